This is an optimization exercise on Yosys and OpenROAD, whose aim is a short achievable clock period and few clock cycles, not a production implementation.
RTL that was checked went through simulation tests only; none was proved equivalent to the original.
The runs stand in the order in which they began. Some may have run side by side, so a run need not build on the results above it, and the first need not be the original design.
Some runs may be left out. An edit can pass the tests and still lose a function that they never use.
The RTL of run 1 was laid out without a check of its function.
No activity file was given, so power comes from the tool's default toggle rates.

$ cat run.sh
#!/bin/bash
# synth_recipe.tcl (not shown) runs the flow's synth.tcl, then flattens the netlist and writes it again
# the make line also repeats each setting of config.mk as NAME=value (left out here)
make -C /OpenROAD-flow-scripts/flow DESIGN_CONFIG=/design/flow/config.mk WORK_HOME=/design/flow/orfs CLKGATE_MAP_FILE= SYNTH_SCRIPT=/design/flow/synth_recipe.tcl finish
$ cat constraint.sdc
create_clock -name core_clock -period 10.0 [get_ports {clk}]
set_input_delay 2.0000 -clock core_clock [delete_from_list [all_inputs] [get_ports {clk}]]
set_output_delay 2.0000 -clock core_clock [all_outputs]
set_load 0.01 [all_outputs]
$ cat design.v
typedef logic [31:0] rv32i_word;
typedef logic [4:0] rv32i_reg;
typedef logic [3:0] rv32i_mem_wmask;
typedef enum bit [6:0] {
    op_lui   = 7'b0110111,  
    op_auipc = 7'b0010111,  
    op_jal   = 7'b1101111,  
    op_jalr  = 7'b1100111,  
    op_br    = 7'b1100011,  
    op_load  = 7'b0000011,  
    op_store = 7'b0100011,  
    op_imm   = 7'b0010011,  
    op_reg   = 7'b0110011,  
    op_csr   = 7'b1110011   
} rv32i_opcode;
typedef enum bit [2:0] {
    beq  = 3'b000,
    bne  = 3'b001,
    blt  = 3'b100,
    bge  = 3'b101,
    bltu = 3'b110,
    bgeu = 3'b111
} branch_funct3_t;
typedef enum bit [2:0] {
    lb  = 3'b000,
    lh  = 3'b001,
    lw  = 3'b010,
    lbu = 3'b100,
    lhu = 3'b101
} load_funct3_t;
typedef enum bit [2:0] {
    sb = 3'b000,
    sh = 3'b001,
    sw = 3'b010
} store_funct3_t;
typedef enum bit [2:0] {
    add  = 3'b000,  
    sll  = 3'b001,
    slt  = 3'b010,
    sltu = 3'b011,
    axor = 3'b100,
    sr   = 3'b101,  
    aor  = 3'b110,
    aand = 3'b111
} arith_funct3_t;
typedef enum bit [2:0] {
    alu_add = 3'b000,
    alu_sll = 3'b001,
    alu_sra = 3'b010,
    alu_sub = 3'b011,
    alu_xor = 3'b100,
    alu_srl = 3'b101,
    alu_or  = 3'b110,
    alu_and = 3'b111
} alu_ops;
 typedef struct packed {
    logic [6:0] opcode;
    logic [2:0] aluop;
    logic [1:0] pcmux_sel;
    logic cmpmux_sel;
    logic alumux1_sel;
    logic [2:0] alumux2_sel;
    logic [3:0] regfilemux_sel;
    logic [2:0] cmpop;
    logic mem_read;
    logic mem_write;
    logic regfile_load;
    logic mem_resp;
    logic [3:0] mem_byte_enable;
 } rv32i_control_word;
   typedef struct packed {
    logic commit;
	 rv32i_word inst; 
    logic trap; 
	 rv32i_reg rs1_addr; 
	 rv32i_reg rs2_addr; 
	 rv32i_word rs1_rdata; 
	 rv32i_word rs2_rdata; 
    logic load_regfile; 
    rv32i_reg rd_addr; 
    rv32i_word rd_wdata; 
    rv32i_word pc_rdata; 
    rv32i_word pc_wdata; 
    rv32i_word mem_addr; 
    rv32i_mem_wmask mem_rmask; 
    rv32i_mem_wmask mem_wmask; 
    rv32i_word mem_rdata;
    rv32i_word mem_wdata; 
    logic [15:0] errorcode; 
} RVFIMonPacket;
package pcmux;
typedef enum bit [1:0] {
    pc_plus4  = 2'b00
    ,alu_out  = 2'b01
    ,alu_mod2 = 2'b10
} pcmux_sel_t;
endpackage
package marmux;
typedef enum bit {
    pc_out = 1'b0
    ,alu_out = 1'b1
} marmux_sel_t;
endpackage
package cmpmux;
typedef enum bit {
    rs2_out = 1'b0
    ,i_imm = 1'b1
} cmpmux_sel_t;
endpackage
package alumux;
typedef enum bit {
    rs1_out = 1'b0
    ,pc_out = 1'b1
} alumux1_sel_t;
typedef enum bit [2:0] {
    i_imm    = 3'b000
    ,u_imm   = 3'b001
    ,b_imm   = 3'b010
    ,s_imm   = 3'b011
    ,j_imm   = 3'b100
    ,rs2_out = 3'b101
} alumux2_sel_t;
endpackage
package regfilemux;
typedef enum bit [3:0] {
    alu_out   = 4'b0000
    ,br_en    = 4'b0001
    ,u_imm    = 4'b0010
    ,lw       = 4'b0011
    ,pc_plus4 = 4'b0100
    ,lb        = 4'b0101
    ,lbu       = 4'b0110   
    ,lh        = 4'b0111
    ,lhu       = 4'b1000   
} regfilemux_sel_t;
endpackage
module cpu(
    input clk,
    input rst,
    input logic [31:0] inst_rdata,
    input logic [31:0] data_rdata,
    input logic inst_resp,
    input logic data_resp,
    input logic icache_hit,
    input logic dcache_hit,
    output logic inst_read,
    output logic [31:0] inst_addr,
    output logic data_read,
    output logic data_write,
    output logic [3:0] data_mbe,
    output logic [31:0] data_addr,
    output logic [31:0] data_wdata
);
    logic [31:0] pc;
    logic        ifid_v;
    logic [31:0] ifid_ins, ifid_pc;
    logic        idex_we, idex_ld, idex_st, idex_br, idex_jalr, idex_pred;
    logic [4:0]  idex_rd;
    logic [2:0]  idex_f3;
    logic [31:0] idex_a, idex_b, idex_sd, idex_pre, idex_alt;
    logic        idex_fa_m, idex_fa_w, idex_fb_m, idex_fb_w, idex_fs_m, idex_fs_w;
    logic        idex_sub, idex_sra;
    logic        idex_r_sum, idex_r_sll, idex_r_slt, idex_r_sltu, idex_r_xor,
                 idex_r_sr, idex_r_or, idex_r_and, idex_r_pre;
    logic        exmem_we, exmem_ld, exmem_st;
    logic [4:0]  exmem_rd;
    logic [2:0]  exmem_f3;
    logic [31:0] exmem_res, exmem_wdata;
    logic [3:0]  exmem_mbe;
    logic        memwb_we;
    logic [4:0]  memwb_rd;
    logic [31:0] memwb_val;
    logic [31:0] rf [1:31];
    assign data_read  = exmem_ld;
    assign data_write = exmem_st;
    assign data_addr  = {exmem_res[31:2], 2'b00};
    assign data_mbe   = exmem_mbe;
    assign data_wdata = exmem_wdata;
    logic stall;
    assign stall = (exmem_ld | exmem_st) & ~data_resp;
    logic [31:0] ld_sh, ld_val, mem_val;
    always_comb begin
        ld_sh = data_rdata >> {exmem_res[1:0], 3'b000};
        case (exmem_f3)
            3'b000:  ld_val = {{24{ld_sh[7]}}, ld_sh[7:0]};
            3'b001:  ld_val = {{16{ld_sh[15]}}, ld_sh[15:0]};
            3'b100:  ld_val = {24'b0, ld_sh[7:0]};
            3'b101:  ld_val = {16'b0, ld_sh[15:0]};
            default: ld_val = ld_sh;
        endcase
        mem_val = exmem_ld ? ld_val : exmem_res;
    end
    logic [31:0] ex_a, ex_b, ex_sd, ex_sum, ex_sll, ex_sr, ex_res, ex_target;
    logic ex_eq, ex_lt, ex_ltu, ex_taken, ex_redirect;
    logic [31:0] ex_wdata;
    logic [3:0]  ex_mbe;
    always_comb begin
        ex_a  = ({32{idex_fa_m}} & exmem_res) | ({32{idex_fa_w}} & memwb_val)
              | ({32{~idex_fa_m & ~idex_fa_w}} & idex_a);
        ex_b  = ({32{idex_fb_m}} & exmem_res) | ({32{idex_fb_w}} & memwb_val)
              | ({32{~idex_fb_m & ~idex_fb_w}} & idex_b);
        ex_sd = ({32{idex_fs_m}} & exmem_res) | ({32{idex_fs_w}} & memwb_val)
              | ({32{~idex_fs_m & ~idex_fs_w}} & idex_sd);
        ex_sum = ex_a + (ex_b ^ {32{idex_sub}}) + {31'b0, idex_sub};
        ex_eq  = (ex_a == ex_b);
        ex_ltu = (ex_a < ex_b);
        ex_lt  = ($signed(ex_a) < $signed(ex_b));
        ex_sll = ex_a << ex_b[4:0];
        ex_sr  = 32'($signed({idex_sra & ex_a[31], ex_a}) >>> ex_b[4:0]);
        ex_res = ({32{idex_r_sum}}  & ex_sum)
               | ({32{idex_r_sll}}  & ex_sll)
               | ({32{idex_r_slt}}  & {31'b0, ex_lt})
               | ({32{idex_r_sltu}} & {31'b0, ex_ltu})
               | ({32{idex_r_xor}}  & (ex_a ^ ex_b))
               | ({32{idex_r_sr}}   & ex_sr)
               | ({32{idex_r_or}}   & (ex_a | ex_b))
               | ({32{idex_r_and}}  & (ex_a & ex_b))
               | ({32{idex_r_pre}}  & idex_pre);
        case (idex_f3)
            3'b000:  ex_taken = ex_eq;
            3'b001:  ex_taken = ~ex_eq;
            3'b100:  ex_taken = ex_lt;
            3'b101:  ex_taken = ~ex_lt;
            3'b110:  ex_taken = ex_ltu;
            default: ex_taken = ~ex_ltu;
        endcase
        ex_redirect = idex_jalr | (idex_br & (ex_taken ^ idex_pred));
        ex_target   = idex_jalr ? {ex_sum[31:1], 1'b0} : idex_alt;
        ex_wdata = ex_sd << {ex_sum[1:0], 3'b000};
        case (idex_f3[1:0])
            2'b00:   ex_mbe = 4'b0001 << ex_sum[1:0];
            2'b01:   ex_mbe = 4'b0011 << ex_sum[1:0];
            default: ex_mbe = 4'b1111;
        endcase
    end
    logic [6:0]  op;
    logic [2:0]  f3;
    logic [4:0]  rs1, rs2, rd;
    logic is_lui, is_auipc, is_jal, is_jalr, is_br, is_ld, is_st, is_opi, is_op;
    logic use1, use2, id_we, use_imm, pred;
    logic [31:0] imm_i, imm_s, imm_b, imm_u, imm_j, imm, timm, id_tgt, id_pc4;
    logic [31:0] rv1, rv2;
    logic lu_stall, id_redirect;
    always_comb begin
        op  = ifid_ins[6:0];
        f3  = ifid_ins[14:12];
        rs1 = ifid_ins[19:15];
        rs2 = ifid_ins[24:20];
        rd  = ifid_ins[11:7];
        is_lui   = op == 7'b0110111;
        is_auipc = op == 7'b0010111;
        is_jal   = op == 7'b1101111;
        is_jalr  = op == 7'b1100111;
        is_br    = op == 7'b1100011;
        is_ld    = op == 7'b0000011;
        is_st    = op == 7'b0100011;
        is_opi   = op == 7'b0010011;
        is_op    = op == 7'b0110011;
        use1 = is_jalr | is_br | is_ld | is_st | is_opi | is_op;
        use2 = is_br | is_st | is_op;
        id_we = (rd != 5'd0) & (is_lui | is_auipc | is_jal | is_jalr | is_ld | is_opi | is_op);
        use_imm = is_jalr | is_ld | is_st | is_opi;
        imm_i = {{21{ifid_ins[31]}}, ifid_ins[30:20]};
        imm_s = {{21{ifid_ins[31]}}, ifid_ins[30:25], ifid_ins[11:7]};
        imm_b = {{20{ifid_ins[31]}}, ifid_ins[7], ifid_ins[30:25], ifid_ins[11:8], 1'b0};
        imm_u = {ifid_ins[31:12], 12'h000};
        imm_j = {{12{ifid_ins[31]}}, ifid_ins[19:12], ifid_ins[20], ifid_ins[30:21], 1'b0};
        imm   = is_st ? imm_s : imm_i;
        timm  = is_jal ? imm_j : (is_br ? imm_b : imm_u);
        id_tgt = ifid_pc + timm;
        id_pc4 = ifid_pc + 32'd4;
        pred   = is_jal | (is_br & ifid_ins[31]);
        rv1 = (rs1 == 5'd0) ? 32'd0 : (memwb_we && memwb_rd == rs1) ? memwb_val : rf[rs1];
        rv2 = (rs2 == 5'd0) ? 32'd0 : (memwb_we && memwb_rd == rs2) ? memwb_val : rf[rs2];
        lu_stall = ifid_v & idex_ld & ((use1 & rs1 == idex_rd) | (use2 & rs2 == idex_rd));
        id_redirect = ifid_v & pred & ~lu_stall;
    end
    assign inst_read = 1'b1;
    assign inst_addr = pc;
    always_ff @(posedge clk) begin
        if (rst) begin
            pc <= 32'h60;
            ifid_v <= 1'b0;
        end else if (!stall) begin
            if (ex_redirect) begin
                pc <= ex_target;
                ifid_v <= 1'b0;
            end else if (!lu_stall) begin
                ifid_v   <= inst_resp & ~id_redirect;
                ifid_ins <= inst_rdata;
                ifid_pc  <= pc;
                if (id_redirect)   pc <= id_tgt;
                else if (inst_resp) pc <= pc + 32'd4;
            end
        end
    end
    logic id_go;
    assign id_go = ifid_v & ~lu_stall & ~ex_redirect;
    always_ff @(posedge clk) begin
        if (rst) begin
            idex_we <= 1'b0; idex_ld <= 1'b0; idex_st <= 1'b0;
            idex_br <= 1'b0; idex_jalr <= 1'b0;
        end else if (!stall) begin
            idex_we   <= id_go & id_we;
            idex_ld   <= id_go & is_ld;
            idex_st   <= id_go & is_st;
            idex_br   <= id_go & is_br;
            idex_jalr <= id_go & is_jalr;
        end
    end
    always_ff @(posedge clk) begin
        if (!stall) begin
            idex_pred <= pred;
            idex_rd   <= rd;
            idex_f3   <= f3;
            idex_a    <= rv1;
            idex_b    <= use_imm ? imm : rv2;
            idex_sd   <= rv2;
            idex_pre  <= (is_jal | is_jalr) ? id_pc4 : (is_lui ? imm_u : id_tgt);
            idex_alt  <= pred ? id_pc4 : id_tgt;
            idex_fa_m <= use1 & idex_we & (idex_rd == rs1);
            idex_fa_w <= use1 & exmem_we & (exmem_rd == rs1) & ~(idex_we & (idex_rd == rs1));
            idex_fb_m <= ~use_imm & use2 & idex_we & (idex_rd == rs2);
            idex_fb_w <= ~use_imm & use2 & exmem_we & (exmem_rd == rs2) & ~(idex_we & (idex_rd == rs2));
            idex_fs_m <= use2 & idex_we & (idex_rd == rs2);
            idex_fs_w <= use2 & exmem_we & (exmem_rd == rs2) & ~(idex_we & (idex_rd == rs2));
            idex_sub  <= is_br | ((is_op | is_opi) & (f3 == 3'b010 | f3 == 3'b011))
                       | (is_op & f3 == 3'b000 & ifid_ins[30]);
            idex_sra  <= ifid_ins[30];
            idex_r_sum  <= ((is_op | is_opi) & f3 == 3'b000) | is_ld | is_st;
            idex_r_sll  <= (is_op | is_opi) & f3 == 3'b001;
            idex_r_slt  <= (is_op | is_opi) & f3 == 3'b010;
            idex_r_sltu <= (is_op | is_opi) & f3 == 3'b011;
            idex_r_xor  <= (is_op | is_opi) & f3 == 3'b100;
            idex_r_sr   <= (is_op | is_opi) & f3 == 3'b101;
            idex_r_or   <= (is_op | is_opi) & f3 == 3'b110;
            idex_r_and  <= (is_op | is_opi) & f3 == 3'b111;
            idex_r_pre  <= is_lui | is_auipc | is_jal | is_jalr;
        end
    end
    always_ff @(posedge clk) begin
        if (rst) begin
            exmem_we <= 1'b0; exmem_ld <= 1'b0; exmem_st <= 1'b0;
            memwb_we <= 1'b0;
        end else if (!stall) begin
            exmem_we <= idex_we;
            exmem_ld <= idex_ld;
            exmem_st <= idex_st;
            memwb_we <= exmem_we;
        end
    end
    always_ff @(posedge clk) begin
        if (!stall) begin
            exmem_rd    <= idex_rd;
            exmem_f3    <= idex_f3;
            exmem_res   <= ex_res;
            exmem_wdata <= ex_wdata;
            exmem_mbe   <= ex_mbe;
            memwb_rd    <= exmem_rd;
            memwb_val   <= mem_val;
        end
    end
    always_ff @(posedge clk) begin
        if (memwb_we) rf[memwb_rd] <= memwb_val;
    end
endmodule
$ cat config.mk
export PLATFORM = sky130hd
export DESIGN_NAME = cpu
export DESIGN_NICKNAME = cpu
export VERILOG_FILES = /design/flow/design.v
export SDC_FILE = /design/flow/constraint.sdc
export NUM_CORES = 4
export LEC_CHECK = 0
export ABC_CLOCK_PERIOD_IN_PS = 4000
export CAP_MARGIN = 20
export CORE_MARGIN = 2
export CORE_UTILIZATION = 40
export SETUP_SLACK_MARGIN = 5
export SLEW_MARGIN = 20
==> results of run 1 <==
==> critical path: stages (launching register included) <==
cell and delay, ps:
edfxtp_1 940, buf_4 520, nor3b_2 190, nor2_1 260, fa_2 280, a21o_1 120
a21oi_1 80, nand2b_1 250, a2111o_1 520, nand2_1 150, a21o_1 120, a21oi_1 70
xnor2_1 900, nand2_1 180, o2111ai_1 220
==> flip-flops by register name (all words and copies together), names as in the netlist, 3 cells and up, named ones only <==
signal	cells
memwb_rd	5
exmem_rd	5
rf	992
idex_rd	5
idex_alt	32
idex_pre	32
exmem_wdata	32
ifid_ins	32
pc	32
ifid_pc	32
memwb_val	32
idex_sd	32
idex_a	32
exmem_mbe	4
idex_b	32
idex_f3	3
exmem_res	32
exmem_f3	3
==> synth_stat cells, types with 31 or more instances <==
| library cell | number |
|---|---|
| nor2b_1 | 49 |
| a221oi_1 | 47 |
| dfxtp_1 | 47 |
| nand3_1 | 65 |
| o21ai_0 | 234 |
| a21o_1 | 94 |
| nor3_1 | 75 |
| xnor2_1 | 108 |
| a22oi_1 | 36 |
| a21oi_1 | 412 |
| buf_4 | 33 |
| edfxtp_1 | 1355 |
| xor2_1 | 69 |
| buf_1 | 82 |
| inv_1 | 110 |
| mux2i_1 | 252 |
| a211oi_1 | 89 |
| o211ai_1 | 72 |
| ha_1 | 159 |
| a22o_1 | 95 |
| nor2_1 | 402 |
| nand2_1 | 322 |
| clkbuf_1 | 298 |
| mux2_2 | 63 |
| mux4_2 | 493 |
| o221ai_1 | 31 |
==> cells by family after synthesis <==
logic type	Yosys count	share of synthesized area, %
flops	1402	55.18
simple gates	1080	6.470
buf+inv	554	2.960
compound gates	1329	11.63
xor+xnor	177	2.055
mux	808	19.00
other cells	2	0.009955
fa+ha+maj	161	2.690
==> path summary, 6_finish.rpt <==
check | cells past startpoint | start | to | slack [ps]
min reg2reg | 0 | pc[1]$_SDFFE_PP0P_ | ifid_pc[1]$_DFFE_PN_ | 480
max reg2reg | 14 | idex_sub$_DFFE_PN_ | exmem_res[16]$_DFFE_PN_ | 4940
max | 14 | idex_sub$_DFFE_PN_ | exmem_res[16]$_DFFE_PN_ | 4940
min | 0 | pc[1]$_SDFFE_PP0P_ | ifid_pc[1]$_DFFE_PN_ | 480
==> report_power, final <==
group / total, mW / internal [mW] / switching (mW) / leakage (nW)
sequential: 6.89 / 6.69 / 0.205 / 13.5
clock: 5.55 / 3.15 / 2.40 / 2.34
combinational: 3.32 / 1.21 / 2.11 / 13.9
total: 15.8 / 11.1 / 4.71 / 29.8
==> stage by stage <==
| step | worst slack, ps | instances | utilization, % | hold slack, ps | total power [mW] |
|---|---|---|---|---|---|
| after floorplan | 3815 | 5514 | - | 424.4 | 8.827 |
| after global placement | 3525 | 7886 | 42.72 | 465.9 | 10.17 |
| after detailed placement | 3460 | 7889 | 42.74 | 458.2 | 10.16 |
| after CTS | 5007 | 8200 | 45.76 | 476.4 | 15.73 |
| after global routing | 4942 | 8231 | 46.00 | 489.4 | 16.23 |
| final | 4936 | 8232 | 46.00 | 482.8 | 15.76 |
==> timing repair <==
item                                    CTS  global route
gates resized for setup                  91            33
setup buffers                            39            28
gates cloned                              2             2
endpoints found under the setup margin  148           127
pin swaps                                 7             7
==> layout make-up <==
| cell class | instances | share of cell area (%) |
|---|---|---|
| Sequential cell | 1402 | 48.26 |
| Multi-Input combinational cell | 3559 | 37.67 |
| Clock buffer | 202 | 4.794 |
| Timing Repair Buffer | 388 | 4.348 |
| Tap cell | 2495 | 3.617 |
| Clock inverter | 68 | 0.7800 |
| Inverter | 117 | 0.5277 |
| Antenna cell | 1 | 0.002900 |
==> metal layers <==
layer  vias to the layer above  global-route usage [%]  wire length, µm
li1                      22101                       -                -
met1                     27006                   37.35           107100
met2                      3026                   43.68           125800
met3                       578                   5.892            26300
met4                        10                   13.95            15350
met5                         -                       0               69
==> flow_metrics.py, run 1 <==
metrics = {
    "route": {
        "drt_iter0_drc": 6920,
        "drc": 0,
        "drtAntennaViolNets": 0,
        "finalWirelength_um": 274600,
        "wire_per_inst_um": 33.36,
        "num_vias": 52721,
        "vias_per_cell": 6.404,
        "firstDrtPassIters": 6,
    },
    "layout": {
        "syn_to_final_growth_pct": 14.40,
        "layout_common_cells": "1,355 x edfxtp_1, 493 x mux4_2, 373 x a21oi_1, 364 x nor2_1, 320 x nand2_1",
        "register_area_um2": 41650,
        "layout_commonest_cell": "edfxtp_1",
        "nFillCells": 16430,
        "multi_input_area_um2": 32510,
        "layout.nets": 5853,
        "stdcell_area_um2": 86300,
        "drive_gt1_share_pct": 20.12,
    },
    "clocking": {
        "cts_root_buffer": "clkbuf_16",
        "tritoncts": "built",
        "cts_hold_buf": 0,
        "cts_inserted_buffers": 154,
        "clockBufferDepth": 3,
        "clk_pin_slew_ps": 70,
        "clkLatencyLatePin_ps": 830,
        "cts_sinks": 1402,
        "htree_levels": 4,
    },
    "floorplan": {
        "io_pins": 173,
        "start_util_pct": 40.21,
        "die_y_um": 438.3,
        "fp.dieArea_um2": 192100,
        "design.core.area_um2": 187600,
        "fp.dieW_um": 438.3,
        "rows": 159,
    },
    "synthesis": {
        "synth_area_leaders": "edfxtp_1 54%, mux4_2 15%, mux2i_1 3.3%",
        "yosysTopAreaCell": "edfxtp_1",
        "synth_top_area_share_pct": 53.93,
        "synth_area_per_cell_um2": 13.68,
        "synthArstFlopShare_pct": 0,
        "synth_ff_type": "edfxtp_1",
        "ys_seq_area_share_pct": 55.18,
        "synth_seq_cells": 1402,
        "synth_area_um2": 75440,
        "syn_inst": 5513,
        "yosysUniqueCellTypes": 83,
        "yosysWarningCount": 1,
        "synth_edf_count": 1355,
    },
    "global_routing": {
        "grt_max_degree": 163,
        "overflow": 0,
        "grt_usage_pct": 28.07,
        "grt_pass1_vias": 50879,
        "antenna_found_initial": 8,
        "grt_pass1_wl_um": 383900,
    },
    "sta": {
        "rsz0062_at_grt": "yes",
        "setup_viol": 0,
        "min_period_ps": 5064,
        "worst_pin_slew_ps": 1160,
        "slew_viol_final": 0,
        "relSlewSlack_pct": 22.13,
        "clock-skew-final_ps": 38.96,
        "min_period_over_period_pct": 50.64,
        "fin_setup_tns_ps": 0,
        "hold_violations": 0,
        "fmax_ghz": 0.1975,
    },
    "critical_path": {
        "worstPathArrival_ps": 5640,
        "worstSetupEndpointType": "register",
        "critPathRequiredTime_ps": 10580,
        "worstPathMaxFanout": 20,
        "crit_type": "register to register",
        "start_kind": "register",
    },
    "power_and_ir_drop": {
        "peakVddDrop_uv": 188.9,
        "leakage_nw": 29.81,
        "power.density_nw_per_um2": 182.6,
    },
    "place": {
        "place_area_um2": 80190,
        "gp_congestion": 1.017,
        "hpwlAfterDp_um": 178900,
        "io_buffers": 167,
    },
    "job": {
        "max-cap-violations": 0,
    },
    "status": {
        "outcome": "finished clean",
    },
    "hold_path": {
        "hold_path_class": "register to register",
    },
}
==> inputs of run 2 (changes only) <==
--- a/design.v
+++ b/design.v
@@ -154,5 +154,6 @@
     logic [31:0] pc;
-    logic        ifid_v;
+    logic        ifid_v, ifid_btb;
+    logic [31:2] ifid_npc;
     logic [31:0] ifid_ins, ifid_pc;
-    logic        idex_we, idex_ld, idex_st, idex_br, idex_jalr, idex_pred;
+    logic        idex_we, idex_ld, idex_st, idex_br, idex_jalr, idex_pred, idex_bad;
     logic [4:0]  idex_rd;
@@ -160,3 +161,4 @@
     logic [31:0] idex_a, idex_b, idex_sd, idex_pre, idex_alt;
-    logic        idex_fa_m, idex_fa_w, idex_fb_m, idex_fb_w, idex_fs_m, idex_fs_w;
+    logic [31:2] idex_pc;
+    logic        idex_fa_m, idex_fb_m, idex_fs_m;
     logic        idex_sub, idex_sra;
@@ -173,13 +175,49 @@
     logic [31:0] rf [1:31];
-    assign data_read  = exmem_ld;
-    assign data_write = exmem_st;
-    assign data_addr  = {exmem_res[31:2], 2'b00};
-    assign data_mbe   = exmem_mbe;
-    assign data_wdata = exmem_wdata;
+    logic        wb_v, lb_v, lr_v, mb_v, lb_take, dep_ex, dep_id;
+    logic [31:0] wb_addr, wb_data, lr_val;
+    logic [3:0]  wb_mbe;
+    logic [4:0]  lb_rd, lr_rd;
+    logic [2:0]  lb_f3;
+    logic        dbusy, d_fetch, d_pre;
+    assign mb_v       = wb_v | lb_v;
+    assign dbusy      = exmem_ld | exmem_st | mb_v;
+    assign data_read  = lb_v | (~wb_v & ((exmem_ld | exmem_st) ? exmem_ld : (d_fetch | d_pre)));
+    assign data_write = wb_v | (~lb_v & exmem_st);
+    assign data_addr  = mb_v ? {wb_addr[31:2], 2'b00} : (exmem_ld | exmem_st) ? {exmem_res[31:2], 2'b00}
+                      : d_fetch ? {pc[31:2], 2'b00} : {pf_line, 5'b0};
+    assign data_mbe   = wb_v ? wb_mbe : exmem_mbe;
+    assign data_wdata = wb_v ? wb_data : exmem_wdata;
+    assign dep_ex  = idex_we & (idex_rd == exmem_rd);
+    assign lb_take = exmem_ld & exmem_we & ~mb_v & ~data_resp & ~dep_ex & ~dep_id;
     logic stall;
-    assign stall = (exmem_ld | exmem_st) & ~data_resp;
+    assign stall = lb_v ? (exmem_ld | exmem_st)
+                 : wb_v ? (exmem_ld | (exmem_st & ~data_resp))
+                 : (exmem_ld & ~data_resp & ~lb_take);
+    always_ff @(posedge clk) begin
+        if (rst) begin
+            wb_v <= 1'b0;
+            lb_v <= 1'b0;
+            lr_v <= 1'b0;
+        end else begin
+            if (!lb_v && (wb_v ? data_resp : 1'b1)) wb_v <= exmem_st & (wb_v | ~data_resp);
+            if (lb_v) lb_v <= ~data_resp;
+            else      lb_v <= lb_take;
+            lr_v <= lb_v & data_resp;
+        end
+    end
+    always_ff @(posedge clk) begin
+        if (!mb_v || (wb_v && data_resp)) begin
+            wb_addr <= exmem_res;
+            wb_data <= exmem_wdata;
+            wb_mbe  <= exmem_mbe;
+            lb_rd   <= exmem_rd;
+            lb_f3   <= exmem_f3;
+        end
+        lr_rd  <= lb_rd;
+        lr_val <= ld_val;
+    end
     logic [31:0] ld_sh, ld_val, mem_val;
     always_comb begin
-        ld_sh = data_rdata >> {exmem_res[1:0], 3'b000};
-        case (exmem_f3)
+        ld_sh = data_rdata >> {(lb_v ? wb_addr[1:0] : exmem_res[1:0]), 3'b000};
+        case (lb_v ? lb_f3 : exmem_f3)
             3'b000:  ld_val = {{24{ld_sh[7]}}, ld_sh[7:0]};
@@ -197,8 +235,5 @@
     always_comb begin
-        ex_a  = ({32{idex_fa_m}} & exmem_res) | ({32{idex_fa_w}} & memwb_val)
-              | ({32{~idex_fa_m & ~idex_fa_w}} & idex_a);
-        ex_b  = ({32{idex_fb_m}} & exmem_res) | ({32{idex_fb_w}} & memwb_val)
-              | ({32{~idex_fb_m & ~idex_fb_w}} & idex_b);
-        ex_sd = ({32{idex_fs_m}} & exmem_res) | ({32{idex_fs_w}} & memwb_val)
-              | ({32{~idex_fs_m & ~idex_fs_w}} & idex_sd);
+        ex_a  = idex_fa_m ? exmem_res : idex_a;
+        ex_b  = idex_fb_m ? exmem_res : idex_b;
+        ex_sd = idex_fs_m ? exmem_res : idex_sd;
         ex_sum = ex_a + (ex_b ^ {32{idex_sub}}) + {31'b0, idex_sub};
@@ -226,4 +261,4 @@
         endcase
-        ex_redirect = idex_jalr | (idex_br & (ex_taken ^ idex_pred));
-        ex_target   = idex_jalr ? {ex_sum[31:1], 1'b0} : idex_alt;
+        ex_redirect = idex_jalr | idex_bad | (idex_br & (ex_taken ^ idex_pred));
+        ex_target   = idex_jalr ? {ex_sum[31:1], 1'b0} : idex_bad ? {idex_pc, 2'b00} : idex_alt;
         ex_wdata = ex_sd << {ex_sum[1:0], 3'b000};
@@ -239,3 +274,3 @@
     logic is_lui, is_auipc, is_jal, is_jalr, is_br, is_ld, is_st, is_opi, is_op;
-    logic use1, use2, id_we, use_imm, pred;
+    logic use1, use2, id_we, use_imm, pred, spred, btb_ok, id_bad;
     logic [31:0] imm_i, imm_s, imm_b, imm_u, imm_j, imm, timm, id_tgt, id_pc4;
@@ -243,2 +278,3 @@
     logic lu_stall, id_redirect;
+    logic [31:0] id_npc;
     always_comb begin
@@ -271,10 +307,148 @@
         id_pc4 = ifid_pc + 32'd4;
-        pred   = is_jal | (is_br & ifid_ins[31]);
-        rv1 = (rs1 == 5'd0) ? 32'd0 : (memwb_we && memwb_rd == rs1) ? memwb_val : rf[rs1];
-        rv2 = (rs2 == 5'd0) ? 32'd0 : (memwb_we && memwb_rd == rs2) ? memwb_val : rf[rs2];
-        lu_stall = ifid_v & idex_ld & ((use1 & rs1 == idex_rd) | (use2 & rs2 == idex_rd));
-        id_redirect = ifid_v & pred & ~lu_stall;
+        spred  = is_jal | (is_br & ifid_ins[31]);
+        btb_ok = ifid_btb & (is_br | is_jal);
+        id_bad = btb_ok & (ifid_npc != id_tgt[31:2]);
+        pred   = btb_ok | spred;
+        rv1 = (rs1 == 5'd0) ? 32'd0 : (exmem_we && exmem_rd == rs1) ? mem_val
+            : (memwb_we && memwb_rd == rs1) ? memwb_val : rf[rs1];
+        rv2 = (rs2 == 5'd0) ? 32'd0 : (exmem_we && exmem_rd == rs2) ? mem_val
+            : (memwb_we && memwb_rd == rs2) ? memwb_val : rf[rs2];
+        lu_stall = ifid_v & ((idex_ld & ((use1 & rs1 == idex_rd) | (use2 & rs2 == idex_rd)))
+                 | (lb_v & ((use1 & rs1 == lb_rd) | (use2 & rs2 == lb_rd) | (id_we & rd == lb_rd)))
+                 | (lr_v & ((use1 & rs1 == lr_rd) | (use2 & rs2 == lr_rd) | (id_we & rd == lr_rd))));
+        dep_id = ifid_v & exmem_we & ((use1 & rs1 == exmem_rd) | (use2 & rs2 == exmem_rd) | (id_we & rd == exmem_rd));
+        id_redirect = ifid_v & ~lu_stall & (ifid_btb ? ~btb_ok : spred);
+        id_npc = pred ? id_tgt : id_pc4;
+    end
+    logic        hold, iv, dv, dsrc, ipm, dpre, pfv, fresp;
+    logic        hit_i, hit_d, nhit_i, nhit_d, k_i, k_d, n_i, n_d;
+    logic        c_unk, c_seq, f_i, f_d, hold_n, pfv_n, nrdy_n, prot_n;
+    logic [26:0] iline, dline, pf_line, p1, p2;
+    logic        crossed;
+    logic [2:0]  scnt;
+    logic [31:0] fdata;
+    logic [2:0]  r0, r1, r2, r3;
+    always_ff @(posedge clk) begin
+        if (rst) begin
+            r0 <= 3'd0;
+            r1 <= 3'd0;
+            r2 <= 3'd0;
+            r3 <= 3'd0;
+        end else if (dbusy & data_resp) begin
+            r0 <= data_addr[7:5];
+            r1 <= r0;
+            r2 <= r1;
+            r3 <= r2;
+        end
+    end
+    assign pf_line = crossed ? p2 : p1;
+    logic [2:0] x1, x2;
+    logic prot1, prot2;
+    assign x1 = pc[7:5] + 3'd1;
+    assign x2 = pc[7:5] + 3'd2;
+    assign prot1 = (x1 == r0) | (x1 == r1) | (x1 == r2) | (x1 == r3);
+    assign prot2 = (x2 == r0) | (x2 == r1) | (x2 == r2) | (x2 == r3);
+    assign d_fetch = dsrc;
+    assign d_pre   = dpre;
+    always_comb begin
+        hit_i  = iv & (iline == pc[31:5]);
+        hit_d  = dv & (dline == pc[31:5]);
+        nhit_i = iv & (iline == pf_line);
+        nhit_d = dv & (dline == pf_line);
+        fresp  = dsrc ? (~dbusy & data_resp) : (~ipm & inst_resp);
+        fdata  = dsrc ? data_rdata : inst_rdata;
+        k_i = hit_i | (~ipm & inst_resp);
+        k_d = (hit_d | (dsrc & ~dbusy & data_resp)) & ~(dsrc & ~dbusy & ~data_resp);
+        n_i = pfv & (nhit_i | (ipm & inst_resp));
+        n_d = pfv & (nhit_d | (dpre & ~dbusy & data_resp));
+        c_unk = ~stall & (ex_redirect | (~lu_stall & (id_redirect | (fresp & btb_hit))));
+        c_seq = ~stall & ~ex_redirect & ~lu_stall & ~id_redirect & fresp & ~btb_hit
+              & (pc[4:2] == 3'b111);
+        f_i = c_unk ? 1'b0 : c_seq ? n_i : k_i;
+        f_d = c_unk ? 1'b0 : c_seq ? n_d : k_d;
+        pfv_n  = ~c_unk;
+        nrdy_n = ~c_seq & (n_i | n_d);
+        prot_n = c_seq ? prot2 : prot1;
+        hold_n = stall & (scnt < 3'd7);
     end
     assign inst_read = 1'b1;
-    assign inst_addr = pc;
+    assign inst_addr = ipm ? {pf_line, 5'b0} : pc;
+    always_ff @(posedge clk) begin
+        p1 <= pc[31:5] + 27'd1;
+        p2 <= pc[31:5] + 27'd2;
+        crossed <= ~rst & c_seq;
+        if (rst) begin
+            iv   <= 1'b0;
+            dv   <= 1'b0;
+            hold <= 1'b0;
+            scnt <= 3'd0;
+            dsrc <= 1'b0;
+            ipm  <= 1'b0;
+            dpre <= 1'b0;
+            pfv  <= 1'b0;
+        end else begin
+            hold <= hold_n;
+            scnt <= stall ? scnt + 3'd1 : 3'd0;
+            dsrc <= ~hold_n & ~f_i & f_d;
+            ipm  <= pfv_n & ~nrdy_n & ((f_d & ~f_i & ~hold_n) | (hold_n & (f_i | f_d)));
+            dpre <= ~(~hold_n & ~f_i & f_d) & pfv_n & ~nrdy_n & ~prot_n;
+            pfv  <= pfv_n;
+            if (inst_resp) begin
+                iv    <= 1'b1;
+                iline <= inst_addr[31:5];
+            end
+            if (~dbusy & data_read & data_resp) begin
+                dv    <= 1'b1;
+                dline <= data_addr[31:5];
+            end else if (dsrc & ~dbusy & ~data_resp) begin
+                dv    <= 1'b0;
+            end
+        end
+    end
+    localparam NB = 8;
+    logic [NB-1:0] bt_v, bt_hit;
+    logic [31:2]   bt_pc [NB];
+    logic [31:2]   bt_tg [NB];
+    logic [2:0]    bt_ptr;
+    logic          u_ins, u_del;
+    logic [31:2]   u_pc, u_tg;
+    logic          btb_hit;
+    logic [31:2]   btb_tgt;
+    always_comb begin
+        btb_tgt = '0;
+        for (int k = 0; k < NB; k++) begin
+            bt_hit[k] = bt_v[k] & (bt_pc[k] == pc[31:2]);
+            btb_tgt = btb_tgt | ({30{bt_hit[k]}} & bt_tg[k]);
+        end
+        btb_hit = |bt_hit;
+    end
+    always_ff @(posedge clk) begin
+        if (rst) begin
+            bt_v   <= '0;
+            bt_ptr <= '0;
+            u_ins  <= 1'b0;
+            u_del  <= 1'b0;
+        end else begin
+            if (u_ins) begin
+                bt_v[bt_ptr]  <= 1'b1;
+                bt_pc[bt_ptr] <= u_pc;
+                bt_tg[bt_ptr] <= u_tg;
+                bt_ptr        <= bt_ptr + 3'd1;
+            end
+            if (u_del)
+                for (int k = 0; k < NB; k++)
+                    if (bt_pc[k] == u_pc) bt_v[k] <= 1'b0;
+            if (idex_br | idex_bad) begin
+                u_pc <= idex_pc;
+                u_tg <= idex_alt[31:2];
+                u_ins <= ~stall & idex_br & ~idex_bad & ~idex_pred & ex_taken;
+                u_del <= ~stall & (idex_bad | (idex_br & idex_pred & ~ex_taken));
+            end else begin
+                u_pc <= ifid_pc[31:2];
+                u_tg <= id_tgt[31:2];
+                u_ins <= ~stall & ~ex_redirect & id_redirect & spred & ~ifid_btb;
+                u_del <= 1'b0;
+            end
+        end
+    end
     always_ff @(posedge clk) begin
@@ -288,7 +462,9 @@
             end else if (!lu_stall) begin
-                ifid_v   <= inst_resp & ~id_redirect;
-                ifid_ins <= inst_rdata;
+                ifid_v   <= fresp & ~id_redirect;
+                ifid_btb <= btb_hit;
+                ifid_npc <= btb_tgt;
+                ifid_ins <= fdata;
                 ifid_pc  <= pc;
-                if (id_redirect)   pc <= id_tgt;
-                else if (inst_resp) pc <= pc + 32'd4;
+                if (id_redirect)   pc <= id_npc;
+                else if (fresp) pc <= btb_hit ? {btb_tgt, 2'b00} : pc + 32'd4;
             end
@@ -301,3 +477,3 @@
             idex_we <= 1'b0; idex_ld <= 1'b0; idex_st <= 1'b0;
-            idex_br <= 1'b0; idex_jalr <= 1'b0;
+            idex_br <= 1'b0; idex_jalr <= 1'b0; idex_bad <= 1'b0;
         end else if (!stall) begin
@@ -308,2 +484,3 @@
             idex_jalr <= id_go & is_jalr;
+            idex_bad  <= id_go & id_bad;
         end
@@ -313,2 +490,3 @@
             idex_pred <= pred;
+            idex_pc   <= ifid_pc[31:2];
             idex_rd   <= rd;
@@ -321,7 +499,4 @@
             idex_fa_m <= use1 & idex_we & (idex_rd == rs1);
-            idex_fa_w <= use1 & exmem_we & (exmem_rd == rs1) & ~(idex_we & (idex_rd == rs1));
             idex_fb_m <= ~use_imm & use2 & idex_we & (idex_rd == rs2);
-            idex_fb_w <= ~use_imm & use2 & exmem_we & (exmem_rd == rs2) & ~(idex_we & (idex_rd == rs2));
             idex_fs_m <= use2 & idex_we & (idex_rd == rs2);
-            idex_fs_w <= use2 & exmem_we & (exmem_rd == rs2) & ~(idex_we & (idex_rd == rs2));
             idex_sub  <= is_br | ((is_op | is_opi) & (f3 == 3'b010 | f3 == 3'b011))
@@ -348,3 +523,3 @@
             exmem_st <= idex_st;
-            memwb_we <= exmem_we;
+            memwb_we <= exmem_we & ~lb_take;
         end
@@ -364,2 +539,3 @@
         if (memwb_we) rf[memwb_rd] <= memwb_val;
+        if (lr_v) rf[lr_rd] <= lr_val;
     end
==> run 2 against run 1 <==
Net effect: utilization increased by 0.11 points; count of clock-buffer cells in the layout increased by 143; die area increased by 68%; clock skew increased by 36 ps; clock power increased by 84%; global-route usage increased by 2.3 points; worst hold slack got worse by 34 ps; flip-flop and latch count increased by 863; first-iteration DRC count increased by 89%; power increased by 70%; combinational power increased by 56%; non-clock buffer count increased by 196; largest power group unchanged.
==> flow_metrics.py, run 2 <==
metrics = {
    "power_and_ir_drop": {
        "peakVddDrop_uv": 125.4,
        "leakage_nw": 51.64,
        "power.density_nw_per_um2": 183.9,
    },
    "layout": {
        "multi_input_area_um2": 58910,
        "largestRegisters": "rf (992), bt_pc (240), bt_tg (240)",
        "layout.nets": 9891,
        "top_register": "rf",
        "layout_commonest_cell": "edfxtp_1",
        "layout_common_cells": "2,083 x edfxtp_1, 1,084 x mux2_2, 597 x mux4_2, 591 x nand2_1, 564 x xnor2_1",
        "stdcell_area_um2": 145500,
        "syn_to_final_growth_pct": 14.52,
        "register_area_um2": 66260,
        "nFillCells": 27966,
        "largest_reg_flops": 992,
        "drive_gt1_share_pct": 28.50,
    },
    "hold_path": {
        "hold_path_class": "register to register",
        "whs_path_depth": 0,
        "hold_start": "exmem_wdata[3]$_SDFFCE_PN0N_",
        "min_to": "wb_data[3]$_DFFE_PP_",
    },
    "critical_path": {
        "reg2reg_from": "ifid_ins[3]$_DFFE_PP_",
        "cp_common_cell": "buf_4",
        "critPathRequiredTime_ps": 10460,
        "crit_type": "primary input to register",
        "crit_path_top_delay_cell": "buf_16",
        "ff2ff_setup_slack_ps": 5030,
        "r2r_end": "idex_bad$_SDFFE_PP0N_",
        "worstSetupEndpointType": "register",
        "worstPathMaxFanout": 176,
        "path_buf_inv": 5,
        "slowest_delay_ps": 540,
        "cp_top_family": "buffers and inverters",
        "path_cells": "clkdlybuf4s50_1 > buf_4 > nor3_1 > nand3_1 > a31o_2 > a221o_1 > buf_4 > inv_12 > buf_16",
        "rr_worst_depth": 18,
        "worstPathArrival_ps": 5430,
        "start_kind": "primary input",
    },
    "route": {
        "vias_per_cell": 6.460,
        "drtAntennaViolNets": 0,
        "wire_per_inst_um": 36.11,
        "num_vias": 90705,
        "drt_iter0_drc": 13053,
        "firstDrtPassIters": 8,
        "drc": 0,
        "finalWirelength_um": 507000,
    },
    "floorplan": {
        "fp.dieArea_um2": 322100,
        "io_pins": 173,
        "die_y_um": 567.5,
        "rows": 206,
        "fp.dieW_um": 567.5,
        "start_util_pct": 40.26,
        "design.core.area_um2": 315500,
    },
    "clocking": {
        "clkLatencyLatePin_ps": 910,
        "clk_pin_slew_ps": 60,
        "cts_inserted_buffers": 267,
        "clockBufferDepth": 4,
        "cts_root_buffer": "clkbuf_16",
        "cts_sinks": 2265,
        "tritoncts": "built",
        "htree_levels": 5,
        "cts_hold_buf": 0,
    },
    "job": {
        "max-cap-violations": 0,
    },
    "synthesis": {
        "synth_area_per_cell_um2": 13.11,
        "synth_area_um2": 127000,
        "synth_ff_type": "edfxtp_1",
        "synthMuxAreaShare_pct": 22.75,
        "synth_edf_count": 2083,
        "ys_seq_area_share_pct": 52.11,
        "synth_area_leaders": "edfxtp_1 49%, mux4_2 11%, mux2_2 9.6%",
        "synth_common_cells": "2,083 x edfxtp_1, 1,084 x mux2_2, 655 x clkbuf_1",
        "yosysUniqueCellTypes": 98,
        "synth_top_area_share_pct": 49.24,
        "synth_top_family_by_area": "multiplexers",
        "synth_most_common_cell": "edfxtp_1",
        "synth-simple-area-share_pct": 6.698,
        "yosysWarningCount": 1,
        "syn_inst": 9688,
        "synth_seq_cells": 2265,
        "synth-xor-area-share_pct": 6.318,
        "synth_compound_area_share_pct": 7.317,
        "synthArstFlopShare_pct": 0,
        "yosysTopAreaCell": "edfxtp_1",
        "synth_fa_ha_area_share_pct": 1.667,
    },
    "place": {
        "place_area_um2": 133600,
        "io_buffers": 167,
        "hpwlAfterDp_um": 315300,
        "gp_congestion": 0.9878,
    },
    "global_routing": {
        "antenna_found_initial": 33,
        "overflow": 0,
        "grt_usage_pct": 30.37,
        "grt_pass1_vias": 87336,
        "grt_max_degree": 177,
        "grt_pass1_wl_um": 692000,
    },
    "sta": {
        "fin_setup_tns_ps": 0,
        "fmax_ghz": 0.2011,
        "setup_viol": 0,
        "min_period_over_period_pct": 49.73,
        "min_period_ps": 4973,
        "hold_violations": 0,
        "slew_viol_final": 0,
        "rsz0062_at_grt": "yes",
        "worst_pin_slew_ps": 1203,
        "clock-skew-final_ps": 74.47,
        "relSlewSlack_pct": 17.53,
    },
    "status": {
        "outcome": "finished clean",
    },
}
-- run 2: cell types whose count changed in the layout (fill, tap and decap cells not counted), sizes merged, moves of 85 or more --
cell,previous run,this run
mux2,63,1093
edfxtp,1355,2083
xnor2,108,578
nand2,324,610
xor2,69,333
buf,219,409
nor2,402,584
clkbuf,203,351
dfxtp,47,182
nand4,11,145
mux4,493,597
a21oi,412,506
a22o,95,10
-- run 2: worst max path at each step --
stage	start	to	slack (ps)	cells past startpoint
6_report	data_resp	idex_a[6]$_SDFFCE_PN0N_	5030	9
5_1_grt	ifid_ins[6]$_DFFE_PP_	idex_bad$_SDFFE_PP0N_	4900	19
4_1_cts	crossed$_DFF_P_	data_addr[18]	4850	9
3_5_place_dp	idex_fb_m$_DFFE_PN_	ifid_pc[26]$_DFFE_PP_	2660	15
3_3_place_gp	idex_fb_m$_DFFE_PN_	ifid_pc[26]$_DFFE_PP_	2710	15
2_1_floorplan	rst	bt_pc[5][0]$_DFFE_PP_	4290	5
-- run 2: layout make-up --
class	count	share of cell area (%)
flip-flops and latches	2265	45.55
multi-input cells	6401	40.50
clock buffers	345	5.030
repair buffers	584	3.843
well taps	4160	3.578
clock inverters	133	1.117
inverters	134	0.3552
diodes	18	0.03096
-- run 2: repair_timing --
action | in CTS | in global routing
endpoints found under the setup margin | 247 | 220
gates cloned | 9 | 6
pin swaps | 23 | 16
buffers inserted | 66 | 34
gates resized for setup | 241 | 97
-- run 2: per-layer routing --
layer  wire length (µm)  part of all wire (%)  vias to the layer above  GRT usage (%)
met5                 42                0.0083                        -              0
met4              34790                   6.9                        6          17.34
met3              57360                    11                     1365          7.138
met2             223800                    44                     6031          46.06
met1             191000                    38                    46246          39.88
li1                   -                     -                    37057              -
-- run 2: power breakdown --
part / total [mW] / internal (mW) / leakage (nW) / switching [mW]
Clock: 10.2 / 6.02 / 4.35 / 4.14
Sequential: 11.4 / 10.8 / 21.5 / 0.590
Combinational: 5.19 / 1.92 / 25.8 / 3.27
-- run 2: cells by family after synthesis --
family	after synthesis
xor+xnor	913
fa+ha+maj	168
other cells	2
flops	2265
mux	2003
buf+inv	1026
compound gates	1459
simple gates	1852
-- run 2: per-stage QoR --
| step | util (%) | total power, mW | hold WS, ps | cells | worst slack, ps |
|---|---|---|---|---|---|
| finish | 46.11 | 26.76 | 449.0 | 14040 | 5027 |
| CTS | 45.74 | 26.61 | 436.3 | 13967 | 4850 |
| floorplan | - | 14.11 | 363.9 | 9689 | 4295 |
| global route | 46.10 | 27.38 | 440.0 | 14026 | 4895 |
| global placement | 42.31 | 16.34 | 432.3 | 13409 | 2710 |
| detailed placement | 42.34 | 16.37 | 430.9 | 13414 | 2661 |
Testbench counts for the RTL of run 2, summed over its fixed seeds: cycles 110,867.
==> inputs of run 3 (changes only) <==
==> flow/run.sh (new file) <==
#!/bin/bash
set -euo pipefail
bash standard.sh SETUP_SLACK_MARGIN=7 finish > standard.log 2>&1
==> standard.sh (new file) <==
#!/bin/bash
# synth_recipe.tcl (not shown) runs the flow's synth.tcl, then flattens the netlist and writes it again
# the make line also repeats each setting of config.mk as NAME=value (left out here)
make -C /OpenROAD-flow-scripts/flow DESIGN_CONFIG=/design/flow/config.mk WORK_HOME=/design/flow/orfs CLKGATE_MAP_FILE= SYNTH_SCRIPT=/design/flow/synth_recipe.tcl "${@:-finish}"
--- a/config.mk
+++ b/config.mk
@@ -11,3 +11,2 @@
 export CORE_UTILIZATION = 40
-export SETUP_SLACK_MARGIN = 5
 export SLEW_MARGIN = 20
removed: run.sh
==> run 3 against run 2 <==
Net effect: non-clock buffer count increased by 908; clock skew rose by 10 ps; synthesized area is the same; count of clock-buffer cells in the layout did not move; flip-flop and latch count unchanged; global-route usage rose by 2.9 points; synthesized cell count did not move; via count rose by 9.0%; utilization increased by 6.2 points; clock power shrank 4%; cell area grew 14%; sequential share of layout area down 5.4 points; largest power group unchanged; highest routed layer unchanged.
==> flow_metrics.py, run 3 <==
metrics = {
    "hold_path": {
        "hold_path_class": "register to register",
        "whs_path_depth": 0,
        "min_to": "wb_data[17]$_DFFE_PP_",
        "hold_start": "exmem_wdata[17]$_DFFE_PN_",
    },
    "layout": {
        "top_register": "rf",
        "layout_commonest_cell": "edfxtp_1",
        "layout_common_cells": "2,083 x edfxtp_1, 1,043 x mux2_2, 631 x buf_4, 597 x mux4_2, 559 x nand2_1",
        "nFillCells": 25649,
        "syn_to_final_growth_pct": 29.99,
        "largestRegisters": "rf (992), bt_pc (240), bt_tg (240)",
        "layout.nets": 10826,
        "drive_gt1_share_pct": 43.09,
        "largest_reg_flops": 992,
        "stdcell_area_um2": 165100,
    },
    "clocking": {
        "cts_sinks": 2265,
        "cts_root_buffer": "clkbuf_16",
        "clkLatencyLatePin_ps": 940,
        "cts_inserted_buffers": 265,
        "tritoncts": "built",
        "clockBufferDepth": 4,
        "htree_levels": 5,
        "clk_pin_slew_ps": 60,
    },
    "route": {
        "drt_iter0_drc": 15639,
        "wl_met2_um": 240500,
        "drtAntennaViolNets": 0,
        "wire_per_inst_um": 37.42,
        "firstDrtPassIters": 9,
        "top_layer": "met5",
        "wl_met1_um": 200900,
        "drc": 0,
        "met3_length_um": 71850,
        "num_vias": 98900,
        "vias_per_cell": 6.599,
        "finalWirelength_um": 560900,
    },
    "sta": {
        "hold_violations": 0,
        "fmax_ghz": 0.2059,
        "rsz0062_at_grt": "yes",
        "clock-skew-final_ps": 84.97,
        "setup_viol": 0,
        "slew_viol_final": 0,
        "worst_hold_slack_ps": 452.8,
        "min_period_over_period_pct": 48.56,
        "worst_pin_slew_ps": 1169,
        "fin_setup_tns_ps": 0,
        "min_period_ps": 4856,
        "relSlewSlack_pct": 22.06,
    },
    "synthesis": {
        "synth_area_per_cell_um2": 13.11,
        "ys_seq_area_share_pct": 52.11,
        "synthArstFlopShare_pct": 0,
        "synth_seq_cells": 2265,
        "syn_inst": 9688,
        "yosysTopAreaCell": "edfxtp_1",
        "synth_most_common_cell": "edfxtp_1",
        "synth_edf_count": 2083,
        "yosysUniqueCellTypes": 98,
        "synth_common_cells": "2,083 x edfxtp_1, 1,084 x mux2_2, 655 x clkbuf_1",
        "synth_area_um2": 127000,
        "synth_ff_type": "edfxtp_1",
        "synth_area_leaders": "edfxtp_1 49%, mux4_2 11%, mux2_2 9.6%",
        "synth_top_area_share_pct": 49.24,
        "yosysWarningCount": 1,
    },
    "floorplan": {
        "rows": 206,
        "design.core.area_um2": 315500,
        "fp.dieW_um": 567.5,
        "die_y_um": 567.5,
        "io_pins": 173,
        "fp.dieArea_um2": 322100,
        "start_util_pct": 40.26,
    },
    "global_routing": {
        "grt_max_degree": 89,
        "grt_usage_pct": 33.27,
        "overflow": 0,
        "grt_pass1_wl_um": 754400,
        "antenna_found_initial": 33,
        "grt_pass1_vias": 94201,
    },
    "critical_path": {
        "ff2ff_setup_slack_ps": 5140,
        "worstSetupEndpointType": "register",
        "start_kind": "register",
        "critPathRequiredTime_ps": 10820,
        "reg2reg_from": "idex_fb_m$_DFFE_PN_",
        "crit_type": "register to register",
        "worstPathMaxFanout": 8,
        "rr_worst_depth": 20,
        "worstPathArrival_ps": 5670,
    },
    "place": {
        "hpwlAfterDp_um": 313700,
        "io_buffers": 167,
        "place_area_um2": 133800,
        "gp_congestion": 0.9800,
    },
    "power_and_ir_drop": {
        "power.density_nw_per_um2": 172.0,
        "leakage_nw": 59.85,
        "peakVddDrop_uv": 162.1,
    },
    "job": {
        "max-cap-violations": 0,
    },
    "status": {
        "outcome": "finished clean",
    },
}
[run 3: worst max path at each step]
stage                     cells after the start           startpoint               endpoint  slack, ps
after floorplan                               4                  rst  bt_pc[0][0]$_DFFE_PP_       5530
after global placement                       16  idex_fb_m$_DFFE_PN_               register       2920
after detailed placement                     16  idex_fb_m$_DFFE_PN_               register       2830
after CTS                                    19  idex_fb_m$_DFFE_PN_               register       5250
after global routing                         21  idex_fb_m$_DFFE_PN_               register       5110
final                                        20  idex_fb_m$_DFFE_PN_               register       5140
[run 3: logic make-up after synthesis]
family	share of synthesized area, %
AND/OR/NAND/NOR	6.698
XOR/XNOR	6.318
multiplexers	22.75
AO/OA/AOI/OAI	7.317
other	0.005912
buffers and inverters	3.137
flip-flops	52.11
adder cells (fa/ha/maj)	1.667
[run 3: timing repair]
item | 4_1_cts | 5_1_grt
gates cloned | 150 | 20
resized for setup | 2252 | 683
hold buffers | 0 | 0
setup endpoints to repair | 1982 | 1116
setup buffers | 632 | 253
pin swaps | 268 | 321
[run 3: routing by layer]
metal  GRT usage, %  vias to the layer above
met5        0.07437                        -
met4          22.55                       16
met3          9.107                     1983
met2          49.17                     7808
met1          42.59                    50014
li1               -                    39079
[run 3: final cells by class]
cell class                 instances  area [µm²]  share of cell area (%)
sequential                      2265       66300                   40.15
multi-input combinational       6419       65620                   39.74
timing repair buffer            1492       18580                   11.25
clock buffer                     345        7222                   4.374
tap                             4160        5205                   3.152
clock inverter                   135        1350                  0.8176
inverter                         134       540.5                  0.3274
timing repair inverter            11       232.7                  0.1409
antenna                           27       67.56                 0.04092
[run 3: worst max-delay path, cell delays in order (launching register included)]
cell and delay, ps:
edfxtp_1 430, buf_6 140, buf_12 180, mux2i_4 300, ha_4 240, or4_4 540
nand2b_4 230, a211oi_4 350, o41ai_4 130, buf_4 180, buf_4 150, and4_1 240
o21ai_2 170, o41a_4 200, and3_4 210, nand2_4 70, nor3_4 140, buf_12 200
buf_12 140, buf_16 150, mux2_4 310
[run 3: per-stage QoR]
step	util (%)	std cells	setup slack [ps]	total power, mW
after floorplan	-	9689	5531	14.15
after global placement	42.39	13405	2924	16.34
after detailed placement	42.42	13409	2833	16.36
after CTS	50.46	14671	5251	27.55
after global routing	52.32	14969	5109	28.96
final	52.34	14988	5144	28.39
[run 3: power breakdown]
part	total, mW	internal (mW)	switching [mW]	leakage [nW]
clock network	9.84	5.65	4.19	4.15
logic	7.15	3.10	4.05	34.2
registers	11.4	10.8	0.577	21.6
total	28.4	19.6	8.81	59.9
==> inputs of run 4 (changes only) <==
--- a/design.v
+++ b/design.v
@@ -155,5 +155,5 @@
     logic        ifid_v, ifid_btb;
-    logic [31:2] ifid_npc;
     logic [31:0] ifid_ins, ifid_pc;
-    logic        idex_we, idex_ld, idex_st, idex_br, idex_jalr, idex_pred, idex_bad;
+    logic        idex_we, idex_ld, idex_st, idex_br, idex_jalr, idex_pred;
+    logic        idex_m_eq, idex_m_ne, idex_m_lt, idex_m_ge, idex_m_ltu, idex_m_geu, idex_fca, idex_fcb;
     logic [4:0]  idex_rd;
@@ -183,8 +183,37 @@
     assign dbusy      = exmem_ld | exmem_st | mb_v;
-    assign data_read  = lb_v | (~wb_v & ((exmem_ld | exmem_st) ? exmem_ld : (d_fetch | d_pre)));
+    logic wb_v_n, lb_v_n, exld_n, exst_n, dsrc_n, ipm_n, dpre_n, crossed_n;
+    logic sa_wb, sa_ex, sa_pc, sa_p1, sa_p2, si_pc, si_p1, si_p2, rd_q, sw_wb, sw_ex;
+    always_comb begin
+        wb_v_n = wb_v;
+        if (!lb_v && (wb_v ? data_resp : 1'b1)) wb_v_n = exmem_st & (wb_v | ~data_resp);
+        lb_v_n = lb_v ? ~data_resp : lb_take;
+        exld_n = stall ? exmem_ld : idex_ld;
+        exst_n = stall ? exmem_st : idex_st;
+        if (rst) begin
+            wb_v_n = 1'b0;
+            lb_v_n = 1'b0;
+            exld_n = 1'b0;
+            exst_n = 1'b0;
+        end
+    end
+    always_ff @(posedge clk) begin
+        sa_wb <= wb_v_n | lb_v_n;
+        sa_ex <= ~(wb_v_n | lb_v_n) & (exld_n | exst_n);
+        sa_pc <= ~(wb_v_n | lb_v_n) & ~(exld_n | exst_n) & dsrc_n;
+        sa_p1 <= ~(wb_v_n | lb_v_n) & ~(exld_n | exst_n) & ~dsrc_n & ~crossed_n;
+        sa_p2 <= ~(wb_v_n | lb_v_n) & ~(exld_n | exst_n) & ~dsrc_n & crossed_n;
+        si_pc <= ~ipm_n;
+        si_p1 <= ipm_n & ~crossed_n;
+        si_p2 <= ipm_n & crossed_n;
+        sw_wb <= wb_v_n;
+        sw_ex <= ~wb_v_n;
+        rd_q  <= lb_v_n | (~wb_v_n & ((exld_n | exst_n) ? exld_n : (dsrc_n | dpre_n)));
+    end
+    assign data_read  = rd_q;
     assign data_write = wb_v | (~lb_v & exmem_st);
-    assign data_addr  = mb_v ? {wb_addr[31:2], 2'b00} : (exmem_ld | exmem_st) ? {exmem_res[31:2], 2'b00}
-                      : d_fetch ? {pc[31:2], 2'b00} : {pf_line, 5'b0};
-    assign data_mbe   = wb_v ? wb_mbe : exmem_mbe;
-    assign data_wdata = wb_v ? wb_data : exmem_wdata;
+    assign data_addr  = ({32{sa_wb}} & {wb_addr[31:2], 2'b00}) | ({32{sa_ex}} & {exmem_res[31:2], 2'b00})
+                      | ({32{sa_pc}} & {pc[31:2], 2'b00}) | ({32{sa_p1}} & {p1, 5'b0})
+                      | ({32{sa_p2}} & {p2, 5'b0});
+    assign data_mbe   = ({4{sw_wb}} & wb_mbe) | ({4{sw_ex}} & exmem_mbe);
+    assign data_wdata = ({32{sw_wb}} & wb_data) | ({32{sw_ex}} & exmem_wdata);
     assign dep_ex  = idex_we & (idex_rd == exmem_rd);
@@ -232,2 +261,4 @@
     logic ex_eq, ex_lt, ex_ltu, ex_taken, ex_redirect;
+    logic [31:0] c_a, c_b;
+    logic c_eq, c_lt, c_ltu;
     logic [31:0] ex_wdata;
@@ -253,12 +284,20 @@
                | ({32{idex_r_pre}}  & idex_pre);
+        c_a   = idex_fca ? exmem_res : idex_a;
+        c_b   = idex_fcb ? exmem_res : idex_b;
+        c_eq  = (c_a == c_b);
+        c_ltu = (c_a < c_b);
+        c_lt  = ($signed(c_a) < $signed(c_b));
         case (idex_f3)
-            3'b000:  ex_taken = ex_eq;
-            3'b001:  ex_taken = ~ex_eq;
-            3'b100:  ex_taken = ex_lt;
-            3'b101:  ex_taken = ~ex_lt;
-            3'b110:  ex_taken = ex_ltu;
-            default: ex_taken = ~ex_ltu;
+            3'b000:  ex_taken = c_eq;
+            3'b001:  ex_taken = ~c_eq;
+            3'b100:  ex_taken = c_lt;
+            3'b101:  ex_taken = ~c_lt;
+            3'b110:  ex_taken = c_ltu;
+            default: ex_taken = ~c_ltu;
         endcase
-        ex_redirect = idex_jalr | idex_bad | (idex_br & (ex_taken ^ idex_pred));
-        ex_target   = idex_jalr ? {ex_sum[31:1], 1'b0} : idex_bad ? {idex_pc, 2'b00} : idex_alt;
+        ex_redirect = idex_jalr
+                    | (c_eq & idex_m_eq) | (~c_eq & idex_m_ne)
+                    | (c_lt & idex_m_lt) | (~c_lt & idex_m_ge)
+                    | (c_ltu & idex_m_ltu) | (~c_ltu & idex_m_geu);
+        ex_target   = idex_jalr ? {ex_sum[31:1], 1'b0} : idex_alt;
         ex_wdata = ex_sd << {ex_sum[1:0], 3'b000};
@@ -274,3 +313,3 @@
     logic is_lui, is_auipc, is_jal, is_jalr, is_br, is_ld, is_st, is_opi, is_op;
-    logic use1, use2, id_we, use_imm, pred, spred, btb_ok, id_bad;
+    logic use1, use2, id_we, use_imm, pred, spred, btb_ok;
     logic [31:0] imm_i, imm_s, imm_b, imm_u, imm_j, imm, timm, id_tgt, id_pc4;
@@ -309,3 +348,2 @@
         btb_ok = ifid_btb & (is_br | is_jal);
-        id_bad = btb_ok & (ifid_npc != id_tgt[31:2]);
         pred   = btb_ok | spred;
@@ -372,5 +410,9 @@
         hold_n = stall & (scnt < 3'd7);
+        dsrc_n = ~rst & ~hold_n & ~f_i & f_d;
+        ipm_n  = ~rst & pfv_n & ~nrdy_n & ((f_d & ~f_i & ~hold_n) | (hold_n & (f_i | f_d)));
+        dpre_n = ~rst & ~(~hold_n & ~f_i & f_d) & pfv_n & ~nrdy_n & ~prot_n;
+        crossed_n = ~rst & c_seq;
     end
     assign inst_read = 1'b1;
-    assign inst_addr = ipm ? {pf_line, 5'b0} : pc;
+    assign inst_addr = ({32{si_pc}} & pc) | ({32{si_p1}} & {p1, 5'b0}) | ({32{si_p2}} & {p2, 5'b0});
     always_ff @(posedge clk) begin
@@ -378,3 +420,3 @@
         p2 <= pc[31:5] + 27'd2;
-        crossed <= ~rst & c_seq;
+        crossed <= crossed_n;
         if (rst) begin
@@ -391,5 +433,5 @@
             scnt <= stall ? scnt + 3'd1 : 3'd0;
-            dsrc <= ~hold_n & ~f_i & f_d;
-            ipm  <= pfv_n & ~nrdy_n & ((f_d & ~f_i & ~hold_n) | (hold_n & (f_i | f_d)));
-            dpre <= ~(~hold_n & ~f_i & f_d) & pfv_n & ~nrdy_n & ~prot_n;
+            dsrc <= dsrc_n;
+            ipm  <= ipm_n;
+            dpre <= dpre_n;
             pfv  <= pfv_n;
@@ -431,2 +473,5 @@
         end else begin
+            if (data_write && data_resp)
+                for (int k = 0; k < NB; k++)
+                    if (bt_pc[k] == data_addr[31:2]) bt_v[k] <= 1'b0;
             if (u_ins) begin
@@ -440,7 +485,7 @@
                     if (bt_pc[k] == u_pc) bt_v[k] <= 1'b0;
-            if (idex_br | idex_bad) begin
+            if (idex_br) begin
                 u_pc <= idex_pc;
                 u_tg <= idex_alt[31:2];
-                u_ins <= ~stall & idex_br & ~idex_bad & ~idex_pred & ex_taken;
-                u_del <= ~stall & (idex_bad | (idex_br & idex_pred & ~ex_taken));
+                u_ins <= ~stall & ~idex_pred & ex_taken;
+                u_del <= ~stall & idex_pred & ~ex_taken;
             end else begin
@@ -463,6 +508,2 @@
                 ifid_v   <= fresp & ~id_redirect;
-                ifid_btb <= btb_hit;
-                ifid_npc <= btb_tgt;
-                ifid_ins <= fdata;
-                ifid_pc  <= pc;
                 if (id_redirect)   pc <= id_npc;
@@ -472,2 +513,9 @@
     end
+    always_ff @(posedge clk) begin
+        if (!stall && !lu_stall) begin
+            ifid_btb <= btb_hit;
+            ifid_ins <= fdata;
+            ifid_pc  <= pc;
+        end
+    end
     logic id_go;
@@ -477,3 +525,5 @@
             idex_we <= 1'b0; idex_ld <= 1'b0; idex_st <= 1'b0;
-            idex_br <= 1'b0; idex_jalr <= 1'b0; idex_bad <= 1'b0;
+            idex_br <= 1'b0; idex_jalr <= 1'b0;
+            idex_m_eq <= 1'b0; idex_m_ne <= 1'b0; idex_m_lt <= 1'b0;
+            idex_m_ge <= 1'b0; idex_m_ltu <= 1'b0; idex_m_geu <= 1'b0;
         end else if (!stall) begin
@@ -484,3 +534,8 @@
             idex_jalr <= id_go & is_jalr;
-            idex_bad  <= id_go & id_bad;
+            idex_m_eq  <= id_go & is_br & ((f3 == 3'b000 & ~pred) | (f3 == 3'b001 & pred));
+            idex_m_ne  <= id_go & is_br & ((f3 == 3'b001 & ~pred) | (f3 == 3'b000 & pred));
+            idex_m_lt  <= id_go & is_br & ((f3 == 3'b100 & ~pred) | (f3 == 3'b101 & pred));
+            idex_m_ge  <= id_go & is_br & ((f3 == 3'b101 & ~pred) | (f3 == 3'b100 & pred));
+            idex_m_ltu <= id_go & is_br & ((f3 == 3'b110 & ~pred) | (f3 == 3'b111 & pred));
+            idex_m_geu <= id_go & is_br & ((f3 == 3'b111 & ~pred) | (f3 == 3'b110 & pred));
         end
@@ -499,2 +554,4 @@
             idex_fa_m <= use1 & idex_we & (idex_rd == rs1);
+            idex_fca  <= is_br & idex_we & (idex_rd == rs1);
+            idex_fcb  <= is_br & idex_we & (idex_rd == rs2);
             idex_fb_m <= ~use_imm & use2 & idex_we & (idex_rd == rs2);
==> run 4 against run 3 <==
Net effect: non-clock buffer count is 60 higher; die area is 2.5% higher; via count is 3.3% higher; first-iteration DRC count is 5.7% higher; global-route usage is 1.2 points higher; utilization is 0.66 points lower; wire length is 5.6% higher; synthesized area is 2.5% higher; largest cell class is now multi-input combinational cells.
==> flow_metrics.py, run 4 <==
metrics = {
    "status": {
        "outcome": "finished clean",
    },
    "layout": {
        "largest_reg_flops": 992,
        "largestRegisters": "rf (992), bt_pc (240), bt_tg (240)",
        "layout_common_cells": "2,055 x edfxtp_1, 1,096 x mux2_2, 704 x xnor2_1, 660 x buf_4, 598 x mux4_2",
        "top_register": "rf",
        "layout_commonest_cell": "edfxtp_1",
        "syn_to_final_growth_pct": 28.62,
        "layout.nets": 11151,
        "drive_gt1_share_pct": 41.92,
        "fin_cells": 15420,
    },
    "critical_path": {
        "critPathRequiredTime_ps": 8000,
        "worstPathMaxFanout": 5,
        "worstPathArrival_ps": 2480,
        "start_kind": "register",
        "rr_worst_depth": 29,
        "path_buf_inv": 5,
        "worstSetupEndpointType": "output port",
        "r2r_end": "iline[14]$_DFFE_PP_",
        "slowest_delay_ps": 460,
        "crit_path_top_delay_cell": "a222oi_1",
        "cp_common_cell": "buf_6",
        "crit_start": "si_pc$_DFF_P_",
        "reg2reg_from": "si_pc$_DFF_P_",
        "crit_type": "register to output port",
        "ff2ff_setup_slack_ps": 5570,
        "cp_top_family": "buffers and inverters",
        "path_cells": "buf_12 > buf_6 > buf_6 > a222oi_1 > inv_1 > buf_6",
    },
    "clocking": {
        "cts_sinks": 2252,
        "cts_hold_buf": 0,
        "tritoncts": "built",
        "cts_root_buffer": "clkbuf_16",
        "clk_pin_slew_ps": 60,
        "htree_levels": 5,
        "clkLatencyLatePin_ps": 990,
        "cts_inserted_buffers": 265,
        "clockBufferDepth": 4,
    },
    "synthesis": {
        "yosysUniqueCellTypes": 95,
        "synth_seq_cells": 2252,
        "syn_inst": 9936,
        "synth_area_per_cell_um2": 13.10,
        "synth_common_cells": "2,055 x edfxtp_1, 1,157 x mux2_2, 743 x xnor2_1",
        "synth_area_leaders": "edfxtp_1 47%, mux4_2 10%, mux2_2 10%",
        "synthArstFlopShare_pct": 0,
        "synth_top_area_share_pct": 47.40,
        "synth_edf_count": 2055,
        "yosysTopAreaCell": "edfxtp_1",
        "synth_most_common_cell": "edfxtp_1",
        "synth_area_um2": 130200,
        "ys_seq_area_share_pct": 50.43,
        "yosysWarningCount": 1,
        "synth_ff_type": "edfxtp_1",
    },
    "hold_path": {
        "hold_start": "exmem_wdata[17]$_DFFE_PN_",
        "min_to": "wb_data[17]$_DFFE_PP_",
        "whs_path_depth": 0,
        "hold_path_class": "register to register",
    },
    "sta": {
        "min_period_over_period_pct": 44.79,
        "fmax_ghz": 0.2233,
        "fin_setup_tns_ps": 0,
        "slew_viol_final": 0,
        "setup_viol": 0,
        "worst_pin_slew_ps": 1260,
        "min_period_ps": 4479,
        "rsz0062_at_grt": "yes",
        "relSlewSlack_pct": 16.00,
        "clock-skew-final_ps": 100.4,
        "hold_violations": 0,
    },
    "power_and_ir_drop": {
        "power.density_nw_per_um2": 155.4,
        "leakage_nw": 60.99,
        "power_mw": 26.01,
        "peakVddDrop_uv": 147.4,
    },
    "place": {
        "gp_congestion": 1.008,
        "dp_cells": 13829,
        "hpwlAfterDp_um": 332300,
        "io_buffers": 167,
    },
    "route": {
        "drt_iter0_drc": 16527,
        "finalWirelength_um": 592200,
        "wire_per_inst_um": 38.41,
        "drtAntennaViolNets": 0,
        "num_vias": 102129,
        "firstDrtPassIters": 10,
        "drc": 0,
        "vias_per_cell": 6.623,
    },
    "global_routing": {
        "grt_max_degree": 70,
        "overflow": 0,
        "grt_pass1_vias": 97268,
        "antenna_found_initial": 42,
        "grt_pass1_wl_um": 794800,
        "grt_usage_pct": 34.44,
    },
    "floorplan": {
        "die_y_um": 574.5,
        "start_util_pct": 40.18,
        "design.core.area_um2": 324000,
        "io_pins": 173,
        "rows": 209,
        "fp.dieW_um": 574.5,
        "fp.dieArea_um2": 330000,
    },
    "job": {
        "max-cap-violations": 0,
    },
}
run 4: worst register-to-register path: cells and delay by family, from the launching register on:
kind / cells / cell delay (ps)
buffers and inverters: 28 / 3410
AO/OA/AOI/OAI: 1 / 440
flip-flops: 1 / 370
run 4: what timing repair did:
action                                  in CTS  in global routing
resized for setup                         1996                590
gates cloned                               125                 15
endpoints found under the setup margin    1656               1331
pin swaps                                  329                313
hold endpoints to repair                     0                  0
setup buffers                              741                211
run 4: final cells by class:
cell class / instances / area, µm²
Antenna cell: 15 / 37.54
Clock buffer: 357 / 7383
Clock inverter: 109 / 1047
Fill cell: 26574 / 156600
Inverter: 168 / 715.7
Multi-Input combinational cell: 6631 / 68050
Sequential cell: 2252 / 65800
Tap cell: 4325 / 5411
Timing Repair Buffer: 1552 / 18800
Timing Repair inverter: 11 / 187.7
run 4: cells by family (layout without fill, tap and decap cells):
kind of cell	count (synthesis)	count (layout)	synth area share [%]
other cells	2	18	0.005769
fa+ha+maj	200	200	1.934
simple gates	1748	1753	6.336
buf+inv	1064	2197	3.135
compound gates	1439	1443	7.511
mux	2122	2123	23.18
flops	2252	2252	50.43
xor+xnor	1109	1109	7.461
run 4: how the worst max path moves through the flow:
stage                     slack (ps)  depth (start not counted)               endpoint
after CTS                       5610                          5           data_addr[6]
after floorplan                 5210                          4  bt_pc[0][0]$_DFFE_PP_
after global placement          4140                         10           rd_q$_DFF_P_
final                           5520                          6          inst_addr[13]
after detailed placement        4130                         17    pc[26]$_SDFFE_PP0P_
after global routing            5430                         29    iline[14]$_DFFE_PP_
run 4: report_power, final:
| group | switching, mW | internal, mW |
|---|---|---|
| combinational | 2.96 | 2.21 |
| sequential | 0.469 | 10.6 |
| clock | 4.16 | 5.60 |
run 4: per-stage QoR:
step	setup slack (ps)	hold WS (ps)	utilization [%]	area, µm²
floorplan	5206	394.1	-	132500
global placement	4138	436.8	42.63	138100
detailed placement	4133	438.9	42.63	138100
CTS	5611	454.1	50.20	162700
global route	5430	467.2	51.67	167400
finish	5521	453.3	51.68	167400
run 4: metal layers:
layer	GRT usage, %	share of wire, %	up-vias
met2	50.66	43	7867
met1	42.95	35	51678
met4	25.49	9.3	42
met5	0	0.044	-
li1	-	-	40353
met3	10.27	13	2189
Testbench counts for the RTL of run 4, summed over its fixed seeds: cycles 110,867.
==> inputs of run 5 (changes only) <==
--- a/design.v
+++ b/design.v
@@ -183,4 +183,4 @@
     assign dbusy      = exmem_ld | exmem_st | mb_v;
-    logic wb_v_n, lb_v_n, exld_n, exst_n, dsrc_n, ipm_n, dpre_n, crossed_n;
-    logic sa_wb, sa_ex, sa_pc, sa_p1, sa_p2, si_pc, si_p1, si_p2, rd_q, sw_wb, sw_ex;
+    logic wb_v_n, lb_v_n, exld_n, exst_n, dsrc_n, ipm_n, dpre_n;
+    logic sa_wb, sa_ex, sa_pc, sa_pf, si_pc, si_pf, rd_q, sw_wb, sw_ex;
     always_comb begin
@@ -202,7 +202,5 @@
         sa_pc <= ~(wb_v_n | lb_v_n) & ~(exld_n | exst_n) & dsrc_n;
-        sa_p1 <= ~(wb_v_n | lb_v_n) & ~(exld_n | exst_n) & ~dsrc_n & ~crossed_n;
-        sa_p2 <= ~(wb_v_n | lb_v_n) & ~(exld_n | exst_n) & ~dsrc_n & crossed_n;
+        sa_pf <= ~(wb_v_n | lb_v_n) & ~(exld_n | exst_n) & ~dsrc_n;
         si_pc <= ~ipm_n;
-        si_p1 <= ipm_n & ~crossed_n;
-        si_p2 <= ipm_n & crossed_n;
+        si_pf <= ipm_n;
         sw_wb <= wb_v_n;
@@ -214,4 +212,3 @@
     assign data_addr  = ({32{sa_wb}} & {wb_addr[31:2], 2'b00}) | ({32{sa_ex}} & {exmem_res[31:2], 2'b00})
-                      | ({32{sa_pc}} & {pc[31:2], 2'b00}) | ({32{sa_p1}} & {p1, 5'b0})
-                      | ({32{sa_p2}} & {p2, 5'b0});
+                      | ({32{sa_pc}} & {pc[31:2], 2'b00}) | ({32{sa_pf}} & {pf_line, 5'b0});
     assign data_mbe   = ({4{sw_wb}} & wb_mbe) | ({4{sw_ex}} & exmem_mbe);
@@ -314,3 +311,3 @@
     logic use1, use2, id_we, use_imm, pred, spred, btb_ok;
-    logic [31:0] imm_i, imm_s, imm_b, imm_u, imm_j, imm, timm, id_tgt, id_pc4;
+    logic [31:0] imm_i, imm_s, imm_b, imm_u, imm_j, imm, id_pc4, tgt_j, tgt_b, tgt_u;
     logic [31:0] rv1, rv2;
@@ -343,4 +340,5 @@
         imm   = is_st ? imm_s : imm_i;
-        timm  = is_jal ? imm_j : (is_br ? imm_b : imm_u);
-        id_tgt = ifid_pc + timm;
+        tgt_j  = ifid_pc + imm_j;
+        tgt_b  = ifid_pc + imm_b;
+        tgt_u  = ifid_pc + imm_u;
         id_pc4 = ifid_pc + 32'd4;
@@ -358,3 +356,3 @@
         id_redirect = ifid_v & ~lu_stall & (ifid_btb ? ~btb_ok : spred);
-        id_npc = pred ? id_tgt : id_pc4;
+        id_npc = ~pred ? id_pc4 : is_jal ? tgt_j : tgt_b;
     end
@@ -363,4 +361,4 @@
     logic        c_unk, c_seq, f_i, f_d, hold_n, pfv_n, nrdy_n, prot_n;
-    logic [26:0] iline, dline, pf_line, p1, p2;
-    logic        crossed;
+    logic [26:0] iline, dline, pf_line;
+    logic        c_seq0;
     logic [2:0]  scnt;
@@ -368,2 +366,4 @@
     logic [2:0]  r0, r1, r2, r3;
+    logic        dwait;
+    always_ff @(posedge clk) dwait <= ~rst & (mb_v | exmem_ld | exmem_st) & ~data_resp;
     always_ff @(posedge clk) begin
@@ -374,3 +374,3 @@
             r3 <= 3'd0;
-        end else if (dbusy & data_resp) begin
+        end else if (dbusy & data_resp & ~dwait) begin
             r0 <= data_addr[7:5];
@@ -381,3 +381,2 @@
     end
-    assign pf_line = crossed ? p2 : p1;
     logic [2:0] x1, x2;
@@ -413,10 +412,8 @@
         dpre_n = ~rst & ~(~hold_n & ~f_i & f_d) & pfv_n & ~nrdy_n & ~prot_n;
-        crossed_n = ~rst & c_seq;
+        c_seq0 = ~stall & ~lu_stall & ~id_redirect & fresp & ~btb_hit & (pc[4:2] == 3'b111);
     end
     assign inst_read = 1'b1;
-    assign inst_addr = ({32{si_pc}} & pc) | ({32{si_p1}} & {p1, 5'b0}) | ({32{si_p2}} & {p2, 5'b0});
+    assign inst_addr = ({32{si_pc}} & pc) | ({32{si_pf}} & {pf_line, 5'b0});
     always_ff @(posedge clk) begin
-        p1 <= pc[31:5] + 27'd1;
-        p2 <= pc[31:5] + 27'd2;
-        crossed <= crossed_n;
+        pf_line <= c_seq0 ? pc[31:5] + 27'd2 : pc[31:5] + 27'd1;
         if (rst) begin
@@ -439,3 +436,3 @@
                 iv    <= 1'b1;
-                iline <= inst_addr[31:5];
+                iline <= ipm ? pf_line : pc[31:5];
             end
@@ -492,3 +489,3 @@
                 u_pc <= ifid_pc[31:2];
-                u_tg <= id_tgt[31:2];
+                u_tg <= is_jal ? tgt_j[31:2] : tgt_b[31:2];
                 u_ins <= ~stall & ~ex_redirect & id_redirect & spred & ~ifid_btb;
@@ -551,4 +548,4 @@
             idex_sd   <= rv2;
-            idex_pre  <= (is_jal | is_jalr) ? id_pc4 : (is_lui ? imm_u : id_tgt);
-            idex_alt  <= pred ? id_pc4 : id_tgt;
+            idex_pre  <= (is_jal | is_jalr) ? id_pc4 : (is_lui ? imm_u : tgt_u);
+            idex_alt  <= pred ? id_pc4 : tgt_b;
             idex_fa_m <= use1 & idex_we & (idex_rd == rs1);
--- a/config.mk
+++ b/config.mk
@@ -10,3 +10,3 @@
 export CORE_MARGIN = 2
-export CORE_UTILIZATION = 40
+export CORE_UTILIZATION = 55
 export SLEW_MARGIN = 20
==> run 5 against run 4 <==
Net effect: still clean; cell area rose by 0.87%; maximum frequency down 7.3%; wire length grew 3.4%; global-route usage is 14 points higher; die area fell by 27%; utilization grew 20 points; via count increased by 4.2%; non-clock buffer count is 148 higher; final cell count fell by 5.5%; count of clock-buffer cells in the layout down 59; first-iteration DRC count up 13%.
==> flow_metrics.py, run 5 <==
metrics = {
    "status": {
        "outcome": "finished clean",
    },
    "layout": {
        "nFillCells": 15790,
        "syn_to_final_growth_pct": 29.34,
        "layout_commonest_cell": "edfxtp_1",
        "largestRegisters": "rf (992), bt_pc (240), bt_tg (240)",
        "final_util_pct": 71.67,
        "layout_common_cells": "2,055 x edfxtp_1, 1,134 x mux2_2, 762 x xnor2_1, 760 x buf_4, 597 x mux4_2",
        "layout.nets": 11492,
        "largest_reg_flops": 992,
        "top_register": "rf",
        "drive_gt1_share_pct": 43.65,
        "fin_cells": 14565,
    },
    "critical_path": {
        "cp_common_cell": "buf_12",
        "crit_type": "register to register",
        "worstPathArrival_ps": 5660,
        "r2r_end": "pc[31]$_SDFFE_PP0P_",
        "start_kind": "register",
        "critPathRequiredTime_ps": 10830,
        "reg2reg_from": "idex_fb_m$_DFFE_PN_",
        "crit_path_top_delay_cell": "xor2_4",
        "path_cells": "buf_6 > buf_12 > buf_12 > buf_4 > buf_12 > mux2i_4 > xnor2_1 > ha_2 > a21oi_1 > nand2_1 > or3_4 > nor3_4 > nor4b_4 > buf_6 > buf_4 > buf_8 > a311oi_4 > xor2_4 > nand2_2 > a311oi_2",
        "ff2ff_setup_slack_ps": 5170,
        "worstSetupEndpointType": "register",
        "rr_worst_depth": 20,
        "worstPathMaxFanout": 8,
        "slowest_delay_ps": 430,
    },
    "place": {
        "dp_cells": 12905,
        "gp_congestion": 1.021,
        "hpwlAfterDp_um": 337000,
        "io_buffers": 167,
    },
    "clocking": {
        "clockBufferDepth": 3,
        "clk_pin_slew_ps": 60,
        "cts_sinks": 2223,
        "htree_levels": 4,
        "clkLatencyLatePin_ps": 960,
        "cts_inserted_buffers": 238,
        "tritoncts": "built",
        "cts_root_buffer": "clkbuf_16",
    },
    "synthesis": {
        "synth_common_cells": "2,055 x edfxtp_1, 1,198 x mux2_2, 805 x xnor2_1",
        "synth-simple-area-share_pct": 6.785,
        "syn_inst": 10145,
        "synth_compound_area_share_pct": 7.585,
        "synth_edf_count": 2055,
        "synth_fa_ha_area_share_pct": 2.198,
        "synth_top_area_share_pct": 47.26,
        "yosysUniqueCellTypes": 89,
        "synth_area_per_cell_um2": 12.87,
        "yosysWarningCount": 1,
        "synth_area_um2": 130600,
        "ys_seq_area_share_pct": 49.83,
        "synth_seq_cells": 2223,
        "synth-xor-area-share_pct": 7.566,
        "yosysTopAreaCell": "edfxtp_1",
        "synth_ff_type": "edfxtp_1",
        "synth_most_common_cell": "edfxtp_1",
        "synth_area_leaders": "edfxtp_1 47%, mux2_2 10%, mux4_2 10%",
        "synthArstFlopShare_pct": 0,
        "synth_top_family_by_area": "multiplexers",
        "synthMuxAreaShare_pct": 22.98,
    },
    "global_routing": {
        "use_met1_pct": 59.01,
        "grt_pass1_vias": 99659,
        "grt_pass1_wl_um": 810000,
        "grt_max_degree": 77,
        "gr-max-usage-layer": "met2",
        "grtUsageMet3_pct": 15.81,
        "grt_usage_pct": 48.47,
        "overflow": 0,
        "met2_usage_pct": 70.13,
        "antenna_found_initial": 43,
    },
    "sta": {
        "rsz0062_at_grt": "yes",
        "min_period_over_period_pct": 48.33,
        "setup_viol": 0,
        "min_period_ps": 4833,
        "clock-skew-final_ps": 117.3,
        "slew_viol_final": 0,
        "hold_violations": 0,
        "fmax_ghz": 0.2069,
        "relSlewSlack_pct": 13.35,
        "worst_pin_slew_ps": 1300,
        "fin_setup_tns_ps": 0,
    },
    "floorplan": {
        "fp.dieArea_um2": 241300,
        "design.core.area_um2": 235600,
        "die_y_um": 491.3,
        "io_pins": 173,
        "rows": 178,
        "fp.dieW_um": 491.3,
        "start_util_pct": 55.42,
    },
    "hold_path": {
        "hold_path_class": "register to register",
        "hold_start": "exmem_wdata[19]$_DFFE_PN_",
        "min_to": "wb_data[19]$_DFFE_PP_",
        "whs_path_depth": 0,
    },
    "route": {
        "wire_per_inst_um": 42.04,
        "drc": 0,
        "vias_per_cell": 7.304,
        "drt_iter0_drc": 18593,
        "drtAntennaViolNets": 0,
        "firstDrtPassIters": 9,
        "finalWirelength_um": 612300,
        "num_vias": 106380,
    },
    "power_and_ir_drop": {
        "leakage_nw": 61.83,
        "power.density_nw_per_um2": 190.7,
        "peakVddDrop_uv": 245.8,
    },
    "job": {
        "max-cap-violations": 0,
    },
}
## run 5: cell count changes after synthesis, sizes merged, moves of 43 or more
| cell | previous run | this run |
|---|---|---|
| clkbuf | 664 | 709 |
| xor2 | 366 | 323 |
| nand2 | 661 | 618 |
| xnor2 | 743 | 805 |
| a22o | 50 | 99 |
| nor2 | 386 | 536 |
| a21oi | 400 | 450 |
| a222oi | 89 | 3 |
| mux2i | 367 | 306 |
| o21ai | 234 | 316 |
| a22oi | 93 | 151 |
## run 5: how the worst max path moves through the flow
stage          cells past startpoint                    end                   start  slack [ps]
6_report                          20    pc[31]$_SDFFE_PP0P_     idex_fb_m$_DFFE_PN_        5170
5_1_grt                           20    pc[30]$_SDFFE_PP0P_     idex_fb_m$_DFFE_PN_        5160
4_1_cts                            5           data_addr[3]  exmem_res[3]$_DFFE_PN_        5550
3_5_place_dp                      11          sa_pf$_DFF_P_               data_resp        3240
3_3_place_gp                      11          sa_pf$_DFF_P_               data_resp        3280
2_1_floorplan                      3  bt_pc[0][0]$_DFFE_PP_                     rst        5380
## run 5: what timing repair did
action                      CTS  global route
cloned                      112            45
pin swaps                   387           377
setup buffers               722           307
setup endpoints to repair  2236          1436
gates resized for setup    2425           695
hold buffers                  0             0
## run 5: routing by layer
| layer | up-vias | wire, µm |
|---|---|---|
| met3 | 2981 | 87330 |
| met5 | - | 369 |
| met1 | 52842 | 199200 |
| li1 | 41078 | - |
| met4 | 46 | 67300 |
| met2 | 9433 | 258100 |
## run 5: cell families (layout without fill, tap and decap cells)
logic type               count (synthesis)  after routing
multiplexers                          2101           2102
buffers and inverters                 1049           2299
XOR/XNOR                              1128           1128
flip-flops                            2223           2223
AO/OA/AOI/OAI                         1523           1524
adder cells (fa/ha/maj)                227            227
AND/OR/NAND/NOR                       1892           1895
other                                    2             17
## run 5: critical path: cells and delay by family (launching register included)
kind | cells | cell delay, ps
multiplexers | 1 | 340
adder cells (fa/ha/maj) | 1 | 340
flip-flops | 1 | 380
buffers and inverters | 8 | 1140
AO/OA/AOI/OAI | 3 | 850
AND/OR/NAND/NOR | 5 | 1020
XOR/XNOR | 2 | 620
## run 5: stage by stage
stage               total power, mW  hold slack (ps)  instance area, µm²  worst slack (ps)
floorplan                     15.75            402.9              131100              5384
global placement              18.93            435.8              136500              3284
detailed placement            18.99            441.1              136600              3235
CTS                           30.69            427.0              162000              5547
global route                  32.62            437.0              168900              5163
finish                        32.21            426.1              168900              5167
## run 5: area by class of cell
type                            instances  area (µm²)  share of cell area (%)
Inverter                              146       656.9                  0.3889
Tap cell                             3150        3941                   2.334
Sequential cell                      2223       65230                   38.62
Multi-Input combinational cell       6879       69840                   41.35
Timing Repair Buffer                 1700       20880                   12.36
Timing Repair inverter                  7       110.1                 0.06520
Clock buffer                          298        6301                   3.731
Antenna cell                           14       35.03                 0.02074
Clock inverter                        148        1898                   1.124
## run 5: report_power, final
part,total [mW],switching [mW],internal [mW]
logic,10.8,6.30,4.52
clock network,9.47,4.09,5.38
registers,11.9,0.883,11.0
Testbench counts for the RTL of run 5, summed over its fixed seeds: cycles 110,665.
==> inputs of run 6 (changes only) <==
--- a/design.v
+++ b/design.v
@@ -175,3 +175,3 @@
     logic [31:0] rf [1:31];
-    logic        wb_v, lb_v, lr_v, mb_v, lb_take, dep_ex, dep_id;
+    logic        wb_v, lb_v, lr_v, mb_v, lb_take, dep_ex, dep_id, byp, byp_n, bq, bq_n, exop_n;
     logic [31:0] wb_addr, wb_data, lr_val;
@@ -183,2 +183,3 @@
     assign dbusy      = exmem_ld | exmem_st | mb_v;
+    assign bq         = mb_v & ~byp;
     logic wb_v_n, lb_v_n, exld_n, exst_n, dsrc_n, ipm_n, dpre_n;
@@ -187,6 +188,8 @@
         wb_v_n = wb_v;
-        if (!lb_v && (wb_v ? data_resp : 1'b1)) wb_v_n = exmem_st & (wb_v | ~data_resp);
-        lb_v_n = lb_v ? ~data_resp : lb_take;
+        if (!lb_v && !byp && (wb_v ? data_resp : 1'b1)) wb_v_n = exmem_st & (wb_v | ~data_resp);
+        lb_v_n = lb_v ? (byp | ~data_resp) : lb_take;
         exld_n = stall ? exmem_ld : idex_ld;
         exst_n = stall ? exmem_st : idex_st;
+        byp_n  = stall & (byp | (mb_v & ~data_resp & (exmem_res[31:2] != wb_addr[31:2])
+                                 & (exmem_ld | (exmem_st & lb_v))));
         if (rst) begin
@@ -196,17 +199,21 @@
             exst_n = 1'b0;
+            byp_n  = 1'b0;
         end
+        bq_n   = (wb_v_n | lb_v_n) & ~byp_n;
+        exop_n = exld_n | exst_n;
     end
     always_ff @(posedge clk) begin
-        sa_wb <= wb_v_n | lb_v_n;
-        sa_ex <= ~(wb_v_n | lb_v_n) & (exld_n | exst_n);
-        sa_pc <= ~(wb_v_n | lb_v_n) & ~(exld_n | exst_n) & dsrc_n;
-        sa_pf <= ~(wb_v_n | lb_v_n) & ~(exld_n | exst_n) & ~dsrc_n;
+        byp   <= byp_n;
+        sa_wb <= bq_n;
+        sa_ex <= ~bq_n & exop_n;
+        sa_pc <= ~bq_n & ~exop_n & dsrc_n;
+        sa_pf <= ~bq_n & ~exop_n & ~dsrc_n;
         si_pc <= ~ipm_n;
         si_pf <= ipm_n;
-        sw_wb <= wb_v_n;
-        sw_ex <= ~wb_v_n;
-        rd_q  <= lb_v_n | (~wb_v_n & ((exld_n | exst_n) ? exld_n : (dsrc_n | dpre_n)));
+        sw_wb <= wb_v_n & ~byp_n;
+        sw_ex <= ~(wb_v_n & ~byp_n);
+        rd_q  <= bq_n ? lb_v_n : exop_n ? exld_n : (dsrc_n | dpre_n);
     end
     assign data_read  = rd_q;
-    assign data_write = wb_v | (~lb_v & exmem_st);
+    assign data_write = (wb_v & ~byp) | (exmem_st & (~mb_v | byp));
     assign data_addr  = ({32{sa_wb}} & {wb_addr[31:2], 2'b00}) | ({32{sa_ex}} & {exmem_res[31:2], 2'b00})
@@ -218,3 +225,4 @@
     logic stall;
-    assign stall = lb_v ? (exmem_ld | exmem_st)
+    assign stall = byp ? ~data_resp
+                 : lb_v ? (exmem_ld | exmem_st)
                  : wb_v ? (exmem_ld | (exmem_st & ~data_resp))
@@ -227,6 +235,5 @@
         end else begin
-            if (!lb_v && (wb_v ? data_resp : 1'b1)) wb_v <= exmem_st & (wb_v | ~data_resp);
-            if (lb_v) lb_v <= ~data_resp;
-            else      lb_v <= lb_take;
-            lr_v <= lb_v & data_resp;
+            wb_v <= wb_v_n;
+            lb_v <= lb_v_n;
+            lr_v <= lb_v & ~byp & data_resp;
         end
@@ -234,3 +241,3 @@
     always_ff @(posedge clk) begin
-        if (!mb_v || (wb_v && data_resp)) begin
+        if (!mb_v || (wb_v && !byp && data_resp)) begin
             wb_addr <= exmem_res;
@@ -246,4 +253,4 @@
     always_comb begin
-        ld_sh = data_rdata >> {(lb_v ? wb_addr[1:0] : exmem_res[1:0]), 3'b000};
-        case (lb_v ? lb_f3 : exmem_f3)
+        ld_sh = data_rdata >> {(bq ? wb_addr[1:0] : exmem_res[1:0]), 3'b000};
+        case (bq ? lb_f3 : exmem_f3)
             3'b000:  ld_val = {{24{ld_sh[7]}}, ld_sh[7:0]};
@@ -500,5 +507,8 @@
         end else if (!stall) begin
-            if (ex_redirect) begin
+            if (ex_redirect && !keep) begin
                 pc <= ex_target;
                 ifid_v <= 1'b0;
+            end else if (ex_redirect) begin
+                ifid_v <= fresp;
+                if (fresp) pc <= btb_hit ? {btb_tgt, 2'b00} : pc + 32'd4;
             end else if (!lu_stall) begin
@@ -517,2 +527,4 @@
     end
+    logic keep;
+    assign keep = idex_br & ~lu_stall & (pc[31:2] == idex_alt[31:2]);
     logic id_go;
==> run 6 against run 5 <==
Net effect: utilization grew 0.13 points; sequential share of layout area shrank 0.74 points; register-to-register slack barely moved; highest routed layer unchanged; clock power is 1% lower; synthesized area up 1.5%; wire length up 3.5%; critical path type unchanged; the layout now fails its checks (capacitance limit, slew limit); final cell count up 3.7%; largest power group unchanged; flip-flop and latch count grew 2.
==> flow_metrics.py, run 6 <==
metrics = {
    "status": {
        "outcome": "failed layout checks",
        "so.violations": "capacitance limit, slew limit",
    },
    "synthesis": {
        "synth_most_common_cell": "edfxtp_1",
        "synth_common_cells": "2,055 x edfxtp_1, 1,140 x mux2_2, 837 x xnor2_1",
        "synth_area_um2": 132500,
        "synth_seq_cells": 2225,
        "synth_edf_count": 2055,
        "ys_seq_area_share_pct": 49.15,
        "synth_area_per_cell_um2": 12.62,
        "yosysWarningCount": 1,
        "synth_ff_type": "edfxtp_1",
        "syn_inst": 10497,
        "synth_top_area_share_pct": 46.58,
        "yosysUniqueCellTypes": 94,
        "synth_area_leaders": "edfxtp_1 47%, mux4_2 10%, mux2_2 9.7%",
        "yosysTopAreaCell": "edfxtp_1",
        "synthArstFlopShare_pct": 0,
    },
    "place": {
        "io_buffers": 167,
        "place_worst_setup_slack_ps": 3250,
        "hpwlAfterDp_um": 351400,
        "gp_congestion": 1.009,
    },
    "sta": {
        "fin_setup_tns_ps": 0,
        "hold_violations": 0,
        "min_period_over_period_pct": 48.27,
        "min_period_ps": 4827,
        "rsz0062_at_grt": "yes",
        "clock-skew-final_ps": 80.81,
        "worst_slack_ps": 5173,
        "setup_viol": 0,
        "slew_viol_final": 2,
        "fmax_ghz": 0.2072,
        "relSlewSlack_pct": -31.32,
        "worst_pin_slew_ps": 1957,
    },
    "layout": {
        "largestRegisters": "rf (992), bt_pc (240), bt_tg (240)",
        "syn_to_final_growth_pct": 30.12,
        "layout_commonest_cell": "edfxtp_1",
        "largest_reg_flops": 992,
        "drive_gt1_share_pct": 43.38,
        "layout_common_cells": "2,055 x edfxtp_1, 1,112 x mux2_2, 900 x buf_4, 772 x xnor2_1, 596 x mux4_2",
        "nFillCells": 16049,
        "layout.nets": 11977,
        "top_register": "rf",
    },
    "route": {
        "wire_per_inst_um": 41.99,
        "drtAntennaViolNets": 0,
        "firstDrtPassIters": 9,
        "finalWirelength_um": 634000,
        "drc": 0,
        "drt_iter0_drc": 20082,
        "vias_per_cell": 7.346,
        "num_vias": 110925,
    },
    "critical_path": {
        "worstPathMaxFanout": 8,
        "critPathRequiredTime_ps": 10800,
        "start_kind": "register",
        "worstPathArrival_ps": 5630,
        "rr_worst_depth": 20,
        "worstSetupEndpointType": "register",
        "crit_type": "register to register",
    },
    "hold_path": {
        "whs_path_depth": 0,
        "hold_path_class": "register to register",
    },
    "floorplan": {
        "start_util_pct": 55.18,
        "io_pins": 173,
        "die_y_um": 494.8,
        "design.core.area_um2": 240100,
        "rows": 180,
        "fp.dieArea_um2": 244800,
        "fp.dieW_um": 494.8,
    },
    "clocking": {
        "clk_pin_slew_ps": 60,
        "cts_sinks": 2225,
        "tritoncts": "built",
        "cts_root_buffer": "clkbuf_16",
        "htree_levels": 4,
        "clkLatencyLatePin_ps": 960,
        "clockBufferDepth": 3,
        "cts_inserted_buffers": 237,
    },
    "global_routing": {
        "antenna_found_initial": 41,
        "grt_max_degree": 67,
        "grt_pass1_wl_um": 834900,
        "grt_pass1_vias": 102792,
        "grt_usage_pct": 49.50,
        "overflow": 0,
    },
    "power_and_ir_drop": {
        "peakVddDrop_uv": 174.7,
        "leakage_nw": 63.35,
        "power_mw": 25.23,
        "power.density_nw_per_um2": 146.4,
    },
    "job": {
        "max-cap-violations": 1,
    },
}
## run 6: per-stage QoR
stage               cells  util [%]  area [µm²]  hold slack (ps)
detailed placement  13239     57.51      138100            436.9
global route        15079     71.78      172300            463.3
global placement    13237     57.49      138000            436.1
floorplan           10498         -      132800            402.9
finish              15101     71.81      172400            453.6
CTS                 14678     68.54      164600            450.8
## run 6: cells by family after synthesis
group / synth area share [%]
AO/OA/AOI/OAI: 8.024
XOR/XNOR: 7.715
adder cells (fa/ha/maj): 2.166
buffers and inverters: 3.310
flip-flops: 49.15
multiplexers: 22.34
other: 0.005669
AND/OR/NAND/NOR: 7.296
## run 6: cell type report
type                       instances  area [µm²]  area share (%)
timing repair inverter            14       325.3          0.1887
sequential                      2225       65310           37.88
inverter                         193       809.5          0.4696
tap                             3185        3985           2.312
clock buffer                     337        6608           3.833
multi-input combinational       7139       71480           41.46
antenna                           23       57.56         0.03339
clock inverter                   115        1540          0.8934
timing repair buffer            1870       22280           12.92
## run 6: path summary, 6_finish.rpt
kind / startpoint / to / slack, ps
max: idex_fca$_DFFE_PN_ / pc[27]$_SDFFE_PP0P_ / 5170
min: exmem_wdata[19]$_DFFE_PN_ / wb_data[19]$_DFFE_PP_ / 450
max reg2reg: idex_fca$_DFFE_PN_ / pc[27]$_SDFFE_PP0P_ / 5170
min reg2reg: exmem_wdata[19]$_DFFE_PN_ / wb_data[19]$_DFFE_PP_ / 450
## run 6: worst max-delay path, cell delays in order (launching register included)
cell and delay (ps):
edfxtp_1 380, buf_6 150, buf_12 150, mux2_2 360
ha_4 320, nand4_1 180, or4_4 500, buf_6 150
nor3_4 160, buf_4 130, o31ai_2 90, a32oi_2 250
a311oi_4 80, buf_4 180, buf_6 130, a31oi_4 160
buf_12 160, nand2_1 140, nor4_1 400, a31oi_2 250
a221oi_2 360
## run 6: routing by layer
layer	routed length (µm)	vias to the layer above	global-route usage (%)
met5	230	-	0
li1	-	42635	-
met3	95410	3131	16.26
met4	70500	36	41.69
met2	260500	10360	69.71
met1	207400	54763	61.66
## run 6: power breakdown
| part | switching (mW) | total (mW) | internal (mW) | leakage, nW |
|---|---|---|---|---|
| Clock | 4.11 | 9.38 | 5.28 | 3.92 |
| Combinational | 2.94 | 5.04 | 2.10 | 38.1 |
| Sequential | 0.375 | 10.8 | 10.4 | 21.4 |
| Total | 7.42 | 25.2 | 17.8 | 63.3 |
## run 6: timing repair
item,CTS,global route
gates cloned,128,24
resized for setup,2410,920
buffers inserted,859,361
hold buffers,0,0
endpoints found under the setup margin,2126,1305
pin swaps,453,452
Testbench counts for the RTL of run 6, summed over its fixed seeds: cycles 109,401.
==> inputs of run 7 (changes only) <==
--- a/design.v
+++ b/design.v
@@ -156,3 +156,3 @@
     logic [31:0] ifid_ins, ifid_pc;
-    logic        idex_we, idex_ld, idex_st, idex_br, idex_jalr, idex_pred;
+    logic        idex_we, idex_ld, idex_st, idex_br, idex_jalr, idex_pred, idex_auipc;
     logic        idex_m_eq, idex_m_ne, idex_m_lt, idex_m_ge, idex_m_ltu, idex_m_geu, idex_fca, idex_fcb;
@@ -321,3 +321,4 @@
     logic lu_stall, id_redirect;
-    logic [31:0] id_npc;
+    logic [31:0] id_npc, jr_tgt;
+    logic        jr_early;
     always_comb begin
@@ -362,4 +363,6 @@
         dep_id = ifid_v & exmem_we & ((use1 & rs1 == exmem_rd) | (use2 & rs2 == exmem_rd) | (id_we & rd == exmem_rd));
-        id_redirect = ifid_v & ~lu_stall & (ifid_btb ? ~btb_ok : spred);
-        id_npc = ~pred ? id_pc4 : is_jal ? tgt_j : tgt_b;
+        jr_early = ifid_v & is_jalr & idex_auipc & idex_we & (idex_rd == rs1);
+        jr_tgt   = idex_pre + imm_i;
+        id_redirect = ifid_v & ~lu_stall & ((ifid_btb ? ~btb_ok : spred) | jr_early);
+        id_npc = jr_early ? {jr_tgt[31:1], 1'b0} : ~pred ? id_pc4 : is_jal ? tgt_j : tgt_b;
     end
@@ -534,3 +537,3 @@
             idex_we <= 1'b0; idex_ld <= 1'b0; idex_st <= 1'b0;
-            idex_br <= 1'b0; idex_jalr <= 1'b0;
+            idex_br <= 1'b0; idex_jalr <= 1'b0; idex_auipc <= 1'b0;
             idex_m_eq <= 1'b0; idex_m_ne <= 1'b0; idex_m_lt <= 1'b0;
@@ -542,3 +545,4 @@
             idex_br   <= id_go & is_br;
-            idex_jalr <= id_go & is_jalr;
+            idex_jalr <= id_go & is_jalr & ~jr_early;
+            idex_auipc <= id_go & is_auipc;
             idex_m_eq  <= id_go & is_br & ((f3 == 3'b000 & ~pred) | (f3 == 3'b001 & pred));
--- a/config.mk
+++ b/config.mk
@@ -10,3 +10,3 @@
 export CORE_MARGIN = 2
-export CORE_UTILIZATION = 55
+export CORE_UTILIZATION = 40
 export SLEW_MARGIN = 20
==> run 7 against run 6 <==
Net effect: now clean on timing, DRC and antenna; worst hold slack got worse by 2.5 ps; combinational power up 5.4%; flip-flop and latch count up 1; count of clock-buffer cells in the layout fell by 4; sequential power about the same; first-iteration DRC count decreased by 9.7%; sequential share of layout area decreased by 0.15 points; wire length fell by 2.4%; die area up 38%; largest power group unchanged; highest routed layer unchanged.
==> flow_metrics.py, run 7 <==
metrics = {
    "clocking": {
        "clockBufferDepth": 4,
        "tritoncts": "built",
        "cts_hold_buf": 0,
        "cts_sinks": 2226,
        "htree_levels": 5,
        "cts_inserted_buffers": 266,
        "cts_root_buffer": "clkbuf_16",
        "clkLatencyLatePin_ps": 950,
        "clk_pin_slew_ps": 60,
    },
    "critical_path": {
        "path_cells": "buf_12 > mux2i_4 > buf_12 > or3_4 > nand2_4 > fa_2 > nor2b_2 > o31a_1 > o41a_1 > a41o_1 > o41a_1 > a221o_1 > a31o_2 > a21o_1 > nand2_2 > mux2i_4 > nand3_2 > a31oi_1",
        "start_kind": "register",
        "ff2ff_setup_slack_ps": 5350,
        "worstPathArrival_ps": 5490,
        "r2r_end": "pc[30]$_SDFFE_PP0P_",
        "worstPathMaxFanout": 6,
        "rr_worst_depth": 18,
        "crit_type": "register to register",
        "reg2reg_from": "idex_fb_m$_DFFE_PN_",
        "slowest_delay_ps": 470,
        "crit_path_top_delay_cell": "o41a_1",
        "worstSetupEndpointType": "register",
        "critPathRequiredTime_ps": 10840,
    },
    "sta": {
        "relSlewSlack_pct": 14.27,
        "fin_setup_tns_ps": 0,
        "worst_pin_slew_ps": 1282,
        "min_period_ps": 4652,
        "fmax_ghz": 0.2150,
        "setup_viol": 0,
        "clock-skew-final_ps": 106.7,
        "rsz0062_at_grt": "yes",
        "hold_violations": 0,
        "min_period_over_period_pct": 46.52,
        "slew_viol_final": 0,
    },
    "synthesis": {
        "ys_seq_area_share_pct": 48.72,
        "synth_area_per_cell_um2": 12.61,
        "synth_edf_count": 2055,
        "yosysWarningCount": 1,
        "syn_inst": 10601,
        "synth_ff_type": "edfxtp_1",
        "synth_common_cells": "2,055 x edfxtp_1, 1,148 x mux2_2, 866 x xnor2_1",
        "synth_area_leaders": "edfxtp_1 46%, mux4_2 10%, mux2_2 9.7%",
        "yosysUniqueCellTypes": 96,
        "synth_seq_cells": 2226,
        "synth_most_common_cell": "edfxtp_1",
        "synthArstFlopShare_pct": 0,
        "yosysTopAreaCell": "edfxtp_1",
        "synth_area_um2": 133700,
        "synth_top_area_share_pct": 46.16,
    },
    "place": {
        "hpwlAfterDp_um": 351300,
        "gp_congestion": 0.9874,
        "io_buffers": 167,
        "place_area_um2": 140600,
    },
    "floorplan": {
        "design.core.area_um2": 333200,
        "rows": 212,
        "io_pins": 173,
        "die_y_um": 582.1,
        "fp.dieW_um": 582.1,
        "fp.dieArea_um2": 338900,
        "start_util_pct": 40.13,
    },
    "route": {
        "firstDrtPassIters": 8,
        "wire_per_inst_um": 38.12,
        "drtAntennaViolNets": 0,
        "drt_iter0_drc": 18142,
        "vias_per_cell": 6.690,
        "drc": 0,
        "finalWirelength_um": 618600,
        "num_vias": 108562,
    },
    "layout": {
        "layout_commonest_cell": "edfxtp_1",
        "top_register": "rf",
        "largestRegisters": "rf (992), bt_pc (240), bt_tg (240)",
        "layout_common_cells": "2,055 x edfxtp_1, 1,125 x mux2_2, 840 x xnor2_1, 764 x buf_4, 596 x mux4_2",
        "syn_to_final_growth_pct": 29.44,
        "drive_gt1_share_pct": 41.01,
        "largest_reg_flops": 992,
        "stdcell_area_um2": 173100,
        "layout.nets": 11924,
        "final_util_pct": 51.94,
    },
    "power_and_ir_drop": {
        "power.density_nw_per_um2": 152.1,
        "leakage_nw": 63.10,
        "power_mw": 26.33,
        "peakVddDrop_uv": 113.0,
    },
    "global_routing": {
        "overflow": 0,
        "grt_usage_pct": 34.95,
        "antenna_found_initial": 44,
        "grt_max_degree": 68,
        "grt_pass1_vias": 102342,
        "grt_pass1_wl_um": 830400,
    },
    "job": {
        "max-cap-violations": 0,
    },
    "hold_path": {
        "whs_path_depth": 0,
        "hold_start": "exmem_wdata[3]$_SDFFCE_PN0N_",
        "min_to": "wb_data[3]$_DFFE_PP_",
        "hold_path_class": "register to register",
    },
    "status": {
        "outcome": "finished clean",
    },
}
run 7: worst max-delay path by stage:
stage	start	endpoint	slack, ps	cells past startpoint
after floorplan	data_resp	rd_q$_DFF_P_	1530	12
after global placement	data_resp	pf_line[14]$_DFF_P_	3830	13
after detailed placement	data_resp	pf_line[14]$_DFF_P_	3790	13
after CTS	idex_fa_m$_DFFE_PN_	pc[30]$_SDFFE_PP0P_	5270	16
after global routing	idex_fb_m$_DFFE_PN_	pc[28]$_SDFFE_PP0P_	5290	18
final	idex_fb_m$_DFFE_PN_	pc[30]$_SDFFE_PP0P_	5350	18
run 7: power breakdown:
group	internal, mW	switching, mW	leakage (nW)	total (mW)
registers	10.5	0.462	21.4	11.0
clock network	5.82	4.24	4.27	10.1
logic	2.23	3.08	37.4	5.31
total	18.5	7.78	63.1	26.3
run 7: layout make-up:
type,count,area [µm²]
Sequential cell,2226,65300
Inverter,187,753.2
Multi-Input combinational cell,7247,71480
Clock buffer,333,7208
Tap cell,4387,5489
Fill cell,27476,160100
Antenna cell,34,85.08
Timing Repair Buffer,1669,21170
Clock inverter,145,1574
run 7: through the flow:
step	cells	setup WS [ps]	hold WS, ps
after CTS	15922	5267	448.1
after global placement	14534	3833	439.0
final	16228	5348	451.1
after detailed placement	14536	3794	442.8
after floorplan	10602	1534	402.9
after global routing	16209	5288	464.2
run 7: cells by family after synthesis:
family / share of synthesized area, %
flops: 48.72
mux: 22.24
simple gates: 7.171
compound gates: 8.353
xor+xnor: 7.783
buf+inv: 3.299
fa+ha+maj: 2.433
other cells: 0.005617
run 7: critical path: cells and delay by family, from the launching register on:
family	cells	cell delay, ps
DFF	1	430
buffers and inverters	2	320
muxes	2	470
adders and majority gates	1	220
AOI/OAI and AO/OA	8	2430
and+or+nand+nor	5	700
run 7: what timing repair did:
action | in CTS | in global routing
setup buffers | 771 | 218
setup endpoints to repair | 1913 | 1400
cloned | 137 | 36
resized for setup | 2256 | 666
pin swaps | 389 | 367
run 7: metal layers:
metal	wire length (µm)	part of all wire, %	vias to the layer above	global-route usage, %
met4	56800	9.2	18	25.11
met5	109	0.018	-	0
met3	83300	13	2291	10.66
met2	262500	42	8918	51.01
li1	-	-	42772	-
met1	215900	35	54563	43.99
Testbench counts for the RTL of run 7, summed over its fixed seeds: cycles 109,070.
==> inputs of run 8 (changes only) <==
==> flow/run.sh (replaced) <==
#!/bin/bash
set -euo pipefail
bash standard.sh SETUP_SLACK_MARGIN=6 finish > standard.log 2>&1
==> run 8 against run 7 <==
Net effect: still clean on timing, DRC and antenna; wire length down 4.6%; clock power about the same; clock skew up 16 ps; final cell count down 3.7%; power down 4.0%; synthesized area unchanged; largest power group unchanged.
==> flow_metrics.py, run 8 <==
metrics = {
    "sta": {
        "slew_viol_final": 0,
        "clock-skew-final_ps": 122.7,
        "rsz0062_at_grt": "yes",
        "min_period_ps": 4578,
        "worst_slack_ps": 5422,
        "relSlewSlack_pct": 18.83,
        "min_period_over_period_pct": 45.78,
        "setup_viol": 0,
        "hold_violations": 0,
        "fin_setup_tns_ps": 0,
        "fmax_ghz": 0.2184,
        "worst_pin_slew_ps": 1218,
    },
    "layout": {
        "top_register": "rf",
        "drive_gt1_share_pct": 33.19,
        "final_util_pct": 48.08,
        "layout_common_cells": "2,055 x edfxtp_1, 1,139 x mux2_2, 851 x xnor2_1, 602 x nand2_1, 596 x mux4_2",
        "layout.nets": 11327,
        "largest_reg_flops": 992,
        "nFillCells": 29016,
        "largestRegisters": "rf (992), bt_pc (240), bt_tg (240)",
        "layout_commonest_cell": "edfxtp_1",
        "syn_to_final_growth_pct": 19.80,
    },
    "synthesis": {
        "ys_seq_area_share_pct": 48.72,
        "synth_edf_count": 2055,
        "yosysUniqueCellTypes": 96,
        "synthArstFlopShare_pct": 0,
        "yosysTopAreaCell": "edfxtp_1",
        "synth_area_per_cell_um2": 12.61,
        "synth_ff_type": "edfxtp_1",
        "yosysWarningCount": 1,
        "synth_seq_cells": 2226,
        "synth_area_leaders": "edfxtp_1 46%, mux4_2 10%, mux2_2 9.7%",
        "synth_common_cells": "2,055 x edfxtp_1, 1,148 x mux2_2, 866 x xnor2_1",
        "syn_inst": 10601,
        "synth_area_um2": 133700,
        "synth_top_area_share_pct": 46.16,
        "synth_most_common_cell": "edfxtp_1",
    },
    "clocking": {
        "clk_pin_slew_ps": 60,
        "htree_levels": 5,
        "clockBufferDepth": 4,
        "tritoncts": "built",
        "cts_sinks": 2226,
        "cts_hold_buf": 0,
        "cts_inserted_buffers": 266,
        "clkLatencyLatePin_ps": 950,
        "cts_root_buffer": "clkbuf_16",
    },
    "power_and_ir_drop": {
        "p_switching_mw": 7.406,
        "intPower_mw": 17.87,
        "power.density_nw_per_um2": 157.8,
        "p_seq_share_pct": 43.4,
        "combPwrFrac_pct": 17.7,
        "p_sw_share_pct": 29.30,
        "power_frac_clock_pct": 38.9,
        "leakage_nw": 57.66,
        "peakVddDrop_uv": 141.2,
    },
    "route": {
        "drt_iter0_drc": 15621,
        "vias_per_cell": 6.572,
        "finalWirelength_um": 590000,
        "num_vias": 102676,
        "wire_per_inst_um": 37.76,
        "firstDrtPassIters": 8,
        "drc": 0,
        "drtAntennaViolNets": 0,
    },
    "floorplan": {
        "fp.dieW_um": 582.1,
        "die_y_um": 582.1,
        "fp.dieArea_um2": 338900,
        "start_util_pct": 40.13,
        "design.core.area_um2": 333200,
        "io_pins": 173,
        "rows": 212,
    },
    "critical_path": {
        "ff2ff_setup_slack_ps": 5420,
        "worstPathMaxFanout": 6,
        "crit_path_top_delay_cell": "edfxtp_1",
        "cp_common_cell": "buf_6",
        "crit_type": "register to register",
        "start_kind": "register",
        "path_cells": "buf_6 > buf_16 > mux2_4 > ha_4 > nand4_1 > and4bb_2 > and3_4 > o31a_1 > buf_6 > nor3_4 > a311oi_4 > buf_12 > a31oi_4 > buf_12 > buf_6 > and2_4 > a2111o_1 > and4_4 > o211a_1 > a221oi_2",
        "critPathRequiredTime_ps": 10810,
        "path_buf_inv": 6,
        "worstPathArrival_ps": 5390,
        "slowest_delay_ps": 480,
        "worstSetupEndpointType": "register",
        "cp_top_family": "compound AO/OA/AOI/OAI gates",
    },
    "status": {
        "outcome": "finished clean",
    },
    "place": {
        "gp_congestion": 0.9887,
        "place_worst_setup_slack_ps": 3750,
        "io_buffers": 167,
        "hpwlAfterDp_um": 353700,
    },
    "job": {
        "max-cap-violations": 0,
    },
    "global_routing": {
        "grt_usage_pct": 33.64,
        "grt_pass1_wl_um": 799700,
        "grt_pass1_vias": 98787,
        "grt_max_degree": 125,
        "antenna_found_initial": 50,
        "overflow": 0,
    },
    "hold_path": {
        "hold_path_class": "register to register",
    },
}
==> run 8: cell counts after synthesis <==
No cell type changed its count.
==> run 8: path summary, 6_finish.rpt <==
| check | cells past startpoint | to | start |
|---|---|---|---|
| max | 20 | rd_q$_DFF_P_ | idex_fca$_DFFE_PN_ |
| min | 0 | wb_data[31]$_DFFE_PP_ | exmem_wdata[31]$_DFFE_PN_ |
| max reg2reg | 20 | rd_q$_DFF_P_ | idex_fca$_DFFE_PN_ |
| min reg2reg | 0 | wb_data[31]$_DFFE_PP_ | exmem_wdata[31]$_DFFE_PN_ |
==> run 8: repair_timing <==
action                                   CTS  global route
gates cloned                              40             7
pin swaps                                157           140
endpoints found under the setup margin   701           225
gates resized for setup                 1172           308
buffers inserted                         412           104
==> run 8: worst reg2reg max path, cell delays in order, from the launching register on <==
cell and delay (ps):
edfxtp_1 480, buf_6 200, buf_16 150, mux2_4 310
ha_4 270, nand4_1 120, and4bb_2 370, and3_4 210
o31a_1 160, buf_6 140, nor3_4 60, a311oi_4 300
buf_12 170, a31oi_4 110, buf_12 170, buf_6 110
and2_4 120, a2111o_1 460, and4_4 220, o211a_1 210
a221oi_2 160
==> run 8: power groups by stage <==
| stage | clock [mW] | sequential, mW | combinational (mW) |
|---|---|---|---|
| floorplan | 0 | 10.8 | 2.38 |
| global placement | 0 | 11.2 | 3.69 |
| detailed placement | 0 | 11.2 | 3.72 |
| CTS | 9.87 | 11.0 | 4.12 |
| global route | 10.2 | 11.0 | 4.62 |
| finish | 9.83 | 11.0 | 4.48 |
==> run 8: area by class of cell <==
class	count	area [µm²]	share of cell area (%)
Antenna cell	27	67.56	0.04218
Clock buffer	356	7495	4.679
Clock inverter	121	1092	0.6820
Inverter	187	753.2	0.4703
Multi-Input combinational cell	7244	67830	42.35
Sequential cell	2226	65310	40.78
Tap cell	4387	5489	3.427
Timing Repair Buffer	1074	12120	7.570
Timing Repair inverter	1	5.005	0.003125
==> run 8: logic make-up after synthesis <==
kind of cell             Yosys count  share of synthesized area (%)
AND/OR/NAND/NOR                 2020                          7.171
AO/OA/AOI/OAI                   1692                          8.353
buffers and inverters           1134                          3.299
adder cells (fa/ha/maj)          257                          2.433
XOR/XNOR                        1188                          7.783
other                              2                       0.005617
multiplexers                    2082                          22.24
flip-flops                      2226                          48.72
==> run 8: stage by stage <==
step	std cells	hold slack [ps]	power [mW]	instance area, µm²
after global routing	15607	465.6	25.82	160100
after detailed placement	14541	439.8	14.89	140700
final	15623	456.6	25.27	160200
after CTS	15470	452.1	24.94	157400
after floorplan	10602	402.9	13.20	133900
after global placement	14536	438.5	14.86	140600
==> run 8: layer usage <==
| layer | wire length (µm) | up-vias | global-route usage, % | part of all wire [%] |
|---|---|---|---|---|
| met2 | 256400 | 7367 | 50.23 | 43 |
| met1 | 211900 | 51955 | 42.08 | 36 |
| li1 | - | 41457 | - | - |
| met5 | 209 | - | 0.1417 | 0.035 |
| met4 | 50640 | 24 | 23.70 | 8.6 |
| met3 | 70790 | 1873 | 9.409 | 12 |
==> inputs of run 9 (changes only) <==
--- a/design.v
+++ b/design.v
@@ -158,2 +158,17 @@
     logic        idex_m_eq, idex_m_ne, idex_m_lt, idex_m_ge, idex_m_ltu, idex_m_geu, idex_fca, idex_fcb;
+    logic        idex_kill;
+    logic        idex_we_r, idex_ld_r, idex_st_r, idex_br_r, idex_jalr_r, idex_auipc_r;
+    logic        idex_m_eq_r, idex_m_ne_r, idex_m_lt_r, idex_m_ge_r, idex_m_ltu_r, idex_m_geu_r;
+    assign idex_we = idex_we_r & ~idex_kill;
+    assign idex_ld = idex_ld_r & ~idex_kill;
+    assign idex_st = idex_st_r & ~idex_kill;
+    assign idex_br = idex_br_r & ~idex_kill;
+    assign idex_jalr = idex_jalr_r & ~idex_kill;
+    assign idex_auipc = idex_auipc_r & ~idex_kill;
+    assign idex_m_eq = idex_m_eq_r & ~idex_kill;
+    assign idex_m_ne = idex_m_ne_r & ~idex_kill;
+    assign idex_m_lt = idex_m_lt_r & ~idex_kill;
+    assign idex_m_ge = idex_m_ge_r & ~idex_kill;
+    assign idex_m_ltu = idex_m_ltu_r & ~idex_kill;
+    assign idex_m_geu = idex_m_geu_r & ~idex_kill;
     logic [4:0]  idex_rd;
@@ -410,4 +425,4 @@
         n_d = pfv & (nhit_d | (dpre & ~dbusy & data_resp));
-        c_unk = ~stall & (ex_redirect | (~lu_stall & (id_redirect | (fresp & btb_hit))));
-        c_seq = ~stall & ~ex_redirect & ~lu_stall & ~id_redirect & fresp & ~btb_hit
+        c_unk = ~stall & ~lu_stall & (id_redirect | (fresp & btb_hit));
+        c_seq = ~stall & ~lu_stall & ~id_redirect & fresp & ~btb_hit
               & (pc[4:2] == 3'b111);
@@ -451,3 +466,3 @@
                 dline <= data_addr[31:5];
-            end else if (dsrc & ~dbusy & ~data_resp) begin
+            end else if (dsrc & ~dbusy & ~data_resp & hit_d) begin
                 dv    <= 1'b0;
@@ -533,22 +548,23 @@
     logic id_go;
-    assign id_go = ifid_v & ~lu_stall & ~ex_redirect;
+    assign id_go = ifid_v & ~lu_stall;
     always_ff @(posedge clk) begin
         if (rst) begin
-            idex_we <= 1'b0; idex_ld <= 1'b0; idex_st <= 1'b0;
-            idex_br <= 1'b0; idex_jalr <= 1'b0; idex_auipc <= 1'b0;
-            idex_m_eq <= 1'b0; idex_m_ne <= 1'b0; idex_m_lt <= 1'b0;
-            idex_m_ge <= 1'b0; idex_m_ltu <= 1'b0; idex_m_geu <= 1'b0;
+            idex_we_r <= 1'b0; idex_kill <= 1'b0; idex_ld_r <= 1'b0; idex_st_r <= 1'b0;
+            idex_br_r <= 1'b0; idex_jalr_r <= 1'b0; idex_auipc_r <= 1'b0;
+            idex_m_eq_r <= 1'b0; idex_m_ne_r <= 1'b0; idex_m_lt_r <= 1'b0;
+            idex_m_ge_r <= 1'b0; idex_m_ltu_r <= 1'b0; idex_m_geu_r <= 1'b0;
         end else if (!stall) begin
-            idex_we   <= id_go & id_we;
-            idex_ld   <= id_go & is_ld;
-            idex_st   <= id_go & is_st;
-            idex_br   <= id_go & is_br;
-            idex_jalr <= id_go & is_jalr & ~jr_early;
-            idex_auipc <= id_go & is_auipc;
-            idex_m_eq  <= id_go & is_br & ((f3 == 3'b000 & ~pred) | (f3 == 3'b001 & pred));
-            idex_m_ne  <= id_go & is_br & ((f3 == 3'b001 & ~pred) | (f3 == 3'b000 & pred));
-            idex_m_lt  <= id_go & is_br & ((f3 == 3'b100 & ~pred) | (f3 == 3'b101 & pred));
-            idex_m_ge  <= id_go & is_br & ((f3 == 3'b101 & ~pred) | (f3 == 3'b100 & pred));
-            idex_m_ltu <= id_go & is_br & ((f3 == 3'b110 & ~pred) | (f3 == 3'b111 & pred));
-            idex_m_geu <= id_go & is_br & ((f3 == 3'b111 & ~pred) | (f3 == 3'b110 & pred));
+            idex_kill <= ex_redirect;
+            idex_we_r   <= id_go & id_we;
+            idex_ld_r   <= id_go & is_ld;
+            idex_st_r   <= id_go & is_st;
+            idex_br_r   <= id_go & is_br;
+            idex_jalr_r <= id_go & is_jalr & ~jr_early;
+            idex_auipc_r <= id_go & is_auipc;
+            idex_m_eq_r  <= id_go & is_br & ((f3 == 3'b000 & ~pred) | (f3 == 3'b001 & pred));
+            idex_m_ne_r  <= id_go & is_br & ((f3 == 3'b001 & ~pred) | (f3 == 3'b000 & pred));
+            idex_m_lt_r  <= id_go & is_br & ((f3 == 3'b100 & ~pred) | (f3 == 3'b101 & pred));
+            idex_m_ge_r  <= id_go & is_br & ((f3 == 3'b101 & ~pred) | (f3 == 3'b100 & pred));
+            idex_m_ltu_r <= id_go & is_br & ((f3 == 3'b110 & ~pred) | (f3 == 3'b111 & pred));
+            idex_m_geu_r <= id_go & is_br & ((f3 == 3'b111 & ~pred) | (f3 == 3'b110 & pred));
         end
==> run 9 against run 8 <==
Net effect: combinational power down about 10%; critical path depth decreased by 15; maximum frequency grew 4.8%; non-clock buffer count shrank 2; global-route usage about the same.
==> flow_metrics.py, run 9 <==
metrics = {
    "synthesis": {
        "yosysUniqueCellTypes": 113,
        "yosysTopAreaCell": "edfxtp_1",
        "ys_seq_area_share_pct": 48.64,
        "synth_common_cells": "2,055 x edfxtp_1, 1,118 x mux2_2, 849 x xnor2_1",
        "syn_inst": 10674,
        "synth_top_area_share_pct": 46.07,
        "yosysWarningCount": 1,
        "synth_ff_type": "edfxtp_1",
        "synth_seq_cells": 2227,
        "synth_area_leaders": "edfxtp_1 46%, mux4_2 10%, mux2_2 9.4%",
        "synth_most_common_cell": "edfxtp_1",
        "synth_area_per_cell_um2": 12.55,
        "synth_area_um2": 133900,
        "synth_edf_count": 2055,
        "synthArstFlopShare_pct": 0,
    },
    "critical_path": {
        "reg2reg_from": "idex_fb_m$_DFFE_PN_",
        "r2r_end": "pc[28]$_SDFFE_PP0P_",
        "crit_path_top_delay_cell": "a22oi_2",
        "crit_type": "register to output port",
        "path_cells": "buf_12 > a22oi_2 > nand2_2 > buf_12 > buf_6",
        "crit_start": "sa_ex$_DFF_P_",
        "worstPathArrival_ps": 2370,
        "start_kind": "register",
        "rr_worst_depth": 17,
        "worstSetupEndpointType": "output port",
        "worstPathMaxFanout": 6,
        "ff2ff_setup_slack_ps": 5790,
        "slowest_delay_ps": 470,
        "cp_common_cell": "buf_12",
        "critPathRequiredTime_ps": 8000,
    },
    "route": {
        "wire_per_inst_um": 37.84,
        "num_vias": 103644,
        "drc": 0,
        "drt_iter0_drc": 16013,
        "finalWirelength_um": 593600,
        "vias_per_cell": 6.606,
        "firstDrtPassIters": 7,
        "drtAntennaViolNets": 0,
    },
    "global_routing": {
        "grt_pass1_wl_um": 800700,
        "grt_max_degree": 96,
        "antenna_found_initial": 44,
        "overflow": 0,
        "grt_pass1_vias": 98483,
        "grt_usage_pct": 33.67,
    },
    "job": {
        "max-cap-violations": 0,
    },
    "layout": {
        "drive_gt1_share_pct": 32.83,
        "syn_to_final_growth_pct": 19.44,
        "layout_commonest_cell": "edfxtp_1",
        "nFillCells": 28995,
        "largestRegisters": "rf (992), bt_pc (240), bt_tg (240)",
        "layout_common_cells": "2,055 x edfxtp_1, 1,113 x mux2_2, 826 x xnor2_1, 662 x nand2_1, 622 x buf_4",
        "stdcell_area_um2": 160000,
        "layout.nets": 11393,
        "final_util_pct": 47.98,
        "top_register": "rf",
        "largest_reg_flops": 992,
    },
    "power_and_ir_drop": {
        "peakVddDrop_uv": 117.3,
        "power.density_nw_per_um2": 155.1,
        "leakage_nw": 57.97,
    },
    "status": {
        "outcome": "finished clean",
    },
    "clocking": {
        "cts_inserted_buffers": 266,
        "cts_sinks": 2227,
        "clk_pin_slew_ps": 60,
        "tritoncts": "built",
        "htree_levels": 5,
        "cts_root_buffer": "clkbuf_16",
        "clockBufferDepth": 4,
        "clkLatencyLatePin_ps": 950,
    },
    "sta": {
        "fmax_ghz": 0.2289,
        "relSlewSlack_pct": 11.99,
        "clock-skew-final_ps": 65.15,
        "setup_viol": 0,
        "rsz0062_at_grt": "yes",
        "fin_setup_tns_ps": 0,
        "worst_pin_slew_ps": 1304,
        "hold_violations": 0,
        "min_period_over_period_pct": 43.69,
        "min_period_ps": 4369,
        "slew_viol_final": 0,
    },
    "floorplan": {
        "die_y_um": 582.7,
        "rows": 212,
        "fp.dieW_um": 582.7,
        "design.core.area_um2": 333400,
        "start_util_pct": 40.17,
        "fp.dieArea_um2": 339500,
        "io_pins": 173,
    },
    "hold_path": {
        "min_to": "wb_data[7]$_DFFE_PP_",
        "whs_path_depth": 0,
        "hold_path_class": "register to register",
        "hold_start": "exmem_wdata[7]$_SDFFCE_PN0N_",
    },
    "place": {
        "gp_congestion": 0.9948,
        "io_buffers": 167,
        "hpwlAfterDp_um": 362100,
        "place_area_um2": 140900,
    },
}
run 9: worst max-delay path: cells and delay by family (launching register included):
kind            cells  cell delay, ps
flops               1             400
compound gates      1             470
buf+inv             3             430
simple gates        1             170
run 9: report_power, final:
| group | internal [mW] | total, mW | leakage [nW] | switching [mW] |
|---|---|---|---|---|
| clock network | 5.76 | 9.97 | 4.25 | 4.21 |
| registers | 10.4 | 10.8 | 21.4 | 0.389 |
| logic | 1.58 | 4.02 | 32.3 | 2.44 |
run 9: final cells by class:
type                       instances  area, µm²  area share, %
timing repair inverter             3      37.54        0.02346
clock inverter                   143       1456         0.9104
multi-input combinational       7328      67960          42.48
sequential                      2227      65330          40.84
antenna                           21      52.55        0.03285
tap                             4387       5489          3.431
inverter                         168      673.1         0.4208
clock buffer                     340       7287          4.555
timing repair buffer            1072      11700          7.311
run 9: worst max path at each step:
stage / endpoint / slack [ps]
6_report: data_addr[27] / 5630
4_1_cts: data_addr[4] / 5670
3_3_place_gp: pc[28]$_SDFFE_PP0P_ / 3560
5_1_grt: data_addr[4] / 5640
3_5_place_dp: pc[28]$_SDFFE_PP0P_ / 3560
2_1_floorplan: sa_pf$_DFF_P_ / 1610
run 9: what timing repair did:
action,in CTS,in global routing
gates resized for setup,1095,265
gates cloned,40,11
buffers inserted,401,106
hold buffers,0,0
pin swaps,145,111
setup endpoints to repair,676,394
run 9: logic make-up after synthesis:
| family | count (synthesis) | share of synthesized area, % |
|---|---|---|
| DFF | 2227 | 48.64 |
| AOI/OAI and AO/OA | 1690 | 8.398 |
| adders and majority gates | 257 | 2.429 |
| xor gates and xnor gates | 1194 | 7.808 |
| buffers and inverters | 1124 | 3.282 |
| and+or+nand+nor | 2132 | 7.490 |
| muxes | 2048 | 21.95 |
| other | 2 | 0.005607 |
run 9: metrics by stage:
step,power (mW),hold WS (ps),setup WS (ps),instances
2_1_floorplan,12.81,402.9,1612,10675
3_3_place_gp,14.32,433.9,3557,14612
3_5_place_dp,14.33,436.9,3563,14613
4_1_cts,24.56,451.4,5667,15537
5_1_grt,25.32,454.4,5642,15669
6_report,24.81,449.5,5631,15689
run 9: routing by layer:
layer	track usage, %	part of all wire (%)	up-vias	routed length, µm
met5	0	0.029	-	175
met4	22.42	8.1	26	48300
met3	7.865	12	1951	69310
met2	50.57	43	7693	258000
met1	43.41	37	52266	217900
li1	-	-	41708	-
Testbench counts for the RTL of run 9, summed over its fixed seeds: cycles 107,975.
==> inputs of run 10 (changes only) <==
==> flow/run.sh (replaced) <==
#!/bin/bash
set -euo pipefail
bash standard.sh SETUP_SLACK_MARGIN=7 finish > standard.log 2>&1
==> run 10 against run 9 <==
Net effect: combinational power grew 25%; sequential share of layout area fell by 3.9 points; setup slack got worse by 51 ps; critical endpoint unchanged; synthesized area unchanged; still clean on timing, DRC and antenna; highest routed layer unchanged; critical path type unchanged.
==> flow_metrics.py, run 10 <==
metrics = {
    "critical_path": {
        "reg2reg_from": "idex_fb_m$_DFFE_PN_",
        "crit_type": "register to output port",
        "worstPathMaxFanout": 6,
        "crit_path_top_delay_cell": "a22oi_2",
        "cp_common_cell": "buf_12",
        "cp_top_family": "compound AO/OA/AOI/OAI gates",
        "path_cells": "buf_12 > a22oi_2 > nand2_2 > buf_12 > buf_6",
        "ff2ff_setup_slack_ps": 5790,
        "slowest_delay_ps": 480,
        "worstSetupEndpointType": "output port",
        "cp.depth": 5,
        "critPathRequiredTime_ps": 8000,
        "path_buf_inv": 3,
        "worstPathArrival_ps": 2420,
        "rr_worst_depth": 21,
        "r2r_end": "pc[28]$_SDFFE_PP0P_",
        "start_kind": "register",
    },
    "sta": {
        "worst_slack_ps": 5580,
        "fin_setup_tns_ps": 0,
        "rsz0062_at_grt": "yes",
        "hold_violations": 0,
        "min_period_over_period_pct": 44.20,
        "relSlewSlack_pct": 14.32,
        "worst_pin_slew_ps": 1285,
        "setup_viol": 0,
        "slew_viol_final": 0,
        "clock-skew-final_ps": 83.02,
        "min_period_ps": 4420,
        "fmax_ghz": 0.2262,
    },
    "hold_path": {
        "hold_path_class": "register to register",
        "hold_start": "exmem_wdata[23]$_DFFE_PN_",
        "whs_path_depth": 0,
        "min_to": "wb_data[23]$_DFFE_PP_",
    },
    "synthesis": {
        "syn_inst": 10674,
        "synth_top_area_share_pct": 46.07,
        "yosysUniqueCellTypes": 113,
        "synth_seq_cells": 2227,
        "synth_most_common_cell": "edfxtp_1",
        "synth_common_cells": "2,055 x edfxtp_1, 1,118 x mux2_2, 849 x xnor2_1",
        "synth_area_um2": 133900,
        "ys_seq_area_share_pct": 48.64,
        "synth_area_per_cell_um2": 12.55,
        "yosysWarningCount": 1,
        "yosysTopAreaCell": "edfxtp_1",
        "synth_ff_type": "edfxtp_1",
        "synth_edf_count": 2055,
        "synthArstFlopShare_pct": 0,
        "synth_area_leaders": "edfxtp_1 46%, mux4_2 10%, mux2_2 9.4%",
    },
    "global_routing": {
        "grt_pass1_vias": 104218,
        "grt_usage_pct": 35.86,
        "antenna_found_initial": 41,
        "grt_max_degree": 67,
        "grt_pass1_wl_um": 849600,
        "overflow": 0,
    },
    "floorplan": {
        "die_y_um": 582.7,
        "start_util_pct": 40.17,
        "fp.dieArea_um2": 339500,
        "io_pins": 173,
        "design.core.area_um2": 333400,
        "fp.dieW_um": 582.7,
        "rows": 212,
    },
    "power_and_ir_drop": {
        "combPwrFrac_pct": 19.4,
        "intPower_mw": 18.33,
        "power_frac_clock_pct": 38.7,
        "power.density_nw_per_um2": 146.0,
        "p_switching_mw": 7.498,
        "leakage_nw": 64.79,
        "peakVddDrop_uv": 117.6,
        "p_sw_share_pct": 29.03,
        "p_seq_share_pct": 41.9,
    },
    "layout": {
        "drive_gt1_share_pct": 43.45,
        "syn_to_final_growth_pct": 32.13,
        "top_register": "rf",
        "layout_common_cells": "2,055 x edfxtp_1, 1,101 x mux2_2, 841 x buf_4, 779 x xnor2_1, 629 x nand2_1",
        "largestRegisters": "rf (992), bt_pc (240), bt_tg (240)",
        "layout_commonest_cell": "edfxtp_1",
        "largest_reg_flops": 992,
        "layout.nets": 12189,
    },
    "route": {
        "firstDrtPassIters": 9,
        "num_vias": 110345,
        "finalWirelength_um": 638800,
        "drt_iter0_drc": 17127,
        "drc": 0,
        "wire_per_inst_um": 38.76,
        "drtAntennaViolNets": 0,
        "vias_per_cell": 6.696,
    },
    "clocking": {
        "tritoncts": "built",
        "cts_inserted_buffers": 266,
        "clkLatencyLatePin_ps": 990,
        "clockBufferDepth": 4,
        "cts_sinks": 2227,
        "htree_levels": 5,
        "clk_pin_slew_ps": 60,
        "cts_root_buffer": "clkbuf_16",
    },
    "place": {
        "place_worst_setup_slack_ps": 3563,
        "gp_congestion": 0.9948,
        "hpwlAfterDp_um": 362100,
        "io_buffers": 167,
    },
    "job": {
        "max-cap-violations": 0,
    },
    "status": {
        "outcome": "finished clean",
    },
}
-- run 10: area by class of cell --
| class | count | area, µm² |
|---|---|---|
| sequential | 2227 | 65350 |
| antenna | 16 | 40.04 |
| timing repair inverter | 5 | 65.06 |
| clock buffer | 340 | 7287 |
| clock inverter | 143 | 1456 |
| multi-input combinational | 7333 | 73360 |
| tap | 4387 | 5489 |
| inverter | 168 | 704.4 |
| fill | 27052 | 156500 |
| timing repair buffer | 1861 | 23220 |
-- run 10: power groups by stage --
stage	Sequential, mW	Clock, mW	Combinational [mW]
after floorplan	10.7	0	2.08
after global placement	11.0	0	3.30
after CTS	10.8	10.0	4.40
after global routing	10.8	10.4	5.10
final	10.8	10.0	5.01
after detailed placement	11.0	0	3.30
-- run 10: how the worst max path moves through the flow --
stage	start	to	slack [ps]
after detailed placement	idex_fb_m$_DFFE_PN_	pc[28]$_SDFFE_PP0P_	3560
after global routing	exmem_res[4]$_DFFE_PN_	data_addr[4]	5590
final	sa_ex$_DFF_P_	data_addr[27]	5580
after CTS	exmem_res[4]$_DFFE_PN_	data_addr[4]	5670
after global placement	idex_fb_m$_DFFE_PN_	pc[28]$_SDFFE_PP0P_	3560
after floorplan	data_resp	sa_pf$_DFF_P_	1610
-- run 10: routing by layer --
layer	vias up	GRT usage, %	part of all wire (%)
li1	43434	-	-
met1	55377	45.11	35
met3	2592	9.474	13
met5	-	0	0.045
met4	32	26.40	9.4
met2	8910	53.18	43
-- run 10: timing repair --
action	CTS	global route
setup endpoints to repair	2002	1447
gates cloned	153	22
pin swaps	483	425
resized for setup	2598	779
hold buffers	0	0
buffers inserted	876	303
-- run 10: cell families after synthesis --
kind of cell | synth area share [%]
AND/OR/NAND/NOR | 7.490
flip-flops | 48.64
adder cells (fa/ha/maj) | 2.429
other | 0.005607
XOR/XNOR | 7.808
buffers and inverters | 3.282
AO/OA/AOI/OAI | 8.398
multiplexers | 21.95
-- run 10: per-stage QoR --
stage	utilization, %	hold WS, ps	power [mW]	cells	instance area, µm²
floorplan	-	402.9	12.81	10675	134000
global placement	42.25	433.9	14.32	14612	140900
detailed placement	42.26	436.9	14.33	14613	140900
CTS	51.09	450.1	25.20	16125	170300
global route	53.07	452.5	26.29	16466	176900
finish	53.08	450.2	25.83	16480	177000
==> inputs of run 11 (changes only) <==
--- a/design.v
+++ b/design.v
@@ -425,3 +425,3 @@
         n_d = pfv & (nhit_d | (dpre & ~dbusy & data_resp));
-        c_unk = ~stall & ~lu_stall & (id_redirect | (fresp & btb_hit));
+        c_unk = 1'b0;
         c_seq = ~stall & ~lu_stall & ~id_redirect & fresp & ~btb_hit
==> flow/run.sh (replaced) <==
#!/bin/bash
set -euo pipefail
bash standard.sh SETUP_SLACK_MARGIN=6 finish > standard.log 2>&1
==> run 11 against run 10 <==
Net effect: maximum frequency increased by 0.23%; register-to-register slack worse by 100 ps; critical endpoint is now data_addr[29]; largest cell class unchanged; still clean on timing, DRC and antenna; non-clock buffer count down 776; power fell by 3.9%; critical path depth increased by 1.
==> flow_metrics.py, run 11 <==
metrics = {
    "layout": {
        "top_register": "rf",
        "largest_reg_flops": 992,
        "stdcell_area_um2": 160200,
        "largestRegisters": "rf (992), bt_pc (240), bt_tg (240)",
        "syn_to_final_growth_pct": 19.32,
        "drive_gt1_share_pct": 32.85,
        "layout.nets": 11450,
        "layout_common_cells": "2,055 x edfxtp_1, 1,100 x mux2_2, 805 x xnor2_1, 669 x nand2_1, 632 x buf_4",
        "layout_commonest_cell": "edfxtp_1",
    },
    "hold_path": {
        "min_to": "wb_data[11]$_DFFE_PP_",
        "whs_path_depth": 0,
        "hold_path_class": "register to register",
        "hold_start": "exmem_wdata[11]$_SDFFCE_PN0N_",
    },
    "power_and_ir_drop": {
        "p_sw_share_pct": 28.76,
        "leakage_nw": 58.13,
        "power_mw": 24.82,
        "power_frac_clock_pct": 39.3,
        "power.density_nw_per_um2": 154.9,
        "p_switching_mw": 7.137,
        "intPower_mw": 17.68,
        "peakVddDrop_uv": 122.8,
        "p_seq_share_pct": 43.7,
        "combPwrFrac_pct": 17.0,
    },
    "sta": {
        "slew_viol_final": 0,
        "fmax_ghz": 0.2268,
        "fin_setup_tns_ps": 0,
        "worst_pin_slew_ps": 1247,
        "min_period_ps": 4410,
        "min_period_over_period_pct": 44.10,
        "rsz0062_at_grt": "yes",
        "relSlewSlack_pct": 16.84,
        "setup_viol": 0,
        "hold_violations": 0,
        "worst_hold_slack_ps": 441.0,
        "clock-skew-final_ps": 77.70,
    },
    "route": {
        "drt_iter0_drc": 15795,
        "finalWirelength_um": 592800,
        "drtAntennaViolNets": 0,
        "vias_per_cell": 6.600,
        "drc": 0,
        "num_vias": 103850,
        "wire_per_inst_um": 37.68,
        "firstDrtPassIters": 9,
    },
    "global_routing": {
        "gr-max-usage-layer": "met2",
        "grt_pass1_vias": 99598,
        "use_met1_pct": 43.51,
        "met2_usage_pct": 50.50,
        "grtUsageMet3_pct": 8.201,
        "grt_pass1_wl_um": 805200,
        "antenna_found_initial": 42,
        "grt_max_degree": 140,
        "overflow": 0,
        "grt_usage_pct": 33.78,
    },
    "critical_path": {
        "critPathRequiredTime_ps": 8000,
        "worstPathMaxFanout": 8,
        "start_kind": "register",
        "worstPathArrival_ps": 2410,
        "ff2ff_setup_slack_ps": 5690,
        "r2r_end": "pc[30]$_SDFFE_PP0P_",
        "rr_worst_depth": 18,
        "crit_type": "register to output port",
        "reg2reg_from": "idex_fa_m$_DFFE_PN_",
        "worstSetupEndpointType": "output port",
    },
    "synthesis": {
        "synth_edf_count": 2055,
        "synth_area_um2": 134200,
        "synth_common_cells": "2,055 x edfxtp_1, 1,107 x mux2_2, 831 x xnor2_1",
        "synth_top_area_share_pct": 45.97,
        "synth_ff_type": "edfxtp_1",
        "synth_area_leaders": "edfxtp_1 46%, mux4_2 10%, mux2_2 9.3%",
        "synth_area_per_cell_um2": 12.52,
        "ys_seq_area_share_pct": 48.54,
        "yosysUniqueCellTypes": 108,
        "synth_seq_cells": 2227,
        "yosysTopAreaCell": "edfxtp_1",
        "synth_most_common_cell": "edfxtp_1",
        "syn_inst": 10719,
        "synthArstFlopShare_pct": 0,
        "yosysWarningCount": 1,
    },
    "place": {
        "io_buffers": 167,
        "place_area_um2": 141200,
        "gp_congestion": 0.9927,
        "hpwlAfterDp_um": 364600,
    },
    "clocking": {
        "cts_inserted_buffers": 269,
        "tritoncts": "built",
        "clk_pin_slew_ps": 60,
        "cts_root_buffer": "clkbuf_16",
        "clkLatencyLatePin_ps": 950,
        "cts_sinks": 2227,
        "htree_levels": 5,
        "clockBufferDepth": 4,
    },
    "floorplan": {
        "fp.dieArea_um2": 340200,
        "fp.dieW_um": 583.3,
        "design.core.area_um2": 333700,
        "start_util_pct": 40.23,
        "die_y_um": 583.3,
        "io_pins": 173,
        "rows": 212,
    },
    "status": {
        "outcome": "finished clean",
    },
    "job": {
        "max-cap-violations": 0,
    },
}
[run 11: changes by cell type after synthesis, moves of 33 or more]
cell / previous run / this run
nor2_1: 601 / 561
nand3_1: 131 / 164
buf_2: 81 / 45
a211oi_1: 103 / 53
mux2i_1: 331 / 366
o21ai_0: 351 / 428
[run 11: how the worst max path moves through the flow]
stage / slack (ps) / to / from
after floorplan: 5280 / bt_pc[1][0]$_DFFE_PP_ / rst
after global placement: 3600 / pc[30]$_SDFFE_PP0P_ / idex_fb_m$_DFFE_PN_
after global routing: 5590 / data_addr[29] / sa_wb$_DFF_P_
final: 5590 / data_addr[29] / sa_wb$_DFF_P_
after CTS: 5630 / data_addr[2] / exmem_res[2]$_DFFE_PN_
after detailed placement: 3590 / pc[28]$_SDFFE_PP0P_ / idex_fb_m$_DFFE_PN_
[run 11: critical path: stages (launching register included)]
cell and delay [ps]:
dfxtp_4 390, buf_12 150, buf_6 120, a22oi_2 440, nand2_2 130, buf_12 160, buf_6 110
[run 11: area by class of cell]
cell class / count / area, µm²
Multi-Input combinational cell: 7368 / 68400
Sequential cell: 2227 / 65330
Inverter: 170 / 699.4
Tap cell: 4387 / 5489
Timing Repair inverter: 2 / 32.53
Fill cell: 29157 / 173500
Antenna cell: 13 / 32.53
Clock buffer: 360 / 7431
Clock inverter: 123 / 1070
Timing Repair Buffer: 1085 / 11680
[run 11: power groups by stage]
stage               logic (mW)  clock network, mW  registers (mW)
CTS                       3.87               9.80            10.8
floorplan                 2.13                  0            10.7
detailed placement        3.40                  0            11.1
global placement          3.40                  0            11.1
finish                    4.21               9.76            10.8
global route              4.33               10.1            10.9
[run 11: repair_timing]
action,4_1_cts,5_1_grt
hold buffers,0,0
resized for setup,1097,305
cloned,36,6
setup buffers,411,104
pin swaps,166,137
endpoints found under the setup margin,592,177
[run 11: layer usage]
layer | routed length (µm) | vias up
met4 | 47850 | 30
met3 | 71350 | 1827
met1 | 215400 | 52468
met2 | 258000 | 7715
met5 | 215 | -
li1 | - | 41810
[run 11: per-stage QoR]
stage | std cells | utilization, % | setup slack (ps)
floorplan | 10720 | - | 5276
detailed placement | 14666 | 42.33 | 3591
global placement | 14663 | 42.31 | 3597
CTS | 15596 | 47.24 | 5630
global route | 15724 | 47.99 | 5590
finish | 15735 | 48.00 | 5590
[run 11: kinds of logic after synthesis]
family | count (synthesis) | synth area share (%)
flip-flops | 2227 | 48.54
adder cells (fa/ha/maj) | 257 | 2.424
AO/OA/AOI/OAI | 1701 | 8.348
buffers and inverters | 1127 | 3.331
XOR/XNOR | 1174 | 7.660
multiplexers | 2075 | 22.12
AND/OR/NAND/NOR | 2156 | 7.576
other | 2 | 0.005595
Testbench counts for the RTL of run 11, summed over its fixed seeds: cycles 107,500.

-- what the ideal ports hide --
No port has a modelled driver above. Below, the same layouts with a new extraction and two added sets of constraints.
Step 1 sets driving cells, clkbuf_16 on the clock port and buf_2 on the other inputs (assumed; they add their load-dependent delay and slew).
Step 2 times the ports against the registers' clock, not the clock port: input delays grow and output delays shrink by t, the midpoint of the rising clock arrivals with the driver on.
Slacks: ideal / step 1 / step 2; pairs: ideal / step 1.
run | t, ns | setup WS [ns] | hold slack, ns | worst setup path at the end | slew at the worst register clock pin (ns)
run 1 | 0.895 | 4.936 / 4.936 / 4.909 | 0.483 / 0.483 / 0.483 | input to register | 0.07 / 0.07
run 2 | 0.974 | 5.027 / 4.953 / 4.128 | 0.449 / 0.449 / 0.449 | input to register | 0.07 / 0.07
run 3 | 1.001 | 5.144 / 5.144 / 5.144 | 0.453 / 0.453 / 0.453 | register to register | 0.07 / 0.07
run 4 | 1.022 | 5.521 / 5.430 / 5.160 | 0.453 / 0.453 / 0.453 | input to register | 0.07 / 0.07
run 5 | 0.997 | 5.167 / 5.167 / 5.046 | 0.426 / 0.426 / 0.426 | input to register | 0.07 / 0.07
run 6 | 1.022 | 5.173 / 5.173 / 4.950 | 0.454 / 0.454 / 0.454 | input to register | 0.08 / 0.08
run 7 | 1.004 | 5.348 / 5.326 / 4.800 | 0.451 / 0.451 / 0.451 | input to register | 0.07 / 0.07
run 8 | 1.010 | 5.422 / 5.329 / 4.743 | 0.457 / 0.457 / 0.457 | input to register | 0.07 / 0.07
run 9 | 1.018 | 5.631 / 5.532 / 5.061 | 0.450 / 0.450 / 0.450 | input to register | 0.07 / 0.07
run 10 | 1.047 | 5.580 / 5.486 / 5.167 | 0.450 / 0.450 / 0.450 | input to register | 0.07 / 0.07
run 11 | 1.014 | 5.590 / 5.482 / 5.030 | 0.441 / 0.441 / 0.441 | input to register | 0.07 / 0.07
For run 2, which loses most, drivers alone change the setup slack by -0.074 ns; drivers and shift together by -0.899 ns.
